This design comes from an exercise in tuning for small area on the open sky130 flow, not from production work.
At most, simulation tests tie the RTL to the original design; equivalence was not proved.
The runs stand in the order in which they began. Some may have run side by side, so a run need not build on the results above it, and the first need not be the original design.
The series may have gaps, and a smaller design here may also do less where the tests do not look.
For run 8, only the layout was checked, not whether the RTL still works.

==> design.v <==
module events_to_apb (
  input   logic         clk,
  input   logic         reset,
  input   logic         event_a_i,
  input   logic         event_b_i,
  input   logic         event_c_i,
  output  logic         apb_psel_o,
  output  logic         apb_penable_o,
  output  logic [31:0]  apb_paddr_o,
  output  logic         apb_pwrite_o,
  output  logic [31:0]  apb_pwdata_o,
  input   logic         apb_pready_i
);
  localparam CNT_W = 16;
  typedef enum logic[1:0] {IDLE, SETUP, ACCESS, ERR='X} state_t;
  state_t cs;
  state_t ns;
  always_ff @(posedge clk or posedge reset) begin
    if (reset)
      cs <= IDLE;
    else
      cs <= ns;
  end
  logic a_transaction;
  logic b_transaction;
  logic c_transaction;
  logic a_transaction_q;
  logic b_transaction_q;
  logic c_transaction_q;
  always_ff @(posedge clk or posedge reset) begin
    if (reset) begin
      a_transaction_q <= 1'b0;
      b_transaction_q <= 1'b0;
      c_transaction_q <= 1'b0;
    end else begin
      a_transaction_q <= a_transaction;
      b_transaction_q <= b_transaction;
      c_transaction_q <= c_transaction;
    end
  end
  logic a_pending;
  logic b_pending;
  logic c_pending;
  always_ff @(posedge clk or posedge reset) begin
    if (reset) begin
      a_pending <= 1'b0;
      b_pending <= 1'b0;
      c_pending <= 1'b0;
    end else if ((cs == SETUP) || (cs == ACCESS)) begin
      if (event_a_i) begin
        a_pending <= 1'b1;
      end else if (event_b_i) begin
        b_pending <= 1'b1;
      end else if (event_c_i) begin
        c_pending <= 1'b1;
      end
    end else if (cs == IDLE) begin
      if (a_transaction) begin
        a_pending <= 1'b0;
      end else if (b_transaction) begin
        b_pending <= 1'b0;
      end else if (c_transaction) begin
        c_pending <= 1'b0;
      end
    end
  end
  logic [CNT_W-1:0] a_events;
  logic [CNT_W-1:0] b_events;
  logic [CNT_W-1:0] c_events;
  always_ff @(posedge clk or posedge reset) begin
    if (reset) begin
      a_events <= '0;
      b_events <= '0;
      c_events <= '0;
    end else if (a_transaction) begin
      a_events <= '0;
    end else if (b_transaction) begin
      b_events <= '0;
    end else if (c_transaction) begin
      c_events <= '0;
    end else if (event_a_i) begin
      a_events <= a_events + 1'b1;
    end else if (event_b_i) begin
      b_events <= b_events + 1'b1;
    end else if (event_c_i) begin
      c_events <= c_events + 1'b1;
    end
  end
  logic [CNT_W-1:0] a_pending_events;
  logic [CNT_W-1:0] b_pending_events;
  logic [CNT_W-1:0] c_pending_events;
  always_ff @(posedge clk or posedge reset) begin
    if (reset) begin
      a_pending_events <= '0;
      b_pending_events <= '0;
      c_pending_events <= '0;
    end else if (a_transaction & event_a_i) begin
      a_pending_events <= a_events + 1'b1;
    end else if (b_transaction & event_b_i) begin
      b_pending_events <= b_events + 1'b1;
    end else if (c_transaction & event_c_i) begin
      c_pending_events <= c_events + 1'b1;
    end else if (a_transaction) begin
      a_pending_events <= a_events;
    end else if (b_transaction) begin
      b_pending_events <= b_events;
    end else if (c_transaction) begin
      c_pending_events <= c_events;
    end 
  end
  always_ff @(posedge clk or posedge reset) begin
    if (reset)
      apb_pwdata_o <= 32'h0;
    else if (cs == SETUP) begin
      if (a_transaction_q)
        apb_pwdata_o <= {{(32-CNT_W){1'b0}}, a_pending_events};
      else if (b_transaction_q)
        apb_pwdata_o <= {{(32-CNT_W){1'b0}}, b_pending_events};
      else if (c_transaction_q)
        apb_pwdata_o <= {{(32-CNT_W){1'b0}}, c_pending_events};
    end
  end
  logic [31:0] address;
  always_ff @(posedge clk or posedge reset) begin
    if (reset)
      address <= 32'h0;
    else if (a_transaction)
      address <= 32'habba0000;
    else if (b_transaction)
      address <= 32'hbaff0000;
    else if (c_transaction)
      address <= 32'hcafe0000;
  end
  always_comb begin
    if (cs == ACCESS)
      apb_paddr_o = address;
    else
      apb_paddr_o = 32'h0;
  end
  always_comb begin
    ns = IDLE;
    a_transaction = 1'b0;
    b_transaction = 1'b0;
    c_transaction = 1'b0;
    apb_psel_o = 1'b0;
    apb_penable_o = 1'b0;
    apb_pwrite_o = 1'b0;
    if (reset) begin
      ns = IDLE;
    end else begin
      case(cs)
        IDLE: begin
          if (event_a_i) begin
            ns = SETUP;
            a_transaction = 1'b1;
          end else if (event_b_i) begin
            ns = SETUP;
            b_transaction = 1'b1;
          end else if (event_c_i) begin
            ns = SETUP;
            c_transaction = 1'b1;
          end else if (a_pending) begin
            ns = SETUP;
            a_transaction = 1'b1;
          end else if (b_pending) begin
            ns = SETUP;
            b_transaction = 1'b1;
          end else if (c_pending) begin
            ns = SETUP;
            c_transaction = 1'b1;
          end
        end
        SETUP: begin
          ns = ACCESS;
          apb_psel_o = 1'b1;
        end
        ACCESS: begin
          if (apb_pready_i) begin
            ns = IDLE;
          end else begin
            ns = ACCESS;
          end
          apb_psel_o = 1'b1;
          apb_penable_o = 1'b1;
          apb_pwrite_o = 1'b1;
        end
        default: begin
          ns = IDLE;
        end
      endcase
    end
  end
endmodule
==> run.sh <==
#!/bin/bash
# synth_recipe.tcl (not shown) runs the flow's synth.tcl, then flattens the netlist and writes it again
# the make line also repeats each setting of config.mk as NAME=value (left out here)
make -C /OpenROAD-flow-scripts/flow DESIGN_CONFIG=/design/flow/config.mk WORK_HOME=/design/flow/orfs CLKGATE_MAP_FILE= SYNTH_SCRIPT=/design/flow/synth_recipe.tcl finish
==> config.mk <==
export PLATFORM = sky130hd
export DESIGN_NAME = events_to_apb
export DESIGN_NICKNAME = events_to_apb
export VERILOG_FILES = /design/flow/design.v
export SDC_FILE = /design/flow/constraint.sdc
export NUM_CORES = 4
export LEC_CHECK = 0
export CAP_MARGIN = 20
export CORE_MARGIN = 2
export CORE_UTILIZATION = 40
export SLEW_MARGIN = 20
==> constraint.sdc <==
create_clock -name core_clock -period 5.0 [get_ports {clk}]
set_input_delay 1.0000 -clock core_clock [delete_from_list [all_inputs] [get_ports {clk}]]
set_output_delay 1.0000 -clock core_clock [all_outputs]
set_load 0.01 [all_outputs]
==> impl_metrics.tcl, run 1 <==
set metrics [dict create \
    outcome "timing/DRC/antenna clean" \
    hold_ws_ns 0.4697 \
    postCtsSetupRepairBufs 0 \
    synthArstFlopShare_pct 100.0 \
    grt_max_degree 68 \
    worst_ep_required_time_ns 4.00 \
    tns_ns 0 \
    crit_path_end_kind "primary output" \
    place_area_um2 7462 \
    gr-total-overflow 0 \
    timing.rr.start "cs[0]" \
    cts.repair.resized 0 \
    min_from "address[24]" \
    yosys_register_bits 126 \
    cts_htree_levels 4 \
    hp-class "flop to flop" \
    synth.avg_cell_area_um2 8.834 \
    yosys_warnings 1 \
    grt_antenna_before_repair 0 \
    fmaxAchievable_mhz 275.3 \
    r2r-end "c_events[7]" \
    synthTopCellsByArea "dfrtp_1, o21ai_0, buf_4" \
    dp_slack_ns 1.224 \
    fin_crit_ns 3.632 \
    grtUsageTotal_pct 20.69 \
    synth_mux_area_share_pct 3.206 \
    wl_per_cell_um 17.81 \
    cts_tree "done" \
    synth_compound_area_share_pct 18.82 \
    grt_pass1_wl_mm 30.17 \
    die_w_um 138.0 \
    synth_top_family_by_area "simple AND/OR/NAND/NOR gates" \
    cts_root_buffer "clkbuf_16" \
    holdBufCountCts 0 \
    period_share_pct 72.64 \
    drc 0 \
    reg2reg_depth 6 \
    r2r_slack_ns 2.35 \
    die_area_um2 19040 \
    crit_type "input port to primary output" \
    yosysMostFrequentCell "dfrtp_1" \
    drtPass1Iterations 5 \
    antenna_cells 0 \
    hold_path_depth 2 \
    core_area_um2 17420 \
    grt_pass1_vias 5353 \
    cap_viol_max_count 0 \
    hold_viol 0 \
    setup_viol 0 \
    synth_top_cell_by_area "dfrtp_1" \
    slew_headroom_pct 30.43 \
    die_y_um 138.0 \
    syn2layout_area_growth_pct 12.72 \
    row_count 48 \
    clkLatencyLatePin_ns 0.43 \
    synth-adder-area-share_pct 1.220 \
    drtIter0Drc 382 \
    rsz0062_at_grt "false" \
    crit_fanout 13 \
    worstMarginPinSlew_ns 1.044 \
    routabilityCongestion 0.8742 \
    synth_edf_count 0 \
    start_util_pct 41.24 \
    via_per_inst 5.571 \
    finalMaxSlewViolations 0 \
    drt.antenna.violating_nets 0 \
    cts.clk_slew.worst_paths_ns 0.06 \
    netlist_area_um2 7182 \
    vias 5833 \
    synthFlopType "dfrtp_1" \
    cts_buffers 17 \
    synth.distinct_cells 76 \
    final_cell_area_um2 8095 \
    yosysSeqAreaShare_pct 43.90 \
    hpwl_mm 13.17 \
    startpoint_type "input port" \
    portBuffers 39 \
    drive_gt1_share_pct 7.299 \
    hold-path-endpoint "address[24]" \
    synth_common_cells "dfrtp_1, nand2_1, o21ai_0" \
    synth-xor-area-share_pct 2.561 \
    fin_ws_ns 1.368 \
    io_pins 73 \
    fin_skew_ns 0.01349 \
    clkSinkCount 126 \
    wl_mm 18.65 \
    synth_top_area_share_pct 43.90 \
    worstPathArrival_ns 2.63 \
    fin_nets 823 \
    synth_cells 813 \
    synthSimpleGateAreaFrac_pct 20.87 \
    clockBufferDepth 2 \
]
worst max-delay path by stage:
stage / from / endpoint
floorplan: reset / a_events[0]
global placement: reset / c_events[7]
detailed placement: reset / c_events[7]
CTS: reset / apb_pwrite_o
global route: reset / apb_pwrite_o
finish: reset / apb_pwrite_o
state kept, by name, indices dropped and copies added, names as in the netlist, 2 cells and up:
name and flops:
apb_pwdata_o 16, a_pending_events 16, cs 2, a_events 16, b_pending_events 16, b_events 16
c_events 16, address 6, c_pending_events 16
critical path, stage by stage:
cell	delay, ns
clkdlybuf4s50_1	0.77
nor2b_1	0.29
clkdlybuf4s50_1	0.56
cells in the final DEF (no fill, tap or decap), drive strengths merged, types with 3 or more instances in the layout:
cell type and n:
nor3 19, or2 3, ha 7, xnor2 16, clkinv 5, clkbuf 18, nand3 26, nand2 84
clkinvlp 5, o31ai 3, a21o 10, nor2 55, a311oi 4, a211oi 5, buf 5, or3 12
clkdlybuf4s50 39, a22o 9, nor4 16, a21oi 54, nand4 17, a31oi 24, dfrtp 126, or4 5
a22oi 6, nor2b 6, nand2b 12, mux2i 23, conb 33, o21ai 79, xor2 5, and3 9
nor3b 6, bufinv 3, inv 26, and2 10
through the flow:
step / cells / utilization (%)
3_3_place_gp: 1015 / 42.84
6_report: 1047 / 46.48
4_1_cts: 1046 / 46.31
5_1_grt: 1047 / 46.48
3_5_place_dp: 1015 / 42.84
2_1_floorplan: 845 / -
final cells by class:
| class | count | area, um^2 |
|---|---|---|
| fill | 1717 | 9321 |
| inverter | 26 | 101.3 |
| timing repair buffer | 44 | 447.9 |
| clock buffer | 18 | 439.2 |
| clock inverter | 13 | 163.9 |
| sequential | 126 | 3153 |
| multi-input combinational | 595 | 3508 |
| tap | 225 | 281.5 |
routing by layer:
metal	GRT usage, %	part of all wire (%)	up-vias
met3	3.984	5.1	13
met2	31.11	45	175
met5	0	0	-
met1	30.74	49	2815
met4	4.875	1.1	0
li1	-	-	2830
kinds of logic after synthesis:
group	after synthesis
xor+xnor	21
fa+ha+maj	7
mux	23
compound gates	220
buf+inv	124
simple gates	291
other cells	1
flops	126
Power of run 1 is not shown: the default activity estimate is doubtful for this run.
==> inputs of run 2 (changes only) <==
==> design.v (replaced) <==
module events_to_apb (
  input   logic         clk,
  input   logic         reset,
  input   logic         event_a_i,
  input   logic         event_b_i,
  input   logic         event_c_i,
  output  logic         apb_psel_o,
  output  logic         apb_penable_o,
  output  logic [31:0]  apb_paddr_o,
  output  logic         apb_pwrite_o,
  output  logic [31:0]  apb_pwdata_o,
  input   logic         apb_pready_i
);
  localparam CNT_W = 16;
  logic sel_q;
  logic en_q;
  logic [1:0] src_q;
  logic a_pending, b_pending, c_pending;
  logic [CNT_W-1:0] a_events, b_events, c_events;
  logic [CNT_W-1:0] wdata;
  wire idle   = ~sel_q;
  wire setup  = sel_q & ~en_q;
  wire access = en_q;
  wire take_a = event_a_i;
  wire take_b = ~event_a_i & event_b_i;
  wire take_c = ~event_a_i & ~event_b_i & event_c_i;
  wire any_ev = event_a_i | event_b_i | event_c_i;
  wire tr_a = take_a | (~any_ev & a_pending);
  wire tr_b = take_b | (~any_ev & ~a_pending & b_pending);
  wire tr_c = take_c | (~any_ev & ~a_pending & ~b_pending & c_pending);
  wire start = any_ev | a_pending | b_pending | c_pending;
  wire clr_a = setup & (src_q == 2'd0);
  wire clr_b = setup & (src_q == 2'd1);
  wire clr_c = setup & (src_q == 2'd2);
  always_ff @(posedge clk or posedge reset) begin
    if (reset) begin
      sel_q <= 1'b0;
      en_q  <= 1'b0;
    end else if (idle) begin
      sel_q <= start;
    end else if (setup) begin
      en_q  <= 1'b1;
    end else if (apb_pready_i) begin
      sel_q <= 1'b0;
      en_q  <= 1'b0;
    end
  end
  always_ff @(posedge clk) begin
    if (idle)
      src_q <= tr_b ? 2'd1 : (tr_c ? 2'd2 : 2'd0);
  end
  always_ff @(posedge clk or posedge reset) begin
    if (reset) begin
      a_pending <= 1'b0;
      b_pending <= 1'b0;
      c_pending <= 1'b0;
    end else if (idle) begin
      a_pending <= a_pending & ~tr_a;
      b_pending <= b_pending & ~tr_b;
      c_pending <= c_pending & ~tr_c;
    end else begin
      a_pending <= a_pending | take_a;
      b_pending <= b_pending | take_b;
      c_pending <= c_pending | take_c;
    end
  end
  always_ff @(posedge clk or posedge reset) begin
    if (reset) begin
      a_events <= '0;
      b_events <= '0;
      c_events <= '0;
    end else begin
      a_events <= (clr_a ? '0 : a_events) + {{(CNT_W-1){1'b0}}, take_a};
      b_events <= (clr_b ? '0 : b_events) + {{(CNT_W-1){1'b0}}, take_b};
      c_events <= (clr_c ? '0 : c_events) + {{(CNT_W-1){1'b0}}, take_c};
    end
  end
  always_ff @(posedge clk or posedge reset) begin
    if (reset)
      wdata <= '0;
    else if (setup)
      wdata <= (src_q == 2'd0) ? a_events :
               (src_q == 2'd1) ? b_events : c_events;
  end
  assign apb_psel_o    = sel_q;
  assign apb_penable_o = en_q;
  assign apb_pwrite_o  = en_q;
  assign apb_pwdata_o  = {{(32-CNT_W){1'b0}}, wdata};
  always_comb begin
    if (!access)
      apb_paddr_o = 32'h0;
    else if (src_q == 2'd0)
      apb_paddr_o = 32'habba0000;
    else if (src_q == 2'd1)
      apb_paddr_o = 32'hbaff0000;
    else
      apb_paddr_o = 32'hcafe0000;
  end
endmodule
==> impl_metrics.tcl, run 2 <==
set metrics [dict create \
    outcome "timing/DRC/antenna clean" \
    clkSinkCount 71 \
    drc 0 \
    cts_root_buffer "clkbuf_8" \
    grt_pass1_vias 2682 \
    antenna_cells 0 \
    rsz0062_at_grt "false" \
    synthArstFlopShare_pct 97.18 \
    slew_headroom_pct 33.60 \
    drtIter0Drc 106 \
    layout_common_cells "dfrtp_1, nor2_1, clkdlybuf4s50_1, conb_1, nand2_1" \
    placed_cells 560 \
    clkLatencyLatePin_ns 0.35 \
    routabilityCongestion 0.8044 \
    via_per_inst 4.917 \
    cap_viol_max_count 0 \
    cts_buffers 9 \
    worst_ep_required_time_ns 5.28 \
    vias 2832 \
    hold_viol 0 \
    cts.repair.resized 0 \
    worstPathArrival_ns 3.61 \
    hpwl_mm 5.925 \
    synth_edf_count 2 \
    tns_ns 0 \
    drive_gt1_share_pct 6.488 \
    drtPass1Iterations 4 \
    synth_common_cells "dfrtp_1, nor2_1, buf_4" \
    fin_skew_ns 0.009038 \
    clockBufferDepth 2 \
    crit_fanout 20 \
    period_share_pct 66.53 \
    grt_pass1_wl_mm 13.54 \
    startpoint_type "flop" \
    fin_ws_ns 1.673 \
    start_util_pct 41.49 \
    synth.avg_cell_area_um2 9.370 \
    syn2layout_area_growth_pct 14.29 \
    grtUsageTotal_pct 16.91 \
    drt.antenna.violating_nets 0 \
    die_area_um2 10480 \
    postCtsSetupRepairBufs 0 \
    wl_per_cell_um 14.05 \
    setup_viol 0 \
    grt_antenna_before_repair 0 \
    finalMaxSlewViolations 0 \
    yosys_register_bits 71 \
    yosysMostFrequentCell "dfrtp_1" \
    yosys_warnings 1 \
    timing.rr.start "src_q[0]" \
    fin_crit_ns 3.327 \
    fmaxAchievable_mhz 300.6 \
    yosysSeqAreaShare_pct 46.17 \
    cts_tree "done" \
    gr-total-overflow 0 \
    fin_nets 454 \
    cts.clk_slew.worst_paths_ns 0.08 \
    dp_slack_ns 1.509 \
    synth_top_area_share_pct 44.62 \
    portBuffers 39 \
    netlist_area_um2 3870 \
    synth.distinct_cells 46 \
    layout.cells.non_filler 576 \
    worstMarginPinSlew_ns 0.9961 \
    crit_start "src_q[0]" \
    final_common_cell "dfrtp_1" \
    hp-class "flop to flop" \
    min_from "wdata[8]" \
    synth_top_cell_by_area "dfrtp_1" \
    wl_mm 8.094 \
    synthFlopType "dfrtp_1" \
    die_y_um 102.4 \
    synthTopCellsByArea "dfrtp_1, buf_4, nor2_1" \
    core_area_um2 9328 \
    cts_htree_levels 3 \
    io_pins 73 \
    crit_path_end_kind "flop" \
    die_w_um 102.4 \
    holdBufCountCts 0 \
    grt_max_degree 41 \
    crit_type "flop to flop" \
    synth_cells 413 \
    row_count 35 \
]
-- run 2: cell count changes in the layout (fill, tap and decap cells not counted), sizes merged, moves of 11 or more --
cell and change:
xor2 +12, dfrtp -57, a31oi -24, inv -18, nand2 -52, nor3 -13, o21ai -56, nor4 -11
a21oi -28
-- run 2: kinds of logic (layout without fill, tap and decap cells) --
logic type	count (synthesis)	after routing	share of synthesized area, %
AOI/OAI and AO/OA	65	65	9.570
and+or+nand+nor	160	160	20.89
DFF	71	71	46.17
buffers and inverters	65	67	10.67
xor gates and xnor gates	30	30	6.789
other	1	33	0.09690
adders and majority gates	6	6	1.940
muxes	15	15	3.880
-- run 2: worst paths after layout --
check	end	depth (start not counted)	slack, ns
max	b_events[15]	8	1.67
min	wdata[8]	2	0.48
max reg2reg	b_events[15]	8	1.67
min reg2reg	wdata[8]	2	0.48
max in group asynchronous	wdata[4]	3	2.94
min in group asynchronous	wdata[10]	2	1.16
-- run 2: metal layers --
layer	vias up	part of all wire (%)	global-route usage, %
met2	70	47	26.62
met1	1359	47	23.39
li1	1395	-	-
met3	8	4.0	4.309
met5	-	0	0
met4	0	1.1	4.308
-- run 2: area by class of cell --
cell class                      count  area [um^2]
Clock buffer                       10        137.6
Inverter                            7        26.28
Timing Repair Buffer               44        427.9
Clock inverter                      6        92.59
Fill cell                         901         4905
Multi-Input combinational cell    309         1790
Sequential cell                    71         1787
Tap cell                          129        161.4
-- run 2: per-stage QoR --
| step | instance area [um^2] | hold WS (ns) | util [%] |
|---|---|---|---|
| 3_3_place_gp | 4193 | 0.4625 | 44.95 |
| 4_1_cts | 4423 | 0.4882 | 47.42 |
| 3_5_place_dp | 4193 | 0.4695 | 44.95 |
| 2_1_floorplan | 3990 | 0.4874 | - |
| 6_report | 4423 | 0.4786 | 47.42 |
| 5_1_grt | 4423 | 0.5136 | 47.42 |
-- run 2: critical path, stage by stage (launching register included) --
cell and delay, ns:
edfxtp_1 0.79, nor2b_1 0.32, and2_0 0.45, nor2b_1 0.23, ha_1 0.19, nand3_1 0.23
or3_1 0.49, or4_1 0.47, nand2_1 0.08
Power of run 2 is not shown: the default activity estimate is doubtful for this run.
==> inputs of run 3 (changes only) <==
--- a/design.v
+++ b/design.v
@@ -32,7 +32,7 @@
   wire clr_a = setup & (src_q == 2'd0);
   wire clr_b = setup & (src_q == 2'd1);
   wire clr_c = setup & (src_q == 2'd2);
-  always_ff @(posedge clk or posedge reset) begin
+  always_ff @(posedge clk) begin
     if (reset) begin
       sel_q <= 1'b0;
       en_q  <= 1'b0;
@@ -49,7 +49,7 @@
     if (idle)
       src_q <= tr_b ? 2'd1 : (tr_c ? 2'd2 : 2'd0);
   end
-  always_ff @(posedge clk or posedge reset) begin
+  always_ff @(posedge clk) begin
     if (reset) begin
       a_pending <= 1'b0;
       b_pending <= 1'b0;
@@ -64,7 +64,7 @@
       c_pending <= c_pending | take_c;
     end
   end
-  always_ff @(posedge clk or posedge reset) begin
+  always_ff @(posedge clk) begin
     if (reset) begin
       a_events <= '0;
       b_events <= '0;
@@ -75,7 +75,7 @@
       c_events <= (clr_c ? '0 : c_events) + {{(CNT_W-1){1'b0}}, take_c};
     end
   end
-  always_ff @(posedge clk or posedge reset) begin
+  always_ff @(posedge clk) begin
     if (reset)
       wdata <= '0;
     else if (setup)
==> impl_metrics.tcl, run 3 <==
set metrics [dict create \
    worstMarginPinSlew_ns 1.047 \
    crit_path_end_kind "flop" \
    layout_common_cells "dfxtp_1, nand2_1, clkdlybuf4s50_1, nor2_1" \
    synth_edf_count 2 \
    final_common_cell "dfxtp_1" \
    wl_per_cell_um 12.63 \
    drtIter0Drc 171 \
    rsz0062_at_grt "false" \
    clkLatencyLatePin_ns 0.34 \
    die_y_um 100.4 \
    synth.distinct_cells 40 \
    critPathTopFamily "simple AND/OR/NAND/NOR gates" \
    cts_tree "done" \
    holdBufCountCts 0 \
    antenna_cells 0 \
    wl_mm 7.490 \
    worstPathArrival_ns 3.41 \
    routabilityCongestion 0.8152 \
    startpoint_type "input port" \
    yosys_register_bits 71 \
    vias 2884 \
    synth.avg_cell_area_um2 8.104 \
    slowest_delay_ns 0.56 \
    grt_max_degree 38 \
    drive_gt1_share_pct 4.772 \
    hold-path-endpoint "wdata[4]" \
    row_count 35 \
    drc 0 \
    setup_viol 0 \
    gr-total-overflow 0 \
    fin_skew_ns 0.006915 \
    grt_pass1_vias 2596 \
    cts_root_buffer "clkbuf_8" \
    synthArstFlopShare_pct 0 \
    syn2layout_area_growth_pct 11.54 \
    tns_ns 0 \
    fin_nets 490 \
    r2r_slack_ns 2.06 \
    grtUsageTotal_pct 15.56 \
    fin_crit_ns 3.128 \
    min_from "wdata[4]" \
    io_pins 73 \
    crit_buf_inv 1 \
    yosysMostFrequentCell "dfxtp_1" \
    reg2reg_depth 9 \
    crit_fanout 5 \
    postCtsSetupRepairBufs 0 \
    cts.clk_slew.worst_paths_ns 0.07 \
    drtPass1Iterations 4 \
    grt_pass1_wl_mm 12.27 \
    worst_ep_required_time_ns 5.29 \
    start_util_pct 40.84 \
    fmaxAchievable_mhz 319.7 \
    core_area_um2 9109 \
    hpwl_mm 5.327 \
    hp-class "flop to flop" \
    crit_type "input port to flop" \
    layout.cells.non_filler 593 \
    hold_viol 0 \
    finalMaxSlewViolations 0 \
    hold_path_depth 2 \
    drt.antenna.violating_nets 0 \
    cp_cell_sequence "clkdlybuf4s50_1 -> nor2b_1 -> ha_1 -> ha_1 -> nand2_1 -> or4_4 -> or4_1 -> nand2_1" \
    grt_antenna_before_repair 0 \
    synth_common_cells "dfxtp_1, nand2_1, buf_4" \
    placed_cells 577 \
    portBuffers 39 \
    cap_viol_max_count 0 \
    cpMaxStageDelayCell "or4_4" \
    slew_headroom_pct 29.92 \
    die_w_um 100.4 \
    via_per_inst 4.863 \
    clockBufferDepth 2 \
    yosysSeqAreaShare_pct 38.75 \
    netlist_area_um2 3720 \
    synth_cells 459 \
    cts_buffers 9 \
    synth_top_cell_by_area "dfxtp_1" \
    yosys_warnings 1 \
    clkSinkCount 71 \
    synthFlopType "dfxtp_1" \
    synth_top_area_share_pct 37.13 \
    cts_htree_levels 3 \
    r2r-end "b_events[12]" \
    timing.rr.start "src_q[0]" \
    cts.repair.resized 0 \
    die_area_um2 10090 \
    synthTopCellsByArea "dfxtp_1, buf_4, nand2_1" \
    outcome "timing/DRC/antenna clean" \
    period_share_pct 62.56 \
]
[run 3: cell count changes after synthesis, sizes merged, moves of 6 or more]
cell	before	now
dfxtp	0	69
and2	8	2
nand3	19	13
nor2b	9	16
a21oi	26	33
xor2	17	7
dfrtp	69	0
nand2	32	65
nor2	48	35
o21ai	23	32
[run 3: metal layers]
layer,wire [um],global-route usage [%]
met1,3835,20.91
met2,3267,24.01
met5,0,0
met4,138,7.587
met3,248,2.925
[run 3: worst max path at each step]
stage	start	end	cells after the start
floorplan	event_b_i	b_events[12]	7
global placement	event_b_i	b_events[12]	8
detailed placement	event_b_i	b_events[12]	8
CTS	src_q[0]	apb_paddr_o[16]	2
global route	en_q	apb_paddr_o[24]	3
finish	event_b_i	b_events[12]	8
[run 3: area by class of cell]
| type | instances | area [um^2] |
|---|---|---|
| clock buffers | 15 | 176.4 |
| flip-flops and latches | 71 | 1441 |
| well taps | 111 | 138.9 |
| inverters | 12 | 45.04 |
| multi-input cells | 342 | 1927 |
| repair buffers | 42 | 420.4 |
| fillers | 897 | 4960 |
[run 3: worst reg2reg max path: stages (launching register included)]
cell and delay (ns):
edfxtp_1 0.57, buf_8 0.25, nor4bb_2 0.24, nor2b_1 0.17, ha_1 0.20, ha_1 0.21
nand2_1 0.12, or4_4 0.57, or4_1 0.48, nand2_1 0.08
[run 3: stage by stage]
stage                     utilization [%]  instance area, um^2  setup slack (ns)  hold slack (ns)
final                               45.55                 4149             1.872           0.4537
after floorplan                         -                 3840             2.260           0.4463
after CTS                           45.38                 4134             1.722           0.4555
after detailed placement            43.45                 3958             1.518           0.4457
after global routing                45.55                 4149             1.741           0.4837
after global placement              43.45                 3958             1.581           0.4425
[run 3: logic make-up after synthesis]
logic type	share of synthesized area [%]
simple gates	25.56
compound gates	10.43
other cells	0.1008
fa+ha+maj	2.018
xor+xnor	5.886
mux	4.574
flops	38.75
buf+inv	12.68
Power of run 3 is not shown: the default activity estimate is doubtful for this run.
==> inputs of run 4 (changes only) <==
==> flow/run.sh (new file) <==
#!/bin/bash
# Standard ORFS layout with small port buffers and a clock tree without
# dummy load cells. Synthesis is the standard synthesis, unchanged.
set -euo pipefail
export BUFFER_PORTS_ARGS="-buffer_cell sky130_fd_sc_hd__buf_1"
export CTS_ARGS="-sink_clustering_enable -repair_clock_nets -dont_use_dummy_load"
bash standard.sh finish > flow_make.log 2>&1
==> standard.sh (new file) <==
#!/bin/bash
# synth_recipe.tcl (not shown) runs the flow's synth.tcl, then flattens the netlist and writes it again
# the make line also repeats each setting of config.mk as NAME=value (left out here)
make -C /OpenROAD-flow-scripts/flow DESIGN_CONFIG=/design/flow/config.mk WORK_HOME=/design/flow/orfs CLKGATE_MAP_FILE= SYNTH_SCRIPT=/design/flow/synth_recipe.tcl "${@:-finish}"
removed: run.sh
==> impl_metrics.tcl, run 4 <==
set metrics [dict create \
    die_y_um 100.4 \
    gr-total-overflow 0 \
    hold_viol 0 \
    fin_ws_ns 1.914 \
    synth-xor-area-share_pct 5.886 \
    place_area_um2 3706 \
    grt_pass1_vias 2602 \
    cts_tree "done" \
    fin_crit_ns 3.086 \
    grt_antenna_before_repair 0 \
    synth_top_cell_by_area "dfxtp_1" \
    synth.avg_cell_area_um2 8.104 \
    crit_fanout 22 \
    die_area_um2 10090 \
    final_common_cell "dfxtp_1" \
    cts.repair.resized 0 \
    clkLatencyLatePin_ns 0.34 \
    die_w_um 100.4 \
    core_area_um2 9109 \
    worstPathArrival_ns 3.37 \
    synthFlopType "dfxtp_1" \
    hold_ws_ns 0.4583 \
    synth_top_area_share_pct 37.13 \
    row_count 35 \
    fmaxAchievable_mhz 324.1 \
    postCtsSetupRepairBufs 0 \
    setup_viol 0 \
    slew_headroom_pct 26.76 \
    layout_common_cells "dfxtp_1, nand2_1, buf_1, nor2_1" \
    hpwl_mm 5.189 \
    drive_gt1_share_pct 4.000 \
    yosysMostFrequentCell "dfxtp_1" \
    finalMaxSlewViolations 0 \
    synthArstFlopShare_pct 0 \
    worst_ep_required_time_ns 5.29 \
    holdBufCountCts 0 \
    yosys_register_bits 71 \
    wl_mm 7.186 \
    synth.distinct_cells 40 \
    grt_max_degree 39 \
    synth-adder-area-share_pct 2.018 \
    worstMarginPinSlew_ns 1.099 \
    drc 0 \
    clockBufferDepth 2 \
    io_pins 73 \
    synth_compound_area_share_pct 10.43 \
    synthTopCellsByArea "dfxtp_1, buf_4, nand2_1" \
    grt_pass1_wl_mm 12.14 \
    synth_common_cells "dfxtp_1, nand2_1, buf_4" \
    crit_path_end_kind "flop" \
    antenna_cells 0 \
    startpoint_type "flop" \
    cts_root_buffer "clkbuf_8" \
    start_util_pct 40.84 \
    cts.clk_slew.worst_paths_ns 0.07 \
    yosys_warnings 1 \
    rsz0062_at_grt "false" \
    cts_htree_levels 3 \
    tns_ns 0 \
    outcome "timing/DRC/antenna clean" \
    routabilityCongestion 0.7908 \
    via_per_inst 4.869 \
    crit_type "flop to flop" \
    wl_per_cell_um 12.26 \
    synth_cells 459 \
    vias 2853 \
    period_share_pct 61.72 \
    netlist_area_um2 3720 \
    cap_viol_max_count 0 \
    fin_skew_ns 0.01824 \
    synth_edf_count 2 \
    synth_top_family_by_area "simple AND/OR/NAND/NOR gates" \
    dp_slack_ns 1.797 \
    syn2layout_area_growth_pct 3.364 \
    synth_mux_area_share_pct 4.575 \
    synthSimpleGateAreaFrac_pct 25.56 \
    portBuffers 39 \
    drtPass1Iterations 4 \
    grtUsageTotal_pct 15.11 \
    fin_nets 489 \
    yosysSeqAreaShare_pct 38.75 \
    drt.antenna.violating_nets 0 \
    cts_buffers 9 \
    clkSinkCount 71 \
    hp-class "flop to flop" \
    final_cell_area_um2 3845 \
    drtIter0Drc 150 \
]
-- run 4: metrics by stage --
step	std cells	util, %
floorplan	491	-
global placement	576	40.69
detailed placement	576	40.69
CTS	585	42.05
global route	586	42.21
finish	586	42.21
-- run 4: per-layer routing --
| metal | routed length [um] | global-route usage (%) | part of all wire (%) |
|---|---|---|---|
| met5 | 0 | 0 | 0 |
| met4 | 95 | 5.374 | 1.3 |
| met3 | 255 | 3.969 | 3.5 |
| met2 | 3250 | 23.44 | 45 |
| met1 | 3585 | 20.32 | 50 |
-- run 4: layout make-up --
cell class / instances / area [um^2]
Clock buffer: 9 / 123.9
Multi-Input combinational cell: 342 / 1927
Fill cell: 901 / 5264
Timing Repair Buffer: 41 / 168.9
Tap cell: 111 / 138.9
Inverter: 12 / 45.04
Sequential cell: 71 / 1441
-- run 4: worst paths after layout --
path	startpoint	end	slack (ns)	cells past startpoint
max	src_q[0]	b_events[12]	1.91	8
min	wdata[12]	wdata[12]	0.46	2
max reg2reg	src_q[0]	b_events[12]	1.91	8
min reg2reg	wdata[12]	wdata[12]	0.46	2
-- run 4: worst max-delay path: stages, from the launching register on --
cell and delay [ns]:
edfxtp_1 0.82, nor4bb_2 0.43, nor2b_1 0.16, ha_1 0.19, ha_1 0.21, nand2_1 0.11
or4_4 0.56, or4_1 0.48, nand2_1 0.08
-- run 4: cell families (layout without fill, tap and decap cells) --
family / after synthesis / in the layout
flip-flops: 71 / 71
multiplexers: 17 / 17
AND/OR/NAND/NOR: 188 / 188
AO/OA/AOI/OAI: 73 / 73
other: 1 / 33
adder cells (fa/ha/maj): 6 / 6
buffers and inverters: 78 / 62
XOR/XNOR: 25 / 25
Power of run 4 is not shown: the default activity estimate is doubtful for this run.
==> inputs of run 5 (changes only) <==
==> flow/run.sh (replaced) <==
#!/bin/bash
set -euo pipefail
export BUFFER_PORTS_ARGS="-buffer_cell sky130_fd_sc_hd__buf_1"
export CTS_ARGS="-sink_clustering_enable -repair_clock_nets -dont_use_dummy_load -buf_list {sky130_fd_sc_hd__clkbuf_2 sky130_fd_sc_hd__clkbuf_4} -root_buf sky130_fd_sc_hd__clkbuf_4 -sink_clustering_size 20 -sink_clustering_max_diameter 60"
bash standard.sh finish > flow_make.log 2>&1
==> impl_metrics.tcl, run 5 <==
set metrics [dict create \
    num-fill-cells 905 \
    startpoint_type "flop" \
    yosysMostFrequentCell "dfxtp_1" \
    crit_path_end "a_events[10]" \
    wl_mm 7.182 \
    hpwl_mm 5.189 \
    fin_nets 489 \
    place_area_um2 3706 \
    drc 0 \
    clockBufferDepth 2 \
    cts_htree_levels 3 \
    final_cell_area_um2 3789 \
    setup_viol 0 \
    antenna_cells 0 \
    worstMarginPinSlew_ns 1.088 \
    io_pins 73 \
    postCtsSetupRepairBufs 0 \
    slowest_delay_ns 1.08 \
    grt_max_degree 39 \
    met3WireLength_um 254 \
    via_per_inst 4.913 \
    final_common_cell "dfxtp_1" \
    synth.distinct_cells 40 \
    hold_ws_ns 0.4628 \
    routabilityCongestion 0.7908 \
    drive_gt1_share_pct 4.000 \
    netlist_area_um2 3720 \
    top_layer_used "met4" \
    dr_wl_met2_mm 3.240 \
    vias 2879 \
    crit_start "src_q[0]" \
    cts.repair.resized 0 \
    drt.antenna.violating_nets 0 \
    m1WireLength_mm 3.561 \
    grt_pass1_vias 2593 \
    grtUsageTotal_pct 15.11 \
    grt_pass1_wl_mm 12.12 \
    cts.clk_slew.worst_paths_ns 0.09 \
    clkSinkCount 71 \
    path_common_cell "ha_1" \
    worst_ep_required_time_ns 5.32 \
    die_w_um 100.4 \
    synth.avg_cell_area_um2 8.104 \
    crit_fanout 22 \
    synth_common_cells "dfxtp_1, nand2_1, buf_4" \
    cpMaxStageDelayCell "edfxtp_1" \
    regArea_um2 1441 \
    synth_edf_count 2 \
    crit_path_end_kind "flop" \
    period_share_pct 61.70 \
    timing.rr.start "src_q[0]" \
    fin_skew_ns 0.02806 \
    clkLatencyLatePin_ns 0.40 \
    cap_viol_max_count 0 \
    worstPathArrival_ns 3.41 \
    rsz0062_at_grt "false" \
    multi_input_area_um2 1927 \
    fin_crit_ns 3.085 \
    syn2layout_area_growth_pct 1.850 \
    tns_ns 0 \
    drtIter0Drc 177 \
    cts_buffers 9 \
    gr-total-overflow 0 \
    finalMaxSlewViolations 0 \
    yosys_warnings 1 \
    core_area_um2 9109 \
    synthTopCellsByArea "dfxtp_1, buf_4, nand2_1" \
    hold_viol 0 \
    cts_tree "done" \
    die_area_um2 10090 \
    synthFlopType "dfxtp_1" \
    reg2reg_depth 8 \
    synth_cells 459 \
    synth_top_cell_by_area "dfxtp_1" \
    row_count 35 \
    yosysSeqAreaShare_pct 38.75 \
    crit_type "flop to flop" \
    holdBufCountCts 0 \
    start_util_pct 40.84 \
    slew_headroom_pct 27.47 \
    hp-class "flop to flop" \
    synth_top_area_share_pct 37.13 \
    yosys_register_bits 71 \
    portBuffers 39 \
    wl_per_cell_um 12.26 \
    outcome "timing/DRC/antenna clean" \
    die_y_um 100.4 \
    final_util_pct 41.59 \
    drtPass1Iterations 4 \
    cts_root_buffer "clkbuf_4" \
    r2r-end "a_events[10]" \
    fmaxAchievable_mhz 324.1 \
    grt_antenna_before_repair 0 \
    cp_cell_sequence "nor4b_4 -> nor2b_1 -> ha_1 -> ha_1 -> nand2_1 -> or4b_1 -> or3_1 -> a21oi_1" \
    r2r_slack_ns 1.91 \
    synthArstFlopShare_pct 0 \
    layout_common_cells "dfxtp_1, nand2_1, buf_1, nor2_1" \
]
## run 5: changes by cell type in the layout (fill, tap and decap cells not counted)
cell	previous run	this run
clkbuf_4	0	9
clkbuf_8	9	0
## run 5: metrics by stage
stage,cells,setup slack [ns]
2_1_floorplan,491,2.260
3_3_place_gp,576,1.900
3_5_place_dp,576,1.797
4_1_cts,585,1.785
5_1_grt,586,1.695
6_report,586,1.915
## run 5: final cells by class
| class | count | share of cell area [%] |
|---|---|---|
| Sequential cell | 71 | 38.04 |
| Inverter | 12 | 1.189 |
| Timing Repair Buffer | 41 | 4.458 |
| Clock buffer | 9 | 1.783 |
| Tap cell | 111 | 3.666 |
| Multi-Input combinational cell | 342 | 50.86 |
## run 5: critical path: cells and delay by family, from the launching register on
kind	cells	cell delay, ns
DFF	1	1.08
AOI/OAI and AO/OA	1	0.14
adders and majority gates	2	0.40
and+or+nand+nor	5	1.40
## run 5: how the worst min path moves through the flow
stage,start,endpoint,cells after the start
floorplan,b_events[15],b_events[15],2
global placement,wdata[8],wdata[8],2
detailed placement,wdata[12],wdata[12],2
CTS,wdata[12],wdata[12],2
global route,wdata[6],wdata[6],2
finish,wdata[12],wdata[12],2
## run 5: cell families after synthesis
family	synth area share (%)
other	0.1008
adders and majority gates	2.018
xor gates and xnor gates	5.886
and+or+nand+nor	25.56
AOI/OAI and AO/OA	10.43
muxes	4.574
buffers and inverters	12.68
DFF	38.75
## run 5: layer usage
layer | track usage (%) | up-vias
met5 | 0 | -
met4 | 6.112 | 0
met3 | 3.830 | 12
met2 | 23.08 | 52
met1 | 20.41 | 1311
li1 | - | 1504
Power of run 5 is not shown: the default activity estimate is doubtful for this run.
==> inputs of run 6 (changes only) <==
==> flow/run.sh (replaced) <==
#!/bin/bash
set -euo pipefail
export BUFFER_PORTS_ARGS="-buffer_cell sky130_fd_sc_hd__buf_1"
export CTS_ARGS="-sink_clustering_enable -repair_clock_nets -dont_use_dummy_load -buf_list {sky130_fd_sc_hd__clkbuf_4} -root_buf sky130_fd_sc_hd__clkbuf_4 -sink_clustering_size 30 -sink_clustering_max_diameter 100"
bash standard.sh finish > flow_make.log 2>&1
==> impl_metrics.tcl, run 6 <==
set metrics [dict create \
    timing.rr.start "src_q[0]" \
    yosys_register_bits 71 \
    routabilityCongestion 0.7908 \
    crit_fanout 22 \
    synth_edf_count 2 \
    worstPathArrival_ns 3.41 \
    critPathTopFamily "simple AND/OR/NAND/NOR gates" \
    wl_mm 7.182 \
    drt.antenna.violating_nets 0 \
    synth.avg_cell_area_um2 8.104 \
    grt_pass1_vias 2593 \
    postCtsSetupRepairBufs 0 \
    fmaxAchievable_mhz 324.1 \
    gr-total-overflow 0 \
    rsz0062_at_grt "false" \
    holdBufCountCts 0 \
    tns_ns 0 \
    slew_headroom_pct 27.47 \
    cts.clk_slew.worst_paths_ns 0.09 \
    min_from "wdata[12]" \
    drive_gt1_share_pct 4.000 \
    die_y_um 100.4 \
    setup_viol 0 \
    period_share_pct 61.70 \
    cts.repair.resized 0 \
    yosysSeqAreaShare_pct 38.75 \
    cts_htree_levels 3 \
    portBuffers 39 \
    fin_skew_ns 0.02806 \
    wl_per_cell_um 12.26 \
    row_count 35 \
    grt_pass1_wl_mm 12.12 \
    drtIter0Drc 177 \
    drtPass1Iterations 4 \
    cts_buffers 9 \
    antenna_cells 0 \
    clkSinkCount 71 \
    cpMaxStageDelayCell "edfxtp_1" \
    synth_top_cell_by_area "dfxtp_1" \
    final_common_cell "dfxtp_1" \
    drc 0 \
    synthTopCellsByArea "dfxtp_1, buf_4, nand2_1" \
    via_per_inst 4.913 \
    cts_root_buffer "clkbuf_4" \
    crit_path_end_kind "flop" \
    die_area_um2 10090 \
    layout_common_cells "dfxtp_1, nand2_1, buf_1, nor2_1" \
    path_common_cell "ha_1" \
    netlist_area_um2 3720 \
    synth.distinct_cells 40 \
    hp-class "flop to flop" \
    cts_tree "done" \
    synthFlopType "dfxtp_1" \
    synthArstFlopShare_pct 0 \
    crit_buf_inv 0 \
    hold_viol 0 \
    worst_ep_required_time_ns 5.32 \
    synth_common_cells "dfxtp_1, nand2_1, buf_4" \
    core_area_um2 9109 \
    synth_top_area_share_pct 37.13 \
    fin_nets 489 \
    start_util_pct 40.84 \
    fin_crit_ns 3.085 \
    r2r_slack_ns 1.91 \
    io_pins 73 \
    crit_type "flop to flop" \
    grt_max_degree 39 \
    slowest_delay_ns 1.08 \
    vias 2879 \
    grt_antenna_before_repair 0 \
    clockBufferDepth 2 \
    hold_path_depth 2 \
    hold-path-endpoint "wdata[12]" \
    yosysMostFrequentCell "dfxtp_1" \
    outcome "timing/DRC/antenna clean" \
    die_w_um 100.4 \
    hold_ws_ns 0.4628 \
    worstMarginPinSlew_ns 1.088 \
    hpwl_mm 5.189 \
    reg2reg_depth 8 \
    cp_cell_sequence "nor4b_4 -> nor2b_1 -> ha_1 -> ha_1 -> nand2_1 -> or4b_1 -> or3_1 -> a21oi_1" \
    clkLatencyLatePin_ns 0.40 \
    finalMaxSlewViolations 0 \
    startpoint_type "flop" \
    cap_viol_max_count 0 \
    r2r-end "a_events[10]" \
    synth_cells 459 \
    yosys_warnings 1 \
    syn2layout_area_growth_pct 1.850 \
    grtUsageTotal_pct 15.11 \
]
run 6: how the worst max path moves through the flow:
stage	slack [ns]	startpoint	cells past startpoint	end
6_report	1.91	src_q[0]	8	a_events[10]
5_1_grt	1.69	src_q[0]	8	b_events[12]
4_1_cts	1.78	src_q[1]	8	b_events[12]
3_5_place_dp	1.80	src_q[1]	8	b_events[12]
3_3_place_gp	1.90	src_q[1]	8	b_events[12]
2_1_floorplan	2.26	event_b_i	7	b_events[12]
run 6: kinds of logic after synthesis:
| family | after synthesis | synth area share [%] |
|---|---|---|
| flops | 71 | 38.75 |
| fa+ha+maj | 6 | 2.018 |
| buf+inv | 78 | 12.68 |
| xor+xnor | 25 | 5.886 |
| other cells | 1 | 0.1008 |
| compound gates | 73 | 10.43 |
| mux | 17 | 4.574 |
| simple gates | 188 | 25.56 |
run 6: worst min-delay path: stages (launching register included):
cell	delay, ns
dfxtp_1	0.32
nand2_1	0.05
a21oi_1	0.05
run 6: per-stage QoR:
step           util [%]  setup WS [ns]  instance area [um^2]  cells
2_1_floorplan         -          2.260                  3840    491
3_3_place_gp      40.69          1.900                  3706    576
3_5_place_dp      40.69          1.797                  3706    576
4_1_cts           41.43          1.785                  3774    585
5_1_grt           41.59          1.695                  3789    586
6_report          41.59          1.915                  3789    586
run 6: final cells by class:
cell class	count	area [um^2]
inverters	12	45.04
flip-flops and latches	71	1441
multi-input cells	342	1927
well taps	111	138.9
repair buffers	41	168.9
fillers	905	5320
clock buffers	9	67.56
run 6: routing by layer:
metal	global-route usage, %	vias to the layer above	share of wire (%)
met5	0	-	0
met4	6.112	0	1.8
met3	3.830	12	3.5
met2	23.08	52	45
met1	20.41	1311	50
li1	-	1504	-
Power of run 6 is not shown: the default activity estimate is doubtful for this run.
==> inputs of run 7 (changes only) <==
--- a/design.v
+++ b/design.v
@@ -29,9 +29,48 @@
   wire tr_b = take_b | (~any_ev & ~a_pending & b_pending);
   wire tr_c = take_c | (~any_ev & ~a_pending & ~b_pending & c_pending);
   wire start = any_ev | a_pending | b_pending | c_pending;
-  wire clr_a = setup & (src_q == 2'd0);
-  wire clr_b = setup & (src_q == 2'd1);
-  wire clr_c = setup & (src_q == 2'd2);
+  wire src_a = (src_q == 2'd0);
+  wire src_b = (src_q == 2'd1);
+  wire src_c = (src_q == 2'd2);
+  wire za = reset | (setup & src_a);
+  wire zb = reset | (setup & src_b);
+  wire zc = reset | (setup & src_c);
+  wire ia = ~reset & take_a;
+  wire ib = ~reset & take_b;
+  wire ic = ~reset & take_c;
+  logic [CNT_W-1:0] ta, tb, tc;
+  logic [CNT_W-1:0] na, nb, nc;
+  always_comb begin
+    ta[0] = ia;
+    tb[0] = ib;
+    tc[0] = ic;
+    for (int k = 1; k < CNT_W; k++) begin
+      ta[k] = ta[k-1] & a_events[k-1];
+      tb[k] = tb[k-1] & b_events[k-1];
+      tc[k] = tc[k-1] & c_events[k-1];
+    end
+    na[0] = za ? ia : (a_events[0] ^ ia);
+    nb[0] = zb ? ib : (b_events[0] ^ ib);
+    nc[0] = zc ? ic : (c_events[0] ^ ic);
+    for (int k = 1; k < CNT_W; k++) begin
+      na[k] = ~za & (a_events[k] ^ ta[k]);
+      nb[k] = ~zb & (b_events[k] ^ tb[k]);
+      nc[k] = ~zc & (c_events[k] ^ tc[k]);
+    end
+  end
+  wire ld    = ~reset & setup;
+  wire la    = ld & src_a;
+  wire lb    = ld & src_b;
+  wire lc    = ld & src_c;
+  wire hold  = ~reset & ~setup;
+  wire [CNT_W-1:0] nw = ({CNT_W{la}} & a_events) | ({CNT_W{lb}} & b_events) |
+                        ({CNT_W{lc}} & c_events) | ({CNT_W{hold}} & wdata);
+  always_ff @(posedge clk) begin
+    a_events <= na;
+    b_events <= nb;
+    c_events <= nc;
+    wdata    <= nw;
+  end
   always_ff @(posedge clk) begin
     if (reset) begin
       sel_q <= 1'b0;
@@ -64,24 +103,6 @@
       c_pending <= c_pending | take_c;
     end
   end
-  always_ff @(posedge clk) begin
-    if (reset) begin
-      a_events <= '0;
-      b_events <= '0;
-      c_events <= '0;
-    end else begin
-      a_events <= (clr_a ? '0 : a_events) + {{(CNT_W-1){1'b0}}, take_a};
-      b_events <= (clr_b ? '0 : b_events) + {{(CNT_W-1){1'b0}}, take_b};
-      c_events <= (clr_c ? '0 : c_events) + {{(CNT_W-1){1'b0}}, take_c};
-    end
-  end
-  always_ff @(posedge clk) begin
-    if (reset)
-      wdata <= '0;
-    else if (setup)
-      wdata <= (src_q == 2'd0) ? a_events :
-               (src_q == 2'd1) ? b_events : c_events;
-  end
   assign apb_psel_o    = sel_q;
   assign apb_penable_o = en_q;
   assign apb_pwrite_o  = en_q;
@@ -89,9 +110,9 @@
   always_comb begin
     if (!access)
       apb_paddr_o = 32'h0;
-    else if (src_q == 2'd0)
+    else if (src_a)
       apb_paddr_o = 32'habba0000;
-    else if (src_q == 2'd1)
+    else if (src_b)
       apb_paddr_o = 32'hbaff0000;
     else
       apb_paddr_o = 32'hcafe0000;
--- a/config.mk
+++ b/config.mk
@@ -5,6 +5,7 @@
 export SDC_FILE = /design/flow/constraint.sdc
 export NUM_CORES = 4
 export LEC_CHECK = 0
+export ABC_AREA = 1
 export CAP_MARGIN = 20
 export CORE_MARGIN = 2
 export CORE_UTILIZATION = 40
==> impl_metrics.tcl, run 7 <==
set metrics [dict create \
    outcome "timing/DRC/antenna clean" \
    hpwl_mm 4.774 \
    die_w_um 101.2 \
    synth_cells 473 \
    synth_top_cell_by_area "dfxtp_1" \
    die_y_um 101.2 \
    synth.distinct_cells 21 \
    cts_root_buffer "clkbuf_4" \
    wl_mm 6.384 \
    top_layer_used "met4" \
    io_pins 73 \
    met3WireLength_um 316 \
    clkSinkCount 71 \
    cts_tree "done" \
    via_per_inst 4.400 \
    row_count 35 \
    drt.antenna.violating_nets 0 \
    portBuffers 39 \
    drc 0 \
    tns_ns 0 \
    drtPass1Iterations 6 \
    fmaxAchievable_mhz 245.1 \
    drtIter0Drc 56 \
    grtUsageTotal_pct 13.59 \
    startpoint_type "input port" \
    slowest_delay_ns 0.31 \
    grt_pass1_wl_mm 10.92 \
    crit_type "input port to flop" \
    worstMarginPinSlew_ns 0.9979 \
    synth_edf_count 2 \
    path_common_cell "ha_1" \
    crit_fanout 6 \
    layout_common_cells "nand2_1, inv_1, dfxtp_1, nor2_1, ha_1" \
    drive_gt1_share_pct 5.645 \
    fin_crit_ns 4.080 \
    clkLatencyLatePin_ns 0.41 \
    worstPathArrival_ns 4.39 \
    dr_wl_met2_mm 3.219 \
    gr-total-overflow 0 \
    synthArstFlopShare_pct 0 \
    die_area_um2 10230 \
    hp-class "flop to flop" \
    clockBufferDepth 2 \
    antenna_cells 0 \
    rsz0062_at_grt "false" \
    worst_ep_required_time_ns 5.31 \
    final_util_pct 41.35 \
    syn2layout_area_growth_pct 0.6959 \
    cpMaxStageDelayCell "buf_1" \
    routabilityCongestion 0.7323 \
    grt_max_degree 43 \
    cp_cell_sequence "buf_1 -> nor2_1 -> ha_1 -> ha_1 -> ha_1 -> ha_1 -> ha_1 -> ha_1 -> ha_1 -> ha_1 -> ha_1 -> ha_1 -> ha_1 -> ha_1 -> ha_1 -> ha_1 -> ha_1 -> xnor2_1 -> nor2_1" \
    cts_buffers 9 \
    grt_antenna_before_repair 0 \
    synth_common_cells "nand2_1, inv_1, dfxtp_1" \
    yosysSeqAreaShare_pct 38.17 \
    vias 2671 \
    synthTopCellsByArea "dfxtp_1, ha_1, buf_4" \
    cts.repair.resized 0 \
    synth_top_area_share_pct 36.58 \
    hold_viol 0 \
    setup_viol 0 \
    synth.avg_cell_area_um2 7.983 \
    cts.clk_slew.worst_paths_ns 0.11 \
    cts_htree_levels 3 \
    yosysMostFrequentCell "nand2_1" \
    final_common_cell "nand2_1" \
    fin_skew_ns 0.03830 \
    slew_headroom_pct 33.31 \
    netlist_area_um2 3776 \
    m1WireLength_mm 2.718 \
    finalMaxSlewViolations 0 \
    core_area_um2 9196 \
    fin_nets 549 \
    yosys_register_bits 71 \
    period_share_pct 81.59 \
    wl_per_cell_um 10.52 \
    postCtsSetupRepairBufs 0 \
    holdBufCountCts 0 \
    grt_pass1_vias 2508 \
    crit_path_end_kind "flop" \
    start_util_pct 41.06 \
    yosys_warnings 1 \
    synthFlopType "dfxtp_1" \
    cap_viol_max_count 0 \
]
-- run 7: per-layer routing --
metal / vias up / global-route usage [%]
li1: 1424 / -
met1: 1178 / 14.65
met2: 59 / 24.76
met3: 10 / 4.210
met4: 0 / 5.301
met5: - / 0
-- run 7: worst max-delay path: cells and delay by family --
family | cells | cell delay, ns
fa+ha+maj | 15 | 2.73
buf+inv | 1 | 0.31
simple gates | 2 | 0.20
xor+xnor | 1 | 0.15
-- run 7: path summary, 6_finish.rpt --
path,startpoint,end,slack (ns),cells after the start
min,wdata[2],wdata[2],0.54,4
max reg2reg,b_events[0],b_events[15],1.67,17
min reg2reg,wdata[2],wdata[2],0.54,4
max,reset,b_events[15],0.92,19
-- run 7: area by class of cell --
| class | instances | area [um^2] |
|---|---|---|
| clock buffer | 9 | 67.56 |
| multi-input combinational | 292 | 1689 |
| tap | 111 | 138.9 |
| sequential | 71 | 1441 |
| fill | 974 | 5394 |
| inverter | 85 | 319.1 |
| timing repair buffer | 39 | 146.4 |
-- run 7: cells by family (layout without fill, tap and decap cells) --
group / Yosys count / in the layout / share of synthesized area [%]
flip-flops: 71 / 71 / 38.17
XOR/XNOR: 3 / 3 / 0.6960
buffers and inverters: 142 / 133 / 20.28
AO/OA/AOI/OAI: 8 / 8 / 1.060
adder cells (fa/ha/maj): 45 / 45 / 14.91
other: 1 / 33 / 0.09931
AND/OR/NAND/NOR: 203 / 203 / 24.78
-- run 7: stage by stage --
step                hold slack [ns]  area (um^2)  worst slack (ns)  cells
detailed placement           0.5234         3735            0.4495    598
CTS                          0.5493         3802            0.9075    607
global placement             0.5099         3735            0.4815    598
floorplan                    0.4898         3896            0.9211    505
global route                 0.5711         3802            0.7647    607
finish                       0.5391         3802            0.9204    607
Power of run 7 is not shown: the default activity estimate is doubtful for this run.
==> inputs of run 8 (changes only) <==
--- a/design.v
+++ b/design.v
@@ -53,9 +53,9 @@
     nb[0] = zb ? ib : (b_events[0] ^ ib);
     nc[0] = zc ? ic : (c_events[0] ^ ic);
     for (int k = 1; k < CNT_W; k++) begin
-      na[k] = ~za & (a_events[k] ^ ta[k]);
-      nb[k] = ~zb & (b_events[k] ^ tb[k]);
-      nc[k] = ~zc & (c_events[k] ^ tc[k]);
+      na[k] = (~za & a_events[k]) ^ (~za & ta[k]);
+      nb[k] = (~zb & b_events[k]) ^ (~zb & tb[k]);
+      nc[k] = (~zc & c_events[k]) ^ (~zc & tc[k]);
     end
   end
   wire ld    = ~reset & setup;
--- a/config.mk
+++ b/config.mk
@@ -5,7 +5,6 @@
 export SDC_FILE = /design/flow/constraint.sdc
 export NUM_CORES = 4
 export LEC_CHECK = 0
-export ABC_AREA = 1
 export CAP_MARGIN = 20
 export CORE_MARGIN = 2
 export CORE_UTILIZATION = 40
==> impl_metrics.tcl, run 8 <==
set metrics [dict create \
    reg2reg_depth 5 \
    crit_type "input port to flop" \
    path_common_cell "nor2_1" \
    drtPass1Iterations 4 \
    hold_viol 0 \
    synthTopCellsByArea "dfxtp_1, buf_4, nor2_1" \
    synthArstFlopShare_pct 0 \
    routabilityCongestion 0.7987 \
    synth_top_area_share_pct 39.44 \
    cts_htree_levels 3 \
    cts_tree "done" \
    hpwl_mm 4.839 \
    clockBufferDepth 2 \
    crit_path_end "c_events[15]" \
    cpMaxStageDelayCell "nor4_1" \
    wl_per_cell_um 12.45 \
    grt_antenna_before_repair 0 \
    rsz0062_at_grt "false" \
    slowest_delay_ns 0.62 \
    via_per_inst 4.864 \
    vias 2539 \
    layout_common_cells "dfxtp_1, nor2_1, buf_1, conb_1, o21ai_0" \
    cts_root_buffer "clkbuf_4" \
    final_common_cell "dfxtp_1" \
    synth.avg_cell_area_um2 8.889 \
    io_pins 73 \
    crit_start "event_a_i" \
    fin_skew_ns 0.03289 \
    num-fill-cells 876 \
    yosysMostFrequentCell "dfxtp_1" \
    crit_fanout 12 \
    drive_gt1_share_pct 5.556 \
    period_share_pct 58.50 \
    grtUsageTotal_pct 14.18 \
    start_util_pct 40.75 \
    finalMaxSlewViolations 0 \
    drt.antenna.violating_nets 0 \
    synth.distinct_cells 44 \
    cap_viol_max_count 0 \
    yosys_register_bits 71 \
    cts.repair.resized 0 \
    netlist_area_um2 3502 \
    hp-class "flop to flop" \
    core_area_um2 8593 \
    yosysSeqAreaShare_pct 41.16 \
    synth_cells 394 \
    drc 0 \
    drtIter0Drc 125 \
    cts_buffers 9 \
    r2r_slack_ns 2.88 \
    cts.clk_slew.worst_paths_ns 0.11 \
    crit_path_end_kind "flop" \
    fmaxAchievable_mhz 341.9 \
    grt_pass1_wl_mm 10.96 \
    worst_ep_required_time_ns 5.29 \
    fin_crit_ns 2.925 \
    row_count 34 \
    wl_mm 6.497 \
    synth_edf_count 2 \
    outcome "timing/DRC/antenna clean" \
    synth_top_cell_by_area "dfxtp_1" \
    postCtsSetupRepairBufs 0 \
    holdBufCountCts 0 \
    grt_max_degree 23 \
    grt_pass1_vias 2321 \
    antenna_cells 0 \
    worstPathArrival_ns 3.21 \
    die_w_um 97.57 \
    syn2layout_area_growth_pct 1.929 \
    startpoint_type "input port" \
    synthFlopType "dfxtp_1" \
    path_depth 9 \
    worstMarginPinSlew_ns 0.6705 \
    cp_cell_sequence "buf_1 -> nor2_1 -> nand2_1 -> nor2_1 -> ha_1 -> nand4_1 -> nor4_1 -> a211oi_1 -> a31o_2" \
    clkSinkCount 71 \
    r2r-end "c_events[15]" \
    portBuffers 39 \
    die_y_um 97.57 \
    gr-total-overflow 0 \
    clkLatencyLatePin_ns 0.40 \
    yosys_warnings 1 \
    crit_buf_inv 1 \
    tns_ns 0 \
    die_area_um2 9520 \
    slew_headroom_pct 55.30 \
    fin_nets 425 \
    synth_common_cells "dfxtp_1, nor2_1, buf_4" \
    setup_viol 0 \
    critPathTopFamily "simple AND/OR/NAND/NOR gates" \
    timing.rr.start "c_events[0]" \
]
==> run 8: per-stage QoR <==
stage	hold slack (ns)	utilization (%)	instance area, um^2	std cells	worst slack [ns]
floorplan	0.4471	-	3622	426	2.421
global placement	0.4616	40.73	3500	513	1.728
detailed placement	0.4634	40.73	3500	513	1.653
CTS	0.4843	41.51	3567	522	2.090
global route	0.5327	41.54	3570	522	1.885
finish	0.4824	41.54	3570	522	2.075
==> run 8: worst reg2reg max path: stages, from the launching register on <==
cell      delay (ns)
dfxtp_1         0.36
ha_1            0.24
nand4_1         0.41
nor4_1          0.62
a211oi_1        0.15
a31o_2          0.23
==> run 8: kinds of logic after synthesis <==
logic type	synth area share (%)
flops	41.16
xor+xnor	8.753
buf+inv	12.83
compound gates	10.47
mux	5.145
simple gates	20.47
other cells	0.1071
fa+ha+maj	1.072
==> run 8: metal layers <==
layer  up-vias  global-route usage (%)  part of all wire [%]
met4         0                   5.449                   1.2
met5         -                       0                     0
met2        41                   22.18                    45
met3         7                   3.885                   3.3
li1       1330                       -                     -
met1      1161                   18.67                    50
==> run 8: worst min-delay path by stage <==
stage / start / endpoint / slack, ns / cells after the start
2_1_floorplan: c_pending / c_pending / 0.45 / 2
3_3_place_gp: c_pending / c_pending / 0.46 / 2
3_5_place_dp: c_pending / c_pending / 0.46 / 2
4_1_cts: c_pending / c_pending / 0.48 / 2
5_1_grt: c_pending / c_pending / 0.53 / 2
6_report: c_pending / c_pending / 0.48 / 2
==> run 8: layout make-up <==
type / count / area (um^2) / area share (%)
multi-input cells: 285 / 1734 / 48.58
flip-flops and latches: 71 / 1441 / 40.38
repair buffers: 41 / 161.4 / 4.522
well taps: 108 / 135.1 / 3.786
clock buffers: 9 / 67.56 / 1.893
inverters: 8 / 30.03 / 0.8412
Power of run 8 is not shown: the default activity estimate is doubtful for this run.
==> inputs of run 9 (changes only) <==
--- a/design.v
+++ b/design.v
@@ -53,9 +53,9 @@
     nb[0] = zb ? ib : (b_events[0] ^ ib);
     nc[0] = zc ? ic : (c_events[0] ^ ic);
     for (int k = 1; k < CNT_W; k++) begin
-      na[k] = (~za & a_events[k]) ^ (~za & ta[k]);
-      nb[k] = (~zb & b_events[k]) ^ (~zb & tb[k]);
-      nc[k] = (~zc & c_events[k]) ^ (~zc & tc[k]);
+      na[k] = ~za & (a_events[k] ^ ta[k]);
+      nb[k] = ~zb & (b_events[k] ^ tb[k]);
+      nc[k] = ~zc & (c_events[k] ^ tc[k]);
     end
   end
   wire ld    = ~reset & setup;
==> impl_metrics.tcl, run 9 <==
set metrics [dict create \
    outcome "timing/DRC/antenna clean" \
    r2r-end "c_events[15]" \
    crit_type "input port to flop" \
    crit_path_end_kind "flop" \
    yosys_warnings 1 \
    fin_crit_ns 4.317 \
    final_common_cell "dfxtp_1" \
    drc 0 \
    synth_cells 321 \
    yosysMostFrequentCell "dfxtp_1" \
    cts_buffers 9 \
    wl_per_cell_um 12.11 \
    via_per_inst 4.692 \
    synth_top_cell_by_area "dfxtp_1" \
    vias 2121 \
    dr_wl_met2_mm 2.446 \
    period_share_pct 86.35 \
    synth_common_cells "dfxtp_1, and2_1, ha_1" \
    layout_common_cells "dfxtp_1, and2_1, ha_1, buf_1, conb_1" \
    drive_gt1_share_pct 5.187 \
    top_layer_used "met4" \
    grt_pass1_wl_mm 8.942 \
    cp_cell_sequence "buf_1 -> buf_4 -> nor2_1 -> ha_1 -> ha_1 -> ha_1 -> ha_1 -> ha_1 -> ha_1 -> ha_1 -> ha_1 -> ha_1 -> ha_1 -> ha_1 -> ha_1 -> ha_1 -> ha_1 -> ha_1 -> xnor2_1 -> nor3_1" \
    yosysSeqAreaShare_pct 42.48 \
    worst_ep_required_time_ns 5.29 \
    synth.distinct_cells 35 \
    routabilityCongestion 0.7292 \
    slowest_delay_ns 0.32 \
    startpoint_type "input port" \
    cts_root_buffer "clkbuf_4" \
    gr-total-overflow 0 \
    min_from "c_events[13]" \
    met3WireLength_um 296 \
    hp-class "flop to flop" \
    fin_skew_ns 0.02195 \
    die_y_um 96.11 \
    drt.antenna.violating_nets 0 \
    grt_antenna_before_repair 0 \
    cts.clk_slew.worst_paths_ns 0.11 \
    grt_pass1_vias 1910 \
    synth_top_area_share_pct 40.71 \
    setup_viol 0 \
    m1WireLength_mm 2.634 \
    crit_buf_inv 2 \
    cts.repair.resized 0 \
    clockBufferDepth 2 \
    cts_htree_levels 3 \
    tns_ns 0 \
    reg2reg_depth 17 \
    die_area_um2 9236 \
    core_area_um2 8217 \
    synth.avg_cell_area_um2 10.57 \
    holdBufCountCts 0 \
    cap_viol_max_count 0 \
    grt_max_degree 25 \
    portBuffers 39 \
    rsz0062_at_grt "false" \
    slew_headroom_pct 44.75 \
    start_util_pct 41.30 \
    clkLatencyLatePin_ns 0.40 \
    drtPass1Iterations 4 \
    synthTopCellsByArea "dfxtp_1, ha_1, buf_4" \
    fin_nets 400 \
    drtIter0Drc 74 \
    worstPathArrival_ns 4.61 \
    worstMarginPinSlew_ns 0.8288 \
    cts_tree "done" \
    critPathTopFamily "adder cells" \
    postCtsSetupRepairBufs 0 \
    yosys_register_bits 71 \
    grtUsageTotal_pct 12.96 \
    r2r_slack_ns 1.58 \
    fmaxAchievable_mhz 231.6 \
    netlist_area_um2 3393 \
    syn2layout_area_growth_pct 3.355 \
    die_w_um 96.11 \
    synth_edf_count 2 \
    antenna_cells 0 \
    hold_viol 0 \
    hpwl_mm 4.060 \
    io_pins 73 \
    crit_fanout 9 \
    clkSinkCount 71 \
    cpMaxStageDelayCell "buf_1" \
    hold-path-endpoint "wdata[13]" \
    synthFlopType "dfxtp_1" \
    path_common_cell "ha_1" \
    finalMaxSlewViolations 0 \
    wl_mm 5.475 \
    hold_path_depth 1 \
    timing.rr.start "c_events[0]" \
    row_count 33 \
    synthArstFlopShare_pct 0 \
]
-- run 9: cell count changes in the layout (fill, tap and decap cells not counted), sizes merged, moves of 6 or more --
| cell | change |
|---|---|
| xnor2 | -13 |
| a221o | +15 |
| o21ai | -24 |
| nand3 | -15 |
| and2 | +43 |
| ha | +42 |
| and4 | -6 |
| or3 | -6 |
| nand4 | -12 |
| xor2 | -19 |
| nand2 | -13 |
| a22oi | -15 |
| nor2 | -21 |
-- run 9: cell type report --
type	count	area (um^2)
Tap cell	105	131.4
Clock buffer	9	67.56
Fill cell	785	4710
Inverter	3	11.26
Sequential cell	71	1441
Multi-Input combinational cell	220	1652
Timing Repair Buffer	44	203.9
-- run 9: per-layer routing --
layer  track usage [%]  vias up
met5                 0        -
met4             5.000        0
met2             19.62       59
met3             4.464        9
li1                  -     1084
met1             16.95      969
-- run 9: cells by family (layout without fill, tap and decap cells) --
logic type	Yosys count	in the layout	synth area share (%)
AND/OR/NAND/NOR	89	89	14.64
flip-flops	71	71	42.48
buffers and inverters	62	56	12.39
adder cells (fa/ha/maj)	45	45	16.59
AO/OA/AOI/OAI	33	33	8.001
multiplexers	17	17	5.015
XOR/XNOR	3	3	0.7745
other	1	33	0.1105
-- run 9: how the worst max path moves through the flow --
stage	from	end	slack [ns]	cells past startpoint
after floorplan	reset	b_events[15]	0.48	20
after global placement	reset	c_events[15]	0.25	20
after detailed placement	reset	c_events[15]	0.25	20
after CTS	reset	c_events[15]	0.67	20
after global routing	reset	c_events[15]	0.52	20
final	reset	c_events[15]	0.68	20
-- run 9: stage by stage --
| stage | instance area (um^2) | hold slack, ns | cells | utilization, % | setup WS, ns |
|---|---|---|---|---|---|
| 2_1_floorplan | 3513 | 0.4615 | 353 | - | 0.4787 |
| 3_3_place_gp | 3412 | 0.4656 | 442 | 41.53 | 0.2540 |
| 3_5_place_dp | 3412 | 0.4691 | 442 | 41.53 | 0.2456 |
| 4_1_cts | 3480 | 0.4827 | 451 | 42.35 | 0.6657 |
| 5_1_grt | 3507 | 0.4867 | 452 | 42.68 | 0.5175 |
| 6_report | 3507 | 0.4770 | 452 | 42.68 | 0.6826 |
-- run 9: worst register-to-register path: cells and delay by family (launching register included) --
family | cells | cell delay [ns]
adder cells (fa/ha/maj) | 15 | 2.78
XOR/XNOR | 1 | 0.17
AND/OR/NAND/NOR | 1 | 0.06
flip-flops | 1 | 0.32
Power of run 9 is not shown: the default activity estimate is doubtful for this run.
==> inputs of run 10 (changes only) <==
==> flow/run.sh (replaced) <==
#!/bin/bash
# Layout flow: the standard ORFS flow with
#  - synthesis through synth_recipe.tcl with an area-oriented ABC script,
#  - sky130_fd_sc_hd__buf_1 as the port buffer cell,
#  - a clock tree built from clkbuf_4 cells, without dummy load cells.
# Each tool's log stays in orfs/logs/; make's own output goes to flow_make.log.
set -euo pipefail
W=$(pwd)
export OWN_WORK="$W"
export OWN_ABC_SCRIPT="$W/flow/abc_area.script"
export BUFFER_PORTS_ARGS="-buffer_cell sky130_fd_sc_hd__buf_1"
export CTS_ARGS="-sink_clustering_enable -repair_clock_nets -dont_use_dummy_load -buf_list {sky130_fd_sc_hd__clkbuf_4} -root_buf sky130_fd_sc_hd__clkbuf_4 -sink_clustering_size 30 -sink_clustering_max_diameter 100"
bash standard.sh SYNTH_SCRIPT="$W/flow/own_synth.tcl" finish > "$W/flow_make.log" 2>&1
==> flow/abc_area.script (new file) <==
&get -n
&st
&syn2
&dch -f
&nf -R 1000
&put
topo
==> flow/own_synth.tcl (new file) <==
# The standard synthesis (synth_recipe.tcl, unchanged), except that the
# ABC mapping step reads an area-oriented ABC script. Flip-flops are mapped
# before ABC runs, so the registers are the standard synthesis's.
proc abc {args} {
  set i [lsearch -exact $args -script]
  if {$i >= 0} {
    set args [lreplace $args [expr {$i + 1}] [expr {$i + 1}] $::env(OWN_ABC_SCRIPT)]
  }
  yosys abc {*}$args
}
source $::env(OWN_WORK)/synth_recipe.tcl
==> impl_metrics.tcl, run 10 <==
set metrics [dict create \
    setup_viol 0 \
    placed_cells 441 \
    crit_path_end_kind "flop" \
    place_area_um2 3302 \
    drtIter0Drc 148 \
    fin_skew_ns 0.02420 \
    tns_ns 0 \
    synth_mux_area_share_pct 0 \
    fmaxAchievable_mhz 239.4 \
    portBuffers 39 \
    clkSinkCount 71 \
    die_w_um 93.14 \
    gr-total-overflow 0 \
    hold_viol 0 \
    hp-class "flop to flop" \
    fin_nets 401 \
    synthArstFlopShare_pct 0 \
    synth-xor-area-share_pct 0.8268 \
    synth_top_area_share_pct 43.46 \
    final_cell_area_um2 3369 \
    hpwl_mm 4.102 \
    startpoint_type "input port" \
    synth_top_family_by_area "simple AND/OR/NAND/NOR gates" \
    vias 2094 \
    rsz0062_at_grt "false" \
    synth-adder-area-share_pct 17.72 \
    yosys_register_bits 71 \
    start_util_pct 41.13 \
    synthTopCellsByArea "dfxtp_1, ha_1, buf_4" \
    wl_per_cell_um 12.30 \
    grtUsageTotal_pct 13.63 \
    period_share_pct 83.53 \
    antenna_cells 0 \
    outcome "timing/DRC/antenna clean" \
    worst_ep_required_time_ns 5.29 \
    cts_tree "done" \
    drc 0 \
    cts_root_buffer "clkbuf_4" \
    synthFlopType "dfxtp_1" \
    synth_edf_count 2 \
    holdBufCountCts 0 \
    cts.clk_slew.worst_paths_ns 0.10 \
    cts_buffers 9 \
    netlist_area_um2 3178 \
    synth.avg_cell_area_um2 10.39 \
    cap_viol_max_count 0 \
    synthSimpleGateAreaFrac_pct 18.07 \
    row_count 32 \
    synth_top_cell_by_area "dfxtp_1" \
    clkLatencyLatePin_ns 0.40 \
    layout_common_cells "dfxtp_1, and2_0, ha_1, buf_1, nand2_1" \
    finalMaxSlewViolations 0 \
    fin_crit_ns 4.177 \
    worstMarginPinSlew_ns 0.9835 \
    via_per_inst 4.653 \
    clockBufferDepth 2 \
    synth_common_cells "dfxtp_1, and2_0, ha_1" \
    worstPathArrival_ns 4.47 \
    drt.antenna.violating_nets 0 \
    cts.repair.resized 0 \
    crit_fanout 7 \
    grt_max_degree 19 \
    final_common_cell "dfxtp_1" \
    synth_cells 306 \
    grt_antenna_before_repair 0 \
    wl_mm 5.535 \
    r2r_slack_ns 1.50 \
    die_area_um2 8674 \
    grt_pass1_vias 1965 \
    yosys_warnings 1 \
    synth_compound_area_share_pct 7.402 \
    crit_type "input port to flop" \
    drtPass1Iterations 5 \
    drive_gt1_share_pct 4.885 \
    grt_pass1_wl_mm 9.149 \
    yosysMostFrequentCell "dfxtp_1" \
    postCtsSetupRepairBufs 0 \
    synth.distinct_cells 23 \
    syn2layout_area_growth_pct 6.024 \
    io_pins 73 \
    slew_headroom_pct 33.88 \
    core_area_um2 7727 \
    die_y_um 93.14 \
    layout.cells.non_filler 450 \
    routabilityCongestion 0.7497 \
    yosysSeqAreaShare_pct 45.35 \
    cts_htree_levels 3 \
]
[run 10: through the flow]
stage	setup slack (ns)	utilization [%]	hold WS, ns
floorplan	0.7759	-	0.4223
global placement	0.4207	42.58	0.4355
detailed placement	0.4001	42.73	0.4513
CTS	0.8230	43.60	0.4439
global route	0.6497	43.60	0.4732
finish	0.8235	43.60	0.4466
[run 10: critical path: stages]
cell and delay, ns:
buf_1 0.21, nor2b_1 0.12, nor2b_1 0.15, ha_1 0.20
ha_1 0.18, ha_1 0.17, ha_1 0.18, ha_1 0.19
ha_1 0.18, ha_1 0.18, ha_1 0.18, ha_1 0.18
ha_1 0.17, ha_1 0.17, ha_1 0.18, ha_1 0.18
ha_1 0.18, ha_1 0.18, xor2_1 0.15, and2_0 0.14
[run 10: worst paths after layout]
check | to | from | depth (start not counted)
setup / recovery | b_events[15] | event_a_i | 20
hold / removal | wdata[2] | b_events[2] | 2
setup reg to reg | a_events[15] | a_events[0] | 17
hold reg to reg | wdata[2] | b_events[2] | 2
[run 10: logic make-up (layout without fill, tap and decap cells)]
logic type,count (synthesis),count (layout)
compound gates,27,27
xor+xnor,3,3
fa+ha+maj,45,45
buf+inv,45,55
flops,71,71
other cells,1,33
simple gates,114,114
[run 10: metal layers]
metal  track usage (%)  share of wire [%]
met3             5.399                5.1
met2             21.68                 46
met4             3.676                1.1
met1             17.24                 48
met5                 0                  0
[run 10: cell type report]
type                       count  area [um^2]
fill                         759         4358
multi-input combinational    222         1534
sequential                    71         1441
timing repair buffer          45        195.2
tap                          102        127.6
clock buffer                   9        67.56
inverter                       1        3.754
Power of run 10 is not shown: the default activity estimate is doubtful for this run.
==> inputs of run 11 (changes only) <==
==> design.v (replaced) <==
module events_to_apb (
  input   logic         clk,
  input   logic         reset,
  input   logic         event_a_i,
  input   logic         event_b_i,
  input   logic         event_c_i,
  output  logic         apb_psel_o,
  output  logic         apb_penable_o,
  output  logic [31:0]  apb_paddr_o,
  output  logic         apb_pwrite_o,
  output  logic [31:0]  apb_pwdata_o,
  input   logic         apb_pready_i
);
  localparam CNT_W = 16;
  logic sa, sb, sc;
  logic acc_q;
  logic a_pending, b_pending, c_pending;
  logic [CNT_W-1:0] a_events, b_events, c_events;
  logic [CNT_W-1:0] wdata;
  wire busy  = sa | sb | sc;
  wire idle  = ~busy;
  wire take_a = event_a_i;
  wire take_b = ~event_a_i & event_b_i;
  wire take_c = ~event_a_i & ~event_b_i & event_c_i;
  wire any_ev = event_a_i | event_b_i | event_c_i;
  wire tr_a = take_a | (~any_ev & a_pending);
  wire tr_b = take_b | (~any_ev & ~a_pending & b_pending);
  wire tr_c = take_c | (~any_ev & ~a_pending & ~b_pending & c_pending);
  wire set_a = sa & ~acc_q;
  wire set_b = sb & ~acc_q;
  wire set_c = sc & ~acc_q;
  wire za = reset | set_a;
  wire zb = reset | set_b;
  wire zc = reset | set_c;
  wire ia = ~reset & take_a;
  wire ib = ~reset & take_b;
  wire ic = ~reset & take_c;
  logic [CNT_W-1:0] ta, tb, tc;
  logic [CNT_W-1:0] na, nb, nc;
  always_comb begin
    ta[0] = ia;
    tb[0] = ib;
    tc[0] = ic;
    for (int k = 1; k < CNT_W; k++) begin
      ta[k] = ta[k-1] & a_events[k-1];
      tb[k] = tb[k-1] & b_events[k-1];
      tc[k] = tc[k-1] & c_events[k-1];
    end
    na[0] = za ? ia : (a_events[0] ^ ia);
    nb[0] = zb ? ib : (b_events[0] ^ ib);
    nc[0] = zc ? ic : (c_events[0] ^ ic);
    for (int k = 1; k < CNT_W; k++) begin
      na[k] = ~za & (a_events[k] ^ ta[k]);
      nb[k] = ~zb & (b_events[k] ^ tb[k]);
      nc[k] = ~zc & (c_events[k] ^ tc[k]);
    end
  end
  wire la    = ~reset & set_a;
  wire lb    = ~reset & set_b;
  wire lc    = ~reset & set_c;
  wire hold  = ~reset & ~(set_a | set_b | set_c);
  wire [CNT_W-1:0] nw = ({CNT_W{la}} & a_events) | ({CNT_W{lb}} & b_events) |
                        ({CNT_W{lc}} & c_events) | ({CNT_W{hold}} & wdata);
  always_ff @(posedge clk) begin
    a_events <= na;
    b_events <= nb;
    c_events <= nc;
    wdata    <= nw;
  end
  wire done = acc_q & apb_pready_i;
  always_ff @(posedge clk) begin
    if (reset) begin
      sa    <= 1'b0;
      sb    <= 1'b0;
      sc    <= 1'b0;
      acc_q <= 1'b0;
    end else if (idle) begin
      sa    <= tr_a;
      sb    <= tr_b;
      sc    <= tr_c;
    end else begin
      sa    <= sa & ~done;
      sb    <= sb & ~done;
      sc    <= sc & ~done;
      acc_q <= ~done;
    end
  end
  always_ff @(posedge clk) begin
    if (reset) begin
      a_pending <= 1'b0;
      b_pending <= 1'b0;
      c_pending <= 1'b0;
    end else begin
      a_pending <= (a_pending & ~set_a) | (busy & take_a);
      b_pending <= (b_pending & ~set_b) | (busy & take_b);
      c_pending <= (c_pending & ~set_c) | (busy & take_c);
    end
  end
  assign apb_psel_o    = busy;
  assign apb_penable_o = acc_q;
  assign apb_pwrite_o  = acc_q;
  assign apb_pwdata_o  = {{(32-CNT_W){1'b0}}, wdata};
  always_comb begin
    if (!acc_q)
      apb_paddr_o = 32'h0;
    else if (sa)
      apb_paddr_o = 32'habba0000;
    else if (sb)
      apb_paddr_o = 32'hbaff0000;
    else
      apb_paddr_o = 32'hcafe0000;
  end
endmodule
--- a/flow/run.sh
+++ b/flow/run.sh
@@ -10,4 +10,5 @@
 export OWN_ABC_SCRIPT="$W/flow/abc_area.script"
 export BUFFER_PORTS_ARGS="-buffer_cell sky130_fd_sc_hd__buf_1"
 export CTS_ARGS="-sink_clustering_enable -repair_clock_nets -dont_use_dummy_load -buf_list {sky130_fd_sc_hd__clkbuf_4} -root_buf sky130_fd_sc_hd__clkbuf_4 -sink_clustering_size 30 -sink_clustering_max_diameter 100"
+export SKIP_REPAIR_TIE_FANOUT=1
 bash standard.sh SYNTH_SCRIPT="$W/flow/own_synth.tcl" finish > "$W/flow_make.log" 2>&1
==> impl_metrics.tcl, run 11 <==
set metrics [dict create \
    tns_ns 0 \
    worstPathArrival_ns 4.40 \
    vias 1997 \
    clkLatencyLatePin_ns 0.39 \
    fin_skew_ns 0.03136 \
    portBuffers 39 \
    slowest_delay_ns 0.20 \
    synth.avg_cell_area_um2 10.64 \
    cts.clk_slew.worst_paths_ns 0.10 \
    postCtsSetupRepairBufs 0 \
    clockBufferDepth 2 \
    synth.distinct_cells 21 \
    startpoint_type "input port" \
    crit_fanout 5 \
    fin_crit_ns 4.103 \
    crit_type "input port to flop" \
    drtPass1Iterations 5 \
    cts_root_buffer "clkbuf_4" \
    yosysSeqAreaShare_pct 44.99 \
    worstMarginPinSlew_ns 0.9082 \
    cts.repair.resized 0 \
    die_y_um 92.87 \
    netlist_area_um2 3159 \
    drtIter0Drc 83 \
    yosysMostFrequentCell "dfxtp_1" \
    synthTopCellsByArea "dfxtp_1, ha_1, buf_4" \
    dp_slack_ns 0.4603 \
    finalMaxSlewViolations 0 \
    layout_common_cells "dfxtp_1, and2_0, ha_1, buf_1, nand2_1" \
    cts_htree_levels 3 \
    yosys_warnings 1 \
    yosys_register_bits 71 \
    crit_path_end_kind "flop" \
    timing.rr.start "b_events[0]" \
    final_util_pct 41.78 \
    via_per_inst 4.895 \
    die_w_um 92.87 \
    synthFlopType "dfxtp_1" \
    syn2layout_area_growth_pct 1.663 \
    fin_ws_ns 0.8968 \
    hold_viol 0 \
    hold-path-endpoint "wdata[2]" \
    clkSinkCount 71 \
    worst_ep_required_time_ns 5.30 \
    path_depth 19 \
    critPathTopFamily "adder cells" \
    start_util_pct 41.10 \
    grtUsageTotal_pct 14.01 \
    synth_edf_count 0 \
    cts_buffers 9 \
    path_common_cell "ha_1" \
    die_area_um2 8625 \
    cpMaxStageDelayCell "ha_1" \
    final_common_cell "dfxtp_1" \
    routabilityCongestion 0.7106 \
    wl_per_cell_um 13.53 \
    outcome "timing/DRC/antenna clean" \
    num-fill-cells 776 \
    grt_antenna_before_repair 0 \
    drc 0 \
    min_from "wdata[2]" \
    drive_gt1_share_pct 4.902 \
    grt_pass1_wl_mm 9.252 \
    cap_viol_max_count 0 \
    fin_nets 359 \
    setup_viol 0 \
    io_pins 73 \
    hold_path_depth 2 \
    reg2reg_depth 17 \
    synth_cells 297 \
    synthArstFlopShare_pct 0 \
    row_count 32 \
    synth_top_area_share_pct 44.99 \
    rsz0062_at_grt "false" \
    grt_max_degree 34 \
    crit_buf_inv 1 \
    r2r_slack_ns 1.48 \
    cts_tree "done" \
    cp_cell_sequence "buf_1 -> nor3b_1 -> ha_1 -> ha_1 -> ha_1 -> ha_1 -> ha_1 -> ha_1 -> ha_1 -> ha_1 -> ha_1 -> ha_1 -> ha_1 -> ha_1 -> ha_1 -> ha_1 -> ha_1 -> xor2_1 -> and2_0" \
    holdBufCountCts 0 \
    grt_pass1_vias 1978 \
    fmaxAchievable_mhz 243.7 \
    slew_headroom_pct 39.45 \
    period_share_pct 82.06 \
    r2r-end "b_events[15]" \
    synth_common_cells "dfxtp_1, and2_0, ha_1" \
    crit_start "event_b_i" \
    core_area_um2 7687 \
    hp-class "flop to flop" \
    gr-total-overflow 0 \
    antenna_cells 0 \
    synth_top_cell_by_area "dfxtp_1" \
    drt.antenna.violating_nets 0 \
    wl_mm 5.521 \
    hpwl_mm 3.888 \
]
[run 11: cell count changes after synthesis, sizes merged, moves of 2 or more]
cell    previous run  this run
nor2              16         8
nor3               7         3
nor3b              0         2
nand2             36        18
mux2               0         3
nor2b              5         1
edfxtp             2         0
a21oi              4         9
o21ai              1        17
dfxtp             69        71
[run 11: worst max path at each step]
stage	to	slack [ns]
6_report	b_events[15]	0.90
5_1_grt	b_events[15]	0.71
4_1_cts	b_events[15]	0.90
3_5_place_dp	b_events[15]	0.46
3_3_place_gp	b_events[15]	0.49
2_1_floorplan	c_events[15]	0.88
[run 11: final cells by class]
type	count	area, um^2	share of cell area (%)
multi-input cells	180	1404	43.71
repair buffers	44	183.9	5.727
well taps	102	127.6	3.973
clock buffers	9	67.56	2.104
flip-flops and latches	71	1421	44.25
inverters	2	7.507	0.2337
[run 11: per-layer routing]
layer	routed length, um	global-route usage, %	vias to the layer above	part of all wire, %
met5	0	0	-	0
met4	121	7.353	0	2.2
met3	180	3.580	8	3.3
met2	2694	22.95	23	49
met1	2525	16.85	936	46
li1	-	-	1030	-
[run 11: per-stage QoR]
step,std cells,hold WS [ns],area [um^2]
2_1_floorplan,297,0.4499,3159
3_3_place_gp,399,0.4331,3141
3_5_place_dp,399,0.4434,3141
4_1_cts,408,0.4582,3208
5_1_grt,408,0.4950,3212
6_report,408,0.4515,3212
[run 11: cells by family after synthesis]
kind of cell | share of synthesized area, %
adders and majority gates | 17.82
muxes | 1.069
buffers and inverters | 10.69
other | 0.1187
DFF | 44.99
AOI/OAI and AO/OA | 10.26
xor gates and xnor gates | 0.8318
and+or+nand+nor | 14.22
[run 11: worst min-delay path: cells and delay by family, from the launching register on]
kind               cells  cell delay [ns]
DFF                    1             0.32
and+or+nand+nor        1             0.04
AOI/OAI and AO/OA      1             0.05
Power of run 11 is not shown: the default activity estimate is doubtful for this run.
==> inputs of run 12 (changes only) <==
--- a/flow/run.sh
+++ b/flow/run.sh
@@ -10,5 +10,4 @@
 export OWN_ABC_SCRIPT="$W/flow/abc_area.script"
 export BUFFER_PORTS_ARGS="-buffer_cell sky130_fd_sc_hd__buf_1"
 export CTS_ARGS="-sink_clustering_enable -repair_clock_nets -dont_use_dummy_load -buf_list {sky130_fd_sc_hd__clkbuf_4} -root_buf sky130_fd_sc_hd__clkbuf_4 -sink_clustering_size 30 -sink_clustering_max_diameter 100"
-export SKIP_REPAIR_TIE_FANOUT=1
 bash standard.sh SYNTH_SCRIPT="$W/flow/own_synth.tcl" finish > "$W/flow_make.log" 2>&1
==> impl_metrics.tcl, run 12 <==
set metrics [dict create \
    outcome "timing/DRC/antenna clean" \
    io_pins 73 \
    hold_path_depth 2 \
    yosys_register_bits 71 \
    synth_top_cell_by_area "dfxtp_1" \
    die_w_um 92.87 \
    wl_per_cell_um 12.82 \
    via_per_inst 4.776 \
    drive_gt1_share_pct 3.869 \
    worst_ep_required_time_ns 5.31 \
    multi_input_area_um2 1524 \
    path_common_cell "ha_1" \
    netlist_area_um2 3159 \
    fin_crit_ns 4.310 \
    yosys_warnings 1 \
    rsz0062_at_grt "false" \
    critPathTopFamily "adder cells" \
    synth_common_cells "dfxtp_1, and2_0, ha_1" \
    routabilityCongestion 0.7770 \
    period_share_pct 86.21 \
    cts_root_buffer "clkbuf_4" \
    row_count 32 \
    drc 0 \
    grtUsageTotal_pct 13.64 \
    start_util_pct 41.10 \
    synth_top_area_share_pct 44.99 \
    startpoint_type "input port" \
    die_y_um 92.87 \
    cts_htree_levels 3 \
    grt_max_degree 24 \
    yosysMostFrequentCell "dfxtp_1" \
    grt_pass1_wl_mm 9.011 \
    cp_cell_sequence "buf_1 -> nor4b_1 -> ha_1 -> ha_1 -> ha_1 -> ha_1 -> ha_1 -> ha_1 -> ha_1 -> ha_1 -> ha_1 -> ha_1 -> ha_1 -> ha_1 -> ha_1 -> ha_1 -> ha_1 -> xor2_1 -> and2_0" \
    yosysSeqAreaShare_pct 44.99 \
    antenna_cells 0 \
    hold-path-endpoint "wdata[11]" \
    portBuffers 39 \
    worstMarginPinSlew_ns 0.9609 \
    crit_buf_inv 1 \
    fin_skew_ns 0.02233 \
    layout_common_cells "dfxtp_1, and2_0, ha_1, buf_1, conb_1" \
    regArea_um2 1421 \
    grt_pass1_vias 1907 \
    drtPass1Iterations 5 \
    fin_nets 389 \
    cts_tree "done" \
    slew_headroom_pct 35.94 \
    reg2reg_depth 17 \
    synthFlopType "dfxtp_1" \
    die_area_um2 8625 \
    drt.antenna.violating_nets 0 \
    cap_viol_max_count 0 \
    syn2layout_area_growth_pct 4.990 \
    grt_antenna_before_repair 0 \
    gr-total-overflow 0 \
    synth.avg_cell_area_um2 10.64 \
    wl_mm 5.613 \
    synth_edf_count 0 \
    drtIter0Drc 127 \
    worstPathArrival_ns 4.62 \
    hp-class "flop to flop" \
    min_from "wdata[11]" \
    cts.repair.resized 0 \
    timing.rr.start "c_events[0]" \
    synth_cells 297 \
    tns_ns 0 \
    vias 2092 \
    num-fill-cells 760 \
    hold_viol 0 \
    slowest_delay_ns 0.37 \
    r2r-end "c_events[15]" \
    synthArstFlopShare_pct 0 \
    crit_fanout 12 \
    clkSinkCount 71 \
    synthTopCellsByArea "dfxtp_1, ha_1, buf_4" \
    cpMaxStageDelayCell "buf_1" \
    holdBufCountCts 0 \
    crit_path_end_kind "flop" \
    r2r_slack_ns 1.51 \
    core_area_um2 7687 \
    clkLatencyLatePin_ns 0.40 \
    final_common_cell "dfxtp_1" \
    hpwl_mm 3.983 \
    crit_type "input port to flop" \
    postCtsSetupRepairBufs 0 \
    cts.clk_slew.worst_paths_ns 0.10 \
    cts_buffers 9 \
    finalMaxSlewViolations 0 \
    synth.distinct_cells 21 \
    fmaxAchievable_mhz 232.0 \
    clockBufferDepth 2 \
    setup_viol 0 \
]
-- run 12: cell types whose count changed in the layout (fill, tap and decap cells not counted) --
cell / previous run / this run
conb_1: 1 / 33
buf_4: 5 / 3
-- run 12: worst max path at each step --
| stage | startpoint | end | slack [ns] | depth (start not counted) |
|---|---|---|---|---|
| final | reset | c_events[15] | 0.69 | 19 |
| after floorplan | event_c_i | c_events[15] | 0.88 | 18 |
| after global placement | reset | c_events[15] | 0.28 | 19 |
| after CTS | reset | a_events[15] | 0.69 | 19 |
| after global routing | reset | a_events[15] | 0.44 | 19 |
| after detailed placement | reset | a_events[15] | 0.24 | 19 |
-- run 12: metrics by stage --
step	utilization [%]	std cells	hold WS [ns]	cell area, um^2	worst slack, ns
6_report	43.15	438	0.4555	3317	0.6898
3_5_place_dp	42.27	429	0.4420	3249	0.2440
5_1_grt	43.15	438	0.4864	3317	0.4382
2_1_floorplan	-	329	0.4499	3279	0.8772
4_1_cts	43.15	438	0.4657	3317	0.6900
3_3_place_gp	42.22	429	0.4337	3246	0.2828
-- run 12: cells by family after synthesis --
logic type / count (synthesis) / share of synthesized area [%]
simple gates: 82 / 14.22
flops: 71 / 44.99
compound gates: 46 / 10.26
buf+inv: 46 / 10.69
fa+ha+maj: 45 / 17.82
xor+xnor: 3 / 0.8318
mux: 3 / 1.069
other cells: 1 / 0.1187
-- run 12: per-layer routing --
metal | GRT usage [%] | routed length, um | up-vias
met5 | 0 | 0 | -
met4 | 7.353 | 100 | 0
met3 | 3.092 | 265 | 8
met2 | 22.28 | 2730 | 58
met1 | 16.64 | 2517 | 963
li1 | - | - | 1063
-- run 12: cell type report --
| class | count | share of cell area (%) |
|---|---|---|
| Timing Repair Buffer | 42 | 5.092 |
| Tap cell | 102 | 3.848 |
| Clock buffer | 9 | 2.037 |
| Inverter | 2 | 0.2263 |
| Sequential cell | 71 | 42.85 |
| Multi-Input combinational cell | 212 | 45.94 |
-- run 12: worst min-delay path, stage by stage (launching register included) --
cell	delay (ns)
dfxtp_1	0.33
nand2_1	0.04
o21ai_0	0.05
Power of run 12 is not shown: the default activity estimate is doubtful for this run.
==> inputs of run 13 (changes only) <==
--- a/flow/run.sh
+++ b/flow/run.sh
@@ -10,4 +10,5 @@
 export OWN_ABC_SCRIPT="$W/flow/abc_area.script"
 export BUFFER_PORTS_ARGS="-buffer_cell sky130_fd_sc_hd__buf_1"
 export CTS_ARGS="-sink_clustering_enable -repair_clock_nets -dont_use_dummy_load -buf_list {sky130_fd_sc_hd__clkbuf_4} -root_buf sky130_fd_sc_hd__clkbuf_4 -sink_clustering_size 30 -sink_clustering_max_diameter 100"
-bash standard.sh SYNTH_SCRIPT="$W/flow/own_synth.tcl" finish > "$W/flow_make.log" 2>&1
+export SKIP_REPAIR_TIE_FANOUT=1
+bash standard.sh SYNTH_SCRIPT="$W/flow/own_synth.tcl" ADDER_MAP_FILE= finish > "$W/flow_make.log" 2>&1
--- a/config.mk
+++ b/config.mk
@@ -7,5 +7,5 @@
 export LEC_CHECK = 0
 export CAP_MARGIN = 20
 export CORE_MARGIN = 2
-export CORE_UTILIZATION = 40
+export CORE_UTILIZATION = 65
 export SLEW_MARGIN = 20
==> impl_metrics.tcl, run 13 <==
set metrics [dict create \
    synth_top_area_share_pct 47.89 \
    synth_edf_count 0 \
    synth.distinct_cells 24 \
    synthTopCellsByArea "dfxtp_1, buf_4, a21oi_1" \
    wl_per_cell_um 14.53 \
    cap_viol_max_count 0 \
    synth.avg_cell_area_um2 8.755 \
    synth_mux_area_share_pct 0 \
    period_share_pct 70.31 \
    cts_tree "done" \
    fin_skew_ns 0.02568 \
    reg2reg_depth 8 \
    yosys_warnings 1 \
    wl_mm 5.769 \
    cp_cell_sequence "buf_1 -> buf_4 -> nor4b_1 -> and3_1 -> nand2_1 -> nor3_1 -> and4_1 -> and4_1 -> nand3_1 -> xor2_1 -> nor2_1" \
    netlist_area_um2 2968 \
    layout_common_cells "dfxtp_1, a21oi_1, nand2_1, buf_1, nor3_1" \
    drive_gt1_share_pct 3.188 \
    crit_type "input port to flop" \
    row_count 24 \
    drtIter0Drc 250 \
    grt_pass1_wl_mm 9.591 \
    crit_fanout 16 \
    hold_path_depth 2 \
    start_util_pct 67.69 \
    synthSimpleGateAreaFrac_pct 21.71 \
    synth_top_cell_by_area "dfxtp_1" \
    regArea_um2 1421 \
    holdBufCountCts 0 \
    crit_path_end_kind "flop" \
    synth_cells 339 \
    fin_nets 353 \
    hp-class "flop to flop" \
    synthFlopType "dfxtp_1" \
    grt_antenna_before_repair 0 \
    hold_viol 0 \
    critPathTopFamily "simple AND/OR/NAND/NOR gates" \
    cts_htree_levels 3 \
    vias 2290 \
    syn2layout_area_growth_pct -1.223 \
    hpwl_mm 4.148 \
    m1WireLength_mm 2.956 \
    worst_ep_required_time_ns 5.30 \
    core_area_um2 4384 \
    synth_common_cells "dfxtp_1, buf_4, a21oi_1" \
    clockBufferDepth 2 \
    synth_compound_area_share_pct 17.83 \
    worstMarginPinSlew_ns 0.9737 \
    die_w_um 71.57 \
    clkLatencyLatePin_ns 0.42 \
    cpMaxStageDelayCell "nor4b_1" \
    synthArstFlopShare_pct 0 \
    rsz0062_at_grt "false" \
    crit_buf_inv 2 \
    antenna_cells 0 \
    crit_start "reset" \
    drt.antenna.violating_nets 0 \
    synth-adder-area-share_pct 0 \
    multi_input_area_um2 1212 \
    setup_viol 0 \
    top_layer_used "met4" \
    routabilityCongestion 0.8851 \
    yosysSeqAreaShare_pct 47.89 \
    r2r_slack_ns 2.73 \
    cts.clk_slew.worst_paths_ns 0.10 \
    final_util_pct 66.87 \
    synth_top_family_by_area "simple AND/OR/NAND/NOR gates" \
    grt_pass1_vias 2033 \
    path_common_cell "and4_1" \
    startpoint_type "input port" \
    cts.repair.resized 0 \
    grt_max_degree 34 \
    drc 0 \
    slowest_delay_ns 0.69 \
    yosys_register_bits 71 \
    final_common_cell "dfxtp_1" \
    portBuffers 39 \
    die_area_um2 5122 \
    fin_crit_ns 3.516 \
    grtUsageTotal_pct 24.47 \
    via_per_inst 5.768 \
    yosysMostFrequentCell "dfxtp_1" \
    outcome "timing/DRC/antenna clean" \
    min_from "a_events[4]" \
    clkSinkCount 71 \
    timing.rr.start "c_events[0]" \
    tns_ns 0 \
    slew_headroom_pct 34.95 \
    drtPass1Iterations 8 \
    die_y_um 71.57 \
    fmaxAchievable_mhz 284.5 \
    finalMaxSlewViolations 0 \
    dr_wl_met2_mm 2.344 \
    cts_root_buffer "clkbuf_4" \
    r2r-end "c_events[15]" \
    io_pins 73 \
    hold-path-endpoint "wdata[4]" \
    cts_buffers 9 \
    postCtsSetupRepairBufs 0 \
    met3WireLength_um 401 \
    gr-total-overflow 0 \
    synth-xor-area-share_pct 1.180 \
    num-fill-cells 386 \
    worstPathArrival_ns 3.82 \
]
==> run 13: worst min-delay path, delay by kind of cell (launching register included) <==
family,cells,cell delay (ns)
flops,1,0.33
simple gates,2,0.10
==> run 13: cell families (layout without fill, tap and decap cells) <==
logic type,after synthesis,count (layout)
other,1,1
buffers and inverters,45,51
DFF,71,71
AOI/OAI and AO/OA,87,87
xor gates and xnor gates,4,4
and+or+nand+nor,131,131
==> run 13: cell type report <==
type	count	share of cell area (%)
flip-flops and latches	71	48.48
multi-input cells	223	41.36
repair buffers	41	5.506
clock buffers	9	2.305
well taps	52	2.219
inverters	1	0.1280
==> run 13: per-stage QoR <==
step | cell area [um^2] | worst slack [ns] | cells | hold slack, ns
3_3_place_gp | 2864 | 1.186 | 388 | 0.4429
2_1_floorplan | 2968 | 1.699 | 339 | 0.4242
3_5_place_dp | 2864 | 1.081 | 388 | 0.4420
4_1_cts | 2932 | 1.554 | 397 | 0.4438
6_report | 2932 | 1.484 | 397 | 0.4401
5_1_grt | 2932 | 1.155 | 397 | 0.4607
==> run 13: per-layer routing <==
| layer | vias to the layer above | global-route usage (%) |
|---|---|---|
| met5 | - | 0 |
| li1 | 1207 | - |
| met1 | 1018 | 34.89 |
| met3 | 8 | 9.845 |
| met4 | 0 | 9.015 |
| met2 | 57 | 33.33 |
==> run 13: worst max path at each step <==
stage / end / slack [ns] / cells past startpoint
2_1_floorplan: c_events[15] / 1.70 / 9
3_3_place_gp: c_events[15] / 1.19 / 11
3_5_place_dp: c_events[15] / 1.08 / 11
4_1_cts: c_events[15] / 1.55 / 11
5_1_grt: c_events[15] / 1.15 / 11
6_report: c_events[15] / 1.48 / 11
Power of run 13 is not shown: the default activity estimate is doubtful for this run.
==> inputs of run 14 (changes only) <==
--- a/design.v
+++ b/design.v
@@ -12,12 +12,15 @@
   input   logic         apb_pready_i
 );
   localparam CNT_W = 16;
-  logic sa, sb, sc;
+  logic [1:0] src_q;
   logic acc_q;
   logic a_pending, b_pending, c_pending;
   logic [CNT_W-1:0] a_events, b_events, c_events;
   logic [CNT_W-1:0] wdata;
-  wire busy  = sa | sb | sc;
+  wire busy  = src_q[1] | src_q[0];
+  wire sa = src_q[1] & src_q[0];
+  wire sb = ~src_q[1] & src_q[0];
+  wire sc = src_q[1] & ~src_q[0];
   wire idle  = ~busy;
   wire take_a = event_a_i;
   wire take_b = ~event_a_i & event_b_i;
@@ -70,19 +73,15 @@
   wire done = acc_q & apb_pready_i;
   always_ff @(posedge clk) begin
     if (reset) begin
-      sa    <= 1'b0;
-      sb    <= 1'b0;
-      sc    <= 1'b0;
+      src_q <= 2'b00;
       acc_q <= 1'b0;
     end else if (idle) begin
-      sa    <= tr_a;
-      sb    <= tr_b;
-      sc    <= tr_c;
+      src_q <= tr_a ? 2'b11 : tr_b ? 2'b01 : tr_c ? 2'b10 : 2'b00;
+    end else if (done) begin
+      src_q <= 2'b00;
+      acc_q <= 1'b0;
     end else begin
-      sa    <= sa & ~done;
-      sb    <= sb & ~done;
-      sc    <= sc & ~done;
-      acc_q <= ~done;
+      acc_q <= 1'b1;
     end
   end
   always_ff @(posedge clk) begin
==> flow/abc_area.script (replaced) <==
&get -n
&st
&dch -f
&nf -R 1000 -p
&put
topo
==> impl_metrics.tcl, run 14 <==
set metrics [dict create \
    crit_fanout 8 \
    slowest_delay_ns 0.31 \
    yosys_register_bits 70 \
    postCtsSetupRepairBufs 0 \
    clockBufferDepth 2 \
    drt.antenna.violating_nets 0 \
    worst_ep_required_time_ns 5.27 \
    cts_htree_levels 3 \
    tns_ns 0 \
    die_w_um 71.29 \
    vias 2255 \
    slew_headroom_pct 50.80 \
    startpoint_type "input port" \
    reg2reg_depth 11 \
    period_share_pct 74.40 \
    cts_buffers 9 \
    synth.distinct_cells 27 \
    critPathTopFamily "simple AND/OR/NAND/NOR gates" \
    cts_root_buffer "clkbuf_4" \
    cts_tree "done" \
    synthTopCellsByArea "dfxtp_1, buf_4, a21oi_1" \
    cts.clk_slew.worst_paths_ns 0.10 \
    synth-xor-area-share_pct 2.381 \
    core_area_um2 4354 \
    synth_top_area_share_pct 47.62 \
    finalMaxSlewViolations 0 \
    synthFlopType "dfxtp_1" \
    min_from "wdata[0]" \
    row_count 24 \
    cpMaxStageDelayCell "nor2b_1" \
    fin_nets 352 \
    synth_mux_area_share_pct 0 \
    worstPathArrival_ns 3.99 \
    grt_antenna_before_repair 0 \
    drc 0 \
    clkSinkCount 70 \
    rsz0062_at_grt "false" \
    hold_path_depth 2 \
    hp-class "flop to flop" \
    drtPass1Iterations 5 \
    grtUsageTotal_pct 23.45 \
    netlist_area_um2 2943 \
    crit_path_end_kind "flop" \
    yosysMostFrequentCell "dfxtp_1" \
    hold-path-endpoint "wdata[0]" \
    synth_top_cell_by_area "dfxtp_1" \
    antenna_cells 0 \
    crit_type "input port to flop" \
    routabilityCongestion 0.7966 \
    setup_viol 0 \
    synth.avg_cell_area_um2 8.758 \
    hpwl_mm 3.782 \
    start_util_pct 67.59 \
    cp_cell_sequence "buf_1 -> nor2b_1 -> nor2b_1 -> and3_1 -> and2_0 -> and3_1 -> and2_0 -> and3_1 -> and2_0 -> and3_1 -> and2_0 -> and3_1 -> and3_1 -> nor3_1" \
    die_y_um 71.29 \
    io_pins 73 \
    synth_compound_area_share_pct 15.90 \
    synth_edf_count 0 \
    grt_pass1_vias 1947 \
    synth_top_family_by_area "simple AND/OR/NAND/NOR gates" \
    final_common_cell "dfxtp_1" \
    r2r-end "a_events[15]" \
    dp_slack_ns 0.9197 \
    r2r_slack_ns 2.14 \
    fin_crit_ns 3.720 \
    synth_cells 336 \
    worstMarginPinSlew_ns 0.7352 \
    timing.rr.start "a_events[0]" \
    drtIter0Drc 282 \
    num-fill-cells 361 \
    final_cell_area_um2 2922 \
    fin_ws_ns 1.280 \
    layout_common_cells "dfxtp_1, nand2_1, buf_1, a21oi_1, nor2_1" \
    wl_per_cell_um 13.87 \
    hold_viol 0 \
    cts.repair.resized 0 \
    drive_gt1_share_pct 3.779 \
    yosys_warnings 1 \
    synth-adder-area-share_pct 0 \
    clkLatencyLatePin_ns 0.38 \
    synth_common_cells "dfxtp_1, buf_4, nand2_1" \
    cap_viol_max_count 0 \
    outcome "timing/DRC/antenna clean" \
    place_area_um2 2854 \
    holdBufCountCts 0 \
    grt_max_degree 34 \
    fin_skew_ns 0.02460 \
    fmaxAchievable_mhz 268.8 \
    syn2layout_area_growth_pct -0.7228 \
    grt_pass1_wl_mm 9.246 \
    gr-total-overflow 0 \
    synthArstFlopShare_pct 0 \
    die_area_um2 5082 \
    wl_mm 5.492 \
    synthSimpleGateAreaFrac_pct 22.49 \
    portBuffers 39 \
    yosysSeqAreaShare_pct 47.62 \
    crit_buf_inv 1 \
    via_per_inst 5.694 \
    path_common_cell "and3_1" \
]
run 14: cell count changes after synthesis, moves of 2 or more:
cell	delta
o21ai_0	-5
nor3_1	-3
and4_1	-4
a21oi_1	-10
nand2b_1	+2
nor2_1	+6
xnor2_1	+4
and2_0	+7
and3_1	-2
run 14: through the flow:
step,util (%),cells,hold slack (ns)
floorplan,-,336,0.4426
global placement,65.55,387,0.4210
detailed placement,65.55,387,0.4285
CTS,67.10,396,0.4431
global route,67.10,396,0.4586
finish,67.10,396,0.4380
run 14: cells by family after synthesis:
kind of cell / count (synthesis)
other: 1
AND/OR/NAND/NOR: 137
buffers and inverters: 46
XOR/XNOR: 8
flip-flops: 70
AO/OA/AOI/OAI: 74
run 14: worst max-delay path by stage:
stage	start	to	slack, ns	cells after the start
after global placement	event_a_i	b_events[15]	0.96	14
after floorplan	event_b_i	b_events[15]	1.46	13
after CTS	reset	c_events[15]	1.33	13
after detailed placement	event_a_i	b_events[15]	0.92	14
final	event_a_i	b_events[15]	1.28	14
after global routing	event_a_i	b_events[14]	0.90	14
run 14: layout make-up:
class / instances / area (um^2) / share of cell area [%]
clock buffers: 9 / 67.56 / 2.313
inverters: 2 / 7.507 / 0.2570
multi-input cells: 220 / 1204 / 41.20
flip-flops and latches: 70 / 1401 / 47.97
well taps: 52 / 65.06 / 2.227
repair buffers: 43 / 176.4 / 6.039
run 14: per-layer routing:
metal	vias up	track usage [%]	share of wire (%)
met1	996	32.61	50
li1	1172	-	-
met4	0	11.32	1.4
met3	10	3.938	6.3
met5	-	0	0
met2	77	35.70	42
run 14: worst reg2reg max path: stages, from the launching register on:
cell and delay, ns:
dfxtp_1 0.41, and4_1 0.28, and2_0 0.25, and3_1 0.25, and2_0 0.26, and3_1 0.22
and2_0 0.24, and3_1 0.24, and2_0 0.26, nand3_1 0.14, xor2_1 0.15, nor2_1 0.05
Power of run 14 is not shown: the default activity estimate is doubtful for this run.
==> inputs of run 15 (changes only) <==
--- a/config.mk
+++ b/config.mk
@@ -7,5 +7,6 @@
 export LEC_CHECK = 0
 export CAP_MARGIN = 20
 export CORE_MARGIN = 2
-export CORE_UTILIZATION = 65
+export CORE_UTILIZATION = 80
+export GPL_TIMING_DRIVEN = 0
 export SLEW_MARGIN = 20
==> impl_metrics.tcl, run 15 <==
set metrics [dict create \
    outcome "timing/DRC/antenna clean" \
    yosys_warnings 1 \
    layout.cells.non_filler 433 \
    worstPathArrival_ns 4.30 \
    synthFlopType "dfxtp_1" \
    placed_cells 424 \
    crit_buf_inv 1 \
    drt.antenna.violating_nets 0 \
    final_common_cell "dfxtp_1" \
    tns_ns 0 \
    layout_common_cells "dfxtp_1, buf_4, nand2_1, buf_1, a21oi_1" \
    yosys_register_bits 70 \
    worstMarginPinSlew_ns 0.7771 \
    portBuffers 39 \
    yosysSeqAreaShare_pct 47.62 \
    gr-total-overflow 0 \
    cts_root_buffer "clkbuf_4" \
    synth_cells 336 \
    fin_skew_ns 0.02496 \
    rsz0062_at_grt "false" \
    hpwl_mm 4.539 \
    synthArstFlopShare_pct 0 \
    slowest_delay_ns 0.52 \
    worst_ep_required_time_ns 5.32 \
    row_count 22 \
    cp_cell_sequence "buf_1 -> nor2_1 -> and3_1 -> and3_1 -> and2_0 -> and3_1 -> and2_0 -> and3_1 -> and2_0 -> and3_1 -> and2_0 -> and3_1 -> nor3_1" \
    path_common_cell "and3_1" \
    grt_antenna_before_repair 0 \
    cts_tree "done" \
    crit_path_end_kind "flop" \
    netlist_area_um2 2943 \
    critPathTopFamily "simple AND/OR/NAND/NOR gates" \
    slew_headroom_pct 48.14 \
    wl_per_cell_um 15.30 \
    clkSinkCount 70 \
    final_cell_area_um2 3237 \
    grt_max_degree 34 \
    startpoint_type "input port" \
    routabilityCongestion 0.8577 \
    cts_buffers 9 \
    fin_nets 393 \
    hp-class "flop to flop" \
    crit_type "input port to flop" \
    drtPass1Iterations 7 \
    antenna_cells 0 \
    grt_pass1_wl_mm 10.41 \
    drive_gt1_share_pct 15.06 \
    cap_viol_max_count 0 \
    cts.clk_slew.worst_paths_ns 0.11 \
    holdBufCountCts 0 \
    period_share_pct 79.50 \
    synth.avg_cell_area_um2 8.758 \
    hold_viol 0 \
    syn2layout_area_growth_pct 9.991 \
    via_per_inst 6.141 \
    setup_viol 0 \
    crit_fanout 16 \
    cts_htree_levels 3 \
    cts.repair.resized 0 \
    die_y_um 64.65 \
    fmaxAchievable_mhz 251.6 \
    yosysMostFrequentCell "dfxtp_1" \
    synthTopCellsByArea "dfxtp_1, buf_4, a21oi_1" \
    vias 2659 \
    finalMaxSlewViolations 0 \
    cpMaxStageDelayCell "buf_1" \
    grt_pass1_vias 2370 \
    fin_crit_ns 3.975 \
    synth_top_area_share_pct 47.62 \
    die_area_um2 4180 \
    core_area_um2 3606 \
    clockBufferDepth 2 \
    die_w_um 64.65 \
    synth_top_cell_by_area "dfxtp_1" \
    grtUsageTotal_pct 32.40 \
    io_pins 73 \
    synth_common_cells "dfxtp_1, buf_4, nand2_1" \
    drtIter0Drc 232 \
    drc 0 \
    wl_mm 6.625 \
    synth.distinct_cells 27 \
    clkLatencyLatePin_ns 0.41 \
    start_util_pct 81.61 \
    synth_edf_count 0 \
    place_area_um2 3164 \
    postCtsSetupRepairBufs 0 \
]
-- run 15: cell counts after synthesis --
No cell type changed its count.
-- run 15: cells by family after synthesis --
group	share of synthesized area (%)
xor+xnor	2.381
buf+inv	11.48
compound gates	15.90
other cells	0.1274
flops	47.62
simple gates	22.49
-- run 15: final timing paths --
kind | slack, ns | depth (start not counted) | startpoint | to
worst max register to register | 2.00 | 11 | a_events[0] | a_events[15]
worst min-delay path | 0.44 | 2 | wdata[3] | wdata[3]
worst min register to register | 0.44 | 2 | wdata[3] | wdata[3]
worst max-delay path | 1.03 | 13 | reset | c_events[15]
-- run 15: area by class of cell --
cell class / count / area, um^2
flip-flops and latches: 70 / 1401
multi-input cells: 220 / 1216
fillers: 182 / 369.1
plain buffers: 44 / 330.3
repair buffers: 40 / 153.9
clock buffers: 9 / 67.56
well taps: 48 / 60.06
inverters: 2 / 7.507
-- run 15: worst reg2reg max path: stages (launching register included) --
cell,delay (ns)
dfxtp_1,0.43
and4_1,0.28
and2_0,0.25
and3_1,0.25
and2_0,0.27
and3_1,0.23
and2_0,0.27
and3_1,0.25
and2_0,0.27
nand3_1,0.15
xor2_1,0.16
nor2_1,0.06
-- run 15: metal layers --
| metal | part of all wire, % | vias up | routed length, um | GRT usage [%] |
|---|---|---|---|---|
| li1 | - | 1249 | - | - |
| met1 | 39 | 1227 | 2586 | 36.41 |
| met2 | 50 | 164 | 3314 | 57.29 |
| met3 | 8.7 | 19 | 575 | 6.944 |
| met4 | 2.2 | 0 | 149 | 17.29 |
| met5 | 0 | - | 0 | 0 |
-- run 15: per-stage QoR --
stage	utilization (%)	setup slack, ns	hold slack [ns]
floorplan	-	1.463	0.4426
global placement	87.34	1.032	0.4211
detailed placement	87.75	0.7292	0.4293
CTS	89.63	1.160	0.4430
global route	89.76	0.8296	0.4540
finish	89.76	1.025	0.4398
Power of run 15 is not shown: the default activity estimate is doubtful for this run.
==> inputs of run 16 (changes only) <==
--- a/config.mk
+++ b/config.mk
@@ -7,6 +7,6 @@
 export LEC_CHECK = 0
 export CAP_MARGIN = 20
 export CORE_MARGIN = 2
-export CORE_UTILIZATION = 80
+export CORE_UTILIZATION = 65
 export GPL_TIMING_DRIVEN = 0
 export SLEW_MARGIN = 20
==> impl_metrics.tcl, run 16 <==
set metrics [dict create \
    outcome "timing/DRC/antenna clean" \
    cpMaxStageDelayCell "buf_1" \
    crit_path_end "b_events[15]" \
    portBuffers 39 \
    hold_viol 0 \
    drtPass1Iterations 8 \
    fin_nets 393 \
    crit_start "reset" \
    cts_tree "done" \
    rsz0062_at_grt "false" \
    io_pins 73 \
    finalMaxSlewViolations 0 \
    synth.distinct_cells 27 \
    synth-xor-area-share_pct 2.381 \
    grt_pass1_wl_mm 9.660 \
    synth_common_cells "dfxtp_1, buf_4, nand2_1" \
    fin_skew_ns 0.02460 \
    crit_path_end_kind "flop" \
    drc 0 \
    cts_htree_levels 3 \
    start_util_pct 67.59 \
    cts.clk_slew.worst_paths_ns 0.11 \
    drtIter0Drc 274 \
    synth_top_area_share_pct 47.62 \
    synth_mux_area_share_pct 0 \
    hp-class "flop to flop" \
    synthTopCellsByArea "dfxtp_1, buf_4, a21oi_1" \
    holdBufCountCts 0 \
    tns_ns 0 \
    synth-adder-area-share_pct 0 \
    layout_common_cells "dfxtp_1, buf_4, nand2_1, buf_1, a21oi_1" \
    fin_crit_ns 3.782 \
    yosysMostFrequentCell "dfxtp_1" \
    fmaxAchievable_mhz 264.4 \
    synthSimpleGateAreaFrac_pct 22.49 \
    fin_ws_ns 1.218 \
    period_share_pct 75.65 \
    final_common_cell "dfxtp_1" \
    worst_ep_required_time_ns 5.34 \
    slowest_delay_ns 0.50 \
    r2r_slack_ns 2.01 \
    worstMarginPinSlew_ns 0.7593 \
    core_area_um2 4354 \
    wl_per_cell_um 13.53 \
    drive_gt1_share_pct 15.06 \
    grt_antenna_before_repair 0 \
    synth_edf_count 0 \
    synth.avg_cell_area_um2 8.758 \
    die_y_um 71.29 \
    worstPathArrival_ns 4.12 \
    yosysSeqAreaShare_pct 47.62 \
    vias 2472 \
    netlist_area_um2 2943 \
    dp_slack_ns 0.8713 \
    via_per_inst 5.657 \
    syn2layout_area_growth_pct 10.29 \
    wl_mm 5.911 \
    antenna_cells 0 \
    timing.rr.start "a_events[0]" \
    clkSinkCount 70 \
    drt.antenna.violating_nets 0 \
    synthFlopType "dfxtp_1" \
    gr-total-overflow 0 \
    synth_cells 336 \
    grtUsageTotal_pct 24.29 \
    synth_top_cell_by_area "dfxtp_1" \
    grt_max_degree 34 \
    synth_compound_area_share_pct 15.90 \
    path_common_cell "and3_1" \
    routabilityCongestion 0.8102 \
    crit_fanout 16 \
    cts_root_buffer "clkbuf_4" \
    hpwl_mm 4.083 \
    grt_pass1_vias 2094 \
    row_count 24 \
    r2r-end "a_events[15]" \
    setup_viol 0 \
    postCtsSetupRepairBufs 0 \
    cts.repair.resized 0 \
    die_area_um2 5082 \
    cap_viol_max_count 0 \
    synth_top_family_by_area "simple AND/OR/NAND/NOR gates" \
    synthArstFlopShare_pct 0 \
    cp_cell_sequence "buf_1 -> nor2b_1 -> and3_1 -> and2_0 -> and3_1 -> and2_0 -> and3_1 -> and2_0 -> and3_1 -> and2_0 -> and3_1 -> and3_1 -> nor3_1" \
    cts_buffers 9 \
    clockBufferDepth 2 \
    clkLatencyLatePin_ns 0.41 \
    yosys_warnings 1 \
    slew_headroom_pct 49.32 \
    reg2reg_depth 11 \
    startpoint_type "input port" \
    crit_type "input port to flop" \
    yosys_register_bits 70 \
    die_w_um 71.29 \
]
[run 16: cell counts after synthesis]
No cell type changed its count.
[run 16: worst min-delay path by stage]
stage | from | endpoint | slack, ns | cells after the start
final | wdata[13] | wdata[13] | 0.44 | 2
after global placement | wdata[3] | wdata[3] | 0.42 | 2
after global routing | wdata[13] | wdata[13] | 0.46 | 2
after CTS | wdata[12] | wdata[12] | 0.44 | 2
after floorplan | c_pending | c_pending | 0.44 | 1
after detailed placement | wdata[2] | wdata[2] | 0.43 | 2
[run 16: area by class of cell]
type | instances | area [um^2]
inverters | 2 | 7.507
flip-flops and latches | 70 | 1401
fillers | 344 | 1109
clock buffers | 9 | 67.56
multi-input cells | 220 | 1216
plain buffers | 44 | 330.3
repair buffers | 40 | 157.7
well taps | 52 | 65.06
[run 16: layer usage]
layer	vias up	GRT usage [%]	wire, um
met4	0	11.95	114
met5	-	0	0
li1	1249	-	-
met2	95	39.09	2687
met3	12	4.501	444
met1	1116	31.55	2665
[run 16: cell families after synthesis]
| kind of cell | count (synthesis) |
|---|---|
| xor gates and xnor gates | 8 |
| other | 1 |
| buffers and inverters | 46 |
| and+or+nand+nor | 137 |
| AOI/OAI and AO/OA | 74 |
| DFF | 70 |
[run 16: critical path, delay by kind of cell]
kind | cells | cell delay, ns
buffers and inverters | 1 | 0.50
and+or+nand+nor | 12 | 2.62
[run 16: per-stage QoR]
step / instances / hold WS [ns] / cell area, um^2 / util, %
finish: 437 / 0.4369 / 3246 / 74.54
global placement: 427 / 0.4214 / 3154 / 72.44
global route: 437 / 0.4582 / 3246 / 74.54
CTS: 437 / 0.4411 / 3241 / 74.43
floorplan: 336 / 0.4426 / 2943 / -
detailed placement: 428 / 0.4282 / 3173 / 72.87
Power of run 16 is not shown: the default activity estimate is doubtful for this run.
==> inputs of run 17 (changes only) <==
--- a/config.mk
+++ b/config.mk
@@ -7,6 +7,5 @@
 export LEC_CHECK = 0
 export CAP_MARGIN = 20
 export CORE_MARGIN = 2
-export CORE_UTILIZATION = 65
-export GPL_TIMING_DRIVEN = 0
+export CORE_UTILIZATION = 80
 export SLEW_MARGIN = 20
==> impl_metrics.tcl, run 17 <==
set metrics [dict create \
    outcome "timing/DRC/antenna clean" \
    layout_common_cells "dfxtp_1, nand2_1, buf_1, a21oi_1, nor2_1" \
    reg2reg_depth 11 \
    yosys_warnings 1 \
    netlist_area_um2 2943 \
    wl_per_cell_um 14.63 \
    crit_path_end_kind "flop" \
    timing.rr.start "b_events[0]" \
    fin_skew_ns 0.03914 \
    hold_path_depth 2 \
    io_pins 73 \
    cts.repair.resized 0 \
    grt_antenna_before_repair 0 \
    synth_top_area_share_pct 47.62 \
    crit_type "input port to flop" \
    die_area_um2 4180 \
    clockBufferDepth 2 \
    grt_pass1_wl_mm 9.611 \
    synthFlopType "dfxtp_1" \
    fin_crit_ns 3.793 \
    setup_viol 0 \
    rsz0062_at_grt "false" \
    tns_ns 0 \
    routabilityCongestion 0.8460 \
    hp-class "flop to flop" \
    antenna_cells 0 \
    grt_pass1_vias 2059 \
    gr-total-overflow 0 \
    portBuffers 39 \
    die_w_um 64.65 \
    drive_gt1_share_pct 3.801 \
    fin_nets 350 \
    die_y_um 64.65 \
    postCtsSetupRepairBufs 0 \
    min_from "wdata[2]" \
    worstPathArrival_ns 4.08 \
    drc 0 \
    fmaxAchievable_mhz 263.6 \
    num-fill-cells 280 \
    finalMaxSlewViolations 0 \
    cts_htree_levels 3 \
    yosys_register_bits 70 \
    start_util_pct 81.61 \
    synth_edf_count 0 \
    final_common_cell "dfxtp_1" \
    startpoint_type "input port" \
    crit_fanout 5 \
    hold_viol 0 \
    clkSinkCount 70 \
    cts_buffers 9 \
    hold-path-endpoint "wdata[2]" \
    yosysMostFrequentCell "dfxtp_1" \
    wl_mm 5.706 \
    holdBufCountCts 0 \
    drt.antenna.violating_nets 0 \
    cts_root_buffer "clkbuf_4" \
    synth_common_cells "dfxtp_1, buf_4, nand2_1" \
    r2r-end "b_events[15]" \
    grt_max_degree 34 \
    hold_ws_ns 0.4360 \
    cts_tree "done" \
    row_count 22 \
    period_share_pct 75.86 \
    synthArstFlopShare_pct 0 \
    placed_cells 381 \
    synth.distinct_cells 27 \
    cts.clk_slew.worst_paths_ns 0.10 \
    synth.avg_cell_area_um2 8.758 \
    synth_top_cell_by_area "dfxtp_1" \
    drtIter0Drc 230 \
    core_area_um2 3606 \
    layout.cells.non_filler 390 \
    worstMarginPinSlew_ns 0.7387 \
    vias 2321 \
    syn2layout_area_growth_pct -1.233 \
    hpwl_mm 3.936 \
    slew_headroom_pct 50.70 \
    synthTopCellsByArea "dfxtp_1, buf_4, a21oi_1" \
    synth_cells 336 \
    via_per_inst 5.951 \
    grtUsageTotal_pct 30.60 \
    clkLatencyLatePin_ns 0.43 \
    r2r_slack_ns 2.14 \
    yosysSeqAreaShare_pct 47.62 \
    drtPass1Iterations 5 \
    worst_ep_required_time_ns 5.29 \
    cap_viol_max_count 0 \
]
run 17: cell counts after synthesis:
Identical to the previous run, type by type.
run 17: cell families after synthesis:
family,count (synthesis),share of synthesized area (%)
other,1,0.1274
buffers and inverters,46,11.48
flip-flops,70,47.62
XOR/XNOR,8,2.381
AND/OR/NAND/NOR,137,22.49
AO/OA/AOI/OAI,74,15.90
run 17: layout make-up:
cell class / count / area, um^2 / share of cell area [%]
inverters: 2 / 7.507 / 0.2583
flip-flops and latches: 70 / 1401 / 48.21
clock buffers: 9 / 67.56 / 2.325
multi-input cells: 220 / 1209 / 41.58
repair buffers: 41 / 161.4 / 5.553
well taps: 48 / 60.06 / 2.066
run 17: critical path: stages:
cell and delay, ns:
buf_1 0.15, nor2b_1 0.21, nor2b_1 0.32, and3_1 0.25, and2_0 0.25, and3_1 0.22
and2_0 0.23, and3_1 0.22, and2_0 0.26, and3_1 0.24, and2_0 0.26, and3_1 0.26
and3_1 0.17, nor3_1 0.04
run 17: how the worst max path moves through the flow:
stage / from / endpoint / slack [ns] / cells after the start
final: event_b_i / b_events[15] / 1.21 / 14
after global routing: event_a_i / b_events[15] / 0.94 / 14
after CTS: event_b_i / b_events[15] / 1.30 / 14
after detailed placement: event_b_i / b_events[15] / 0.92 / 14
after global placement: event_a_i / b_events[15] / 1.02 / 14
after floorplan: event_b_i / b_events[15] / 1.46 / 13
run 17: routing by layer:
layer	share of wire, %	up-vias	routed length [um]	global-route usage [%]
li1	-	1167	-	-
met2	46	95	2642	48.83
met1	46	1049	2644	39.19
met5	0	-	0	0
met3	5.3	10	304	7.465
met4	2.0	0	114	14.36
run 17: metrics by stage:
step | area, um^2 | setup WS [ns] | utilization, %
after floorplan | 2943 | 1.463 | -
after global placement | 2834 | 1.020 | 78.59
after detailed placement | 2834 | 0.9189 | 78.59
after CTS | 2902 | 1.300 | 80.47
after global routing | 2907 | 0.9426 | 80.60
final | 2907 | 1.207 | 80.60
Power of run 17 is not shown: the default activity estimate is doubtful for this run.
==> inputs of run 18 (changes only) <==
==> flow/run.sh (replaced) <==
#!/bin/bash
# Layout flow: the standard ORFS flow (standard.sh) with
#  - synthesis through synth_recipe.tcl, but with an area-oriented ABC script,
#    no xor2/xnor2 cells in ABC's mapping, and no yosys full/half-adder
#    extraction (ADDER_MAP_FILE empty), so ABC maps the counters;
#  - sky130_fd_sc_hd__buf_1 as the port buffer cell;
#  - a clock tree of clkbuf_4 cells, without dummy load cells;
#  - one tie cell for the constant outputs (no tie fanout repair).
# Each tool's log stays in orfs/logs/; make's own output goes to flow_make.log.
set -euo pipefail
W=$(pwd)
export OWN_WORK="$W"
export OWN_ABC_SCRIPT="$W/flow/abc_area.script"
export OWN_ABC_DONTUSE="sky130_fd_sc_hd__xor2_1 sky130_fd_sc_hd__xnor2_1"
export BUFFER_PORTS_ARGS="-buffer_cell sky130_fd_sc_hd__buf_1"
export CTS_ARGS="-sink_clustering_enable -repair_clock_nets -dont_use_dummy_load -buf_list {sky130_fd_sc_hd__clkbuf_4} -root_buf sky130_fd_sc_hd__clkbuf_4 -sink_clustering_size 30 -sink_clustering_max_diameter 100"
export SKIP_REPAIR_TIE_FANOUT=1
bash standard.sh SYNTH_SCRIPT="$W/flow/own_synth.tcl" ADDER_MAP_FILE= finish > "$W/flow_make.log" 2>&1
==> flow/own_synth.tcl (replaced) <==
# The standard synthesis (synth_recipe.tcl, unchanged), except for the
# ABC mapping step: it reads an area-oriented ABC script and may leave out
# some more cells (OWN_ABC_DONTUSE). Flip-flops are mapped before ABC runs,
# so the registers are the standard synthesis's.
proc abc {args} {
  set i [lsearch -exact $args -script]
  if {$i >= 0} {
    set args [lreplace $args [expr {$i + 1}] [expr {$i + 1}] $::env(OWN_ABC_SCRIPT)]
  }
  if {[info exists ::env(OWN_ABC_DONTUSE)]} {
    foreach c $::env(OWN_ABC_DONTUSE) { lappend args -dont_use $c }
  }
  yosys abc {*}$args
}
source $::env(OWN_WORK)/synth_recipe.tcl
--- a/config.mk
+++ b/config.mk
@@ -7,5 +7,5 @@
 export LEC_CHECK = 0
 export CAP_MARGIN = 20
 export CORE_MARGIN = 2
-export CORE_UTILIZATION = 80
+export CORE_UTILIZATION = 70
 export SLEW_MARGIN = 20
==> impl_metrics.tcl, run 18 <==
set metrics [dict create \
    outcome "timing/DRC/antenna clean" \
    r2r-end "c_events[15]" \
    clkLatencyLatePin_ns 0.41 \
    synthArstFlopShare_pct 0 \
    clockBufferDepth 2 \
    fin_skew_ns 0.02504 \
    tns_ns 0 \
    r2r_slack_ns 2.12 \
    worst_ep_required_time_ns 5.32 \
    syn2layout_area_growth_pct -1.151 \
    crit_path_end "b_events[14]" \
    hpwl_mm 3.917 \
    via_per_inst 5.921 \
    gr-total-overflow 0 \
    slew_headroom_pct 38.02 \
    setup_viol 0 \
    grt_max_degree 34 \
    grt_pass1_vias 2003 \
    core_area_um2 4029 \
    die_w_um 68.74 \
    yosys_register_bits 70 \
    reg2reg_depth 11 \
    synthTopCellsByArea "dfxtp_1, buf_4, a21oi_1" \
    drt.antenna.violating_nets 0 \
    drc 0 \
    timing.rr.start "c_events[0]" \
    wl_mm 5.730 \
    synthFlopType "dfxtp_1" \
    path_common_cell "and3_1" \
    die_area_um2 4725 \
    io_pins 73 \
    start_util_pct 72.83 \
    fmaxAchievable_mhz 266.9 \
    grtUsageTotal_pct 26.38 \
    cts_tree "done" \
    drive_gt1_share_pct 3.779 \
    wl_per_cell_um 14.54 \
    cpMaxStageDelayCell "nor2b_1" \
    vias 2333 \
    yosys_warnings 1 \
    yosysSeqAreaShare_pct 47.76 \
    cap_viol_max_count 0 \
    fin_nets 352 \
    row_count 23 \
    period_share_pct 74.93 \
    crit_start "event_b_i" \
    layout_common_cells "dfxtp_1, a21oi_1, buf_1, nand2_1, o21ai_0" \
    drtIter0Drc 185 \
    cts.repair.resized 0 \
    postCtsSetupRepairBufs 0 \
    grt_pass1_wl_mm 8.990 \
    portBuffers 39 \
    synth_top_cell_by_area "dfxtp_1" \
    finalMaxSlewViolations 0 \
    fin_crit_ns 3.746 \
    netlist_area_um2 2934 \
    final_common_cell "dfxtp_1" \
    cp_cell_sequence "buf_1 -> nor2b_1 -> nor2b_1 -> and3_1 -> and2_0 -> and3_1 -> and2_0 -> and3_1 -> and2_0 -> and3_1 -> and2_0 -> and3_1 -> o21ai_0 -> a21oi_1" \
    synth_cells 338 \
    synth.avg_cell_area_um2 8.681 \
    die_y_um 68.74 \
    hp-class "flop to flop" \
    num-fill-cells 349 \
    crit_path_end_kind "flop" \
    grt_antenna_before_repair 0 \
    routabilityCongestion 0.7764 \
    drtPass1Iterations 8 \
    synth_common_cells "dfxtp_1, buf_4, a21oi_1" \
    cts_buffers 9 \
    worstPathArrival_ns 4.06 \
    cts.clk_slew.worst_paths_ns 0.08 \
    synth_edf_count 0 \
    synth_top_area_share_pct 47.76 \
    holdBufCountCts 0 \
    synth.distinct_cells 23 \
    clkSinkCount 70 \
    cts_root_buffer "clkbuf_4" \
    rsz0062_at_grt "false" \
    cts_htree_levels 3 \
    startpoint_type "input port" \
    crit_fanout 5 \
    hold_viol 0 \
    crit_type "input port to flop" \
    yosysMostFrequentCell "dfxtp_1" \
    slowest_delay_ns 0.35 \
    worstMarginPinSlew_ns 0.9226 \
    antenna_cells 0 \
]
==> run 18: cell count changes after synthesis, moves of 2 or more <==
cell / before / now
o21ai_0: 19 / 26
nor3_1: 22 / 20
xnor2_1: 6 / 0
xor2_1: 2 / 0
nor2_1: 30 / 25
o21a_1: 0 / 2
a21oi_1: 32 / 41
and3_1: 16 / 21
==> run 18: kinds of logic (layout without fill, tap and decap cells) <==
| kind of cell | Yosys count | count (layout) | synth area share, % |
|---|---|---|---|
| AND/OR/NAND/NOR | 131 | 131 | 21.79 |
| AO/OA/AOI/OAI | 89 | 89 | 18.46 |
| flip-flops | 70 | 70 | 47.76 |
| buffers and inverters | 46 | 52 | 11.51 |
| other | 1 | 1 | 0.1278 |
| multiplexers | 1 | 1 | 0.3412 |
==> run 18: cell type report <==
| type | instances | area, um^2 | area share (%) |
|---|---|---|---|
| clock buffer | 9 | 67.56 | 2.330 |
| timing repair buffer | 41 | 161.4 | 5.565 |
| multi-input combinational | 222 | 1200 | 41.37 |
| tap | 50 | 62.56 | 2.157 |
| sequential | 70 | 1401 | 48.32 |
| inverter | 2 | 7.507 | 0.2588 |
==> run 18: worst max-delay path, delay by kind of cell <==
| family | cells | cell delay (ns) |
|---|---|---|
| simple gates | 11 | 2.68 |
| buf+inv | 1 | 0.13 |
| compound gates | 2 | 0.25 |
==> run 18: layer usage <==
metal	up-vias	share of wire, %	routed length (um)	global-route usage (%)
met2	76	44	2536	43.27
li1	1187	-	-	-
met3	14	7.7	440	5.682
met5	-	0	0	0
met1	1056	46	2610	32.30
met4	0	2.5	142	14.22
==> run 18: metrics by stage <==
step                hold WS [ns]  util (%)  worst slack [ns]  instance area, um^2  instances
floorplan                 0.4425         -             1.474                 2934        338
global route              0.4636     71.99            0.8909                 2900        394
detailed placement        0.4274     70.19            0.9075                 2828        385
global placement          0.4209     70.19            0.9930                 2828        385
CTS                       0.4395     71.86             1.296                 2895        394
finish                    0.4373     71.99             1.254                 2900        394
==> run 18: how the worst min path moves through the flow <==
| stage | cells after the start | slack (ns) | to | startpoint |
|---|---|---|---|---|
| 2_1_floorplan | 1 | 0.44 | c_pending | c_pending |
| 3_3_place_gp | 2 | 0.42 | wdata[3] | wdata[3] |
| 3_5_place_dp | 2 | 0.43 | wdata[15] | wdata[15] |
| 4_1_cts | 2 | 0.44 | wdata[15] | wdata[15] |
| 5_1_grt | 2 | 0.46 | wdata[11] | wdata[11] |
| 6_report | 2 | 0.44 | wdata[15] | wdata[15] |
Power of run 18 is not shown: the default activity estimate is doubtful for this run.
==> inputs of run 19 (changes only) <==
--- a/config.mk
+++ b/config.mk
@@ -7,5 +7,5 @@
 export LEC_CHECK = 0
 export CAP_MARGIN = 20
 export CORE_MARGIN = 2
-export CORE_UTILIZATION = 70
+export CORE_UTILIZATION = 75
 export SLEW_MARGIN = 20
==> impl_metrics.tcl, run 19 <==
set metrics [dict create \
    worstMarginPinSlew_ns 0.8564 \
    cts.repair.resized 0 \
    grt_pass1_vias 2048 \
    hp-class "flop to flop" \
    die_y_um 66.55 \
    cts_buffers 9 \
    yosysSeqAreaShare_pct 47.76 \
    antenna_cells 0 \
    drt.antenna.violating_nets 0 \
    crit_type "input port to flop" \
    critPathTopFamily "simple AND/OR/NAND/NOR gates" \
    netlist_area_um2 2934 \
    synthArstFlopShare_pct 0 \
    synth.avg_cell_area_um2 8.681 \
    grt_max_degree 34 \
    final_common_cell "dfxtp_1" \
    cts_tree "done" \
    synth_cells 338 \
    setup_viol 0 \
    tns_ns 0 \
    synthTopCellsByArea "dfxtp_1, buf_4, a21oi_1" \
    drtIter0Drc 207 \
    hold_viol 0 \
    wl_mm 5.754 \
    rsz0062_at_grt "false" \
    cap_viol_max_count 0 \
    grt_antenna_before_repair 0 \
    drc 0 \
    crit_fanout 16 \
    place_area_um2 2825 \
    path_common_cell "and3_1" \
    num-fill-cells 288 \
    clkSinkCount 70 \
    via_per_inst 5.957 \
    fin_skew_ns 0.02324 \
    core_area_um2 3716 \
    cp_cell_sequence "buf_1 -> nor2b_1 -> and3_1 -> and2_0 -> and3_1 -> and2_0 -> and3_1 -> and2_0 -> and3_1 -> and2_0 -> and3_1 -> and3_1 -> nor3_1" \
    holdBufCountCts 0 \
    wl_per_cell_um 14.68 \
    yosys_warnings 1 \
    crit_buf_inv 1 \
    cpMaxStageDelayCell "buf_1" \
    portBuffers 39 \
    hold_ws_ns 0.4391 \
    postCtsSetupRepairBufs 0 \
    finalMaxSlewViolations 0 \
    cts_htree_levels 3 \
    syn2layout_area_growth_pct -1.237 \
    layout_common_cells "dfxtp_1, a21oi_1, buf_1, nand2_1, o21ai_0" \
    crit_path_end_kind "flop" \
    cts_root_buffer "clkbuf_4" \
    synth_common_cells "dfxtp_1, buf_4, a21oi_1" \
    drive_gt1_share_pct 3.779 \
    startpoint_type "input port" \
    yosysMostFrequentCell "dfxtp_1" \
    period_share_pct 76.12 \
    start_util_pct 78.96 \
    clkLatencyLatePin_ns 0.40 \
    clockBufferDepth 2 \
    die_area_um2 4428 \
    drtPass1Iterations 7 \
    synth_top_area_share_pct 47.76 \
    io_pins 73 \
    vias 2335 \
    synth.distinct_cells 23 \
    synthFlopType "dfxtp_1" \
    final_cell_area_um2 2898 \
    hpwl_mm 3.895 \
    routabilityCongestion 0.8026 \
    fin_nets 352 \
    synth_edf_count 0 \
    grtUsageTotal_pct 28.44 \
    cts.clk_slew.worst_paths_ns 0.09 \
    yosys_register_bits 70 \
    worstPathArrival_ns 4.12 \
    slowest_delay_ns 0.49 \
    slew_headroom_pct 42.79 \
    row_count 22 \
    die_w_um 66.55 \
    synth_top_cell_by_area "dfxtp_1" \
    outcome "timing/DRC/antenna clean" \
    grt_pass1_wl_mm 9.225 \
    fin_crit_ns 3.806 \
    gr-total-overflow 0 \
    fmaxAchievable_mhz 262.8 \
    worst_ep_required_time_ns 5.32 \
]
run 19: cell counts after synthesis:
Identical to the previous run, type by type.
run 19: logic make-up (layout without fill, tap and decap cells):
group,after synthesis,after routing,synth area share (%)
other,1,1,0.1278
buffers and inverters,46,52,11.51
AND/OR/NAND/NOR,131,131,21.79
multiplexers,1,1,0.3412
AO/OA/AOI/OAI,89,89,18.46
flip-flops,70,70,47.76
run 19: layer usage:
layer | up-vias | share of wire (%) | global-route usage, %
met1 | 1060 | 45 | 33.69
met5 | - | 0 | 0
met3 | 14 | 7.0 | 9.291
li1 | 1179 | - | -
met4 | 0 | 2.3 | 11.99
met2 | 82 | 46 | 47.13
run 19: path summary, 6_finish.rpt:
check	slack (ns)	startpoint	endpoint	cells after the start
worst max register to register	2.07	b_events[0]	b_events[15]	11
worst min register to register	0.44	wdata[10]	wdata[10]	2
worst max-delay path	1.19	reset	b_events[15]	13
worst min-delay path	0.44	wdata[10]	wdata[10]	2
run 19: area by class of cell:
cell class	count	area, um^2	area share [%]
multi-input combinational	222	1200	41.41
clock buffer	9	67.56	2.332
timing repair buffer	41	161.4	5.570
sequential	70	1401	48.36
inverter	2	7.507	0.2591
tap	48	60.06	2.073
run 19: worst register-to-register path, stage by stage (launching register included):
cell     delay (ns)
dfxtp_1        0.43
and3_1         0.22
and2_0         0.25
and3_1         0.23
and2_0         0.24
and3_1         0.22
and2_0         0.25
and3_1         0.22
and2_0         0.24
and3_1         0.27
a21oi_1        0.09
nor3_1         0.17
run 19: through the flow:
| stage | util (%) | worst slack [ns] | instances |
|---|---|---|---|
| detailed placement | 76.03 | 0.8760 | 383 |
| floorplan | - | 1.474 | 338 |
| CTS | 77.85 | 1.262 | 392 |
| global placement | 76.03 | 0.9943 | 383 |
| global route | 77.98 | 0.8540 | 392 |
| finish | 77.98 | 1.194 | 392 |
Power of run 19 is not shown: the default activity estimate is doubtful for this run.
==> inputs of run 20 (changes only) <==
--- a/design.v
+++ b/design.v
@@ -15,7 +15,11 @@
   logic [1:0] src_q;
   logic acc_q;
   logic a_pending, b_pending, c_pending;
-  logic [CNT_W-1:0] a_events, b_events, c_events;
+  localparam logic [CNT_W-1:0] INV = 16'hAAAA;
+  logic [CNT_W-1:0] a_q, b_q, c_q;
+  wire  [CNT_W-1:0] a_events = a_q ^ INV;
+  wire  [CNT_W-1:0] b_events = b_q ^ INV;
+  wire  [CNT_W-1:0] c_events = c_q ^ INV;
   logic [CNT_W-1:0] wdata;
   wire busy  = src_q[1] | src_q[0];
   wire sa = src_q[1] & src_q[0];
@@ -38,24 +42,23 @@
   wire ia = ~reset & take_a;
   wire ib = ~reset & take_b;
   wire ic = ~reset & take_c;
-  logic [CNT_W-1:0] ta, tb, tc;
+  logic [CNT_W:0] ca, cb, cc;   
   logic [CNT_W-1:0] na, nb, nc;
-  always_comb begin
-    ta[0] = ia;
-    tb[0] = ib;
-    tc[0] = ic;
-    for (int k = 1; k < CNT_W; k++) begin
-      ta[k] = ta[k-1] & a_events[k-1];
-      tb[k] = tb[k-1] & b_events[k-1];
-      tc[k] = tc[k-1] & c_events[k-1];
-    end
-    na[0] = za ? ia : (a_events[0] ^ ia);
-    nb[0] = zb ? ib : (b_events[0] ^ ib);
-    nc[0] = zc ? ic : (c_events[0] ^ ic);
-    for (int k = 1; k < CNT_W; k++) begin
-      na[k] = ~za & (a_events[k] ^ ta[k]);
-      nb[k] = ~zb & (b_events[k] ^ tb[k]);
-      nc[k] = ~zc & (c_events[k] ^ tc[k]);
+  assign na[0] = za ? ia : (a_q[0] ^ ia);
+  assign nb[0] = zb ? ib : (b_q[0] ^ ib);
+  assign nc[0] = zc ? ic : (c_q[0] ^ ic);
+  assign ca[1] = ~(ia & a_q[0]);
+  assign cb[1] = ~(ib & b_q[0]);
+  assign cc[1] = ~(ic & c_q[0]);
+  for (genvar k = 1; k < CNT_W; k++) begin : g_bit
+    if (k % 2 == 1) begin : g_odd
+      count_bit_inv ua (.q(a_q[k]), .cin_n(ca[k]), .z(za), .d(na[k]), .cout(ca[k+1]));
+      count_bit_inv ub (.q(b_q[k]), .cin_n(cb[k]), .z(zb), .d(nb[k]), .cout(cb[k+1]));
+      count_bit_inv uc (.q(c_q[k]), .cin_n(cc[k]), .z(zc), .d(nc[k]), .cout(cc[k+1]));
+    end else begin : g_even
+      count_bit ua (.q(a_q[k]), .cin(ca[k]), .z(za), .d(na[k]), .cout_n(ca[k+1]));
+      count_bit ub (.q(b_q[k]), .cin(cb[k]), .z(zb), .d(nb[k]), .cout_n(cb[k+1]));
+      count_bit uc (.q(c_q[k]), .cin(cc[k]), .z(zc), .d(nc[k]), .cout_n(cc[k+1]));
     end
   end
   wire la    = ~reset & set_a;
@@ -65,9 +68,9 @@
   wire [CNT_W-1:0] nw = ({CNT_W{la}} & a_events) | ({CNT_W{lb}} & b_events) |
                         ({CNT_W{lc}} & c_events) | ({CNT_W{hold}} & wdata);
   always_ff @(posedge clk) begin
-    a_events <= na;
-    b_events <= nb;
-    c_events <= nc;
+    a_q <= na;
+    b_q <= nb;
+    c_q <= nc;
     wdata    <= nw;
   end
   wire done = acc_q & apb_pready_i;
@@ -110,3 +113,23 @@
       apb_paddr_o = 32'hcafe0000;
   end
 endmodule
+module count_bit (
+  input  logic q,
+  input  logic cin,
+  input  logic z,
+  output logic d,
+  output logic cout_n
+);
+  assign cout_n = ~(cin & q);
+  assign d      = ~(z | ~((q | cin) & cout_n));
+endmodule
+module count_bit_inv (
+  input  logic q,
+  input  logic cin_n,
+  input  logic z,
+  output logic d,
+  output logic cout
+);
+  assign cout = ~(cin_n | q);
+  assign d    = (q & cin_n) | cout | z;
+endmodule
==> flow/run.sh (replaced) <==
#!/bin/bash
# Layout flow: the standard ORFS flow (standard.sh) with
#  - synthesis through synth_recipe.tcl, keeping the (combinational) count
#    bit-slice modules apart until after mapping, mapping them by hand
#    (flow/count_cells.v) and the rest with an area-oriented ABC script,
#    without yosys's full/half-adder extraction (ADDER_MAP_FILE empty);
#  - sky130_fd_sc_hd__buf_1 as the port buffer cell;
#  - a clock tree of clkbuf_4 cells, without dummy load cells;
#  - one tie cell for the constant outputs (no tie fanout repair).
# Each tool's log stays in orfs/logs/; make's own output goes to flow_make.log.
set -euo pipefail
W=$(pwd)
export OWN_WORK="$W"
export OWN_ABC_SCRIPT="$W/flow/abc_area.script"
export BUFFER_PORTS_ARGS="-buffer_cell sky130_fd_sc_hd__buf_1"
export CTS_ARGS="-sink_clustering_enable -repair_clock_nets -dont_use_dummy_load -buf_list {sky130_fd_sc_hd__clkbuf_4} -root_buf sky130_fd_sc_hd__clkbuf_4 -sink_clustering_size 30 -sink_clustering_max_diameter 100"
export SKIP_REPAIR_TIE_FANOUT=1
bash standard.sh SYNTH_SCRIPT="$W/flow/own_synth.tcl" ADDER_MAP_FILE= \
  SYNTH_HIERARCHICAL=1 SYNTH_MINIMUM_KEEP_SIZE=0 finish > "$W/flow_make.log" 2>&1
==> flow/abc_area.script (replaced) <==
strash
&get -n
&st
&dch
&nf -R 1000
&put
topo
==> flow/count_cells.v (new file) <==
// Hand-mapped count bit slices (sky130_fd_sc_hd), same function as the
// RTL modules of the same names in rtl/events_to_apb.sv.
module count_bit (q, cin, z, d, cout_n);
  input q, cin, z;
  output d, cout_n;
  wire x;
  sky130_fd_sc_hd__nand2_1 u_c (.A(cin), .B(q), .Y(cout_n));
  sky130_fd_sc_hd__o21ai_0 u_x (.A1(q), .A2(cin), .B1(cout_n), .Y(x));
  sky130_fd_sc_hd__nor2_1  u_d (.A(z), .B(x), .Y(d));
endmodule

module count_bit_inv (q, cin_n, z, d, cout);
  input q, cin_n, z;
  output d, cout;
  sky130_fd_sc_hd__nor2_1  u_c (.A(cin_n), .B(q), .Y(cout));
  sky130_fd_sc_hd__a211o_1 u_d (.A1(q), .A2(cin_n), .B1(cout), .C1(z), .X(d));
endmodule
==> flow/own_synth.tcl (replaced) <==
# The standard synthesis (synth_recipe.tcl, unchanged), except for the
# ABC mapping step:
#  - the count bit-slice modules (count_bit, count_bit_inv) are replaced by
#    hand-mapped cell netlists of the same function (flow/count_cells.v);
#  - ABC reads an area-oriented script (flow/abc_area.script).
# Flip-flops are mapped before ABC runs and all sit in the top module, so
# the registers are the standard synthesis's.
proc abc {args} {
  set i [lsearch -exact $args -script]
  if {$i >= 0} {
    set args [lreplace $args [expr {$i + 1}] [expr {$i + 1}] $::env(OWN_ABC_SCRIPT)]
  }
  yosys read_verilog -overwrite $::env(OWN_WORK)/flow/count_cells.v
  yosys abc {*}$args
}
source $::env(OWN_WORK)/synth_recipe.tcl
==> impl_metrics.tcl, run 20 <==
set metrics [dict create \
    drt.antenna.violating_nets 0 \
    gr-total-overflow 0 \
    row_count 22 \
    grt_max_degree 34 \
    hp-class "flop to flop" \
    outcome "timing/DRC/antenna clean" \
    drtPass1Iterations 4 \
    cts_tree "done" \
    synth_cells 332 \
    yosysMostFrequentCell "dfxtp_1" \
    yosys_warnings 7 \
    synthArstFlopShare_pct 0 \
    cts.repair.resized 0 \
    final_util_pct 77.00 \
    cts_buffers 9 \
    cts.clk_slew.worst_paths_ns 0.10 \
    crit_fanout 16 \
    postCtsSetupRepairBufs 0 \
    vias 2281 \
    tns_ns 0 \
    holdBufCountCts 0 \
    cts_root_buffer "clkbuf_4" \
    slew_headroom_pct 50.30 \
    yosysSeqAreaShare_pct 48.67 \
    final_common_cell "dfxtp_1" \
    hold_viol 0 \
    drive_gt1_share_pct 3.561 \
    hpwl_mm 4.032 \
    synth.distinct_cells 25 \
    synthFlopType "dfxtp_1" \
    die_y_um 65.96 \
    synth_top_cell_by_area "dfxtp_1" \
    die_area_um2 4350 \
    worstPathArrival_ns 4.26 \
    multi_input_area_um2 1142 \
    grt_pass1_vias 2074 \
    yosys_register_bits 70 \
    routabilityCongestion 0.8815 \
    num-fill-cells 298 \
    synth.avg_cell_area_um2 8.672 \
    syn2layout_area_growth_pct -1.347 \
    synth_top_area_share_pct 48.67 \
    clockBufferDepth 2 \
    synth_edf_count 0 \
    cts_htree_levels 3 \
    wl_per_cell_um 15.43 \
    start_util_pct 78.05 \
    regArea_um2 1401 \
    fin_crit_ns 3.972 \
    cap_viol_max_count 0 \
    crit_path_end_kind "flop" \
    grt_antenna_before_repair 0 \
    drtIter0Drc 131 \
    crit_type "input port to flop" \
    clkLatencyLatePin_ns 0.39 \
    rsz0062_at_grt "false" \
    grtUsageTotal_pct 29.00 \
    layout_common_cells "dfxtp_1, nor2_1, nand2_1, buf_1, a211o_1" \
    finalMaxSlewViolations 0 \
    period_share_pct 79.43 \
    grt_pass1_wl_mm 9.342 \
    startpoint_type "input port" \
    worst_ep_required_time_ns 5.29 \
    die_w_um 65.96 \
    synthTopCellsByArea "dfxtp_1, buf_4, nor2_1" \
    clkSinkCount 70 \
    via_per_inst 5.925 \
    core_area_um2 3689 \
    netlist_area_um2 2879 \
    fin_skew_ns 0.02088 \
    synth_common_cells "dfxtp_1, nor2_1, nand2_1" \
    portBuffers 39 \
    antenna_cells 0 \
    worstMarginPinSlew_ns 0.7440 \
    fin_nets 345 \
    drc 0 \
    wl_mm 5.940 \
    io_pins 73 \
    fmaxAchievable_mhz 251.8 \
    setup_viol 0 \
]
==> run 20: worst max-delay path: stages <==
cell     delay [ns]
buf_1          0.28
nor2b_1        0.28
nand2_1        0.13
nor2_1         0.19
nand2_1        0.13
nor2_1         0.24
nand2_1        0.14
nor2_1         0.21
nand2_1        0.12
nor2_1         0.18
nand2_1        0.11
nor2_1         0.20
nand2_1        0.13
nor2_1         0.19
nand2_1        0.12
nor2_1         0.20
nand2_1        0.12
a211o_1        0.29
==> run 20: Yosys stat by module (local to each module, per instance) <==
module	cells inside	area, um^2
count_bit	3	12.51
events_to_apb	221	2316
count_bit_inv	2	12.51
==> run 20: stage by stage <==
| step | area [um^2] | setup slack (ns) | hold slack, ns | std cells |
|---|---|---|---|---|
| floorplan | 2879 | 1.452 | 0.4424 | 332 |
| global placement | 2763 | 0.8997 | 0.4237 | 376 |
| detailed placement | 2763 | 0.7092 | 0.4310 | 376 |
| CTS | 2830 | 1.131 | 0.4448 | 385 |
| global route | 2840 | 0.6208 | 0.4626 | 385 |
| finish | 2840 | 1.028 | 0.4428 | 385 |
==> run 20: kinds of logic (layout without fill, tap and decap cells) <==
family,count (synthesis),in the layout,share of synthesized area (%)
buffers and inverters,48,53,11.99
XOR/XNOR,1,1,0.3043
other,1,1,0.1303
flip-flops,70,70,48.67
AO/OA/AOI/OAI,84,84,20.64
AND/OR/NAND/NOR,127,127,17.91
multiplexers,1,1,0.3477
==> run 20: final cells by class <==
| cell class | instances | share of cell area, % |
|---|---|---|
| clock buffer | 9 | 2.379 |
| inverter | 4 | 0.5286 |
| multi-input combinational | 214 | 40.22 |
| sequential | 70 | 49.34 |
| tap | 48 | 2.115 |
| timing repair buffer | 40 | 5.419 |
==> run 20: final timing paths <==
check / to / from / slack [ns] / cells after the start
setup / recovery: a_q[15] / reset / 1.03 / 18
setup reg to reg: a_q[15] / a_q[0] / 1.82 / 16
hold reg to reg: wdata[8] / wdata[8] / 0.44 / 2
hold / removal: wdata[8] / wdata[8] / 0.44 / 2
==> run 20: metal layers <==
metal  up-vias  GRT usage, %  routed length (um)
li1       1136             -                   -
met1      1081         36.30                2625
met2        59         47.85                2933
met3         5         6.814                 328
met4         0         12.50                  53
met5         -             0                   0
Power of run 20 is not shown: the default activity estimate is doubtful for this run.
==> inputs of run 21 (changes only) <==
--- a/config.mk
+++ b/config.mk
@@ -7,5 +7,5 @@
 export LEC_CHECK = 0
 export CAP_MARGIN = 20
 export CORE_MARGIN = 2
-export CORE_UTILIZATION = 75
+export CORE_UTILIZATION = 85
 export SLEW_MARGIN = 20
==> impl_metrics.tcl, run 21 <==
set metrics [dict create \
    synth_edf_count 0 \
    synthTopCellsByArea "dfxtp_1, buf_4, nor2_1" \
    multi_input_area_um2 1132 \
    slew_headroom_pct 15.58 \
    gr-total-overflow 0 \
    yosys_warnings 7 \
    synth_top_family_by_area "compound AO/OA/AOI/OAI gates" \
    fin_nets 346 \
    grt_pass1_wl_mm 10.27 \
    hold_viol 0 \
    cts_htree_levels 3 \
    regArea_um2 1401 \
    synth.avg_cell_area_um2 8.672 \
    setup_viol 0 \
    drtPass1Iterations 8 \
    finalMaxSlewViolations 0 \
    yosysMostFrequentCell "dfxtp_1" \
    fin_crit_ns 3.979 \
    crit_fanout 16 \
    num-fill-cells 191 \
    grt_pass1_vias 2299 \
    outcome "timing/DRC/antenna clean" \
    hpwl_mm 4.079 \
    die_area_um2 3869 \
    synth-adder-area-share_pct 0 \
    worstPathArrival_ns 4.30 \
    grt_max_degree 34 \
    routabilityCongestion 0.8456 \
    portBuffers 39 \
    drt.antenna.violating_nets 0 \
    startpoint_type "input port" \
    via_per_inst 6.331 \
    clkSinkCount 70 \
    synthFlopType "dfxtp_1" \
    cts.clk_slew.worst_paths_ns 0.11 \
    drtIter0Drc 244 \
    wl_per_cell_um 16.65 \
    synth.distinct_cells 25 \
    cts_tree "done" \
    period_share_pct 79.57 \
    drc 0 \
    core_area_um2 3284 \
    antenna_cells 0 \
    io_pins 73 \
    die_y_um 62.20 \
    netlist_area_um2 2879 \
    die_w_um 62.20 \
    grtUsageTotal_pct 34.52 \
    grt_antenna_before_repair 0 \
    synth_compound_area_share_pct 20.64 \
    clkLatencyLatePin_ns 0.42 \
    drive_gt1_share_pct 3.254 \
    hp-class "flop to flop" \
    synthSimpleGateAreaFrac_pct 17.91 \
    yosys_register_bits 70 \
    worstMarginPinSlew_ns 1.257 \
    place_area_um2 2760 \
    syn2layout_area_growth_pct -1.608 \
    tns_ns 0 \
    row_count 21 \
    wl_mm 6.392 \
    cts_root_buffer "clkbuf_4" \
    crit_path_end_kind "flop" \
    synth_mux_area_share_pct 0.3477 \
    synth-xor-area-share_pct 0.3042 \
    worst_ep_required_time_ns 5.32 \
    synth_top_area_share_pct 48.67 \
    final_cell_area_um2 2833 \
    start_util_pct 87.66 \
    fmaxAchievable_mhz 251.3 \
    dp_slack_ns 0.6925 \
    fin_ws_ns 1.021 \
    crit_type "input port to flop" \
    postCtsSetupRepairBufs 0 \
    rsz0062_at_grt "false" \
    synth_top_cell_by_area "dfxtp_1" \
    vias 2431 \
    cts_buffers 9 \
    synthArstFlopShare_pct 0 \
    layout_common_cells "dfxtp_1, nor2_1, nand2_1, buf_1, a211o_1" \
    holdBufCountCts 0 \
    synth_common_cells "dfxtp_1, nor2_1, nand2_1" \
    final_common_cell "dfxtp_1" \
    clockBufferDepth 2 \
    cts.repair.resized 0 \
    yosysSeqAreaShare_pct 48.67 \
    synth_cells 332 \
    cap_viol_max_count 0 \
    fin_skew_ns 0.03355 \
]
==> run 21: final timing paths <==
path                                start        end  slack, ns  depth (start not counted)
worst max-delay path                reset    a_q[15]       1.02                         18
worst min-delay path            wdata[12]  wdata[12]       0.44                          2
worst max register to register     a_q[0]    a_q[15]       1.79                         16
worst min register to register  wdata[12]  wdata[12]       0.44                          2
==> run 21: cell families after synthesis <==
logic type,after synthesis
and+or+nand+nor,127
AOI/OAI and AO/OA,84
DFF,70
buffers and inverters,48
xor gates and xnor gates,1
muxes,1
other,1
==> run 21: layer usage <==
metal  global-route usage, %  routed length [um]
met1                   39.90                2463
met2                   59.38                3109
met3                   8.514                 631
met4                   18.06                 187
met5                       0                   0
==> run 21: layout make-up <==
| type | count | area share [%] |
|---|---|---|
| clock buffers | 9 | 2.385 |
| inverters | 4 | 0.5300 |
| multi-input cells | 214 | 39.97 |
| flip-flops and latches | 70 | 49.47 |
| well taps | 46 | 2.032 |
| repair buffers | 41 | 5.610 |
==> run 21: worst max-delay path, cell delays in order <==
cell     delay (ns)
buf_1          0.26
nor2b_1        0.29
nand2_1        0.14
nor2_1         0.20
nand2_1        0.11
nor2_1         0.18
nand2_1        0.11
nor2_1         0.23
nand2_1        0.13
nor2_1         0.19
nand2_1        0.11
nor2_1         0.22
nand2_1        0.13
nor2_1         0.23
nand2_1        0.15
nor2_1         0.20
nand2_1        0.11
a211o_1        0.30
==> run 21: metrics by stage <==
stage	std cells	hold slack [ns]	utilization, %
CTS	383	0.4427	86.10
floorplan	332	0.4424	-
global placement	374	0.4215	84.04
detailed placement	374	0.4300	84.04
global route	384	0.4569	86.25
finish	384	0.4394	86.25
==> run 21: per-module statistics from Yosys, one instance, submodules excluded <==
module / copies in the design / cell area (um^2) / cells inside / flip-flops and latches
events_to_apb: 1 / 2316 / 221 / 70
count_bit_inv: 24 / 12.51 / 2 / 0
count_bit: 21 / 12.51 / 3 / 0
Power of run 21 is not shown: the default activity estimate is doubtful for this run.
==> inputs of run 22 (changes only) <==
--- a/config.mk
+++ b/config.mk
@@ -7,5 +7,5 @@
 export LEC_CHECK = 0
 export CAP_MARGIN = 20
 export CORE_MARGIN = 2
-export CORE_UTILIZATION = 85
+export CORE_UTILIZATION = 90
 export SLEW_MARGIN = 20
==> impl_metrics.tcl, run 22 <==
set metrics [dict create \
    die_w_um 60.56 \
    die_y_um 60.56 \
    synth_edf_count 0 \
    synth_common_cells "dfxtp_1, nor2_1, nand2_1" \
    synth.distinct_cells 25 \
    netlist_area_um2 2879 \
    yosysSeqAreaShare_pct 48.67 \
    firstError "[ERROR GPL-0301] Utilization 107.391 % exceeds 100%." \
    start_util_pct 94.30 \
    outcome "stopped before the end" \
    synthTopCellsByArea "dfxtp_1, buf_4, nor2_1" \
    synthFlopType "dfxtp_1" \
    yosys_warnings 7 \
    yosys_register_bits 70 \
    row_count 20 \
    synth_top_area_share_pct 48.67 \
    haltStage "3_1_place_gp_skip_io" \
    synth_cells 332 \
    synth.avg_cell_area_um2 8.672 \
    synthArstFlopShare_pct 0 \
    synth_top_cell_by_area "dfxtp_1" \
    yosysMostFrequentCell "dfxtp_1" \
]
## run 22: cells by family after synthesis
logic type	count (synthesis)	share of synthesized area, %
other	1	0.1303
buffers and inverters	48	11.99
XOR/XNOR	1	0.3043
AND/OR/NAND/NOR	127	17.91
flip-flops	70	48.67
AO/OA/AOI/OAI	84	20.64
multiplexers	1	0.3477
## run 22: modules after synthesis (local to each module, per instance)
module | cells inside | area (um^2)
events_to_apb | 221 | 2316
count_bit_inv | 2 | 12.51
count_bit | 3 | 12.51
==> inputs of run 23 (changes only) <==
--- a/design.v
+++ b/design.v
@@ -36,12 +36,12 @@
   wire set_a = sa & ~acc_q;
   wire set_b = sb & ~acc_q;
   wire set_c = sc & ~acc_q;
-  wire za = reset | set_a;
-  wire zb = reset | set_b;
-  wire zc = reset | set_c;
-  wire ia = ~reset & take_a;
-  wire ib = ~reset & take_b;
-  wire ic = ~reset & take_c;
+  wire za = set_a;
+  wire zb = set_b;
+  wire zc = set_c;
+  wire ia = take_a;
+  wire ib = take_b;
+  wire ic = take_c;
   logic [CNT_W:0] ca, cb, cc;   
   logic [CNT_W-1:0] na, nb, nc;
   assign na[0] = za ? ia : (a_q[0] ^ ia);
@@ -61,20 +61,27 @@
       count_bit uc (.q(c_q[k]), .cin(cc[k]), .z(zc), .d(nc[k]), .cout_n(cc[k+1]));
     end
   end
-  wire la    = ~reset & set_a;
-  wire lb    = ~reset & set_b;
-  wire lc    = ~reset & set_c;
-  wire hold  = ~reset & ~(set_a | set_b | set_c);
+  wire la    = set_a;
+  wire lb    = set_b;
+  wire lc    = set_c;
+  wire hold  = ~(set_a | set_b | set_c);
   wire [CNT_W-1:0] nw = ({CNT_W{la}} & a_events) | ({CNT_W{lb}} & b_events) |
                         ({CNT_W{lc}} & c_events) | ({CNT_W{hold}} & wdata);
-  always_ff @(posedge clk) begin
-    a_q <= na;
-    b_q <= nb;
-    c_q <= nc;
-    wdata    <= nw;
+  always_ff @(posedge clk or posedge reset) begin
+    if (reset) begin
+      a_q   <= INV;
+      b_q   <= INV;
+      c_q   <= INV;
+      wdata <= '0;
+    end else begin
+      a_q   <= na;
+      b_q   <= nb;
+      c_q   <= nc;
+      wdata <= nw;
+    end
   end
   wire done = acc_q & apb_pready_i;
-  always_ff @(posedge clk) begin
+  always_ff @(posedge clk or posedge reset) begin
     if (reset) begin
       src_q <= 2'b00;
       acc_q <= 1'b0;
@@ -87,7 +94,7 @@
       acc_q <= 1'b1;
     end
   end
-  always_ff @(posedge clk) begin
+  always_ff @(posedge clk or posedge reset) begin
     if (reset) begin
       a_pending <= 1'b0;
       b_pending <= 1'b0;
--- a/config.mk
+++ b/config.mk
@@ -7,5 +7,5 @@
 export LEC_CHECK = 0
 export CAP_MARGIN = 20
 export CORE_MARGIN = 2
-export CORE_UTILIZATION = 90
+export CORE_UTILIZATION = 75
 export SLEW_MARGIN = 20
==> impl_metrics.tcl, run 23 <==
set metrics [dict create \
    via_per_inst 5.981 \
    clockBufferDepth 2 \
    synthSimpleGateAreaFrac_pct 15.04 \
    die_area_um2 4822 \
    cpMaxStageDelayCell "nor2b_1" \
    cts_buffers 9 \
    synthTopCellsByArea "dfrtp_1, dfstp_2, buf_4" \
    period_share_pct 74.00 \
    worst_ep_required_time_ns 5.34 \
    synth-xor-area-share_pct 0.8181 \
    synth_top_family_by_area "compound AO/OA/AOI/OAI gates" \
    worstPathArrival_ns 4.04 \
    synth_top_area_share_pct 35.84 \
    critPathTopFamily "simple AND/OR/NAND/NOR gates" \
    drt.antenna.violating_nets 0 \
    yosys_warnings 7 \
    holdBufCountCts 0 \
    synth.distinct_cells 28 \
    crit_type "input port to flop" \
    grt_pass1_vias 2071 \
    crit_fanout 8 \
    cts.repair.resized 0 \
    slew_headroom_pct 44.17 \
    fmaxAchievable_mhz 270.3 \
    netlist_area_um2 3212 \
    synthArstFlopShare_pct 100.0 \
    grtUsageTotal_pct 26.98 \
    setup_viol 0 \
    fin_crit_ns 3.700 \
    slowest_delay_ns 0.32 \
    dp_slack_ns 0.9074 \
    drtIter0Drc 208 \
    synth.avg_cell_area_um2 10.07 \
    syn2layout_area_growth_pct -1.441 \
    clkLatencyLatePin_ns 0.41 \
    fin_skew_ns 0.02180 \
    synth_cells 319 \
    drtPass1Iterations 5 \
    cts_htree_levels 3 \
    crit_buf_inv 1 \
    path_common_cell "nand2_1" \
    vias 2237 \
    synth_mux_area_share_pct 0.3506 \
    io_pins 73 \
    place_area_um2 3098 \
    finalMaxSlewViolations 0 \
    cap_viol_max_count 0 \
    fin_nets 332 \
    cp_cell_sequence "buf_1 -> nor2b_1 -> nand2_1 -> nor2_1 -> nand2_1 -> nor2_1 -> nand2_1 -> nor2_1 -> nand2_1 -> nor2_1 -> nand2_1 -> nor2_1 -> nand2_1 -> nor2_1 -> nand2_1 -> nor2_1 -> nand2_1 -> a211o_1" \
    final_util_pct 78.01 \
    wl_mm 6.004 \
    yosys_register_bits 70 \
    synth_common_cells "nor2_1, dfrtp_1, nand2_1" \
    core_area_um2 4058 \
    grt_pass1_wl_mm 10.09 \
    hp-class "flop to flop" \
    layout_common_cells "nor2_1, nand2_1, dfrtp_1, buf_1" \
    startpoint_type "input port" \
    cts.clk_slew.worst_paths_ns 0.10 \
    grt_max_degree 71 \
    gr-total-overflow 0 \
    drive_gt1_share_pct 10.80 \
    final_common_cell "nor2_1" \
    start_util_pct 79.16 \
    row_count 23 \
    rsz0062_at_grt "false" \
    synth_top_cell_by_area "dfrtp_1" \
    cts_root_buffer "clkbuf_4" \
    outcome "timing/DRC/antenna clean" \
    synth_compound_area_share_pct 17.34 \
    hold_viol 0 \
    fin_ws_ns 1.300 \
    yosysMostFrequentCell "nor2_1" \
    worstMarginPinSlew_ns 0.8375 \
    die_y_um 69.44 \
    portBuffers 39 \
    yosysSeqAreaShare_pct 55.47 \
    tns_ns 0 \
    die_w_um 69.44 \
    drc 0 \
    cts_tree "done" \
    antenna_cells 0 \
    synth-adder-area-share_pct 0 \
    clkSinkCount 70 \
    routabilityCongestion 0.7652 \
    hpwl_mm 3.937 \
    synthFlopType "dfrtp_1" \
    synth_edf_count 0 \
    postCtsSetupRepairBufs 0 \
    wl_per_cell_um 16.05 \
    grt_antenna_before_repair 0 \
    crit_path_end_kind "flop" \
    final_cell_area_um2 3166 \
]
==> run 23: layout make-up <==
cell class	count	area (um^2)
Fill cell	269	892.1
Sequential cell	70	1782
Tap cell	50	62.56
Timing Repair Buffer	40	153.9
Clock buffer	9	67.56
Multi-Input combinational cell	200	1081
Inverter	5	18.77
==> run 23: per-stage QoR <==
step	hold slack (ns)	instances
global placement	0.4477	365
floorplan	0.4500	319
detailed placement	0.4559	365
CTS	0.4779	374
global route	0.4949	374
finish	0.4722	374
==> run 23: path summary, 6_finish.rpt <==
path	endpoint	cells after the start	slack, ns	from
min	wdata[6]	2	0.47	wdata[6]
min reg2reg	wdata[6]	2	0.47	wdata[6]
max in group asynchronous	wdata[15]	3	3.64	reset
min in group asynchronous	wdata[7]	3	0.81	reset
max	b_q[15]	18	1.30	event_a_i
max reg2reg	c_q[15]	16	1.91	c_q[0]
==> run 23: per-module statistics from Yosys, one instance, submodules excluded <==
module / copies in the design / flops+latches / area, um^2
count_bit: 21 / 0 / 12.51
events_to_apb: 1 / 70 / 2649
count_bit_inv: 24 / 0 / 12.51
==> run 23: cells by family after synthesis <==
group | Yosys count
AOI/OAI and AO/OA | 77
xor gates and xnor gates | 3
buffers and inverters | 49
DFF | 70
muxes | 1
other | 1
and+or+nand+nor | 118
==> run 23: worst min-delay path, stage by stage (launching register included) <==
cell and delay (ns):
dfrtp_1 0.36, nand2_1 0.05, nand2_1 0.04
==> run 23: per-layer routing <==
metal | GRT usage, % | wire length [um] | vias up
li1 | - | - | 1080
met3 | 5.669 | 348 | 9
met5 | 0 | 0 | -
met2 | 39.64 | 2811 | 79
met4 | 10.46 | 94 | 0
met1 | 39.94 | 2750 | 1069
Power of run 23 is not shown: the default activity estimate is doubtful for this run.
==> inputs of run 24 (changes only) <==
--- a/design.v
+++ b/design.v
@@ -36,12 +36,12 @@
   wire set_a = sa & ~acc_q;
   wire set_b = sb & ~acc_q;
   wire set_c = sc & ~acc_q;
-  wire za = set_a;
-  wire zb = set_b;
-  wire zc = set_c;
-  wire ia = take_a;
-  wire ib = take_b;
-  wire ic = take_c;
+  wire za = reset | set_a;
+  wire zb = reset | set_b;
+  wire zc = reset | set_c;
+  wire ia = ~reset & take_a;
+  wire ib = ~reset & take_b;
+  wire ic = ~reset & take_c;
   logic [CNT_W:0] ca, cb, cc;   
   logic [CNT_W-1:0] na, nb, nc;
   assign na[0] = za ? ia : (a_q[0] ^ ia);
@@ -61,27 +61,20 @@
       count_bit uc (.q(c_q[k]), .cin(cc[k]), .z(zc), .d(nc[k]), .cout_n(cc[k+1]));
     end
   end
-  wire la    = set_a;
-  wire lb    = set_b;
-  wire lc    = set_c;
-  wire hold  = ~(set_a | set_b | set_c);
+  wire la    = ~reset & set_a;
+  wire lb    = ~reset & set_b;
+  wire lc    = ~reset & set_c;
+  wire hold  = ~reset & ~(set_a | set_b | set_c);
   wire [CNT_W-1:0] nw = ({CNT_W{la}} & a_events) | ({CNT_W{lb}} & b_events) |
                         ({CNT_W{lc}} & c_events) | ({CNT_W{hold}} & wdata);
-  always_ff @(posedge clk or posedge reset) begin
-    if (reset) begin
-      a_q   <= INV;
-      b_q   <= INV;
-      c_q   <= INV;
-      wdata <= '0;
-    end else begin
-      a_q   <= na;
-      b_q   <= nb;
-      c_q   <= nc;
-      wdata <= nw;
-    end
+  always_ff @(posedge clk) begin
+    a_q <= na;
+    b_q <= nb;
+    c_q <= nc;
+    wdata    <= nw;
   end
   wire done = acc_q & apb_pready_i;
-  always_ff @(posedge clk or posedge reset) begin
+  always_ff @(posedge clk) begin
     if (reset) begin
       src_q <= 2'b00;
       acc_q <= 1'b0;
@@ -94,7 +87,7 @@
       acc_q <= 1'b1;
     end
   end
-  always_ff @(posedge clk or posedge reset) begin
+  always_ff @(posedge clk) begin
     if (reset) begin
       a_pending <= 1'b0;
       b_pending <= 1'b0;
--- a/flow/run.sh
+++ b/flow/run.sh
@@ -15,5 +15,6 @@
 export BUFFER_PORTS_ARGS="-buffer_cell sky130_fd_sc_hd__buf_1"
 export CTS_ARGS="-sink_clustering_enable -repair_clock_nets -dont_use_dummy_load -buf_list {sky130_fd_sc_hd__clkbuf_4} -root_buf sky130_fd_sc_hd__clkbuf_4 -sink_clustering_size 30 -sink_clustering_max_diameter 100"
 export SKIP_REPAIR_TIE_FANOUT=1
+export REMOVE_ABC_BUFFERS=1
 bash standard.sh SYNTH_SCRIPT="$W/flow/own_synth.tcl" ADDER_MAP_FILE= \
   SYNTH_HIERARCHICAL=1 SYNTH_MINIMUM_KEEP_SIZE=0 finish > "$W/flow_make.log" 2>&1
--- a/config.mk
+++ b/config.mk
@@ -8,4 +8,5 @@
 export CAP_MARGIN = 20
 export CORE_MARGIN = 2
 export CORE_UTILIZATION = 75
+export GPL_TIMING_DRIVEN = 0
 export SLEW_MARGIN = 20
==> impl_metrics.tcl, run 24 <==
set metrics [dict create \
    yosys_register_bits 70 \
    hold_path_depth 2 \
    final_common_cell "dfxtp_1" \
    timing.rr.start "b_q[0]" \
    critPathTopFamily "simple AND/OR/NAND/NOR gates" \
    die_y_um 65.96 \
    reg2reg_depth 16 \
    synth_cells 332 \
    crit_fanout 4 \
    layout.cells.non_filler 385 \
    cts.clk_slew.worst_paths_ns 0.09 \
    fin_skew_ns 0.02700 \
    holdBufCountCts 0 \
    cts.repair.resized 0 \
    worstMarginPinSlew_ns 1.177 \
    io_pins 73 \
    num-fill-cells 274 \
    die_w_um 65.96 \
    path_common_cell "nand2_1" \
    via_per_inst 6.070 \
    cap_viol_max_count 0 \
    layout_common_cells "dfxtp_1, nor2_1, nand2_1, buf_1, a211o_1" \
    top_layer_used "met4" \
    gr-total-overflow 0 \
    rsz0062_at_grt "false" \
    netlist_area_um2 2879 \
    yosysMostFrequentCell "dfxtp_1" \
    tns_ns 0 \
    yosysSeqAreaShare_pct 48.67 \
    cts_root_buffer "clkbuf_4" \
    drtPass1Iterations 6 \
    setup_viol 0 \
    m1WireLength_mm 2.468 \
    cts_buffers 9 \
    clkLatencyLatePin_ns 0.40 \
    wl_mm 5.837 \
    grtUsageTotal_pct 30.13 \
    drc 0 \
    portBuffers 39 \
    routabilityCongestion 0.7986 \
    startpoint_type "input port" \
    grt_pass1_vias 2171 \
    grt_max_degree 34 \
    regArea_um2 1401 \
    crit_path_end_kind "flop" \
    dr_wl_met2_mm 2.746 \
    synth_top_area_share_pct 48.67 \
    syn2layout_area_growth_pct -1.260 \
    placed_cells 376 \
    clockBufferDepth 2 \
    fin_nets 345 \
    clkSinkCount 70 \
    yosys_warnings 7 \
    synth_common_cells "dfxtp_1, nor2_1, nand2_1" \
    finalMaxSlewViolations 0 \
    crit_type "input port to flop" \
    synthArstFlopShare_pct 0 \
    cts_htree_levels 3 \
    synth.avg_cell_area_um2 8.672 \
    synth_top_cell_by_area "dfxtp_1" \
    fin_crit_ns 4.078 \
    row_count 22 \
    synthTopCellsByArea "dfxtp_1, buf_4, nor2_1" \
    hp-class "flop to flop" \
    min_from "wdata[12]" \
    vias 2337 \
    worstPathArrival_ns 4.36 \
    outcome "timing/DRC/antenna clean" \
    crit_buf_inv 1 \
    worst_ep_required_time_ns 5.28 \
    synthFlopType "dfxtp_1" \
    drtIter0Drc 169 \
    hold_viol 0 \
    cp_cell_sequence "buf_1 -> nor2b_1 -> nor2b_1 -> nand2_1 -> nor2_1 -> nand2_1 -> nor2_1 -> nand2_1 -> nor2_1 -> nand2_1 -> nor2_1 -> nand2_1 -> nor2_1 -> nand2_1 -> nor2_1 -> nand2_1 -> nor2_1 -> nand2_1 -> a211o_1" \
    postCtsSetupRepairBufs 0 \
    start_util_pct 78.05 \
    drive_gt1_share_pct 3.561 \
    slowest_delay_ns 0.30 \
    path_depth 19 \
    cpMaxStageDelayCell "a211o_1" \
    met3WireLength_um 498 \
    drt.antenna.violating_nets 0 \
    multi_input_area_um2 1141 \
    grt_antenna_before_repair 0 \
    die_area_um2 4350 \
    final_util_pct 77.07 \
    slew_headroom_pct 20.92 \
    synth_edf_count 0 \
    hpwl_mm 4.122 \
    period_share_pct 81.56 \
    antenna_cells 0 \
    grt_pass1_wl_mm 9.680 \
    core_area_um2 3689 \
    wl_per_cell_um 15.16 \
    synth.distinct_cells 25 \
    cts_tree "done" \
    crit_start "event_b_i" \
    fmaxAchievable_mhz 245.2 \
]
-- run 24: cell types whose count changed in the layout (fill, tap and decap cells not counted), moves of 2 or more --
cell     previous run  this run
dfstp_2            24         0
dfrtp_1            46         0
nor2_1             57        66
or3_1               0         2
a31oi_1             0         3
a21oi_1             9        15
dfxtp_1             0        70
nand3_1             2         0
nor2b_1             3         5
or3b_1              2         0
o21ai_0            24        22
-- run 24: area by class of cell --
type / count / area share [%]
clock buffers: 9 / 2.377
flip-flops and latches: 70 / 49.30
multi-input cells: 214 / 40.14
well taps: 48 / 2.113
inverters: 4 / 0.5282
repair buffers: 40 / 5.546
-- run 24: metal layers --
metal	track usage, %	vias up
li1	-	1141
met1	36.18	1086
met2	50.25	96
met3	10.39	14
met4	10.46	0
met5	0	-
-- run 24: final timing paths --
kind | to | slack (ns)
hold / removal | wdata[12] | 0.44
setup / recovery | b_q[15] | 0.92
hold reg to reg | wdata[12] | 0.44
setup reg to reg | b_q[15] | 1.86
-- run 24: modules after synthesis, one instance, submodules excluded --
| module | flip-flops and latches | cells | times used |
|---|---|---|---|
| events_to_apb | 70 | 221 | 1 |
| count_bit_inv | 0 | 2 | 24 |
| count_bit | 0 | 3 | 21 |
-- run 24: cell families (layout without fill, tap and decap cells) --
group           after synthesis  in the layout  synth area share, %
xor+xnor                      1              1               0.3043
compound gates               84             84                20.64
simple gates                127            127                17.91
mux                           1              1               0.3477
buf+inv                      48             53                11.99
other cells                   1              1               0.1303
flops                        70             70                48.67
-- run 24: tightest hold or removal path, delay by kind of cell, from the launching register on --
family | cells | cell delay, ns
AND/OR/NAND/NOR | 2 | 0.09
flip-flops | 1 | 0.32
-- run 24: through the flow --
stage	setup slack (ns)	instance area, um^2	hold WS, ns
final	0.9223	2843	0.4420
after global routing	0.4729	2843	0.4700
after CTS	1.003	2838	0.4442
after detailed placement	0.6308	2770	0.4311
after global placement	0.9176	2755	0.4218
after floorplan	1.452	2549	0.4424
Power of run 24 is not shown: the default activity estimate is doubtful for this run.

## afterwards: timing with drivers on the ports
Ports are ideal in the flow. The routed layouts listed here were re-timed in OpenROAD. Step 1: set_driving_cell puts a clkbuf_16 on clk and a buf_2 on each other input, an assumption about the parent block. Step 2 also shifts input and output timing later by t, the mid clock arrival at the registers, as if the neighbouring blocks saw the same clock. Slacks: no drivers / after step 1 / after step 2; pairs: no drivers / after step 1.
run | t (ns) | setup WS [ns] | worst hold slack (ns) | worst setup path at the end | slew at the worst register clock pin (ns)
run 1 | 0.464 | 1.368 / 1.345 / 1.254 | 0.470 / 0.470 / 0.470 | input to register | 0.06 / 0.06
run 2 | 0.371 | 1.673 / 1.647 / 1.501 | 0.479 / 0.479 / 0.479 | input to register | 0.08 / 0.08
run 3 | 0.372 | 1.872 / 1.882 / 1.510 | 0.454 / 0.454 / 0.454 | input to register | 0.07 / 0.07
run 4 | 0.363 | 1.914 / 1.914 / 1.914 | 0.458 / 0.458 / 0.458 | register to register | 0.07 / 0.07
run 5 | 0.419 | 1.915 / 1.915 / 1.915 | 0.463 / 0.463 / 0.463 | register to register | 0.11 / 0.11
run 6 | 0.419 | 1.915 / 1.915 / 1.915 | 0.463 / 0.463 / 0.463 | register to register | 0.11 / 0.11
run 7 | 0.419 | 0.920 / 0.920 / 0.501 | 0.539 / 0.539 / 0.539 | input to register | 0.11 / 0.11
run 8 | 0.412 | 2.075 / 2.085 / 1.672 | 0.482 / 0.482 / 0.482 | input to register | 0.11 / 0.11
run 9 | 0.417 | 0.683 / 0.683 / 0.266 | 0.477 / 0.477 / 0.477 | input to register | 0.11 / 0.11
run 10 | 0.415 | 0.823 / 0.829 / 0.414 | 0.447 / 0.447 / 0.447 | input to register | 0.11 / 0.11
run 11 | 0.405 | 0.897 / 0.905 / 0.500 | 0.452 / 0.452 / 0.452 | input to register | 0.10 / 0.10
run 12 | 0.418 | 0.690 / 0.690 / 0.272 | 0.456 / 0.456 / 0.456 | input to register | 0.11 / 0.11
run 13 | 0.430 | 1.484 / 1.493 / 1.063 | 0.440 / 0.440 / 0.440 | input to register | 0.10 / 0.10
run 14 | 0.396 | 1.280 / 1.281 / 0.884 | 0.438 / 0.438 / 0.438 | input to register | 0.10 / 0.10
run 15 | 0.418 | 1.025 / 1.027 / 0.608 | 0.440 / 0.440 / 0.440 | input to register | 0.11 / 0.11
run 16 | 0.430 | 1.218 / 1.216 / 0.786 | 0.437 / 0.437 / 0.437 | input to register | 0.11 / 0.11
run 17 | 0.434 | 1.207 / 1.212 / 0.778 | 0.436 / 0.436 / 0.436 | input to register | 0.12 / 0.12
run 18 | 0.422 | 1.254 / 1.258 / 0.836 | 0.437 / 0.437 / 0.437 | input to register | 0.10 / 0.10
run 19 | 0.417 | 1.194 / 1.194 / 0.777 | 0.439 / 0.439 / 0.439 | input to register | 0.10 / 0.10
run 20 | 0.409 | 1.028 / 1.031 / 0.621 | 0.443 / 0.443 / 0.443 | input to register | 0.10 / 0.10
run 21 | 0.427 | 1.021 / 1.023 / 0.596 | 0.439 / 0.439 / 0.439 | input to register | 0.12 / 0.12
run 23 | 0.419 | 1.300 / 1.303 / 0.884 | 0.472 / 0.472 / 0.472 | input to register | 0.10 / 0.10
run 24 | 0.410 | 0.922 / 0.927 / 0.517 | 0.442 / 0.442 / 0.442 | input to register | 0.11 / 0.11
After both steps every run listed still meets setup and hold. For run 16, which loses most, drivers alone change the setup slack by -0.002 ns; drivers and shift together by -0.432 ns.
